Source: an optimization exercise on an open RTL-to-GDS flow (aim: small area). Production flows keep margins and buffers that such runs may drop. RTL that was checked went through simulation tests only; none was proved equivalent to the original. Runs are listed by start time; runs that overlapped did not see each other's results, and the first one shown may already differ from the original design. The series may have gaps, and a smaller design here may also do less where the tests do not look. No functional check of the RTL was part of run 12. Power is estimated from default activity; no workload was simulated.

**config.mk**
```make
export PLATFORM = sky130hd
export DESIGN_NAME = GameOfLife_20
export DESIGN_NICKNAME = GameOfLife_20
export VERILOG_FILES = /design/flow/design.v
export SDC_FILE = /design/flow/constraint.sdc
export NUM_CORES = 4
export LEC_CHECK = 0
export CAP_MARGIN = 20
export CORE_MARGIN = 2
export CORE_UTILIZATION = 40
export SLEW_MARGIN = 20
```
**constraint.sdc**
```tcl
create_clock -name core_clock -period 10.0 [get_ports {clk}]
set_input_delay 2.0000 -clock core_clock [delete_from_list [all_inputs] [get_ports {clk}]]
set_output_delay 2.0000 -clock core_clock [all_outputs]
set_load 0.01 [all_outputs]
```
**design.v**
```verilog
module edge_detector(
  input  logic clk,
  input  logic rst,
  input  logic in,
  output logic out
);
  logic [1:0] s_reg;
  always_ff @(posedge clk,posedge rst) begin
    if (rst)
      s_reg <= 2'b0;
    else begin
      s_reg[1] <= s_reg[0];
      s_reg[0] <= in;
    end
  end
  assign out = ~s_reg[1] & s_reg[0];
endmodule
module cellCA_sv(
	input logic clk,
	input logic rst,
	input logic load,
	input logic userIn,
	input logic l,
	input logic r,
	input logic u,
	input logic d,
	input logic ul,
	input logic ur,
	input logic dl,
	input logic dr,
	output logic sigOut,
	input logic [8:0] vsync_edge,
	input logic edgeDet,
	input logic [1:0] speedCounter);
logic cellState;
logic [3:0] neighboursSum;
always_comb
begin
	neighboursSum=l+r+u+d+ul+ur+dl+dr;
end
always_ff @ (posedge clk, posedge rst)
	begin
		if(rst)
			cellState<=1'b0;
		else if (load)
		  cellState<=userIn;
		else begin
		if(vsync_edge >= 9'd3 - {7'd0, speedCounter} && edgeDet)
			begin
                if (cellState==1 && (neighboursSum==2 || neighboursSum==3))
					cellState <= 1'b1;
				else if (cellState==0 && neighboursSum==3)
					cellState <= 1'b1;
				else
					cellState <=1'b0;
			end
		end
	end	
	assign sigOut=cellState;
endmodule
module PanelDisplay (
	input logic clk,
	input logic rst,
	input logic [19:0][19:0] deadOrAlive,
	output logic hsync,
	output logic vsync,
	output logic [3:0] red,
	output logic [3:0] green,
	output logic [3:0] blue);
  localparam H_PIXELS = 800; 
  localparam H_FRONT= 56; 
  localparam H_SYNC = 120; 
  localparam H_BACK= 64; 
  localparam H_SUM = H_PIXELS + H_FRONT + H_SYNC + H_BACK;
  localparam V_LINES = 600; 
  localparam V_FRONT= 37; 
  localparam V_SYNC = 6; 
  localparam V_BACK= 23; 
  localparam V_SUM = V_LINES + V_FRONT + V_SYNC + V_BACK;
  logic [10:0] cntRow;
  logic [10:0] cntColumn;
  logic enable;
  always_ff @(posedge clk, posedge rst) begin
    if (rst)
      enable <= 1'b1;
    else
      enable <=  ~enable;
  end
  always_ff @(posedge clk, posedge rst) begin
    if (rst) 
      cntColumn <= 0;
    else begin
      if (enable) begin
        cntColumn <= cntColumn + 1;
        if (cntColumn == H_SUM-1)
          cntColumn <= 0;
      end
	end	
  end
  always_ff @(posedge clk,posedge rst) begin
    if (rst) 
      cntRow <= 0;
    else begin
      if (enable) begin
        if (cntColumn == H_SUM-1) begin
          cntRow <= cntRow + 1;
          if (cntRow == V_SUM-1)
            cntRow <= 0;
        end
      end
    end
  end
  assign hsync = (cntColumn >= H_PIXELS + H_FRONT && cntColumn <H_PIXELS+H_FRONT+H_SYNC) ? 1'b0 : 1'b1;
  assign vsync = (cntRow >= V_LINES + V_FRONT && cntRow <V_LINES+V_FRONT+V_SYNC) ? 1'b0 : 1'b1;
  logic [5:0] cx, cy, x,y;
  always_ff @(posedge clk, posedge rst) begin
  if (rst) begin
   x<=0;
   y<=0;
   cx<=1;
   cy<=1;
  end else begin
    if (enable) begin
    if(cntColumn>=100 && cntColumn<H_PIXELS-100 && cntRow>=0 && cntRow<V_LINES) begin
      x <= (x==29 || cntColumn==H_PIXELS-100) ? 0 : x+1;
      if (x == 29) begin
        cx <= (cx==20 || cntColumn==H_PIXELS-100)? 1 : cx+1;
      end else cx <= cx;
      if (cx==20 && x==29 && cntColumn==H_PIXELS -101) begin
         y <= (y==29 || cntRow==V_LINES)? 0 : y+1;
      end else y <= y;
       if (y ==29 && cntColumn==H_PIXELS-101 ) begin
            cy <= (cy == 20 || cntRow==V_LINES) ? 1 : cy + 1;
      end else cy <= cy;
   end   
  end
  end
  end
logic temp;  
assign temp=deadOrAlive[cy-1][cx-1];  
  always_comb begin
	red = 4'b0000;
    green = 4'b0000;
	blue = 4'b0000;
			if(cntColumn<H_PIXELS && cntRow<V_LINES) begin
            if (cntColumn<100 || cntColumn>=H_PIXELS-100) begin
				red = 4'b1111;
				green = 4'b1001;
				blue = 4'b1111;	
			end else if (x==29 || x==30 || y==29 || y==30) begin
					red = 4'b1111;
					green = 4'b0000;
					blue = 4'b0000;						
			end else if(  temp==1'b1)begin			        
					red = 4'b1111;
					green = 4'b1111;
					blue = 4'b1111;
				end else begin
	               red = 4'b0000;
	               green = 4'b0000;
	               blue = 4'b0000;								
				end		
  end
  end
endmodule
module GameOfLife_20(
	input logic clk,
	input logic rst,
	input logic load,
	input logic [4:0] load_row,  
	input logic [19:0] load_data,  
	input logic speedButton,  
	output logic vsync_out,
	output logic hsync_out,
	output logic [3:0] red,
	output logic [3:0] green,
	output logic [3:0] blue);
localparam GRID_SIZE_H=20;  
localparam GRID_SIZE_V=20;  
logic [19:0][19:0] userIn;
logic [19:0] rowLoad;
logic [8:0] vsync_edge;
logic vsync, hsync;
logic [19:0][19:0] arrayOut;
logic edgeDet;
logic [1:0] speedCounter;  
genvar i;
genvar j;
edge_detector hsync_edge_det(.clk(clk),
                            .rst(rst),
                            .in(vsync),
                            .out(edgeDet));
assign vsync_out = vsync;
assign hsync_out=hsync;
generate
for (i=0;i<=GRID_SIZE_V-1;i++) begin
	assign rowLoad[i] = load && (load_row == i);
	for (j=0;j<=GRID_SIZE_H-1;j++) begin
	   assign userIn[i][j]=load_data[j];
		if(i==0 && j==0)  
			cellCA_sv caCell00 (clk,rst,rowLoad[i],userIn[i][j],1'b0,arrayOut[i][j+1],1'b0,arrayOut[i+1][j],1'b0,1'b0,1'b0,arrayOut[i+1][j+1],arrayOut[i][j],vsync_edge,edgeDet,speedCounter);
		else if(i==0 && j==GRID_SIZE_H-1)
			cellCA_sv caCell1919 (clk,rst,rowLoad[i],userIn[i][j],arrayOut[i][j-1],1'b0,1'b0,arrayOut[i+1][j],1'b0,1'b0,arrayOut[i+1][j-1],1'b0,arrayOut[i][j],vsync_edge,edgeDet,speedCounter);
		else if (i==GRID_SIZE_V-1 && j==0)
			cellCA_sv caCell018 (clk,rst,rowLoad[i],userIn[i][j],1'b0,arrayOut[i][j+1],arrayOut[i-1][j],1'b0,1'b0,arrayOut[i-1][j+1],1'b0,1'b0,arrayOut[i][j],vsync_edge,edgeDet,speedCounter);	
		else if (i==GRID_SIZE_V-1 && j==GRID_SIZE_H-1)
			cellCA_sv caCell018 (clk,rst,rowLoad[i],userIn[i][j],arrayOut[i][j-1],1'b0,arrayOut[i-1][j],1'b0,arrayOut[i-1][j-1],1'b0,1'b0,1'b0,arrayOut[i][j],vsync_edge,edgeDet,speedCounter);
		else if(i==0 && j <GRID_SIZE_H-1)
			cellCA_sv caCell018 (clk,rst,rowLoad[i],userIn[i][j],arrayOut[i][j-1],arrayOut[i][j+1],1'b0,arrayOut[i+1][j],1'b0,1'b0,arrayOut[i+1][j-1],arrayOut[i+1][j+1],arrayOut[i][j],vsync_edge,edgeDet,speedCounter);
		else if(i<GRID_SIZE_V-1 && j==0)
			cellCA_sv caCell018 (clk,rst,rowLoad[i],userIn[i][j],1'b0,arrayOut[i][j+1],arrayOut[i-1][j],arrayOut[i+1][j],1'b0,arrayOut[i-1][j+1],1'b0,arrayOut[i+1][j+1],arrayOut[i][j],vsync_edge,edgeDet,speedCounter);
		else if(i==GRID_SIZE_V-1 && j <GRID_SIZE_H-1)
			cellCA_sv caCell018 (clk,rst,rowLoad[i],userIn[i][j],arrayOut[i][j-1],arrayOut[i][j+1],arrayOut[i-1][j],1'b0,arrayOut[i-1][j-1],arrayOut[i-1][j+1],1'b0,1'b0,arrayOut[i][j],vsync_edge,edgeDet,speedCounter);		
		else if(i<GRID_SIZE_V-1 && j==GRID_SIZE_H-1)
			cellCA_sv caCell018 (clk,rst,rowLoad[i],userIn[i][j],arrayOut[i][j-1],1'b0,arrayOut[i-1][j],arrayOut[i+1][j],arrayOut[i-1][j-1],1'b0,arrayOut[i+1][j-1],1'b0,arrayOut[i][j],vsync_edge,edgeDet,speedCounter);		
		else
			cellCA_sv caCell018 (clk,rst,rowLoad[i],userIn[i][j],arrayOut[i][j-1],arrayOut[i][j+1],arrayOut[i-1][j],arrayOut[i+1][j],arrayOut[i-1][j-1],arrayOut[i-1][j+1],arrayOut[i+1][j-1],arrayOut[i+1][j+1],arrayOut[i][j],vsync_edge,edgeDet,speedCounter);		
	end
end
endgenerate
PanelDisplay panel(.clk(clk),
                    .rst(rst),
                    .deadOrAlive(arrayOut),
                    .hsync(hsync),
                    .vsync(vsync),
                    .red(red),
                    .green(green),
                    .blue(blue));
  logic speedButtonEdge;  
  always_ff @ (posedge clk, posedge rst) begin  
  if(rst) begin
    speedCounter<=0;
  end else begin
    if(speedButtonEdge)
     speedCounter <= speedCounter +1;
    end   
  end
edge_detector speedButton_edge (.rst(rst),
                                .clk(clk),
                                .in(speedButton),
                                .out(speedButtonEdge));
always_ff @(posedge clk, posedge rst) begin
    if (rst)
        vsync_edge<=0;
    else begin
        if(edgeDet) begin
            if (vsync_edge >= 9'd3 - {7'd0, speedCounter})
                vsync_edge<=0;
            else
                vsync_edge<=vsync_edge+1;
            end
        end
    end
endmodule
```
**run.sh**
```bash
#!/bin/bash
# synth_recipe.tcl (not shown) runs the flow's synth.tcl, then flattens the netlist and writes it again
# the make line also repeats each setting of config.mk as NAME=value (left out here)
make -C /OpenROAD-flow-scripts/flow DESIGN_CONFIG=/design/flow/config.mk WORK_HOME=/design/flow/orfs CLKGATE_MAP_FILE= SYNTH_SCRIPT=/design/flow/synth_recipe.tcl finish
```
==> results.yml, run 1 <==
run:
  max-cap-violations: 0
floorplanning:
  die_w_um: 469
  core_mm2: 0.215
  fp.dieH_um: 469
  rows: 170
  die_area_mm2: 0.220
  ioPinCount: 43
  start_util_pct: 40.3
final_layout:
  stdcell_count: 12409
  multi_input_area_mm2: 0.0631
  area_delta_synth_final_pct: 6.77
  layout.nets: 12151
  seq_area_mm2: 0.0116
  final.fill_count: 20639
  layout-drive-gt1-share_pct: 3.04
synthesis:
  synthTopCellsByArea: "fa_1 (34%), ha_1 (17%), dfrtp_1 (13%), inv_1 (12%), a21oi_1 (4.8%)"
  ys.flop_type: "dfrtp_1"
  synth_top_family_by_area: "adder cells"
  ys_seq_area_share_pct: 13.4
  netlist-cell-type-count: 72
  synthXorXnorAreaFrac_pct: 0.375
  synth_top_area_share_pct: 33.5
  synth-seq-cells: 462
  synth.yosys.warnings: 4
  synth.largest_area_cell: "fa_1"
  synth_edf_count: 0
  syn_nets: 12237
  yosys.area_share.adder_pct: 50.3
  avgSynthCellArea_um2: 9.00
  async_flop_share_pct: 100
  synth_compound_area_share_pct: 12.3
  synthesis.area_mm2: 0.0864
  syn_inst: 9599
  yosys-mux-area-fraction_pct: 2.58
  synthSimpleGateAreaFrac_pct: 7.37
placement:
  dp_cells: 12274
  io_buffers: 42
  hpwl_um: 194000
  pre_cts_slack_ps: 1390
  place.gp.congestion: 0.961
critical_path:
  worstPathMaxFanout: 23
  r2r_cells: 9
  worst_ep_arrival_time_ps: 7660
  cp_cell_sequence: "clkinv_1 -> ha_4 -> xor2_1 -> ha_4 -> fa_2 -> clkinv_1 -> mux4_2 -> o211a_1 -> a2111oi_0 -> o41a_1 -> o311ai_1 -> a211oi_1 -> buf_4 -> nor3b_1 -> clkdlybuf4s50_1"
  end_kind: "primary output"
  cp_data_required_time_ps: 8000
  reg2reg_slack_ps: 6120
  critPathLaunchType: "flip-flop"
  regToRegStartpoint: "vsync_edge[0]"
  worstSetupPathType: "reg -> out"
  crit_slowest_cell: "clkinv_1"
  max_stage_delay_ps: 870
  cp-startpoint: "panel.cx[0]"
detailed_routing:
  first_pass_iters: 7
  drtAntennaViolNets: 0
  drt-initial-drc-count: 4001
  vias: 65430
  routedWlPerCell_um: 20.0
  drc: 0
  routed_wl_um: 249000
  viasPerCell: 5.27
min_path:
  holdPathStages: 0
  hp-class: "reg -> reg"
  hp-start: "speedButton_edge.s_reg[0]"
  min_to: "speedButton_edge.s_reg[1]"
timing:
  fin_skew_ps: 38.4
  clock.fmax_mhz: 103
  rsz0062_at_grt: "no"
  tightest_slew_ps: 1060
  period_minus_slack_ps: 9660
  final.setup.tns_ps: 0
  setup_viol: 0
  setup_slack_ps: 337
  slew_headroom_pct: 29.0
  period_share_pct: 96.6
  slew_violations: 0
  hold_viol_final: 0
clock_network:
  numCtsBuffers: 72
  cts_root_buf: "clkbuf_16"
  htreeDepth: 3
  cts_setup_buffers: 0
  clock-sinks: 462
  post_cts_resized: 0
  cts_tree: "built"
  cts_hold_buf: 0
  clkTransAtPathRegs_ps: 60
  insertion_delay_ps: 730
  clockBufferDepth: 3
power_and_ir_drop:
  power_density_mw_per_mm2: 254
  power_w: 0.0235
  leakage_nw: 46.7
  vdd_ir_drop_max_mv: 0.135
global_route:
  grt_pass1_wl_um: 396000
  grt_max_degree: 121
  antenna_found_initial: 10
  grt_use_total_pct: 23.3
  grt_pass1_vias: 69335
  grt_overflow: 0
run_status:
  outcome: "no timing/DRC/antenna violations"
[worst max-delay path by stage]
stage	endpoint	slack, ps	cells past startpoint
3_3_place_gp	green[1]	1410	14
4_1_cts	green[2]	570	14
2_1_floorplan	genblk1[0].genblk1[0].genblk1.caCell00.cellState	1750	1
3_5_place_dp	green[2]	1390	14
6_report	green[2]	340	15
5_1_grt	green[1]	160	14
[final cells by class]
type / instances / share of cell area [%]
inverters: 2856 / 11.6
well taps: 2838 / 3.85
diodes: 4 / 0.0109
flip-flops and latches: 462 / 12.5
clock inverters: 16 / 0.221
repair buffers: 99 / 1.00
multi-input cells: 6022 / 68.4
clock buffers: 112 / 2.32
[metal layers]
metal	routed length (µm)	global-route usage [%]	up-vias
met5	30	0	-
met4	11100	9.48	6
met3	12200	3.09	395
met2	121000	40.0	1460
met1	105000	29.6	33451
li1	-	-	30118
[Yosys cell counts, types with 9 or more instances]
library cell	n
mux2i_1	21
a221oi_1	9
mux4_2	84
o31ai_1	59
buf_4	15
nor3b_1	9
buf_2	25
ha_1	1163
xor2_1	14
mux2_2	11
nand3_1	154
o21ai_0	409
nand2_1	553
a211oi_1	10
o22ai_1	245
a2111oi_0	134
nor3_1	29
a31oi_1	88
a21oi_1	825
nor2b_1	121
clkinv_1	20
fa_1	1446
or3_1	10
inv_1	2836
nand2b_1	127
xnor2_1	23
and3_1	12
clkbuf_1	209
nor4_1	10
dfrtp_1	459
nor2_1	355
[where the power goes]
part	total [W]	switching [W]	leakage [nW]	internal (W)
Clock	0.00270	0.00115	1.15	0.00155
Sequential	0.00337	0.00117	5.82	0.00219
Combinational	0.0174	0.00985	39.7	0.00756
[layout by cell type (no fill, tap or decap), drive strengths merged, types with 154 or more instances in the layout]
cell type	n
a21oi	826
dfrtp	459
fa	1446
ha	1163
inv	2839
nand2	553
nand3	154
nor2	355
o21ai	417
o22ai	245
[through the flow]
step	instance area, µm²	hold WS, ps	util (%)
6_report	92300	374	43.0
3_3_place_gp	89800	366	41.9
2_1_floorplan	86400	347	-
4_1_cts	92200	384	43.0
3_5_place_dp	89800	370	41.9
5_1_grt	92200	389	43.0
[logic make-up (layout without fill, tap and decap cells)]
| group | count (synthesis) | after routing |
|---|---|---|
| xor+xnor | 37 | 37 |
| buf+inv | 3115 | 3083 |
| flops | 462 | 462 |
| mux | 116 | 116 |
| other cells | 0 | 4 |
| fa+ha+maj | 2609 | 2609 |
| compound gates | 1849 | 1849 |
| simple gates | 1411 | 1411 |
[worst max-delay path: cells and delay by family, from the launching register on]
kind | cells | cell delay, ps
buf+inv | 4 | 2160
compound gates | 5 | 1760
fa+ha+maj | 3 | 1420
flops | 1 | 610
mux | 1 | 530
simple gates | 1 | 250
xor+xnor | 1 | 160
==> run 2, diff against run 1 <==
==> design.v (replaced) <==
module edge_detector(
  input  logic clk,
  input  logic rst,
  input  logic in,
  output logic out
);
  logic [1:0] s_reg;
  always_ff @(posedge clk,posedge rst) begin
    if (rst)
      s_reg <= 2'b0;
    else begin
      s_reg[1] <= s_reg[0];
      s_reg[0] <= in;
    end
  end
  assign out = ~s_reg[1] & s_reg[0];
endmodule
module cellCA_sv(
	input logic self,
	input logic [1:0] vl,  
	input logic [1:0] vc,  
	input logic [1:0] vr,  
	output logic next);
logic [3:0] s9;
always_comb begin
	s9 = vl + vc + vr;  
	next = (s9 == 4'd3) | (self & (s9 == 4'd4));
end
endmodule
module PanelDisplay (
	input logic clk,
	input logic rst,
	input logic cellOn,
	output logic [4:0] cellRow,
	output logic [4:0] cellCol,
	output logic hsync,
	output logic vsync,
	output logic [3:0] red,
	output logic [3:0] green,
	output logic [3:0] blue);
  localparam H_PIXELS = 800;
  localparam H_FRONT= 56;
  localparam H_SYNC = 120;
  localparam H_BACK= 64;
  localparam H_SUM = H_PIXELS + H_FRONT + H_SYNC + H_BACK;
  localparam V_LINES = 600;
  localparam V_FRONT= 37;
  localparam V_SYNC = 6;
  localparam V_BACK= 23;
  localparam V_SUM = V_LINES + V_FRONT + V_SYNC + V_BACK;
  logic [10:0] cntRow;
  logic [10:0] cntColumn;
  logic enable;
  always_ff @(posedge clk, posedge rst) begin
    if (rst)
      enable <= 1'b1;
    else
      enable <= ~enable;
  end
  always_ff @(posedge clk, posedge rst) begin
    if (rst)
      cntColumn <= 0;
    else if (enable) begin
      if (cntColumn == H_SUM-1)
        cntColumn <= 0;
      else
        cntColumn <= cntColumn + 1;
    end
  end
  always_ff @(posedge clk, posedge rst) begin
    if (rst)
      cntRow <= 0;
    else if (enable && cntColumn == H_SUM-1) begin
      if (cntRow == V_SUM-1)
        cntRow <= 0;
      else
        cntRow <= cntRow + 1;
    end
  end
  assign hsync = (cntColumn >= H_PIXELS + H_FRONT && cntColumn < H_PIXELS+H_FRONT+H_SYNC) ? 1'b0 : 1'b1;
  assign vsync = (cntRow >= V_LINES + V_FRONT && cntRow < V_LINES+V_FRONT+V_SYNC) ? 1'b0 : 1'b1;
  logic [4:0] x, y;
  always_ff @(posedge clk, posedge rst) begin
    if (rst) begin
      x <= 0;
      y <= 0;
      cellCol <= 0;
      cellRow <= 0;
    end else if (enable && cntColumn >= 100 && cntColumn < H_PIXELS-100 && cntRow < V_LINES) begin
      x <= (x == 29) ? 5'd0 : x + 5'd1;
      if (x == 29)
        cellCol <= (cellCol == 19) ? 5'd0 : cellCol + 5'd1;
      if (cellCol == 19 && x == 29 && cntColumn == H_PIXELS-101)
        y <= (y == 29) ? 5'd0 : y + 5'd1;
      if (y == 29 && cntColumn == H_PIXELS-101)
        cellRow <= (cellRow == 19) ? 5'd0 : cellRow + 5'd1;
    end
  end
  always_comb begin
    red = 4'b0000;
    green = 4'b0000;
    blue = 4'b0000;
    if (cntColumn < H_PIXELS && cntRow < V_LINES) begin
      if (cntColumn < 100 || cntColumn >= H_PIXELS-100) begin
        red = 4'b1111;
        green = 4'b1001;
        blue = 4'b1111;
      end else if (x == 29 || y == 29) begin
        red = 4'b1111;
      end else if (cellOn) begin
        red = 4'b1111;
        green = 4'b1111;
        blue = 4'b1111;
      end
    end
  end
endmodule
module GameOfLife_20(
	input logic clk,
	input logic rst,
	input logic load,
	input logic [4:0] load_row,  
	input logic [19:0] load_data,  
	input logic speedButton,  
	output logic vsync_out,
	output logic hsync_out,
	output logic [3:0] red,
	output logic [3:0] green,
	output logic [3:0] blue);
localparam logic [4:0] R0_RESET = 5'd0;
localparam int QN = 10;  
logic vsync, hsync;
logic edgeDet, speedButtonEdge, step;
logic [1:0] vsync_edge;
logic [1:0] speedCounter;
logic [19:0][19:0] ring;   
logic [19:0] vld;          
logic [4:0] r0;            
logic [19:0] prev;         
logic sweep;               
logic sweepReg;
always_ff @(posedge clk, posedge rst) begin
	if (rst)
		r0 <= R0_RESET;
	else
		r0 <= (r0 == 5'd19) ? 5'd0 : r0 + 5'd1;
end
assign sweep = step | sweepReg;
always_ff @(posedge clk, posedge rst) begin
	if (rst)
		sweepReg <= 1'b0;
	else
		sweepReg <= sweep & (r0 != 5'd19);
end
logic rowOk, pending, enq;
logic [5:0] dsum;
logic [4:0] dslot;
logic [19:0] ldSlot;
assign rowOk = load && (load_row < 5'd20);
assign pending = sweep && (load_row > r0);    
assign enq = rowOk && pending;
assign dsum = {1'b0, load_row} + 6'd19 - {1'b0, r0};
assign dslot = (dsum >= 6'd20) ? 5'(dsum - 6'd20) : dsum[4:0];
always_comb
	for (int s = 0; s < 20; s++)
		ldSlot[s] = rowOk && !pending && (dslot == 5'(s));
logic [QN-1:0] qv;
logic [QN-1:0][4:0] qtag;
logic [QN-1:0][19:0] qdata;
logic [QN-1:0] qhit, qfree, qalloc, qwr, qcm;
logic qanyhit, qcommit;
logic [19:0] qout;
always_comb begin
	qanyhit = 1'b0;
	qcommit = 1'b0;
	qout = 20'd0;
	for (int i = 0; i < QN; i++) begin
		qhit[i] = qv[i] && (qtag[i] == load_row);
		qfree[i] = !qv[i];
		qcm[i] = qv[i] && (qtag[i] == r0);
		qanyhit |= qhit[i];
		qcommit |= qcm[i];
		qout |= qcm[i] ? qdata[i] : 20'd0;
	end
	for (int i = 0; i < QN; i++) begin
		qalloc[i] = qfree[i];
		for (int k = 0; k < i; k++)
			if (qfree[k]) qalloc[i] = 1'b0;
		qwr[i] = enq && (qanyhit ? qhit[i] : qalloc[i]);
	end
end
always_ff @(posedge clk, posedge rst) begin
	if (rst)
		qv <= '0;
	else
		for (int i = 0; i < QN; i++)
			if (qwr[i])
				qv[i] <= 1'b1;
			else if (sweep && qcm[i])
				qv[i] <= 1'b0;
end
always_ff @(posedge clk)
	for (int i = 0; i < QN; i++)
		if (qwr[i]) begin
			qtag[i] <= load_row;
			qdata[i] <= load_data;
		end
logic [19:0] above, below, self, newRow;
logic [21:0][1:0] vsum;
assign self = ring[0];
assign above = (r0 == 5'd0) ? 20'd0 : prev;
assign below = (r0 == 5'd19) ? 20'd0 : ring[1];
assign vsum[0] = 2'd0;
assign vsum[21] = 2'd0;
genvar j;
generate
for (j = 0; j < 20; j++) begin : g_col
	assign vsum[j+1] = above[j] + self[j] + below[j];
	cellCA_sv u_cell (.self(self[j]), .vl(vsum[j]), .vc(vsum[j+1]), .vr(vsum[j+2]),
	                .next(newRow[j]));
end
endgenerate
logic [19:0] wpoint;
always_comb begin
	if (!vld[0])
		wpoint = 20'd0;
	else if (sweep)
		wpoint = qcommit ? qout : newRow;
	else
		wpoint = ring[0];
end
always_ff @(posedge clk) begin
	prev <= ring[0];
	for (int s = 0; s < 19; s++)
		ring[s] <= ldSlot[s] ? load_data : ring[s+1];
	ring[19] <= ldSlot[19] ? load_data : wpoint;
end
always_ff @(posedge clk, posedge rst) begin
	if (rst)
		vld <= '0;
	else begin
		for (int s = 0; s < 19; s++)
			vld[s] <= ldSlot[s] | vld[s+1];
		vld[19] <= 1'b1;
	end
end
logic [4:0] cellRow, cellCol;
logic [19:0] lineBuf;   
always_ff @(posedge clk) begin
	if (rowOk && load_row == cellRow)
		lineBuf <= load_data;
	else if (r0 == cellRow)
		lineBuf <= ring[0];
end
PanelDisplay panel(.clk(clk), .rst(rst), .cellOn(lineBuf[cellCol]),
                   .cellRow(cellRow), .cellCol(cellCol), .hsync(hsync),
                   .vsync(vsync), .red(red), .green(green), .blue(blue));
assign vsync_out = vsync;
assign hsync_out = hsync;
edge_detector vsync_edge_det(.clk(clk), .rst(rst), .in(vsync), .out(edgeDet));
edge_detector speedButton_edge(.clk(clk), .rst(rst), .in(speedButton), .out(speedButtonEdge));
always_ff @(posedge clk, posedge rst) begin
	if (rst)
		speedCounter <= 2'd0;
	else if (speedButtonEdge)
		speedCounter <= speedCounter + 2'd1;
end
assign step = edgeDet && ({1'b0, vsync_edge} >= 3'd3 - {1'b0, speedCounter});
always_ff @(posedge clk, posedge rst) begin
	if (rst)
		vsync_edge <= 2'd0;
	else if (edgeDet) begin
		if (step)
			vsync_edge <= 2'd0;
		else
			vsync_edge <= vsync_edge + 2'd1;
	end
end
endmodule
==> results.yml, run 2 <==
final_layout:
  mostFrequentLayoutCells: "dfxtp_1 (420), mux2_2 (382), edfxtp_1 (270)"
  stdcell_count: 3668
  regMostFlops: "ring"
  layout-drive-gt1-share_pct: 24.5
  largest_registers: "ring: 400 flops, qdata: 200 flops, qtag: 50 flops"
  final_common_cell: "dfxtp_1"
  layout.nets: 2711
  fin_util_pct: 45.9
  area_delta_synth_final_pct: 13.4
  largest_reg_flops: 400
critical_path:
  cp_cell_sequence: "clkdlybuf4s50_1 -> buf_4 -> inv_1 -> ha_1 -> fa_1 -> xor2_1 -> ha_1 -> a21bo_1 -> o211a_2 -> or4_1 -> and2_1 -> or4_4 -> mux2_1"
  cp_data_required_time_ps: 10520
  end_kind: "flip-flop"
  crit_top_cell: "ha_1"
  critPathTopFamily: "simple AND/OR/NAND/NOR gates"
  worstSetupPathType: "in -> reg"
  worst_ep_arrival_time_ps: 6850
  max_stage_delay_ps: 710
  crit_slowest_cell: "or4_4"
  regToRegStartpoint: "r0[1]"
  worstPathMaxFanout: 24
  cp-startpoint: "load_row[2]"
  crit_buf_inv: 3
  critPathLaunchType: "primary input"
clock_network:
  cts_hold_buf: 0
  post_cts_resized: 0
  cts_tree: "built"
  cts_setup_buffers: 0
  htreeDepth: 3
  cts_root_buf: "clkbuf_16"
  clock-sinks: 777
  insertion_delay_ps: 650
  clockBufferDepth: 3
  numCtsBuffers: 80
  clkTransAtPathRegs_ps: 60
synthesis:
  syn_inst: 2505
  synthesis.area_mm2: 0.0327
  synthXorXnorAreaFrac_pct: 3.48
  netlist-cell-type-count: 74
  synth_compound_area_share_pct: 5.97
  syn_nets: 2675
  synth_top_family_by_area: "multiplexers"
  avgSynthCellArea_um2: 13.0
  synthSimpleGateAreaFrac_pct: 8.00
  yosys.area_share.adder_pct: 6.78
  synth.largest_area_cell: "dfxtp_1"
  async_flop_share_pct: 11.2
  ys_seq_area_share_pct: 57.2
  synth-seq-cells: 777
  yosys-mux-area-fraction_pct: 15.4
  synth_edf_count: 270
  ys.flop_type: "dfxtp_1"
  synth.yosys.warnings: 4
  synth_top_area_share_pct: 25.7
  synthTopCellsByArea: "dfxtp_1 (26%), edfxtp_1 (25%), mux2_2 (13%), dfrtp_1 (6.6%), fa_1 (3.7%)"
  synth_most_common_cell: "dfxtp_1"
  synth_common_cells: "dfxtp_1 (420), mux2_2 (382), edfxtp_1 (270)"
floorplanning:
  rows: 104
  start_util_pct: 40.5
  die_w_um: 290
  core_mm2: 0.0807
  fp.dieH_um: 290
  ioPinCount: 43
  die_area_mm2: 0.0840
placement:
  dp_cells: 3516
  hpwl_um: 50100
  io_buffers: 42
  place.gp.congestion: 0.870
detailed_routing:
  routed_wl_um: 81000
  first_pass_iters: 6
  drc: 0
  vias: 19796
  drtAntennaViolNets: 0
  viasPerCell: 5.40
  routedWlPerCell_um: 22.1
  drt-initial-drc-count: 1498
run_status:
  outcome: "no timing/DRC/antenna violations"
global_route:
  grt_pass1_vias: 20601
  top_usage_layer: "met2"
  grt_pass1_wl_um: 124000
  grt_use_total_pct: 19.1
  grt_max_degree: 53
  grt_util_met1_pct: 25.1
  grt_use_met3_pct: 3.16
  gr-usage-met2_pct: 32.0
  antenna_found_initial: 1
  grt_overflow: 0
min_path:
  hp-class: "reg -> reg"
  hp-start: "speedButton_edge.s_reg[0]"
power_and_ir_drop:
  vdd_ir_drop_max_mv: 0.128
  power_w: 0.00888
  power_density_mw_per_mm2: 240
  leakage_nw: 14.5
timing:
  slew_violations: 0
  fin_skew_ps: 22.5
  slew_headroom_pct: 27.0
  clock.fmax_mhz: 158
  setup_viol: 0
  hold_viol_final: 0
  rsz0062_at_grt: "no"
  period_minus_slack_ps: 6330
  period_share_pct: 63.3
  tightest_slew_ps: 1090
  hold_slack_ps: 380
  final.setup.tns_ps: 0
run:
  max-cap-violations: 0
run 2: cells by family after synthesis:
kind of cell    after synthesis
compound gates              279
xor+xnor                    130
fa+ha+maj                   141
buf+inv                     255
flops                       777
mux                         444
other cells                   1
simple gates                478
run 2: per-layer routing:
metal | wire [µm] | up-vias | share of wire [%]
li1 | - | 9094 | -
met1 | 35300 | 10004 | 44
met2 | 38700 | 560 | 48
met3 | 4060 | 138 | 5.0
met4 | 2840 | 0 | 3.5
met5 | 0 | - | 0
run 2: worst reg2reg max path, cell delays in order (launching register included):
cell      delay (ps)
dfrtp_1          940
ha_1             390
nand3_1          740
and2_1           510
fa_1             470
ha_1             240
fa_1             590
inv_1             90
fa_1             480
nor2b_1          140
mux2i_1           70
o21ai_0          370
a211oi_1         180
o31ai_1          650
run 2: where the power goes:
| group | switching, W | leakage [nW] | internal (W) |
|---|---|---|---|
| Combinational | 0.00108 | 6.30 | 0.000999 |
| Clock | 0.00125 | 1.25 | 0.00163 |
| Sequential | 0.000193 | 6.98 | 0.00372 |
| Total | 0.00253 | 14.5 | 0.00635 |
run 2: stage by stage:
step | area (µm²) | setup WS, ps
after global routing | 37100 | 3480
after floorplan | 32700 | 2880
after detailed placement | 34500 | 2840
final | 37100 | 3670
after global placement | 34500 | 2980
after CTS | 37000 | 3490
run 2: area by class of cell:
cell class                 count  area, µm²
clock inverter                37        360
inverter                      94        355
timing repair buffer         115        980
tap                         1060       1330
antenna                        2       5.00
fill                        7169      43600
sequential                   777      18700
multi-input combinational   1473      13200
clock buffer                 110       2180
run 2: path summary, 6_finish.rpt:
path	endpoint	slack [ps]	cells after the start
setup / recovery	ring[4]	3670	13
hold / removal	speedButton_edge.s_reg[1]	380	0
setup reg to reg	ring[381]	3970	13
hold reg to reg	speedButton_edge.s_reg[1]	380	0
max in group asynchronous	panel.cntColumn[4]	7100	3
min in group asynchronous	r0[3]	1800	2
==> run 3, diff against run 2 <==
==> design.v (replaced) <==
module edge_detector(
  input  logic clk,
  input  logic rst,
  input  logic in,
  output logic out
);
  logic [1:0] s_reg;
  always_ff @(posedge clk,posedge rst) begin
    if (rst)
      s_reg <= 2'b0;
    else begin
      s_reg[1] <= s_reg[0];
      s_reg[0] <= in;
    end
  end
  assign out = ~s_reg[1] & s_reg[0];
endmodule
module cellCA_sv(
	input logic self,
	input logic [2:0] vs,
	input logic [2:0] vc,
	output logic next);
logic p0, p1, q0, q1;
assign {p1, p0} = vs[0] + vs[1] + vs[2];
assign {q1, q0} = vc[0] + vc[1] + vc[2];
assign next = (p0 & ~q1 & (q0 ^ p1)) |
              (self & ~p0 & (q1 ? (~q0 & ~p1) : (q0 & p1)));
endmodule
module PanelDisplay (
	input logic clk,
	input logic rst,
	input logic cellOn,
	output logic [4:0] cellRow,
	output logic [5:0] cellCol,
	output logic [4:0] cycle20,
	output logic hsync,
	output logic vsync,
	output logic [3:0] red,
	output logic [3:0] green,
	output logic [3:0] blue);
  logic half;            
  logic [3:0] hOne;      
  logic [1:0] hTen;      
  logic [5:0] hCell;     
  logic [4:0] vLine;     
  logic [4:0] vCell;     
  logic hOneEnd, hTenEnd, lineEnd;
  assign hOneEnd = !half && hOne == 4'd9;
  assign hTenEnd = hOneEnd && (hTen == 2'd2 || (hCell == 6'd34 && hTen == 2'd1));
  assign lineEnd = hOneEnd && hCell == 6'd31 && hTen == 2'd0;
  always_ff @(posedge clk, posedge rst) begin
    if (rst) begin
      half <= 1'b0;
      hOne <= 4'd0;
      hTen <= 2'd1;      
      hCell <= 6'd31;
      vLine <= 5'd0;
      vCell <= 5'd0;
    end else begin
      half <= !half;
      if (!half)
        hOne <= (hOne == 4'd9) ? 4'd0 : hOne + 4'd1;
      if (hOneEnd)
        hTen <= hTenEnd ? 2'd0 : hTen + 2'd1;
      if (hTenEnd)
        hCell <= (hCell == 6'd34) ? 6'd0 : hCell + 6'd1;
      if (lineEnd) begin
        if (vLine == 5'd29 || (vCell == 5'd22 && vLine == 5'd5)) begin
          vLine <= 5'd0;
          vCell <= (vCell == 5'd22) ? 5'd0 : vCell + 5'd1;
        end else
          vLine <= vLine + 5'd1;
      end
    end
  end
  assign cellRow = vCell;
  assign cellCol = hCell;
  logic [3:0] hOneLag;
  assign hOneLag = !half ? hOne : (hOne == 4'd0) ? 4'd9 : hOne - 4'd1;
  assign cycle20 = {hOneLag, half};
  logic hsLow;
  always_comb begin
    if (hCell > 6'd25 && hCell < 6'd29)
      hsLow = 1'b1;
    else if (hCell == 6'd25)
      hsLow = hTen != 2'd0 || hOne >= 4'd6;
    else if (hCell == 6'd29)
      hsLow = hTen == 2'd0 && hOne <= 4'd5;
    else
      hsLow = 1'b0;
  end
  assign hsync = !hsLow;
  assign vsync = !(vCell == 5'd21 && vLine >= 5'd7 && vLine <= 5'd12);
  logic leftBar, rightBar, board, grid;
  assign leftBar = hCell > 6'd31 || (hCell == 6'd31 && hTen != 2'd0);   
  assign rightBar = (hCell >= 6'd20 && hCell <= 6'd22) || (hCell == 6'd23 && hTen == 2'd0);  
  assign board = hCell < 6'd20;                                           
  assign grid = (hTen == 2'd2 && hOne == 4'd9) || vLine == 5'd29;
  always_comb begin
    red = 4'b0000;
    green = 4'b0000;
    blue = 4'b0000;
    if (vCell < 5'd20) begin
      if (leftBar || rightBar) begin
        red = 4'b1111;
        green = 4'b1001;
        blue = 4'b1111;
      end else if (board) begin
        if (grid)
          red = 4'b1111;
        else if (cellOn) begin
          red = 4'b1111;
          green = 4'b1111;
          blue = 4'b1111;
        end
      end
    end
  end
endmodule
module GameOfLife_20(
	input logic clk,
	input logic rst,
	input logic load,
	input logic [4:0] load_row,  
	input logic [19:0] load_data,  
	input logic speedButton,  
	output logic vsync_out,
	output logic hsync_out,
	output logic [3:0] red,
	output logic [3:0] green,
	output logic [3:0] blue);
localparam int QN = 10;  
logic vsync, hsync;
logic edgeDet, speedButtonEdge, step;
logic [1:0] vsync_edge;
logic [1:0] speedCounter;
logic [19:0][19:0] ring;   
logic [19:0] vld;          
logic [4:0] r0;            
logic [19:0] prev;         
logic sweep;               
logic sweepReg;
assign sweep = step | sweepReg;
always_ff @(posedge clk, posedge rst) begin
	if (rst)
		sweepReg <= 1'b0;
	else
		sweepReg <= sweep & (r0 != 5'd19);
end
logic rowOk, pending, enq;
logic [5:0] dsum;
logic [4:0] dslot;
logic [19:0] ldSlot;
assign rowOk = load && (load_row < 5'd20);
assign pending = sweep && (load_row > r0);    
assign enq = rowOk && pending;
assign dsum = {1'b0, load_row} + 6'd19 - {1'b0, r0};
assign dslot = (dsum >= 6'd20) ? 5'(dsum - 6'd20) : dsum[4:0];
always_comb
	for (int s = 0; s < 20; s++)
		ldSlot[s] = rowOk && !pending && (dslot == 5'(s));
logic [QN-1:0] qv;
logic [QN-1:0][4:0] qtag;
logic [QN-1:0][19:0] qdata;
logic [QN-1:0] qhit, qfree, qalloc, qwr, qcm;
logic qanyhit, qcommit;
logic [19:0] qout;
always_comb begin
	qanyhit = 1'b0;
	qcommit = 1'b0;
	qout = 20'd0;
	for (int i = 0; i < QN; i++) begin
		qhit[i] = qv[i] && (qtag[i] == load_row);
		qfree[i] = !qv[i];
		qcm[i] = qv[i] && (qtag[i] == r0);
		qanyhit |= qhit[i];
		qcommit |= qcm[i];
		qout |= qcm[i] ? qdata[i] : 20'd0;
	end
	for (int i = 0; i < QN; i++) begin
		qalloc[i] = qfree[i];
		for (int k = 0; k < i; k++)
			if (qfree[k]) qalloc[i] = 1'b0;
		qwr[i] = enq && (qanyhit ? qhit[i] : qalloc[i]);
	end
end
always_ff @(posedge clk, posedge rst) begin
	if (rst)
		qv <= '0;
	else
		for (int i = 0; i < QN; i++)
			if (qwr[i])
				qv[i] <= 1'b1;
			else if (sweep && qcm[i])
				qv[i] <= 1'b0;
end
always_ff @(posedge clk)
	for (int i = 0; i < QN; i++)
		if (qwr[i]) begin
			qtag[i] <= load_row;
			qdata[i] <= load_data;
		end
logic [19:0] above, below, self, newRow;
logic [21:0] vs, vc;   
assign self = ring[0];
assign above = (r0 == 5'd0) ? 20'd0 : prev;
assign below = (r0 == 5'd19) ? 20'd0 : ~ring[1];
assign vs[0] = 1'b0;
assign vc[0] = 1'b0;
assign vs[21] = 1'b0;
assign vc[21] = 1'b0;
genvar j;
generate
for (j = 0; j < 20; j++) begin : g_col
	assign {vc[j+1], vs[j+1]} = above[j] + self[j] + below[j];
	cellCA_sv u_cell (.self(self[j]), .vs(vs[j+2:j]), .vc(vc[j+2:j]), .next(newRow[j]));
end
endgenerate
logic [19:0] wpoint;
always_comb begin
	if (!vld[0])
		wpoint = 20'd0;
	else if (sweep)
		wpoint = qcommit ? qout : newRow;
	else
		wpoint = ring[0];
end
always_ff @(posedge clk) begin
	prev <= ring[0];
	for (int s = 0; s < 19; s++)
		ring[s] <= ldSlot[s] ? ((s % 2 == 1) ? ~load_data : load_data) : ~ring[s+1];
	ring[19] <= ldSlot[19] ? ~load_data : ~wpoint;
end
always_ff @(posedge clk, posedge rst) begin
	if (rst)
		vld <= '0;
	else begin
		for (int s = 0; s < 19; s++)
			vld[s] <= ldSlot[s] | vld[s+1];
		vld[19] <= 1'b1;
	end
end
logic [4:0] cellRow;
logic [5:0] cellCol;
logic [19:0] lineBuf;   
always_ff @(posedge clk) begin
	if (rowOk && load_row == cellRow)
		lineBuf <= load_data;
	else if (r0 == cellRow)
		lineBuf <= ring[0];
end
PanelDisplay panel(.clk(clk), .rst(rst), .cellOn(lineBuf[cellCol[4:0]]),
                   .cellRow(cellRow), .cellCol(cellCol), .cycle20(r0), .hsync(hsync),
                   .vsync(vsync), .red(red), .green(green), .blue(blue));
assign vsync_out = vsync;
assign hsync_out = hsync;
edge_detector vsync_edge_det(.clk(clk), .rst(rst), .in(vsync), .out(edgeDet));
edge_detector speedButton_edge(.clk(clk), .rst(rst), .in(speedButton), .out(speedButtonEdge));
always_ff @(posedge clk, posedge rst) begin
	if (rst)
		speedCounter <= 2'd0;
	else if (speedButtonEdge)
		speedCounter <= speedCounter + 2'd1;
end
assign step = edgeDet && ({1'b0, vsync_edge} >= 3'd3 - {1'b0, speedCounter});
always_ff @(posedge clk, posedge rst) begin
	if (rst)
		vsync_edge <= 2'd0;
	else if (edgeDet) begin
		if (step)
			vsync_edge <= 2'd0;
		else
			vsync_edge <= vsync_edge + 2'd1;
	end
end
endmodule
--- a/config.mk
+++ b/config.mk
@@ -8,4 +8,5 @@
 export CAP_MARGIN = 20
 export CORE_MARGIN = 2
 export CORE_UTILIZATION = 40
+export CTS_BUF_LIST = sky130_fd_sc_hd__clkbuf_4
 export SLEW_MARGIN = 20
==> results.yml, run 3 <==
run_status:
  outcome: "no timing/DRC/antenna violations"
detailed_routing:
  first_pass_iters: 5
  drtAntennaViolNets: 0
  routedWlPerCell_um: 20.3
  drt-initial-drc-count: 1171
  drc: 0
  routed_wl_um: 77800
  viasPerCell: 5.14
  vias: 19710
clock_network:
  clkTransAtPathRegs_ps: 70
  htreeDepth: 4
  cts_setup_buffers: 0
  clock-sinks: 752
  clockBufferDepth: 3
  cts_root_buf: "clkbuf_4"
  cts_tree: "built"
  numCtsBuffers: 191
  cts_hold_buf: 0
  post_cts_resized: 0
  insertion_delay_ps: 1050
final_layout:
  mostFrequentLayoutCells: "dfxtp_1 (420), mux2i_1 (291), clkbuf_4 (277)"
  largest_reg_flops: 400
  regMostFlops: "ring"
  layout-drive-gt1-share_pct: 16.8
  final_common_cell: "dfxtp_1"
  design_area_mm2: 0.0350
  layout.nets: 2828
  final.fill_count: 6907
  area_delta_synth_final_pct: 13.7
  largest_registers: "ring: 400 flops, qdata: 200 flops, qtag: 50 flops"
critical_path:
  critPathTopFamily: "adder cells"
  worstSetupPathType: "reg -> reg"
  cp_cell_sequence: "inv_1 -> ha_1 -> inv_1 -> ha_1 -> ha_1 -> inv_1 -> fa_1 -> xnor2_1 -> inv_1 -> ha_1 -> nand2_1 -> nand2_1 -> a21oi_1 -> nand2_1 -> mux2_2 -> nor2_4 -> mux2i_1"
  worstPathMaxFanout: 21
  crit_buf_inv: 4
  critPathLaunchType: "flip-flop"
  crit_slowest_cell: "dfrtp_1"
  cp-startpoint: "panel.half"
  regToRegStartpoint: "panel.half"
  cp_data_required_time_ps: 10920
  worst_ep_arrival_time_ps: 7170
  end_kind: "flip-flop"
  max_stage_delay_ps: 1020
global_route:
  grt_overflow: 0
  grt_max_degree: 63
  grt_pass1_vias: 20443
  antenna_found_initial: 3
  grt_pass1_wl_um: 120000
  grt_use_total_pct: 20.0
timing:
  setup_viol: 0
  final.setup.tns_ps: 0
  clock.fmax_mhz: 160
  hold_viol_final: 0
  period_minus_slack_ps: 6250
  slew_headroom_pct: 23.3
  rsz0062_at_grt: "no"
  period_share_pct: 62.5
  fin_skew_ps: 77.7
  slew_violations: 0
  tightest_slew_ps: 1150
floorplanning:
  ioPinCount: 43
  die_area_mm2: 0.0792
  core_mm2: 0.0761
  rows: 101
  start_util_pct: 40.5
  fp.dieH_um: 281
  die_w_um: 281
synthesis:
  avgSynthCellArea_um2: 12.3
  synth_top_family_by_area: "multiplexers"
  netlist-cell-type-count: 68
  synth-seq-cells: 752
  synthSimpleGateAreaFrac_pct: 8.05
  synthXorXnorAreaFrac_pct: 3.27
  synth_most_common_cell: "dfxtp_1"
  yosys.area_share.adder_pct: 6.80
  syn_nets: 2674
  async_flop_share_pct: 8.24
  syn_inst: 2513
  synth.yosys.warnings: 3
  synth_top_area_share_pct: 27.3
  synthTopCellsByArea: "dfxtp_1 (27%), edfxtp_1 (26%), mux2i_1 (9.5%), dfrtp_1 (4.6%), fa_1 (3.8%)"
  synth.largest_area_cell: "dfxtp_1"
  synth_edf_count: 270
  synth_compound_area_share_pct: 8.54
  ys_seq_area_share_pct: 58.7
  synth_common_cells: "dfxtp_1 (420), mux2i_1 (291), edfxtp_1 (270)"
  yosys-mux-area-fraction_pct: 10.8
  ys.flop_type: "dfxtp_1"
  synthesis.area_mm2: 0.0308
power_and_ir_drop:
  power_density_mw_per_mm2: 254
  leakage_nw: 12.9
  power_w: 0.00887
  vdd_ir_drop_max_mv: 0.145
placement:
  hpwl_um: 47400
  place.gp.congestion: 0.865
  io_buffers: 42
  dpl_cell_area_mm2: 0.0326
min_path:
  hp-class: "reg -> reg"
  hp-start: "ring[78]"
run:
  max-cap-violations: 0
## run 3: changes by cell type after synthesis, moves of 44 or more
cell,before,now
mux2_2,382,24
inv_1,94,145
a22oi_1,65,21
a21oi_1,37,117
mux2i_1,37,291
nor2_1,39,165
## run 3: worst register-to-register path: cells and delay by family (launching register included)
| kind | cells | cell delay, ps |
|---|---|---|
| flops | 1 | 1020 |
| xor+xnor | 1 | 350 |
| compound gates | 1 | 310 |
| simple gates | 4 | 1150 |
| fa+ha+maj | 5 | 2070 |
| buf+inv | 4 | 550 |
| mux | 2 | 700 |
## run 3: logic make-up after synthesis
| logic type | Yosys count |
|---|---|
| xor+xnor | 113 |
| mux | 322 |
| flops | 752 |
| buf+inv | 292 |
| compound gates | 386 |
| fa+ha+maj | 132 |
| other cells | 1 |
| simple gates | 515 |
## run 3: routing by layer
| layer | wire length [µm] | vias to the layer above | global-route usage (%) |
|---|---|---|---|
| met5 | 0 | - | 0 |
| met4 | 2500 | 0 | 8.40 |
| met3 | 3680 | 132 | 4.03 |
| met2 | 37100 | 529 | 32.7 |
| met1 | 34500 | 9768 | 25.8 |
| li1 | - | 9281 | - |
## run 3: power breakdown
part           internal (W)  switching (W)
combinational       0.00101        0.00132
clock               0.00129        0.00126
sequential          0.00377       0.000215
total               0.00608        0.00280
## run 3: cell type report
class	count	area (µm²)	area share [%]
repair buffers	108	916	2.62
diodes	2	5.00	0.0143
multi-input cells	1469	11800	33.6
clock inverters	53	327	0.933
clock buffers	277	2080	5.94
well taps	1030	1290	3.68
inverters	145	544	1.56
flip-flops and latches	752	18100	51.6
## run 3: worst paths after layout
check,endpoint,slack [ps],cells after the start
worst max-delay path,ring[297],3750,17
worst min-delay path,ring[58],350,1
worst max register to register,ring[297],3750,17
worst min register to register,ring[58],350,1
max in group asynchronous,vld[0],7810,3
min in group asynchronous,speedCounter[0],1520,3
## run 3: per-stage QoR
| step | std cells | utilization [%] | setup slack, ps | hold WS [ps] |
|---|---|---|---|---|
| after global routing | 3836 | 46.0 | 3390 | 348 |
| after detailed placement | 3504 | 42.8 | 3460 | 362 |
| after CTS | 3834 | 46.0 | 3810 | 332 |
| final | 3836 | 46.0 | 3750 | 353 |
| after floorplan | 2513 | - | 3370 | 346 |
| after global placement | 3504 | 42.8 | 3570 | 359 |
==> run 4, diff against run 3 <==
--- a/config.mk
+++ b/config.mk
@@ -7,6 +7,7 @@
 export LEC_CHECK = 0
 export CAP_MARGIN = 20
 export CORE_MARGIN = 2
-export CORE_UTILIZATION = 40
-export CTS_BUF_LIST = sky130_fd_sc_hd__clkbuf_4
+export CORE_UTILIZATION = 60
+export CTS_BUF_LIST = sky130_fd_sc_hd__clkbuf_8
+export CTS_CLUSTER_SIZE = 30
 export SLEW_MARGIN = 20
==> results.yml, run 4 <==
run_status:
  outcome: "no timing/DRC/antenna violations"
timing:
  slew_violations: 0
  clock.fmax_mhz: 167
  slew_headroom_pct: 24.0
  hold_viol_final: 0
  period_share_pct: 60.0
  fin_skew_ps: 22.4
  tightest_slew_ps: 1140
  rsz0062_at_grt: "no"
  setup_viol: 0
  final.setup.tns_ps: 0
  period_minus_slack_ps: 6000
floorplanning:
  rows: 83
  core_mm2: 0.0510
  start_util_pct: 60.4
  ioPinCount: 43
  die_area_mm2: 0.0532
  die_w_um: 231
  fp.dieH_um: 231
detailed_routing:
  drc: 0
  drtAntennaViolNets: 0
  routedWlPerCell_um: 23.8
  first_pass_iters: 7
  viasPerCell: 5.86
  routed_wl_um: 80300
  vias: 19763
  drt-initial-drc-count: 1479
clock_network:
  cts_setup_buffers: 0
  cts_tree: "built"
  clockBufferDepth: 3
  insertion_delay_ps: 750
  post_cts_resized: 0
  clkTransAtPathRegs_ps: 60
  cts_root_buf: "clkbuf_8"
  htreeDepth: 3
  clock-sinks: 752
  numCtsBuffers: 116
  cts_hold_buf: 0
final_layout:
  final.fill_count: 3842
  largest_registers: "ring: 400 flops, qdata: 200 flops, qtag: 50 flops"
  area_delta_synth_final_pct: 12.5
  final_common_cell: "dfxtp_1"
  stdcell_count: 3374
  layout-drive-gt1-share_pct: 12.8
  mostFrequentLayoutCells: "dfxtp_1 (420), mux2i_1 (291), edfxtp_1 (270)"
  largest_reg_flops: 400
  layout.nets: 2753
  design_area_mm2: 0.0346
  regMostFlops: "ring"
placement:
  dpl_cell_area_mm2: 0.0322
  dp_cells: 3153
  hpwl_um: 50600
  place.gp.congestion: 0.862
  io_buffers: 42
critical_path:
  regToRegStartpoint: "panel.half"
  reg2reg_slack_ps: 4340
  rr_endpoint: "ring[300]"
  worst_ep_arrival_time_ps: 6660
  r2r_cells: 17
  worstSetupPathType: "in -> reg"
  end_kind: "flip-flop"
  worstPathMaxFanout: 24
  critPathLaunchType: "primary input"
  cp_data_required_time_ps: 10660
synthesis:
  ys.flop_type: "dfxtp_1"
  synthTopCellsByArea: "dfxtp_1 (27%), edfxtp_1 (26%), mux2i_1 (9.5%), dfrtp_1 (4.6%), fa_1 (3.8%)"
  synth_common_cells: "dfxtp_1 (420), mux2i_1 (291), edfxtp_1 (270)"
  synth_edf_count: 270
  syn_nets: 2674
  synth.largest_area_cell: "dfxtp_1"
  avgSynthCellArea_um2: 12.3
  synth_top_area_share_pct: 27.3
  synth.yosys.warnings: 3
  synth_most_common_cell: "dfxtp_1"
  syn_inst: 2513
  netlist-cell-type-count: 68
  synthesis.area_mm2: 0.0308
  synth-seq-cells: 752
  ys_seq_area_share_pct: 58.7
  async_flop_share_pct: 8.24
power_and_ir_drop:
  power_density_mw_per_mm2: 261
  leakage_nw: 12.9
  vdd_ir_drop_max_mv: 0.155
  internal-power_w: 0.00619
  power.switching_w: 0.00285
  comb_power_share_pct: 26.4
  seqPwrFrac_pct: 44.5
  p_clk_share_pct: 29.1
  swShare_pct: 31.5
global_route:
  grt_use_total_pct: 30.7
  antenna_found_initial: 1
  grt_pass1_wl_um: 123000
  grt_pass1_vias: 20231
  grt_max_degree: 63
  grt_overflow: 0
min_path:
  hp-start: "ring[15]"
  min_to: "prev[15]"
  hp-class: "reg -> reg"
  holdPathStages: 0
run:
  max-cap-violations: 0
run 4: cell counts after synthesis:
Identical to the previous run, type by type.
run 4: worst max-delay path, stage by stage:
cell             delay [ps]
clkdlybuf4s50_1         460
buf_4                   350
inv_1                    90
ha_1                    370
fa_1                    450
xnor2_1                 310
inv_1                   140
ha_1                    200
nand2_1                  50
nand2_1                  50
a21oi_1                 300
nand2_1                 130
mux2_2                  390
nor2_2                  680
buf_4                   420
mux2i_1                 240
run 4: worst max-delay path by stage:
| stage | start | end | cells past startpoint |
|---|---|---|---|
| 3_5_place_dp | load_row[2] | ring[390] | 15 |
| 6_report | load_row[2] | ring[300] | 16 |
| 2_1_floorplan | load_row[1] | qdata[120] | 9 |
| 5_1_grt | load_row[2] | ring[315] | 16 |
| 3_3_place_gp | load_row[2] | ring[386] | 15 |
| 4_1_cts | load_row[2] | ring[389] | 15 |
run 4: through the flow:
stage / setup WS (ps) / utilization (%) / hold WS [ps] / total power (W)
after detailed placement: 3220 / 63.1 / 365 / 0.00643
after floorplan: 3370 / - / 346 / 0.00566
after global routing: 3800 / 67.9 / 390 / 0.00959
after CTS: 3980 / 67.9 / 376 / 0.00907
after global placement: 3310 / 63.0 / 362 / 0.00624
final: 4000 / 67.9 / 371 / 0.00904
run 4: layer usage:
| metal | vias up | track usage [%] | part of all wire [%] |
|---|---|---|---|
| met5 | - | 0 | 0 |
| met1 | 9910 | 41.1 | 43 |
| met4 | 0 | 10.5 | 3.3 |
| li1 | 9035 | - | - |
| met2 | 656 | 51.4 | 48 |
| met3 | 162 | 4.62 | 5.7 |
run 4: power by group through the flow:
| stage | combinational (W) | clock, W | sequential [W] |
|---|---|---|---|
| after floorplan | 0.00171 | 0 | 0.00396 |
| final | 0.00239 | 0.00263 | 0.00402 |
| after global routing | 0.00272 | 0.00280 | 0.00407 |
| after CTS | 0.00238 | 0.00267 | 0.00402 |
| after global placement | 0.00217 | 0 | 0.00408 |
| after detailed placement | 0.00236 | 0 | 0.00408 |
run 4: layout make-up:
class	instances	area, µm²	share of cell area (%)
Timing Repair Buffer	108	922	2.66
Antenna cell	1	2.50	0.00722
Clock buffer	146	2010	5.80
Sequential cell	752	18100	52.2
Multi-Input combinational cell	1469	11800	34.0
Clock inverter	73	445	1.29
Tap cell	680	851	2.46
Inverter	145	544	1.57
run 4: cell families after synthesis:
group	count (synthesis)	share of synthesized area, %
other	1	0.0122
AOI/OAI and AO/OA	386	8.54
and+or+nand+nor	515	8.05
buffers and inverters	292	3.81
DFF	752	58.7
xor gates and xnor gates	113	3.27
adders and majority gates	132	6.80
muxes	322	10.8
==> run 5, diff against run 4 <==
--- a/config.mk
+++ b/config.mk
@@ -8,6 +8,5 @@
 export CAP_MARGIN = 20
 export CORE_MARGIN = 2
 export CORE_UTILIZATION = 60
-export CTS_BUF_LIST = sky130_fd_sc_hd__clkbuf_8
-export CTS_CLUSTER_SIZE = 30
+export CTS_BUF_LIST = sky130_fd_sc_hd__clkbuf_1 sky130_fd_sc_hd__clkbuf_2 sky130_fd_sc_hd__clkbuf_4 sky130_fd_sc_hd__clkbuf_8
 export SLEW_MARGIN = 20
==> results.yml, run 5 <==
run_status:
  outcome: "no timing/DRC/antenna violations"
synthesis:
  yosys-mux-area-fraction_pct: 10.8
  synth.yosys.warnings: 3
  synth_most_common_cell: "dfxtp_1"
  ys_seq_area_share_pct: 58.7
  synthesis.area_mm2: 0.0308
  ys.flop_type: "dfxtp_1"
  synth_common_cells: "dfxtp_1 (420), mux2i_1 (291), edfxtp_1 (270)"
  syn_nets: 2674
  synthTopCellsByArea: "dfxtp_1 (27%), edfxtp_1 (26%), mux2i_1 (9.5%), dfrtp_1 (4.6%), fa_1 (3.8%)"
  synth.largest_area_cell: "dfxtp_1"
  async_flop_share_pct: 8.24
  avgSynthCellArea_um2: 12.3
  synth-seq-cells: 752
  yosys.area_share.adder_pct: 6.80
  synth_compound_area_share_pct: 8.54
  synth_top_area_share_pct: 27.3
  synth_edf_count: 270
  synth_top_family_by_area: "multiplexers"
  synthSimpleGateAreaFrac_pct: 8.05
  syn_inst: 2513
  synthXorXnorAreaFrac_pct: 3.27
  netlist-cell-type-count: 68
timing:
  period_share_pct: 59.9
  fin_skew_ps: 25.1
  slew_headroom_pct: 24.7
  clock.fmax_mhz: 167
  period_minus_slack_ps: 5990
  tightest_slew_ps: 1130
  slew_violations: 0
  hold_slack_ps: 372
  hold_viol_final: 0
  setup_viol: 0
  rsz0062_at_grt: "no"
  final.setup.tns_ps: 0
final_layout:
  largest_registers: "ring: 400 flops, qdata: 200 flops, qtag: 50 flops"
  largest_reg_flops: 400
  mostFrequentLayoutCells: "dfxtp_1 (420), mux2i_1 (291), edfxtp_1 (270)"
  layout-drive-gt1-share_pct: 12.8
  seq_area_mm2: 0.0181
  final_common_cell: "dfxtp_1"
  regMostFlops: "ring"
  layout.nets: 2753
  multi_input_area_mm2: 0.0118
  area_delta_synth_final_pct: 12.5
  final.fill_count: 3842
placement:
  hpwl_um: 50600
  io_buffers: 42
  place.gp.congestion: 0.862
clock_network:
  cts_root_buf: "clkbuf_8"
  insertion_delay_ps: 750
  cts_tree: "built"
  clockBufferDepth: 3
  cts_setup_buffers: 0
  htreeDepth: 3
  clkTransAtPathRegs_ps: 60
  clock-sinks: 752
  post_cts_resized: 0
  cts_hold_buf: 0
  numCtsBuffers: 116
critical_path:
  end_kind: "flip-flop"
  worstSetupPathType: "in -> reg"
  cp_data_required_time_ps: 10660
  worstPathMaxFanout: 24
  critPathLaunchType: "primary input"
  worst_ep_arrival_time_ps: 6650
global_route:
  grt_pass1_vias: 20230
  grt_max_degree: 63
  antenna_found_initial: 1
  grt_use_total_pct: 30.7
  grt_overflow: 0
  grt_pass1_wl_um: 123000
detailed_routing:
  routedWlPerCell_um: 23.8
  routed_wl_um: 80300
  drtAntennaViolNets: 0
  drc: 0
  first_pass_iters: 8
  vias: 19736
  drt-initial-drc-count: 1451
  viasPerCell: 5.85
floorplanning:
  start_util_pct: 60.4
  die_area_mm2: 0.0532
  die_w_um: 231
  fp.dieH_um: 231
  rows: 83
  core_mm2: 0.0510
  ioPinCount: 43
power_and_ir_drop:
  vdd_ir_drop_max_mv: 0.155
  power_density_mw_per_mm2: 262
  leakage_nw: 12.7
min_path:
  hp-class: "reg -> reg"
run:
  max-cap-violations: 0
==> run 5: changes by cell type in the layout (fill, tap and decap cells not counted) <==
cell | previous run | this run
clkbuf_1 | 0 | 42
inv_1 | 186 | 144
==> run 5: cell families after synthesis <==
group,Yosys count
flip-flops,752
XOR/XNOR,113
other,1
multiplexers,322
adder cells (fa/ha/maj),132
AO/OA/AOI/OAI,386
buffers and inverters,292
AND/OR/NAND/NOR,515
==> run 5: through the flow <==
| step | worst slack, ps | util, % | total power (W) | instances | cell area (µm²) |
|---|---|---|---|---|---|
| final | 4010 | 67.9 | 0.00908 | 3374 | 34600 |
| after global routing | 3800 | 67.9 | 0.00963 | 3374 | 34600 |
| after CTS | 3980 | 67.9 | 0.00911 | 3372 | 34600 |
| after detailed placement | 3220 | 63.1 | 0.00643 | 3153 | 32200 |
| after global placement | 3310 | 63.0 | 0.00624 | 3151 | 32100 |
| after floorplan | 3370 | - | 0.00566 | 2513 | 30800 |
==> run 5: metal layers <==
layer / vias up / global-route usage [%] / share of wire, %
met5: - / 0 / 0
met4: 0 / 10.5 / 3.2
met3: 161 / 4.62 / 5.5
met2: 634 / 51.4 / 48
met1: 9902 / 41.1 / 43
li1: 9039 / - / -
==> run 5: worst paths after layout <==
kind                        startpoint            end  slack, ps  cells past startpoint
max reg2reg                 panel.half      ring[300]       4330                     17
min reg2reg                   ring[15]       prev[15]        370                      0
min in group asynchronous          rst  vsync_edge[1]       1880                      3
max in group asynchronous          rst         vld[5]       7470                      3
max                        load_row[2]      ring[300]       4010                     16
min                           ring[15]       prev[15]        370                      0
==> run 5: final cells by class <==
class                           instances  share of cell area (%)
Antenna cell                            1                 0.00722
Multi-Input combinational cell       1469                    34.0
Timing Repair Buffer                  108                    2.66
Tap cell                              680                    2.46
Clock inverter                         31                   0.831
Clock buffer                          188                    6.26
Inverter                              145                    1.57
Sequential cell                       752                    52.2
==> run 5: worst max-delay path, stage by stage <==
cell and delay [ps]:
clkdlybuf4s50_1 460, buf_4 350, inv_1 80, ha_1 370
fa_1 450, xnor2_1 310, inv_1 140, ha_1 200
nand2_1 50, nand2_1 50, a21oi_1 300, nand2_1 130
mux2_2 390, nor2_2 680, buf_4 410, mux2i_1 240
==> run 5: power by group <==
part / internal [W] / switching (W)
logic: 0.00101 / 0.00137
clock network: 0.00145 / 0.00123
registers: 0.00378 / 0.000249
total: 0.00624 / 0.00285
==> run 6, diff against run 5 <==
--- a/config.mk
+++ b/config.mk
@@ -8,5 +8,6 @@
 export CAP_MARGIN = 20
 export CORE_MARGIN = 2
 export CORE_UTILIZATION = 60
-export CTS_BUF_LIST = sky130_fd_sc_hd__clkbuf_1 sky130_fd_sc_hd__clkbuf_2 sky130_fd_sc_hd__clkbuf_4 sky130_fd_sc_hd__clkbuf_8
+export CTS_BUF_LIST = sky130_fd_sc_hd__clkbuf_2
+export CTS_CLUSTER_SIZE = 10
 export SLEW_MARGIN = 20
==> results.yml, run 6 <==
detailed_routing:
  first_pass_iters: 5
  drc: 0
  viasPerCell: 5.76
  routedWlPerCell_um: 23.1
  routed_wl_um: 80700
  drt-initial-drc-count: 1416
  vias: 20100
  drtAntennaViolNets: 0
critical_path:
  max_stage_delay_ps: 720
  cp_data_required_time_ps: 8000
  worstSetupPathType: "reg -> out"
  worstPathMaxFanout: 10
  crit_slowest_cell: "dfstp_2"
  end_kind: "primary output"
  worst_ep_arrival_time_ps: 4250
  cp_cell_sequence: "mux4_2 -> mux4_2 -> mux2_2 -> nor4bb_1 -> o21bai_1 -> clkdlybuf4s50_1"
  crit_top_cell: "mux4_2"
  critPathLaunchType: "flip-flop"
run:
  max-cap-violations: 0
timing:
  fin_skew_ps: 71.2
  setup_viol: 0
  tightest_slew_ps: 1160
  clock.fmax_mhz: 160
  setup_slack_ps: 3750
  hold_viol_final: 0
  period_minus_slack_ps: 6250
  period_share_pct: 62.5
  final.setup.tns_ps: 0
  slew_headroom_pct: 22.8
  rsz0062_at_grt: "no"
  slew_violations: 0
floorplanning:
  fp.dieH_um: 231
  core_mm2: 0.0510
  die_w_um: 231
  rows: 83
  start_util_pct: 60.4
  ioPinCount: 43
  die_area_mm2: 0.0532
clock_network:
  numCtsBuffers: 184
  cts_setup_buffers: 0
  cts_root_buf: "clkbuf_2"
  clockBufferDepth: 3
  insertion_delay_ps: 1350
  post_cts_resized: 0
  htreeDepth: 4
  cts_hold_buf: 0
  clkTransAtPathRegs_ps: 100
  clock-sinks: 752
  cts_tree: "built"
synthesis:
  synth_top_family_by_area: "multiplexers"
  synthXorXnorAreaFrac_pct: 3.27
  synth_common_cells: "dfxtp_1 (420), mux2i_1 (291), edfxtp_1 (270)"
  syn_inst: 2513
  yosys-mux-area-fraction_pct: 10.8
  async_flop_share_pct: 8.24
  netlist-cell-type-count: 68
  synthesis.area_mm2: 0.0308
  synth.largest_area_cell: "dfxtp_1"
  ys_seq_area_share_pct: 58.7
  synthSimpleGateAreaFrac_pct: 8.05
  synth-seq-cells: 752
  avgSynthCellArea_um2: 12.3
  synth_most_common_cell: "dfxtp_1"
  syn_nets: 2674
  synth.yosys.warnings: 3
  synth_top_area_share_pct: 27.3
  yosys.area_share.adder_pct: 6.80
  ys.flop_type: "dfxtp_1"
  synth_compound_area_share_pct: 8.54
  synth_edf_count: 270
  synthTopCellsByArea: "dfxtp_1 (27%), edfxtp_1 (26%), mux2i_1 (9.5%), dfrtp_1 (4.6%), fa_1 (3.8%)"
power_and_ir_drop:
  vdd_ir_drop_max_mv: 0.131
  leakage_nw: 12.8
  power_density_mw_per_mm2: 250
placement:
  io_buffers: 42
  place.gp.congestion: 0.862
  pre_cts_slack_ps: 3220
  hpwl_um: 50600
final_layout:
  multi_input_area_mm2: 0.0118
  largest_registers: "ring: 400 flops, qdata: 200 flops, qtag: 50 flops"
  mostFrequentLayoutCells: "dfxtp_1 (420), mux2i_1 (291), clkbuf_2 (282)"
  largest_reg_flops: 400
  final.fill_count: 3994
  regMostFlops: "ring"
  layout-drive-gt1-share_pct: 16.9
  seq_area_mm2: 0.0181
  final_common_cell: "dfxtp_1"
  layout.nets: 2821
  area_delta_synth_final_pct: 10.1
min_path:
  hp-class: "reg -> reg"
global_route:
  grt_pass1_vias: 20809
  grt_overflow: 0
  antenna_found_initial: 1
  grt_max_degree: 63
  grt_pass1_wl_um: 123000
  grt_use_total_pct: 31.2
run_status:
  outcome: "no timing/DRC/antenna violations"
run 6: cell types whose count changed in the layout (fill, tap and decap cells not counted), sizes merged:
cell / previous run / this run
diode: 1 / 2
clkinv: 23 / 40
clkbuf: 188 / 282
bufinv: 3 / 4
run 6: cell families after synthesis:
kind of cell | Yosys count
adders and majority gates | 132
and+or+nand+nor | 515
DFF | 752
muxes | 322
xor gates and xnor gates | 113
buffers and inverters | 292
AOI/OAI and AO/OA | 386
other | 1
run 6: final cells by class:
cell class                      count  share of cell area (%)
Sequential cell                   752                    53.3
Multi-Input combinational cell   1469                    34.8
Clock buffer                      282                    4.16
Timing Repair Buffer              108                    2.72
Tap cell                          680                    2.51
Inverter                          145                    1.60
Clock inverter                     49                   0.930
Antenna cell                        2                  0.0148
run 6: report_power, final:
group          internal (W)  total (W)  switching (W)
sequential          0.00377    0.00402       0.000250
clock              0.000853    0.00207        0.00121
combinational       0.00101    0.00239        0.00138
total               0.00563    0.00847        0.00284
run 6: worst paths after layout:
check | startpoint | endpoint | slack, ps | depth (start not counted)
max in group asynchronous | rst | vld[14] | 8060 | 3
setup reg to reg | panel.half | ring[311] | 4390 | 17
setup / recovery | panel.hCell[0] | blue[0] | 3750 | 6
min in group asynchronous | rst | vsync_edge[0] | 1270 | 3
hold / removal | ring[17] | prev[17] | 380 | 0
hold reg to reg | ring[17] | prev[17] | 380 | 0
run 6: metrics by stage:
stage	area (µm²)	hold WS [ps]	util, %	std cells	power (W)
CTS	33900	384	66.5	3484	0.00851
global placement	32100	362	63.0	3151	0.00624
floorplan	30800	346	-	2513	0.00566
detailed placement	32200	365	63.1	3153	0.00643
global route	33900	388	66.5	3487	0.00905
finish	33900	381	66.5	3487	0.00847
run 6: routing by layer:
layer / vias up / routed length, µm / part of all wire (%) / track usage, %
li1: 9252 / - / - / -
met1: 10096 / 35100 / 44 / 40.9
met2: 623 / 39000 / 48 / 51.7
met3: 129 / 4250 / 5.3 / 5.30
met4: 0 / 2250 / 2.8 / 12.7
met5: - / 0 / 0 / 0
run 6: worst max-delay path, delay by kind of cell (launching register included):
| kind | cells | cell delay (ps) |
|---|---|---|
| AOI/OAI and AO/OA | 1 | 240 |
| buffers and inverters | 1 | 500 |
| DFF | 1 | 720 |
| muxes | 3 | 1300 |
| and+or+nand+nor | 1 | 160 |
==> run 7, diff against run 6 <==
--- a/design.v
+++ b/design.v
@@ -135,17 +135,19 @@
 logic [1:0] vsync_edge;
 logic [1:0] speedCounter;
 logic [19:0][19:0] ring;   
-logic [19:0] vld;          
 logic [4:0] r0;            
-logic [19:0] prev;         
 logic sweep;               
 logic sweepReg;
+logic clearing;            
 assign sweep = step | sweepReg;
 always_ff @(posedge clk, posedge rst) begin
-	if (rst)
-		sweepReg <= 1'b0;
-	else
+	if (rst) begin
+		sweepReg <= 1'b1;
+		clearing <= 1'b1;
+	end else begin
 		sweepReg <= sweep & (r0 != 5'd19);
+		clearing <= clearing & (r0 != 5'd19);
+	end
 end
 logic rowOk, pending, enq;
 logic [5:0] dsum;
@@ -201,9 +203,10 @@
 			qdata[i] <= load_data;
 		end
 logic [19:0] above, below, self, newRow;
+logic [19:0] lineBuf;
 logic [21:0] vs, vc;   
 assign self = ring[0];
-assign above = (r0 == 5'd0) ? 20'd0 : prev;
+assign above = (r0 == 5'd0) ? 20'd0 : lineBuf;   
 assign below = (r0 == 5'd19) ? 20'd0 : ~ring[1];
 assign vs[0] = 1'b0;
 assign vc[0] = 1'b0;
@@ -218,35 +221,22 @@
 endgenerate
 logic [19:0] wpoint;
 always_comb begin
-	if (!vld[0])
-		wpoint = 20'd0;
-	else if (sweep)
-		wpoint = qcommit ? qout : newRow;
+	if (sweep)
+		wpoint = qcommit ? qout : clearing ? 20'd0 : newRow;
 	else
 		wpoint = ring[0];
 end
 always_ff @(posedge clk) begin
-	prev <= ring[0];
 	for (int s = 0; s < 19; s++)
 		ring[s] <= ldSlot[s] ? ((s % 2 == 1) ? ~load_data : load_data) : ~ring[s+1];
 	ring[19] <= ldSlot[19] ? ~load_data : ~wpoint;
 end
-always_ff @(posedge clk, posedge rst) begin
-	if (rst)
-		vld <= '0;
-	else begin
-		for (int s = 0; s < 19; s++)
-			vld[s] <= ldSlot[s] | vld[s+1];
-		vld[19] <= 1'b1;
-	end
-end
 logic [4:0] cellRow;
 logic [5:0] cellCol;
-logic [19:0] lineBuf;   
 always_ff @(posedge clk) begin
 	if (rowOk && load_row == cellRow)
 		lineBuf <= load_data;
-	else if (r0 == cellRow)
+	else if (sweep || r0 == cellRow)
 		lineBuf <= ring[0];
 end
 PanelDisplay panel(.clk(clk), .rst(rst), .cellOn(lineBuf[cellCol[4:0]]),
==> flow/run.sh (new file) <==
#!/bin/bash
set -e
cp standard.sh standard_sh_copy.log
export CTS_ARGS="-sink_clustering_enable -repair_clock_nets -buf_list sky130_fd_sc_hd__clkbuf_2 -sink_clustering_size 10 -dont_use_dummy_load"
bash standard.sh > standard_run.log 2>&1
==> standard.sh (new file) <==
#!/bin/bash
# synth_recipe.tcl (not shown) runs the flow's synth.tcl, then flattens the netlist and writes it again
# the make line also repeats each setting of config.mk as NAME=value (left out here)
make -C /OpenROAD-flow-scripts/flow DESIGN_CONFIG=/design/flow/config.mk WORK_HOME=/design/flow/orfs CLKGATE_MAP_FILE= SYNTH_SCRIPT=/design/flow/synth_recipe.tcl "${@:-finish}"
removed: run.sh
==> results.yml, run 7 <==
run_status:
  outcome: "no timing/DRC/antenna violations"
detailed_routing:
  drtAntennaViolNets: 0
  drc: 0
  routed_wl_um: 78000
  vias: 19826
  viasPerCell: 5.94
  first_pass_iters: 5
  routedWlPerCell_um: 23.4
  drt-initial-drc-count: 1597
final_layout:
  area_delta_synth_final_pct: 6.52
  fin_util_pct: 64.4
  mostFrequentLayoutCells: "dfxtp_1 (400), mux2i_1 (332), edfxtp_1 (270)"
  largest_registers: "ring: 400 flops, qdata: 200 flops, qtag: 50 flops"
  layout.nets: 2786
  regMostFlops: "ring"
  layout-drive-gt1-share_pct: 11.7
  final.fill_count: 3979
  stdcell_count: 3335
  largest_reg_flops: 400
  design_area_mm2: 0.0322
  final_common_cell: "dfxtp_1"
synthesis:
  synth.yosys.warnings: 3
  synthesis.area_mm2: 0.0302
  synth.largest_area_cell: "edfxtp_1"
  async_flop_share_pct: 6.03
  synth_common_cells: "dfxtp_1 (400), mux2i_1 (332), edfxtp_1 (270)"
  synth-seq-cells: 713
  avgSynthCellArea_um2: 11.9
  synth_most_common_cell: "dfxtp_1"
  ys_seq_area_share_pct: 56.9
  syn_nets: 2662
  netlist-cell-type-count: 83
  synthTopCellsByArea: "edfxtp_1 (27%), dfxtp_1 (26%), mux2i_1 (11%), ha_1 (3.0%), dfrtp_1 (2.9%)"
  ys.flop_type: "dfxtp_1"
  synth_edf_count: 270
  synth_top_area_share_pct: 26.8
  syn_inst: 2534
critical_path:
  worstPathMaxFanout: 10
  crit_slowest_cell: "dfstp_2"
  critPathTopFamily: "multiplexers"
  crit_cells: 7
  worst_ep_arrival_time_ps: 4090
  end_kind: "primary output"
  cp_cell_sequence: "mux4_2 -> mux4_2 -> nand2b_1 -> a21oi_1 -> nand2_1 -> a21oi_1 -> clkdlybuf4s50_1"
  r2r_cells: 15
  max_stage_delay_ps: 730
  cp_data_required_time_ps: 8000
  crit_buf_inv: 1
  critPathLaunchType: "flip-flop"
  worstSetupPathType: "reg -> out"
placement:
  hpwl_um: 49800
  dpl_cell_area_mm2: 0.0313
  dp_cells: 3155
  io_buffers: 42
  place.gp.congestion: 0.906
timing:
  rsz0062_at_grt: "no"
  clock.fmax_mhz: 164
  setup_viol: 0
  period_share_pct: 60.9
  fin_skew_ps: 180
  slew_violations: 0
  hold_viol_final: 0
  slew_headroom_pct: 30.3
  tightest_slew_ps: 1050
  period_minus_slack_ps: 6090
  final.setup.tns_ps: 0
floorplanning:
  ioPinCount: 43
  die_w_um: 228
  core_mm2: 0.0500
  start_util_pct: 60.5
  rows: 82
  die_area_mm2: 0.0522
  fp.dieH_um: 228
min_path:
  hp-class: "reg -> reg"
  holdPathStages: 1
clock_network:
  post_cts_resized: 0
  numCtsBuffers: 172
  cts_hold_buf: 0
  cts_root_buf: "clkbuf_2"
  clkTransAtPathRegs_ps: 90
  clockBufferDepth: 3
  clock-sinks: 713
  cts_tree: "built"
  insertion_delay_ps: 1360
  cts_setup_buffers: 0
  htreeDepth: 4
power_and_ir_drop:
  leakage_nw: 14.1
  internal-power_w: 0.00520
  comb_power_share_pct: 31.1
  power_w: 0.00789
  seqPwrFrac_pct: 50.6
  power_density_mw_per_mm2: 245
  p_clk_share_pct: 18.3
  power.switching_w: 0.00269
  vdd_ir_drop_max_mv: 0.138
  swShare_pct: 34.1
global_route:
  grt_pass1_vias: 20208
  grt_max_degree: 46
  grt_pass1_wl_um: 119000
  grt_overflow: 0
  antenna_found_initial: 2
  grt_use_total_pct: 30.3
run:
  max-cap-violations: 0
run 7: logic make-up after synthesis:
family	synth area share [%]
AOI/OAI and AO/OA	9.18
and+or+nand+nor	8.53
muxes	11.8
xor gates and xnor gates	4.33
adders and majority gates	5.23
DFF	56.9
buffers and inverters	4.02
run 7: path summary, 6_finish.rpt:
path | startpoint | end | slack [ps]
worst max-delay path | panel.hCell[0] | blue[2] | 3910
worst min-delay path | ring[144] | ring[124] | 320
worst max register to register | panel.half | ring[388] | 4280
worst min register to register | ring[144] | ring[124] | 320
max in group asynchronous | rst | qv[5] | 8120
min in group asynchronous | rst | vsync_edge_det.s_reg[1] | 1180
run 7: power groups by stage:
stage	logic, W	registers, W	clock network [W]
2_1_floorplan	0.00178	0.00390	0
3_3_place_gp	0.00233	0.00406	0
3_5_place_dp	0.00243	0.00405	0
4_1_cts	0.00245	0.00399	0.00149
5_1_grt	0.00272	0.00404	0.00163
6_report	0.00246	0.00400	0.00144
run 7: per-layer routing:
layer,global-route usage [%],routed length (µm),vias up
met5,0,0,-
met4,14.3,2880,0
met3,5.83,4730,148
met2,49.7,37300,683
met1,39.0,33100,9748
li1,-,-,9247
run 7: area by class of cell:
| cell class | instances | area (µm²) | share of cell area (%) |
|---|---|---|---|
| Inverter | 121 | 454 | 1.41 |
| Sequential cell | 713 | 17200 | 53.4 |
| Antenna cell | 7 | 17.5 | 0.0544 |
| Multi-Input combinational cell | 1537 | 11900 | 36.8 |
| Clock buffer | 172 | 861 | 2.67 |
| Tap cell | 672 | 841 | 2.61 |
| Timing Repair Buffer | 113 | 956 | 2.97 |
run 7: per-stage QoR:
step                      hold slack, ps  setup slack (ps)
after floorplan                      355              4490
final                                321              3910
after detailed placement             378              3340
after global placement               361              3520
after global routing                 299              3630
after CTS                            287              3750
==> run 8, diff against run 7 <==
==> flow/run.sh (replaced) <==
#!/bin/bash
set -e
export CTS_ARGS="-sink_clustering_enable -repair_clock_nets -buf_list sky130_fd_sc_hd__clkbuf_4 -dont_use_dummy_load"
bash standard.sh > standard_run.log 2>&1
--- a/config.mk
+++ b/config.mk
@@ -8,6 +8,4 @@
 export CAP_MARGIN = 20
 export CORE_MARGIN = 2
 export CORE_UTILIZATION = 60
-export CTS_BUF_LIST = sky130_fd_sc_hd__clkbuf_2
-export CTS_CLUSTER_SIZE = 10
 export SLEW_MARGIN = 20
==> results.yml, run 8 <==
run_status:
  outcome: "no timing/DRC/antenna violations"
timing:
  hold_slack_ps: 352
  hold_viol_final: 0
  setup_viol: 0
  clock.fmax_mhz: 173
  rsz0062_at_grt: "no"
  slew_violations: 0
  slew_headroom_pct: 28.1
  fin_skew_ps: 102
  setup_slack_ps: 4230
  period_minus_slack_ps: 5770
  final.setup.tns_ps: 0
  period_share_pct: 57.7
  tightest_slew_ps: 1080
synthesis:
  synth.largest_area_cell: "edfxtp_1"
  synthTopCellsByArea: "edfxtp_1 (27%), dfxtp_1 (26%), mux2i_1 (11%), ha_1 (3.0%), dfrtp_1 (2.9%)"
  synth_most_common_cell: "dfxtp_1"
  netlist-cell-type-count: 83
  async_flop_share_pct: 6.03
  synth_edf_count: 270
  synthesis.area_mm2: 0.0302
  ys_seq_area_share_pct: 56.9
  synth_top_area_share_pct: 26.8
  synth-seq-cells: 713
  syn_nets: 2662
  syn_inst: 2534
  synth_common_cells: "dfxtp_1 (400), mux2i_1 (332), edfxtp_1 (270)"
  avgSynthCellArea_um2: 11.9
  synth.yosys.warnings: 3
  ys.flop_type: "dfxtp_1"
critical_path:
  regToRegStartpoint: "panel.half"
  rr_endpoint: "ring[388]"
  reg2reg_slack_ps: 4350
  end_kind: "primary output"
  worstSetupPathType: "reg -> out"
  worstPathMaxFanout: 22
  critPathLaunchType: "flip-flop"
  cp_data_required_time_ps: 8000
  r2r_cells: 15
  worst_ep_arrival_time_ps: 3770
clock_network:
  insertion_delay_ps: 990
  cts_root_buf: "clkbuf_4"
  cts_hold_buf: 0
  clock-sinks: 713
  cts_setup_buffers: 0
  cts_tree: "built"
  clkTransAtPathRegs_ps: 60
  htreeDepth: 4
  post_cts_resized: 0
  clockBufferDepth: 3
  numCtsBuffers: 178
placement:
  hpwl_um: 49800
  place.gp.congestion: 0.906
  io_buffers: 42
  pre_cts_slack_ps: 3340
floorplanning:
  start_util_pct: 60.5
  ioPinCount: 43
  fp.dieH_um: 228
  die_area_mm2: 0.0522
  core_mm2: 0.0500
  rows: 82
  die_w_um: 228
global_route:
  grt_max_degree: 46
  grt_pass1_vias: 20281
  antenna_found_initial: 2
  grt_overflow: 0
  grt_use_total_pct: 30.3
  grt_pass1_wl_um: 119000
power_and_ir_drop:
  leakage_nw: 14.2
  vdd_ir_drop_max_mv: 0.156
  power_density_mw_per_mm2: 253
min_path:
  min_to: "ring[123]"
  holdPathStages: 1
  hp-start: "ring[143]"
  hp-class: "reg -> reg"
detailed_routing:
  viasPerCell: 5.97
  drtAntennaViolNets: 0
  vias: 19903
  routedWlPerCell_um: 23.3
  first_pass_iters: 6
  drt-initial-drc-count: 1563
  routed_wl_um: 77800
  drc: 0
final_layout:
  final.fill_count: 3892
  seq_area_mm2: 0.0172
  layout-drive-gt1-share_pct: 11.9
  largest_registers: "ring: 400 flops, qdata: 200 flops, qtag: 50 flops"
  regMostFlops: "ring"
  largest_reg_flops: 400
  final_common_cell: "dfxtp_1"
  layout.nets: 2791
  area_delta_synth_final_pct: 8.00
  mostFrequentLayoutCells: "dfxtp_1 (400), mux2i_1 (332), edfxtp_1 (270)"
  multi_input_area_mm2: 0.0119
run:
  max-cap-violations: 0
-- run 8: cell count changes in the layout (fill, tap and decap cells not counted), sizes merged --
cell,before,now
buf,72,71
diode,7,2
clkbuf,172,178
-- run 8: cell families after synthesis --
group,count (synthesis),share of synthesized area (%)
AO/OA/AOI/OAI,408,9.18
XOR/XNOR,148,4.33
AND/OR/NAND/NOR,522,8.53
adder cells (fa/ha/maj),113,5.23
buffers and inverters,284,4.02
multiplexers,346,11.8
flip-flops,713,56.9
-- run 8: worst max path at each step --
stage                  start   endpoint  slack, ps
4_1_cts        panel.hOne[1]    blue[2]       4110
2_1_floorplan    load_row[2]  ring[320]       4490
6_report       panel.hOne[1]   green[1]       4230
3_3_place_gp     load_row[2]  ring[382]       3520
5_1_grt        panel.hOne[1]    blue[2]       3960
3_5_place_dp     load_row[2]  ring[332]       3340
-- run 8: worst max-delay path: stages (launching register included) --
cell             delay [ps]
dfrtp_1                 890
inv_1                   530
a41oi_1                 400
nand2_1                 130
nor3b_1                 280
clkdlybuf4s50_1         590
-- run 8: where the power goes --
part | leakage, nW | switching (W) | internal (W)
clock network | 0.819 | 0.000999 | 0.000804
logic | 6.93 | 0.00140 | 0.00105
registers | 6.43 | 0.000292 | 0.00371
-- run 8: through the flow --
step           cell area (µm²)  instances  util (%)  power (W)
6_report                 32600       3335      65.3    0.00826
5_1_grt                  32600       3335      65.3    0.00877
4_1_cts                  32600       3333      65.3    0.00830
3_5_place_dp             31300       3155      62.7    0.00648
3_3_place_gp             31300       3155      62.7    0.00638
2_1_floorplan            30200       2534         -    0.00568
-- run 8: final cells by class --
type / count / area share [%]
timing repair buffer: 112 / 2.88
antenna: 2 / 0.0153
sequential: 713 / 52.7
clock buffer: 178 / 4.09
tap: 672 / 2.58
inverter: 121 / 1.39
multi-input combinational: 1537 / 36.3
-- run 8: routing by layer --
metal / vias up / track usage, % / wire length, µm
met5: - / 0 / 0
met4: 0 / 14.4 / 2950
met3: 151 / 5.60 / 5030
met2: 712 / 49.8 / 37100
met1: 9764 / 38.9 / 32700
li1: 9276 / - / -
==> run 9, diff against run 8 <==
==> flow/run.sh (replaced) <==
#!/bin/bash
set -e
export CTS_ARGS="-sink_clustering_enable -repair_clock_nets -buf_list sky130_fd_sc_hd__clkbuf_2 -sink_clustering_size 8 -dont_use_dummy_load"
bash standard.sh > standard_run.log 2>&1
--- a/config.mk
+++ b/config.mk
@@ -7,5 +7,5 @@
 export LEC_CHECK = 0
 export CAP_MARGIN = 20
 export CORE_MARGIN = 2
-export CORE_UTILIZATION = 60
+export CORE_UTILIZATION = 70
 export SLEW_MARGIN = 20
==> results.yml, run 9 <==
timing:
  period_minus_slack_ps: 6120
  slew_headroom_pct: 28.6
  period_share_pct: 61.2
  setup_viol: 0
  clock.fmax_mhz: 163
  hold_viol_final: 0
  tightest_slew_ps: 1070
  fin_skew_ps: 118
  rsz0062_at_grt: "no"
  slew_violations: 0
  final.setup.tns_ps: 0
clock_network:
  clock-sinks: 713
  cts_hold_buf: 0
  post_cts_resized: 0
  htreeDepth: 4
  clockBufferDepth: 3
  cts_tree: "built"
  numCtsBuffers: 168
  clkTransAtPathRegs_ps: 80
  cts_setup_buffers: 0
  insertion_delay_ps: 1350
  cts_root_buf: "clkbuf_2"
power_and_ir_drop:
  vdd_ir_drop_max_mv: 0.184
  power_density_mw_per_mm2: 246
  power_w: 0.00788
  leakage_nw: 14.1
final_layout:
  final.fill_count: 2955
  largest_reg_flops: 400
  area_delta_synth_final_pct: 6.10
  stdcell_count: 3241
  regMostFlops: "ring"
  multi_input_area_mm2: 0.0119
  fin_util_pct: 74.8
  layout.nets: 2781
  layout-drive-gt1-share_pct: 11.5
  largest_registers: "ring: 400 flops, qdata: 200 flops, qtag: 50 flops"
  final_common_cell: "dfxtp_1"
  mostFrequentLayoutCells: "dfxtp_1 (400), mux2i_1 (332), edfxtp_1 (270)"
  seq_area_mm2: 0.0172
critical_path:
  worstSetupPathType: "reg -> out"
  worstPathMaxFanout: 22
  regToRegStartpoint: "panel.half"
  rr_endpoint: "ring[382]"
  cp_data_required_time_ps: 8000
  worst_ep_arrival_time_ps: 4120
  critPathLaunchType: "flip-flop"
  end_kind: "primary output"
  r2r_cells: 15
  reg2reg_slack_ps: 4320
placement:
  place.gp.congestion: 0.942
  dp_cells: 3067
  hpwl_um: 48700
  io_buffers: 42
global_route:
  grt_overflow: 0
  grt_use_total_pct: 34.7
  grt_max_degree: 46
  grt_pass1_vias: 20148
  antenna_found_initial: 2
  grt_pass1_wl_um: 115000
min_path:
  min_to: "ring[136]"
  hp-start: "ring[156]"
  holdPathStages: 1
  hp-class: "reg -> reg"
detailed_routing:
  drc: 0
  vias: 19972
  viasPerCell: 6.16
  first_pass_iters: 9
  drtAntennaViolNets: 0
  routedWlPerCell_um: 23.3
  drt-initial-drc-count: 2031
  routed_wl_um: 75600
synthesis:
  syn_nets: 2662
  ys.flop_type: "dfxtp_1"
  synth.largest_area_cell: "edfxtp_1"
  synth_edf_count: 270
  ys_seq_area_share_pct: 56.9
  synthTopCellsByArea: "edfxtp_1 (27%), dfxtp_1 (26%), mux2i_1 (11%), ha_1 (3.0%), dfrtp_1 (2.9%)"
  synthesis.area_mm2: 0.0302
  synth.yosys.warnings: 3
  synth_most_common_cell: "dfxtp_1"
  synth_top_area_share_pct: 26.8
  synth_common_cells: "dfxtp_1 (400), mux2i_1 (332), edfxtp_1 (270)"
  netlist-cell-type-count: 83
  syn_inst: 2534
  synth-seq-cells: 713
  async_flop_share_pct: 6.03
  avgSynthCellArea_um2: 11.9
floorplanning:
  core_mm2: 0.0429
  die_w_um: 212
  fp.dieH_um: 212
  die_area_mm2: 0.0449
  start_util_pct: 70.5
  rows: 76
  ioPinCount: 43
run_status:
  outcome: "no timing/DRC/antenna violations"
run:
  max-cap-violations: 0
[run 9: worst max-delay path: stages, from the launching register on]
cell,delay [ps]
dfrtp_1,890
inv_1,510
a41oi_1,390
nand2_1,140
a21oi_1,320
clkdlybuf4s50_1,600
[run 9: routing by layer]
layer | routed length [µm] | up-vias | global-route usage [%]
met2 | 36300 | 792 | 57.0
li1 | - | 9252 | -
met3 | 5330 | 148 | 8.20
met5 | 0 | - | 0
met4 | 2850 | 0 | 15.6
met1 | 31200 | 9780 | 44.0
[run 9: logic make-up after synthesis]
group                      Yosys count  synth area share (%)
DFF                                713                  56.9
and+or+nand+nor                    522                  8.53
AOI/OAI and AO/OA                  408                  9.18
muxes                              346                  11.8
buffers and inverters              284                  4.02
xor gates and xnor gates           148                  4.33
adders and majority gates          113                  5.23
[run 9: worst max-delay path by stage]
stage | start | endpoint | slack (ps)
3_5_place_dp | load_row[2] | ring[382] | 3330
5_1_grt | panel.hOne[1] | blue[3] | 3640
3_3_place_gp | load_row[2] | ring[396] | 3440
4_1_cts | panel.hOne[1] | blue[2] | 3770
6_report | panel.hOne[1] | blue[2] | 3880
2_1_floorplan | load_row[2] | ring[320] | 4490
[run 9: cell type report]
| cell class | instances | share of cell area (%) |
|---|---|---|
| clock buffer | 168 | 2.62 |
| multi-input combinational | 1537 | 37.0 |
| tap | 585 | 2.28 |
| timing repair buffer | 112 | 3.00 |
| sequential | 713 | 53.6 |
| antenna | 5 | 0.0390 |
| inverter | 121 | 1.42 |
[run 9: per-stage QoR]
stage	area, µm²	hold slack [ps]	setup slack, ps
after floorplan	30200	355	4490
after global placement	31200	363	3440
after detailed placement	31200	375	3330
after CTS	32000	320	3770
after global routing	32100	347	3640
final	32100	319	3880
[run 9: power by group]
group	leakage, nW	total [W]	internal (W)	switching [W]
Clock	0.698	0.00141	0.000436	0.000970
Combinational	6.93	0.00248	0.00106	0.00142
Sequential	6.43	0.00400	0.00370	0.000297
==> run 10, diff against run 9 <==
--- a/config.mk
+++ b/config.mk
@@ -5,7 +5,7 @@
 export SDC_FILE = /design/flow/constraint.sdc
 export NUM_CORES = 4
 export LEC_CHECK = 0
-export CAP_MARGIN = 20
+export CAP_MARGIN = 0
 export CORE_MARGIN = 2
 export CORE_UTILIZATION = 70
-export SLEW_MARGIN = 20
+export SLEW_MARGIN = 0
==> results.yml, run 10 <==
global_route:
  grt_pass1_vias: 20200
  grt_use_total_pct: 34.7
  antenna_found_initial: 1
  grt_overflow: 0
  grt_pass1_wl_um: 116000
  grt_max_degree: 46
final_layout:
  mostFrequentLayoutCells: "dfxtp_1 (400), mux2i_1 (332), edfxtp_1 (270)"
  regMostFlops: "ring"
  layout.nets: 2778
  final_common_cell: "dfxtp_1"
  final.fill_count: 2990
  largest_registers: "ring: 400 flops, qdata: 200 flops, qtag: 50 flops"
  layout-drive-gt1-share_pct: 11.4
  area_delta_synth_final_pct: 5.97
  design_area_mm2: 0.0320
  stdcell_count: 3237
  largest_reg_flops: 400
floorplanning:
  core_mm2: 0.0429
  fp.dieH_um: 212
  die_w_um: 212
  die_area_mm2: 0.0449
  rows: 76
  ioPinCount: 43
  start_util_pct: 70.5
synthesis:
  synth_edf_count: 270
  avgSynthCellArea_um2: 11.9
  async_flop_share_pct: 6.03
  synth-seq-cells: 713
  synth_top_area_share_pct: 26.8
  netlist-cell-type-count: 83
  synth_common_cells: "dfxtp_1 (400), mux2i_1 (332), edfxtp_1 (270)"
  syn_inst: 2534
  synth.largest_area_cell: "edfxtp_1"
  synthesis.area_mm2: 0.0302
  syn_nets: 2662
  synthTopCellsByArea: "edfxtp_1 (27%), dfxtp_1 (26%), mux2i_1 (11%), ha_1 (3.0%), dfrtp_1 (2.9%)"
  ys.flop_type: "dfxtp_1"
  ys_seq_area_share_pct: 56.9
  synth_most_common_cell: "dfxtp_1"
  synth.yosys.warnings: 3
detailed_routing:
  routedWlPerCell_um: 23.4
  first_pass_iters: 6
  vias: 19960
  drt-initial-drc-count: 1736
  drc: 0
  drtAntennaViolNets: 0
  viasPerCell: 6.17
  routed_wl_um: 75700
clock_network:
  cts_tree: "built"
  numCtsBuffers: 167
  cts_root_buf: "clkbuf_2"
  clkTransAtPathRegs_ps: 90
  cts_setup_buffers: 0
  clock-sinks: 713
  htreeDepth: 4
  post_cts_resized: 0
  insertion_delay_ps: 1350
  cts_hold_buf: 0
  clockBufferDepth: 3
placement:
  io_buffers: 42
  hpwl_um: 48600
  dp_cells: 3066
  place.gp.congestion: 0.942
  dpl_cell_area_mm2: 0.0312
  pre_cts_slack_ps: 3280
timing:
  setup_slack_ps: 3900
  hold_slack_ps: 341
  slew_headroom_pct: 17.6
  setup_viol: 0
  fin_skew_ps: 135
  period_minus_slack_ps: 6100
  rsz0062_at_grt: "no"
  clock.fmax_mhz: 164
  tightest_slew_ps: 1230
  slew_violations: 0
  hold_viol_final: 0
  final.setup.tns_ps: 0
  period_share_pct: 61.0
critical_path:
  critPathLaunchType: "flip-flop"
  worst_ep_arrival_time_ps: 4100
  worstSetupPathType: "reg -> out"
  end_kind: "primary output"
  cp_data_required_time_ps: 8000
  worstPathMaxFanout: 22
power_and_ir_drop:
  vdd_ir_drop_max_mv: 0.173
  power_density_mw_per_mm2: 246
  leakage_nw: 14.0
run_status:
  outcome: "no timing/DRC/antenna violations"
min_path:
  hp-class: "reg -> reg"
run:
  max-cap-violations: 0
## run 10: kinds of logic (layout without fill, tap and decap cells)
logic type / after synthesis / in the layout / share of synthesized area (%)
DFF: 713 / 713 / 56.9
muxes: 346 / 346 / 11.8
adders and majority gates: 113 / 113 / 5.23
xor gates and xnor gates: 148 / 148 / 4.33
buffers and inverters: 284 / 398 / 4.02
and+or+nand+nor: 522 / 522 / 8.53
other: 0 / 4 / 0
AOI/OAI and AO/OA: 408 / 408 / 9.18
## run 10: cell type report
| type | count | area, µm² | share of cell area, % |
|---|---|---|---|
| timing repair buffer | 110 | 931 | 2.91 |
| tap | 585 | 732 | 2.29 |
| clock buffer | 167 | 836 | 2.61 |
| antenna | 4 | 10.0 | 0.0313 |
| multi-input combinational | 1537 | 11900 | 37.0 |
| sequential | 713 | 17200 | 53.7 |
| inverter | 121 | 454 | 1.42 |
## run 10: through the flow
step,power (W),util [%]
after detailed placement,0.00648,72.7
after floorplan,0.00568,-
after global placement,0.00635,72.7
final,0.00788,74.7
after CTS,0.00789,74.7
after global routing,0.00834,74.7
## run 10: final timing paths
kind                               startpoint  slack (ps)              to  cells after the start
worst max-delay path            panel.hOne[1]        3900         blue[3]                      5
worst min-delay path                ring[213]         340       ring[193]                      1
worst max register to register     panel.half        4430       ring[382]                     15
worst min register to register      ring[213]         340       ring[193]                      1
max in group asynchronous                 rst        8090      panel.half                      2
min in group asynchronous                 rst        1240  panel.hCell[5]                      2
## run 10: layer usage
| metal | routed length, µm | global-route usage (%) | up-vias |
|---|---|---|---|
| li1 | - | - | 9241 |
| met1 | 31200 | 44.5 | 9809 |
| met2 | 36400 | 56.6 | 775 |
| met3 | 5460 | 7.74 | 135 |
| met4 | 2660 | 15.8 | 0 |
| met5 | 0 | 0 | - |
## run 10: critical path: stages, from the launching register on
cell and delay (ps):
dfrtp_1 890, inv_1 500, a41oi_1 390, nand2_1 130, a21oi_1 300, clkdlybuf4s50_1 600
## run 10: power breakdown
group	internal, W	leakage [nW]	switching (W)
clock network	0.000434	0.694	0.000972
logic	0.00106	6.92	0.00142
registers	0.00370	6.43	0.000296
total	0.00519	14.0	0.00269
==> run 11, diff against run 10 <==
==> flow/run.sh (replaced) <==
#!/bin/bash
set -e
export CTS_ARGS="-sink_clustering_enable -repair_clock_nets -buf_list sky130_fd_sc_hd__clkbuf_2 -sink_clustering_size 8 -dont_use_dummy_load"
export BUFFER_PORTS_ARGS="-buffer_cell sky130_fd_sc_hd__buf_1"
bash standard.sh > standard_run.log 2>&1
==> results.yml, run 11 <==
synthesis:
  syn_inst: 2534
  synth_top_area_share_pct: 26.8
  synth-seq-cells: 713
  ys.flop_type: "dfxtp_1"
  avgSynthCellArea_um2: 11.9
  async_flop_share_pct: 6.03
  synth_most_common_cell: "dfxtp_1"
  synthesis.area_mm2: 0.0302
  ys_seq_area_share_pct: 56.9
  synth.yosys.warnings: 3
  synth.largest_area_cell: "edfxtp_1"
  netlist-cell-type-count: 83
  syn_nets: 2662
  synth_common_cells: "dfxtp_1 (400), mux2i_1 (332), edfxtp_1 (270)"
  synthTopCellsByArea: "edfxtp_1 (27%), dfxtp_1 (26%), mux2i_1 (11%), ha_1 (3.0%), dfrtp_1 (2.9%)"
  synth_edf_count: 270
power_and_ir_drop:
  vdd_ir_drop_max_mv: 0.173
  internal-power_w: 0.00519
  seqPwrFrac_pct: 50.7
  p_clk_share_pct: 17.9
  power.switching_w: 0.00270
  power_w: 0.00789
  swShare_pct: 34.2
  power_density_mw_per_mm2: 248
  comb_power_share_pct: 31.3
  leakage_nw: 13.9
global_route:
  grt_pass1_wl_um: 115000
  grt_pass1_vias: 20182
  grt_use_total_pct: 34.8
  grt_max_degree: 46
  grt_overflow: 0
  antenna_found_initial: 2
detailed_routing:
  drtAntennaViolNets: 0
  drc: 0
  drt-initial-drc-count: 1871
  first_pass_iters: 8
  vias: 20088
  routed_wl_um: 76000
  viasPerCell: 6.20
  routedWlPerCell_um: 23.5
final_layout:
  layout-drive-gt1-share_pct: 11.5
  area_delta_synth_final_pct: 5.15
  regMostFlops: "ring"
  largest_registers: "ring: 400 flops, qdata: 200 flops, qtag: 50 flops"
  final.fill_count: 2993
  mostFrequentLayoutCells: "dfxtp_1 (400), mux2i_1 (332), edfxtp_1 (270)"
  largest_reg_flops: 400
  layout.nets: 2780
  fin_util_pct: 74.1
  final_common_cell: "dfxtp_1"
critical_path:
  end_kind: "flip-flop"
  crit_slowest_cell: "nor2_4"
  critPathLaunchType: "flip-flop"
  worst_ep_arrival_time_ps: 6750
  cp_cell_sequence: "buf_4 -> nand2b_1 -> nand2_1 -> and2_1 -> inv_1 -> ha_1 -> fa_1 -> xor2_1 -> ha_1 -> nand2_1 -> a21oi_1 -> mux2_2 -> nor2_4 -> nor2_2 -> a221o_1"
  worstSetupPathType: "reg -> reg"
  max_stage_delay_ps: 640
  cp-startpoint: "panel.half"
  worstPathMaxFanout: 40
  reg2reg_slack_ps: 4350
  regToRegStartpoint: "panel.half"
  cp_data_required_time_ps: 11100
min_path:
  hp-class: "reg -> reg"
  hp-start: "ring[333]"
timing:
  rsz0062_at_grt: "no"
  hold_viol_final: 0
  clock.fmax_mhz: 177
  hold_slack_ps: 361
  final.setup.tns_ps: 0
  period_share_pct: 56.5
  slew_violations: 0
  period_minus_slack_ps: 5650
  tightest_slew_ps: 1120
  slew_headroom_pct: 25.5
  fin_skew_ps: 166
  setup_viol: 0
clock_network:
  cts_hold_buf: 0
  clkTransAtPathRegs_ps: 110
  clockBufferDepth: 3
  insertion_delay_ps: 1320
  cts_root_buf: "clkbuf_2"
  htreeDepth: 4
  numCtsBuffers: 168
  post_cts_resized: 0
  clock-sinks: 713
  cts_setup_buffers: 0
  cts_tree: "built"
floorplanning:
  rows: 76
  ioPinCount: 43
  core_mm2: 0.0429
  fp.dieH_um: 212
  die_w_um: 212
  die_area_mm2: 0.0449
  start_util_pct: 70.5
run_status:
  outcome: "no timing/DRC/antenna violations"
run:
  max-cap-violations: 0
placement:
  place.gp.congestion: 0.985
  io_buffers: 42
  hpwl_um: 49100
==> run 11: cell type report <==
class / instances / area, µm² / area share (%)
inverters: 121 / 454 / 1.43
clock buffers: 168 / 841 / 2.65
flip-flops and latches: 713 / 17200 / 54.1
multi-input cells: 1537 / 11900 / 37.3
repair buffers: 111 / 677 / 2.13
diodes: 4 / 10.0 / 0.0315
well taps: 585 / 732 / 2.30
==> run 11: metal layers <==
layer,wire length (µm),track usage (%),vias to the layer above
li1,-,-,9244
met1,31000,44.6,9818
met2,35300,55.0,838
met3,5710,7.70,188
met4,3940,19.8,0
met5,0,0,-
==> run 11: metrics by stage <==
stage | setup slack [ps] | instances | cell area [µm²]
detailed placement | 3680 | 3067 | 30900
global placement | 3830 | 3067 | 30900
finish | 4350 | 3239 | 31800
CTS | 4230 | 3235 | 31800
global route | 4050 | 3239 | 31800
floorplan | 4490 | 2534 | 30200
==> run 11: path summary, 6_finish.rpt <==
check                            endpoint  depth (start not counted)
setup reg to reg                ring[395]                         15
hold reg to reg                 ring[313]                          1
hold / removal                  ring[313]                          1
max in group asynchronous  panel.vLine[3]                          2
min in group asynchronous           qv[5]                          2
setup / recovery                ring[395]                         15
==> run 11: kinds of logic (layout without fill, tap and decap cells) <==
family	after synthesis	in the layout	synth area share (%)
compound gates	408	408	9.18
xor+xnor	148	148	4.33
fa+ha+maj	113	113	5.23
buf+inv	284	400	4.02
flops	713	713	56.9
mux	346	346	11.8
other cells	0	4	0
simple gates	522	522	8.53
==> run 11: power groups by stage <==
| stage | sequential [W] | combinational [W] | clock (W) |
|---|---|---|---|
| floorplan | 0.00390 | 0.00178 | 0 |
| global placement | 0.00405 | 0.00228 | 0 |
| detailed placement | 0.00405 | 0.00242 | 0 |
| CTS | 0.00399 | 0.00245 | 0.00145 |
| global route | 0.00404 | 0.00274 | 0.00158 |
| finish | 0.00400 | 0.00247 | 0.00141 |
==> run 11: critical path, delay by kind of cell, from the launching register on <==
family	cells	cell delay, ps
AO/OA/AOI/OAI	2	790
AND/OR/NAND/NOR	6	1930
buffers and inverters	2	440
adder cells (fa/ha/maj)	3	1050
XOR/XNOR	1	460
multiplexers	1	460
flip-flops	1	340
==> run 12, diff against run 11 <==
--- a/design.v
+++ b/design.v
@@ -129,55 +129,69 @@
 	output logic [3:0] red,
 	output logic [3:0] green,
 	output logic [3:0] blue);
-localparam int QN = 10;  
+localparam int QN = 6;
 logic vsync, hsync;
 logic edgeDet, speedButtonEdge, step;
 logic [1:0] vsync_edge;
 logic [1:0] speedCounter;
-logic [19:0][19:0] ring;   
-logic [4:0] r0;            
-logic sweep;               
+logic [9:0][19:0] ringE, ringO;
+logic [4:0] cycle20;      
+logic [3:0] pair;         
+logic sweep;              
 logic sweepReg;
-logic clearing;            
+logic clearing;           
+assign pair = (cycle20 >= 5'd10) ? 4'(cycle20 - 5'd10) : cycle20[3:0];
 assign sweep = step | sweepReg;
 always_ff @(posedge clk, posedge rst) begin
 	if (rst) begin
 		sweepReg <= 1'b1;
 		clearing <= 1'b1;
 	end else begin
-		sweepReg <= sweep & (r0 != 5'd19);
-		clearing <= clearing & (r0 != 5'd19);
+		sweepReg <= sweep & (pair != 4'd9);
+		clearing <= clearing & (pair != 4'd9);
 	end
 end
 logic rowOk, pending, enq;
-logic [5:0] dsum;
-logic [4:0] dslot;
-logic [19:0] ldSlot;
+logic [3:0] lpair;
+logic [4:0] dsum;
+logic [3:0] dslot;
+logic [9:0] ldE, ldO;
 assign rowOk = load && (load_row < 5'd20);
-assign pending = sweep && (load_row > r0);    
+assign lpair = load_row[4:1];
+assign pending = sweep && (lpair > pair);    
 assign enq = rowOk && pending;
-assign dsum = {1'b0, load_row} + 6'd19 - {1'b0, r0};
-assign dslot = (dsum >= 6'd20) ? 5'(dsum - 6'd20) : dsum[4:0];
+assign dsum = {1'b0, lpair} + 5'd9 - {1'b0, pair};
+assign dslot = (dsum >= 5'd10) ? 4'(dsum - 5'd10) : dsum[3:0];
 always_comb
-	for (int s = 0; s < 20; s++)
-		ldSlot[s] = rowOk && !pending && (dslot == 5'(s));
+	for (int s = 0; s < 10; s++) begin
+		ldE[s] = rowOk && !pending && !load_row[0] && (dslot == 4'(s));
+		ldO[s] = rowOk && !pending && load_row[0] && (dslot == 4'(s));
+	end
 logic [QN-1:0] qv;
 logic [QN-1:0][4:0] qtag;
 logic [QN-1:0][19:0] qdata;
 logic [QN-1:0] qhit, qfree, qalloc, qwr, qcm;
-logic qanyhit, qcommit;
-logic [19:0] qout;
+logic qanyhit, qcommitE, qcommitO;
+logic [19:0] qoutE, qoutO;
 always_comb begin
 	qanyhit = 1'b0;
-	qcommit = 1'b0;
-	qout = 20'd0;
+	qcommitE = 1'b0;
+	qcommitO = 1'b0;
+	qoutE = 20'd0;
+	qoutO = 20'd0;
 	for (int i = 0; i < QN; i++) begin
 		qhit[i] = qv[i] && (qtag[i] == load_row);
-		qfree[i] = !qv[i];
-		qcm[i] = qv[i] && (qtag[i] == r0);
+		qcm[i] = sweep && qv[i] && (qtag[i][4:1] == pair);
+		qfree[i] = !qv[i] || qcm[i];    
 		qanyhit |= qhit[i];
-		qcommit |= qcm[i];
-		qout |= qcm[i] ? qdata[i] : 20'd0;
+		if (qcm[i] && !qtag[i][0]) begin
+			qcommitE = 1'b1;
+			qoutE |= qdata[i];
+		end
+		if (qcm[i] && qtag[i][0]) begin
+			qcommitO = 1'b1;
+			qoutO |= qdata[i];
+		end
 	end
 	for (int i = 0; i < QN; i++) begin
 		qalloc[i] = qfree[i];
@@ -193,7 +207,7 @@
 		for (int i = 0; i < QN; i++)
 			if (qwr[i])
 				qv[i] <= 1'b1;
-			else if (sweep && qcm[i])
+			else if (qcm[i])
 				qv[i] <= 1'b0;
 end
 always_ff @(posedge clk)
@@ -202,45 +216,58 @@
 			qtag[i] <= load_row;
 			qdata[i] <= load_data;
 		end
-logic [19:0] above, below, self, newRow;
 logic [19:0] lineBuf;
-logic [21:0] vs, vc;   
-assign self = ring[0];
-assign above = (r0 == 5'd0) ? 20'd0 : lineBuf;   
-assign below = (r0 == 5'd19) ? 20'd0 : ~ring[1];
-assign vs[0] = 1'b0;
-assign vc[0] = 1'b0;
-assign vs[21] = 1'b0;
-assign vc[21] = 1'b0;
+logic [19:0] rowA, rowE, rowO, rowB, newE, newO;
+assign rowA = (pair == 4'd0) ? 20'd0 : lineBuf;
+assign rowE = ringE[0];
+assign rowO = ringO[0];
+assign rowB = (pair == 4'd9) ? 20'd0 : ~ringE[1];
+logic [21:0] vsE, vcE, vsO, vcO;   
+assign vsE[0] = 1'b0;
+assign vcE[0] = 1'b0;
+assign vsE[21] = 1'b0;
+assign vcE[21] = 1'b0;
+assign vsO[0] = 1'b0;
+assign vcO[0] = 1'b0;
+assign vsO[21] = 1'b0;
+assign vcO[21] = 1'b0;
 genvar j;
 generate
 for (j = 0; j < 20; j++) begin : g_col
-	assign {vc[j+1], vs[j+1]} = above[j] + self[j] + below[j];
-	cellCA_sv u_cell (.self(self[j]), .vs(vs[j+2:j]), .vc(vc[j+2:j]), .next(newRow[j]));
+	assign {vcE[j+1], vsE[j+1]} = rowA[j] + rowE[j] + rowO[j];
+	assign {vcO[j+1], vsO[j+1]} = rowE[j] + rowO[j] + rowB[j];
+	cellCA_sv u_cellE (.self(rowE[j]), .vs(vsE[j+2:j]), .vc(vcE[j+2:j]), .next(newE[j]));
+	cellCA_sv u_cellO (.self(rowO[j]), .vs(vsO[j+2:j]), .vc(vcO[j+2:j]), .next(newO[j]));
 end
 endgenerate
-logic [19:0] wpoint;
+logic [19:0] wpE, wpO;
 always_comb begin
-	if (sweep)
-		wpoint = qcommit ? qout : clearing ? 20'd0 : newRow;
-	else
-		wpoint = ring[0];
+	if (sweep) begin
+		wpE = qcommitE ? qoutE : clearing ? 20'd0 : newE;
+		wpO = qcommitO ? qoutO : clearing ? 20'd0 : newO;
+	end else begin
+		wpE = ringE[0];
+		wpO = ringO[0];
+	end
 end
 always_ff @(posedge clk) begin
-	for (int s = 0; s < 19; s++)
-		ring[s] <= ldSlot[s] ? ((s % 2 == 1) ? ~load_data : load_data) : ~ring[s+1];
-	ring[19] <= ldSlot[19] ? ~load_data : ~wpoint;
+	for (int s = 0; s < 9; s++) begin
+		ringE[s] <= ldE[s] ? ((s % 2 == 1) ? ~load_data : load_data) : ~ringE[s+1];
+		ringO[s] <= ldO[s] ? ((s % 2 == 1) ? ~load_data : load_data) : ~ringO[s+1];
+	end
+	ringE[9] <= ldE[9] ? ~load_data : ~wpE;
+	ringO[9] <= ldO[9] ? ~load_data : ~wpO;
 end
 logic [4:0] cellRow;
 logic [5:0] cellCol;
 always_ff @(posedge clk) begin
 	if (rowOk && load_row == cellRow)
 		lineBuf <= load_data;
-	else if (sweep || r0 == cellRow)
-		lineBuf <= ring[0];
+	else if (sweep || cellRow[4:1] == pair)
+		lineBuf <= (sweep || cellRow[0]) ? ringO[0] : ringE[0];
 end
 PanelDisplay panel(.clk(clk), .rst(rst), .cellOn(lineBuf[cellCol[4:0]]),
-                   .cellRow(cellRow), .cellCol(cellCol), .cycle20(r0), .hsync(hsync),
+                   .cellRow(cellRow), .cellCol(cellCol), .cycle20(cycle20), .hsync(hsync),
                    .vsync(vsync), .red(red), .green(green), .blue(blue));
 assign vsync_out = vsync;
 assign hsync_out = hsync;
==> flow/run.sh (replaced) <==
#!/bin/bash
set -e
export CTS_ARGS="-sink_clustering_enable -repair_clock_nets -buf_list sky130_fd_sc_hd__clkbuf_2 -sink_clustering_size 6 -dont_use_dummy_load"
export BUFFER_PORTS_ARGS="-buffer_cell sky130_fd_sc_hd__buf_1"
bash standard.sh > standard_run.log 2>&1
==> results.yml, run 12 <==
timing:
  slew_headroom_pct: 15.8
  period_share_pct: 72.6
  hold_slack_ps: 377
  rsz0062_at_grt: "no"
  slew_violations: 0
  fin_skew_ps: 111
  final.setup.tns_ps: 0
  tightest_slew_ps: 1260
  clock.fmax_mhz: 138
  period_minus_slack_ps: 7260
  setup_viol: 0
  hold_viol_final: 0
detailed_routing:
  routed_wl_um: 82100
  routedWlPerCell_um: 22.9
  vias: 22599
  drt-initial-drc-count: 2841
  viasPerCell: 6.29
  drc: 0
  drtAntennaViolNets: 0
  first_pass_iters: 6
synthesis:
  ys.flop_type: "dfxtp_1"
  synth.yosys.warnings: 3
  syn_inst: 2957
  synth_edf_count: 170
  synth_common_cells: "dfxtp_1 (400), nor2_1 (255), a21oi_1 (244)"
  syn_nets: 3214
  synth-seq-cells: 609
  synth_top_area_share_pct: 26.5
  synthesis.area_mm2: 0.0303
  ys_seq_area_share_pct: 46.6
  async_flop_share_pct: 6.40
  synth_most_common_cell: "dfxtp_1"
  synthTopCellsByArea: "dfxtp_1 (26%), edfxtp_1 (17%), fa_1 (7.5%), mux2i_1 (6.4%), ha_1 (4.7%)"
  avgSynthCellArea_um2: 10.2
  netlist-cell-type-count: 76
  synth.largest_area_cell: "dfxtp_1"
final_layout:
  mostFrequentLayoutCells: "dfxtp_1 (400), nor2_1 (251), a21oi_1 (244)"
  final.fill_count: 3125
  layout.nets: 3260
  layout-drive-gt1-share_pct: 13.5
  design_area_mm2: 0.0316
  area_delta_synth_final_pct: 4.24
  final_common_cell: "dfxtp_1"
  largest_registers: "ringE: 200 flops, ringO: 200 flops, qdata: 120 flops"
placement:
  place.gp.congestion: 0.986
  hpwl_um: 55500
  dpl_cell_area_mm2: 0.0308
  io_buffers: 42
critical_path:
  end_kind: "flip-flop"
  critPathTopFamily: "simple AND/OR/NAND/NOR gates"
  max_stage_delay_ps: 970
  crit_buf_inv: 3
  worst_ep_arrival_time_ps: 8200
  cp_data_required_time_ps: 10940
  critPathLaunchType: "flip-flop"
  cp_cell_sequence: "inv_1 -> nand2_1 -> and2_1 -> ha_1 -> nor2b_4 -> o21ai_1 -> and4b_1 -> a31o_2 -> inv_1 -> ha_1 -> inv_1 -> ha_1 -> fa_1 -> or3b_2 -> a21boi_1 -> a21oi_4 -> xnor2_2 -> or2_1 -> or3_2 -> nor2_1 -> a21oi_2"
  crit_slowest_cell: "or3_2"
  worstSetupPathType: "reg -> reg"
  worstPathMaxFanout: 40
floorplanning:
  fp.dieH_um: 212
  die_area_mm2: 0.0449
  ioPinCount: 43
  die_w_um: 212
  start_util_pct: 70.6
  rows: 76
  core_mm2: 0.0429
global_route:
  grt_pass1_wl_um: 126000
  grt_use_total_pct: 37.2
  grt_overflow: 0
  antenna_found_initial: 5
  grt_max_degree: 50
  grt_pass1_vias: 22309
power_and_ir_drop:
  internal-power_w: 0.00544
  p_clk_share_pct: 13.7
  swShare_pct: 40.1
  power_density_mw_per_mm2: 288
  vdd_ir_drop_max_mv: 0.173
  power.switching_w: 0.00364
  comb_power_share_pct: 45.4
  leakage_nw: 14.0
  seqPwrFrac_pct: 40.9
clock_network:
  insertion_delay_ps: 1130
  clockBufferDepth: 3
  cts_tree: "built"
  clkTransAtPathRegs_ps: 100
  numCtsBuffers: 147
  clock-sinks: 609
  post_cts_resized: 0
  cts_root_buf: "clkbuf_2"
  cts_hold_buf: 0
  cts_setup_buffers: 0
  htreeDepth: 4
min_path:
  hp-class: "reg -> reg"
run:
  max-cap-violations: 0
run_status:
  outcome: "no timing/DRC/antenna violations"
==> run 12: cell type report <==
cell class	count	area (µm²)	area share [%]
Antenna cell	4	10.0	0.0317
Clock buffer	147	736	2.33
Inverter	237	890	2.82
Multi-Input combinational cell	1900	14400	45.7
Sequential cell	609	14100	44.7
Tap cell	585	732	2.32
Timing Repair Buffer	108	653	2.07
==> run 12: logic make-up (layout without fill, tap and decap cells) <==
family	Yosys count	count (layout)	synth area share, %
other	0	4	0
DFF	609	609	46.6
buffers and inverters	448	492	6.19
AOI/OAI and AO/OA	628	628	13.3
adders and majority gates	228	228	12.3
muxes	201	201	6.89
xor gates and xnor gates	54	54	1.59
and+or+nand+nor	789	789	13.2
==> run 12: power by group through the flow <==
stage          clock network, W  logic [W]  registers, W
5_1_grt                 0.00136    0.00466       0.00375
4_1_cts                 0.00126    0.00408       0.00368
3_3_place_gp                  0    0.00364       0.00372
6_report                0.00124    0.00413       0.00372
2_1_floorplan                 0    0.00299       0.00350
3_5_place_dp                  0    0.00404       0.00373
==> run 12: path summary, 6_finish.rpt <==
kind,from,slack [ps],endpoint,cells past startpoint
setup / recovery,panel.half,2740,ringE[87],21
hold / removal,ringO[97],380,ringO[77],1
setup reg to reg,panel.half,2740,ringE[87],21
hold reg to reg,ringO[97],380,ringO[77],1
max in group asynchronous,rst,8540,panel.vCell[3],3
min in group asynchronous,rst,1000,vsync_edge_det.s_reg[0],3
==> run 12: layer usage <==
| layer | up-vias | global-route usage (%) | wire [µm] |
|---|---|---|---|
| li1 | 10273 | - | - |
| met1 | 10762 | 52.8 | 33700 |
| met2 | 1367 | 52.5 | 34200 |
| met3 | 195 | 12.6 | 11600 |
| met4 | 2 | 14.3 | 2450 |
| met5 | - | 0 | 13 |
==> run 12: stage by stage <==
step / worst slack (ps) / cells / power (W) / util, %
6_report: 2740 / 3590 / 0.00909 / 73.6
5_1_grt: 2340 / 3587 / 0.00977 / 73.6
4_1_cts: 2860 / 3586 / 0.00901 / 73.6
3_5_place_dp: 2850 / 3439 / 0.00777 / 71.8
3_3_place_gp: 3170 / 3439 / 0.00736 / 71.8
2_1_floorplan: 4430 / 2957 / 0.00650 / -
==> run 12: worst register-to-register path, delay by kind of cell (launching register included) <==
family,cells,cell delay (ps)
AO/OA/AOI/OAI,5,1090
XOR/XNOR,1,260
adder cells (fa/ha/maj),4,1390
buffers and inverters,3,510
flip-flops,1,930
AND/OR/NAND/NOR,8,3000
==> run 13, diff against run 12 <==
--- a/design.v
+++ b/design.v
@@ -20,11 +20,12 @@
 	input logic [2:0] vs,
 	input logic [2:0] vc,
 	output logic next);
-logic p0, p1, q0, q1;
-assign {p1, p0} = vs[0] + vs[1] + vs[2];
-assign {q1, q0} = vc[0] + vc[1] + vc[2];
-assign next = (p0 & ~q1 & (q0 ^ p1)) |
-              (self & ~p0 & (q1 ? (~q0 & ~p1) : (q0 & p1)));
+logic p0, p1, q0, q1, h, c;
+assign {p1, p0} = {1'b0, vs[0]} + {1'b0, vs[1]} + {1'b0, vs[2]};
+assign {q1, q0} = {1'b0, vc[0]} + {1'b0, vc[1]} + {1'b0, vc[2]};
+assign h = p1 ^ q0;
+assign c = p1 & q0;
+assign next = (p0 & h & ~(c | q1)) | (self & ~p0 & ~h & (c ^ q1));
 endmodule
 module PanelDisplay (
 	input logic clk,
@@ -234,8 +235,8 @@
 genvar j;
 generate
 for (j = 0; j < 20; j++) begin : g_col
-	assign {vcE[j+1], vsE[j+1]} = rowA[j] + rowE[j] + rowO[j];
-	assign {vcO[j+1], vsO[j+1]} = rowE[j] + rowO[j] + rowB[j];
+	assign {vcE[j+1], vsE[j+1]} = {1'b0, rowA[j]} + {1'b0, rowE[j]} + {1'b0, rowO[j]};
+	assign {vcO[j+1], vsO[j+1]} = {1'b0, rowE[j]} + {1'b0, rowO[j]} + {1'b0, rowB[j]};
 	cellCA_sv u_cellE (.self(rowE[j]), .vs(vsE[j+2:j]), .vc(vcE[j+2:j]), .next(newE[j]));
 	cellCA_sv u_cellO (.self(rowO[j]), .vs(vsO[j+2:j]), .vc(vcO[j+2:j]), .next(newO[j]));
 end
==> results.yml, run 13 <==
run_status:
  outcome: "no timing/DRC/antenna violations"
detailed_routing:
  vias: 23144
  first_pass_iters: 8
  drtAntennaViolNets: 0
  routedWlPerCell_um: 25.0
  routed_wl_um: 87900
  drc: 0
  drt-initial-drc-count: 2580
  viasPerCell: 6.58
clock_network:
  cts_root_buf: "clkbuf_2"
  clockBufferDepth: 3
  numCtsBuffers: 151
  cts_setup_buffers: 0
  clkTransAtPathRegs_ps: 80
  post_cts_resized: 0
  cts_tree: "built"
  insertion_delay_ps: 1390
  htreeDepth: 4
  clock-sinks: 609
  cts_hold_buf: 0
floorplanning:
  die_area_mm2: 0.0440
  start_util_pct: 70.7
  ioPinCount: 43
  core_mm2: 0.0419
  fp.dieH_um: 210
  die_w_um: 210
  rows: 75
synthesis:
  async_flop_share_pct: 6.40
  netlist-cell-type-count: 79
  synthTopCellsByArea: "dfxtp_1 (27%), edfxtp_1 (17%), fa_1 (8.0%), mux2i_1 (5.4%), a21oi_1 (4.7%)"
  synth_top_area_share_pct: 27.0
  synthesis.area_mm2: 0.0296
  synth.largest_area_cell: "dfxtp_1"
  syn_nets: 3171
  syn_inst: 2922
  synth_edf_count: 170
  avgSynthCellArea_um2: 10.1
  synth_most_common_cell: "dfxtp_1"
  ys.flop_type: "dfxtp_1"
  synth_common_cells: "dfxtp_1 (400), nor2_1 (307), a21oi_1 (280)"
  synth-seq-cells: 609
  ys_seq_area_share_pct: 47.6
  synth.yosys.warnings: 3
power_and_ir_drop:
  leakage_nw: 12.7
  power_density_mw_per_mm2: 275
  vdd_ir_drop_max_mv: 0.183
timing:
  hold_viol_final: 0
  slew_headroom_pct: 7.14
  period_minus_slack_ps: 7540
  fin_skew_ps: 204
  period_share_pct: 75.4
  rsz0062_at_grt: "no"
  final.setup.tns_ps: 0
  tightest_slew_ps: 1370
  slew_violations: 0
  setup_viol: 0
  clock.fmax_mhz: 133
placement:
  io_buffers: 42
  dpl_cell_area_mm2: 0.0302
  hpwl_um: 59900
  place.gp.congestion: 1.05
global_route:
  grt_pass1_vias: 23211
  grt_use_total_pct: 40.9
  grt_max_degree: 63
  grt_pass1_wl_um: 134000
  grt_overflow: 0
  antenna_found_initial: 6
critical_path:
  worst_ep_arrival_time_ps: 8680
  worstPathMaxFanout: 20
  r2r_cells: 23
  worstSetupPathType: "reg -> reg"
  cp_data_required_time_ps: 11150
  cp-startpoint: "panel.half"
  critPathLaunchType: "flip-flop"
  end_kind: "flip-flop"
  regToRegStartpoint: "panel.half"
min_path:
  holdPathStages: 1
  hp-start: "ringO[67]"
  hp-class: "reg -> reg"
final_layout:
  area_delta_synth_final_pct: 4.65
  layout-drive-gt1-share_pct: 10.5
  largest_registers: "ringE: 200 flops, ringO: 200 flops, qdata: 120 flops"
  mostFrequentLayoutCells: "dfxtp_1 (400), nor2_1 (293), a21oi_1 (280)"
  design_area_mm2: 0.0310
  final_common_cell: "dfxtp_1"
  layout.nets: 3226
run:
  max-cap-violations: 0
## run 13: changes by cell type after synthesis, moves of 32 or more
cell	previous run	this run
nor2_1	255	307
nand2_1	213	164
a22oi_1	89	47
a21oi_2	40	0
nand3_1	51	89
nor2_2	38	0
a21oi_1	244	280
buf_2	46	12
mux2i_1	195	161
nand4b_1	0	33
clkbuf_1	117	149
## run 13: per-layer routing
metal,track usage [%],part of all wire [%],vias to the layer above
met4,26.5,6.7,4
met5,0,0.025,-
li1,-,-,10287
met1,51.0,37,11091
met2,62.5,45,1417
met3,12.2,12,345
## run 13: path summary, 6_finish.rpt
kind / endpoint / slack (ps)
min in group asynchronous: speedCounter[1] / 800
worst min register to register: ringO[47] / 280
worst min-delay path: ringO[47] / 280
worst max register to register: ringO[188] / 2460
max in group asynchronous: qv[5] / 8690
worst max-delay path: ringO[188] / 2460
## run 13: cells by family after synthesis
family / count (synthesis) / synth area share, %
AO/OA/AOI/OAI: 562 / 12.0
XOR/XNOR: 55 / 1.63
adder cells (fa/ha/maj): 220 / 12.3
buffers and inverters: 446 / 5.89
flip-flops: 609 / 47.6
multiplexers: 169 / 5.98
AND/OR/NAND/NOR: 861 / 14.7
## run 13: report_power, final
| group | internal [W] | switching, W |
|---|---|---|
| clock | 0.000393 | 0.000881 |
| sequential | 0.00322 | 0.000349 |
| combinational | 0.00162 | 0.00205 |
## run 13: through the flow
step | hold slack, ps | total power, W | utilization, % | setup slack, ps | instances
global placement | 370 | 0.00689 | 72.2 | 3010 | 3363
CTS | 290 | 0.00845 | 74.0 | 2650 | 3514
detailed placement | 373 | 0.00719 | 72.2 | 2690 | 3363
global route | 245 | 0.00912 | 74.0 | 2020 | 3517
floorplan | 355 | 0.00605 | - | 4170 | 2922
finish | 283 | 0.00852 | 74.0 | 2460 | 3519
## run 13: critical path: stages (launching register included)
cell and delay, ps:
dfrtp_1 840, nor2b_2 430, o21ai_0 170, mux2_2 300
ha_1 300, and3b_1 240, or4_1 230, and4b_1 490
a31o_2 260, inv_1 70, ha_1 300, inv_1 50
ha_1 220, fa_1 550, inv_1 90, ha_1 220
inv_1 90, a221o_1 360, nor3_1 210, o21ai_1 300
a211oi_4 1010, a2111oi_0 140, nand3_1 390, o221ai_1 190
## run 13: final cells by class
class	count	area, µm²
fill	3006	10900
timing repair buffer	112	686
inverter	236	886
clock buffer	151	756
sequential	609	14100
antenna	5	12.5
multi-input combinational	1867	13900
tap	539	674
==> run 14, diff against run 13 <==
==> flow/run.sh (replaced) <==
#!/bin/bash
set -e
export CTS_ARGS="-sink_clustering_enable -repair_clock_nets -buf_list sky130_fd_sc_hd__clkbuf_2 -sink_clustering_size 6 -sink_buffer_max_cap_derate 0.7 -dont_use_dummy_load"
export BUFFER_PORTS_ARGS="-buffer_cell sky130_fd_sc_hd__buf_1"
bash standard.sh > standard_run.log 2>&1
==> results.yml, run 14 <==
run_status:
  outcome: "no timing/DRC/antenna violations"
floorplanning:
  fp.dieH_um: 210
  ioPinCount: 43
  start_util_pct: 70.7
  die_area_mm2: 0.0440
  rows: 75
  core_mm2: 0.0419
  die_w_um: 210
timing:
  hold_slack_ps: 283
  slew_violations: 0
  period_share_pct: 75.4
  final.setup.tns_ps: 0
  rsz0062_at_grt: "no"
  hold_viol_final: 0
  fin_skew_ps: 204
  period_minus_slack_ps: 7540
  setup_viol: 0
  tightest_slew_ps: 1370
  clock.fmax_mhz: 133
  slew_headroom_pct: 7.14
synthesis:
  ys_seq_area_share_pct: 47.6
  synthTopCellsByArea: "dfxtp_1 (27%), edfxtp_1 (17%), fa_1 (8.0%), mux2i_1 (5.4%), a21oi_1 (4.7%)"
  netlist-cell-type-count: 79
  syn_nets: 3171
  synth_most_common_cell: "dfxtp_1"
  synthesis.area_mm2: 0.0296
  synth_top_area_share_pct: 27.0
  ys.flop_type: "dfxtp_1"
  async_flop_share_pct: 6.40
  syn_inst: 2922
  avgSynthCellArea_um2: 10.1
  synth_edf_count: 170
  synth-seq-cells: 609
  synth_common_cells: "dfxtp_1 (400), nor2_1 (307), a21oi_1 (280)"
  synth.largest_area_cell: "dfxtp_1"
  synth.yosys.warnings: 3
power_and_ir_drop:
  power.switching_w: 0.00328
  seqPwrFrac_pct: 42.0
  comb_power_share_pct: 43.1
  internal-power_w: 0.00524
  swShare_pct: 38.5
  p_clk_share_pct: 15.0
  leakage_nw: 12.7
  vdd_ir_drop_max_mv: 0.183
  power_density_mw_per_mm2: 275
global_route:
  grt_pass1_wl_um: 134000
  grt_use_total_pct: 40.9
  grt_pass1_vias: 23211
  antenna_found_initial: 6
  grt_max_degree: 63
  grt_overflow: 0
final_layout:
  stdcell_count: 3519
  layout.nets: 3226
  fin_util_pct: 74.0
  design_area_mm2: 0.0310
  area_delta_synth_final_pct: 4.65
  final_common_cell: "dfxtp_1"
  layout-drive-gt1-share_pct: 10.5
  mostFrequentLayoutCells: "dfxtp_1 (400), nor2_1 (293), a21oi_1 (280)"
  largest_registers: "ringE: 200 flops, ringO: 200 flops, qdata: 120 flops"
clock_network:
  cts_tree: "built"
  cts_setup_buffers: 0
  cts_root_buf: "clkbuf_2"
  clock-sinks: 609
  cts_hold_buf: 0
  post_cts_resized: 0
  numCtsBuffers: 151
  htreeDepth: 4
  clockBufferDepth: 3
  insertion_delay_ps: 1390
  clkTransAtPathRegs_ps: 80
detailed_routing:
  first_pass_iters: 8
  drc: 0
  drtAntennaViolNets: 0
  vias: 23144
  viasPerCell: 6.58
  routed_wl_um: 87900
  drt-initial-drc-count: 2580
  routedWlPerCell_um: 25.0
placement:
  dp_cells: 3363
  dpl_cell_area_mm2: 0.0302
  hpwl_um: 59900
  io_buffers: 42
  place.gp.congestion: 1.05
critical_path:
  end_kind: "flip-flop"
  critPathLaunchType: "flip-flop"
  cp_data_required_time_ps: 11150
  worstPathMaxFanout: 20
  worstSetupPathType: "reg -> reg"
  worst_ep_arrival_time_ps: 8680
run:
  max-cap-violations: 0
min_path:
  hp-class: "reg -> reg"
## run 14: cell counts after synthesis
Identical to the previous run, type by type.
## run 14: path summary, 6_finish.rpt
path / from / cells after the start / end / slack (ps)
max: panel.half / 23 / ringO[188] / 2460
min: ringO[67] / 1 / ringO[47] / 280
max reg2reg: panel.half / 23 / ringO[188] / 2460
min reg2reg: ringO[67] / 1 / ringO[47] / 280
max in group asynchronous: rst / 3 / qv[5] / 8690
min in group asynchronous: rst / 3 / speedCounter[1] / 800
## run 14: cell type report
class	count	area, µm²
antenna	5	12.5
sequential	609	14100
fill	3006	10900
timing repair buffer	112	686
tap	539	674
inverter	236	886
clock buffer	151	756
multi-input combinational	1867	13900
## run 14: per-layer routing
layer  global-route usage, %  share of wire, %  up-vias
li1                        -                 -    10287
met1                    51.0                37    11091
met2                    62.5                45     1417
met4                    26.5               6.7        4
met5                       0             0.025        -
met3                    12.2                12      345
## run 14: critical path, stage by stage (launching register included)
cell       delay, ps
dfrtp_1          840
nor2b_2          430
o21ai_0          170
mux2_2           300
ha_1             300
and3b_1          240
or4_1            230
and4b_1          490
a31o_2           260
inv_1             70
ha_1             300
inv_1             50
ha_1             220
fa_1             550
inv_1             90
ha_1             220
inv_1             90
a221o_1          360
nor3_1           210
o21ai_1          300
a211oi_4        1010
a2111oi_0        140
nand3_1          390
o221ai_1         190
## run 14: metrics by stage
stage | setup WS, ps | power [W]
final | 2460 | 0.00852
after global routing | 2020 | 0.00912
after CTS | 2650 | 0.00845
after detailed placement | 2690 | 0.00719
after global placement | 3010 | 0.00689
after floorplan | 4170 | 0.00605
## run 14: cells by family after synthesis
logic type                 share of synthesized area (%)
and+or+nand+nor                                     14.7
DFF                                                 47.6
AOI/OAI and AO/OA                                   12.0
buffers and inverters                               5.89
adders and majority gates                           12.3
muxes                                               5.98
xor gates and xnor gates                            1.63
## run 14: power groups by stage
stage	clock, W	combinational (W)	sequential (W)
2_1_floorplan	0	0.00263	0.00342
3_3_place_gp	0	0.00330	0.00359
3_5_place_dp	0	0.00359	0.00360
4_1_cts	0.00129	0.00362	0.00354
5_1_grt	0.00140	0.00412	0.00361
6_report	0.00127	0.00367	0.00357
==> run 15, diff against run 14 <==
==> flow/run.sh (replaced) <==
#!/bin/bash
set -e
export CTS_ARGS="-sink_clustering_enable -repair_clock_nets -buf_list sky130_fd_sc_hd__clkbuf_4 -dont_use_dummy_load"
export BUFFER_PORTS_ARGS="-buffer_cell sky130_fd_sc_hd__buf_1"
bash standard.sh > standard_run.log 2>&1
--- a/config.mk
+++ b/config.mk
@@ -5,7 +5,7 @@
 export SDC_FILE = /design/flow/constraint.sdc
 export NUM_CORES = 4
 export LEC_CHECK = 0
-export CAP_MARGIN = 0
+export CAP_MARGIN = 10
 export CORE_MARGIN = 2
 export CORE_UTILIZATION = 70
 export SLEW_MARGIN = 0
==> results.yml, run 15 <==
run_status:
  outcome: "failed layout checks"
  so_faults: "max-capacitance violations, max-slew violations"
power_and_ir_drop:
  internal-power_w: 0.00555
  power_density_mw_per_mm2: 281
  power.switching_w: 0.00327
  p_clk_share_pct: 17.8
  power_w: 0.00882
  seqPwrFrac_pct: 40.6
  comb_power_share_pct: 41.6
  vdd_ir_drop_max_mv: 0.191
  leakage_nw: 12.8
  swShare_pct: 37.1
clock_network:
  cts_setup_buffers: 0
  numCtsBuffers: 155
  insertion_delay_ps: 1020
  post_cts_resized: 0
  htreeDepth: 4
  cts_hold_buf: 0
  clock-sinks: 609
  cts_tree: "built"
  cts_root_buf: "clkbuf_4"
  clkTransAtPathRegs_ps: 60
  clockBufferDepth: 3
final_layout:
  layout.nets: 3230
  final_common_cell: "dfxtp_1"
  mostFrequentLayoutCells: "dfxtp_1 (400), nor2_1 (293), a21oi_1 (280)"
  layout-drive-gt1-share_pct: 10.6
  largest_registers: "ringE: 200 flops, ringO: 200 flops, qdata: 120 flops"
  area_delta_synth_final_pct: 6.04
  seq_area_mm2: 0.0141
  multi_input_area_mm2: 0.0139
  final.fill_count: 2947
floorplanning:
  fp.dieH_um: 210
  start_util_pct: 70.7
  ioPinCount: 43
  die_w_um: 210
  rows: 75
  core_mm2: 0.0419
  die_area_mm2: 0.0440
placement:
  place.gp.congestion: 1.05
  io_buffers: 42
  hpwl_um: 59900
timing:
  slew_violations: 1
  hold_viol_final: 0
  rsz0062_at_grt: "no"
  setup_viol: 0
  clock.fmax_mhz: 134
  period_share_pct: 74.7
  period_minus_slack_ps: 7470
  slew_headroom_pct: -1.36
  tightest_slew_ps: 1500
  final.setup.tns_ps: 0
  fin_skew_ps: 124
detailed_routing:
  vias: 23099
  drtAntennaViolNets: 0
  viasPerCell: 6.55
  drt-initial-drc-count: 2560
  routedWlPerCell_um: 24.9
  routed_wl_um: 87700
  first_pass_iters: 9
  drc: 0
synthesis:
  ys.flop_type: "dfxtp_1"
  synth_edf_count: 170
  synth.yosys.warnings: 3
  ys_seq_area_share_pct: 47.6
  syn_inst: 2922
  synth.largest_area_cell: "dfxtp_1"
  synth_top_area_share_pct: 27.0
  avgSynthCellArea_um2: 10.1
  synth-seq-cells: 609
  netlist-cell-type-count: 79
  synth_most_common_cell: "dfxtp_1"
  syn_nets: 3171
  async_flop_share_pct: 6.40
  synth_common_cells: "dfxtp_1 (400), nor2_1 (307), a21oi_1 (280)"
  synthTopCellsByArea: "dfxtp_1 (27%), edfxtp_1 (17%), fa_1 (8.0%), mux2i_1 (5.4%), a21oi_1 (4.7%)"
  synthesis.area_mm2: 0.0296
global_route:
  antenna_found_initial: 6
  grt_overflow: 0
  grt_max_degree: 63
  grt_pass1_wl_um: 134000
  grt_pass1_vias: 23318
  grt_use_total_pct: 41.0
critical_path:
  worstSetupPathType: "reg -> reg"
  worstPathMaxFanout: 20
  cp_data_required_time_ps: 10830
  end_kind: "flip-flop"
  worst_ep_arrival_time_ps: 8310
  critPathLaunchType: "flip-flop"
min_path:
  hp-class: "reg -> reg"
run:
  max-cap-violations: 1
==> run 15: cell counts after synthesis <==
Identical to the previous run, type by type.
==> run 15: power groups by stage <==
stage                     Combinational, W  Sequential, W  Clock (W)
after floorplan                    0.00263        0.00342          0
after global placement             0.00330        0.00359          0
after detailed placement           0.00359        0.00360          0
after CTS                          0.00362        0.00355    0.00160
after global routing               0.00412        0.00361    0.00172
final                              0.00367        0.00358    0.00157
==> run 15: layer usage <==
layer	vias up	wire, µm	GRT usage (%)
li1	10291	-	-
met4	8	5900	27.4
met2	1412	39300	62.5
met3	332	9980	12.7
met5	-	46	0
met1	11056	32500	50.4
==> run 15: layout make-up <==
cell class / instances / share of cell area [%]
flip-flops and latches: 609 / 44.9
well taps: 539 / 2.15
multi-input cells: 1867 / 44.2
repair buffers: 112 / 2.18
clock buffers: 155 / 3.71
inverters: 236 / 2.82
diodes: 7 / 0.0558
==> run 15: critical path, cell delays in order, from the launching register on <==
cell	delay [ps]
dfrtp_1	840
nor2b_2	430
o21ai_0	180
mux2_2	300
ha_1	300
and3b_1	240
or4_1	230
and4b_1	500
a31o_2	260
inv_1	70
ha_1	300
inv_1	50
ha_1	220
fa_1	550
inv_1	90
ha_1	220
inv_1	90
a221o_1	360
o21a_1	190
o21ai_1	620
a211o_1	210
and2_1	680
nand3_1	170
o31ai_1	300
==> run 15: cell families (layout without fill, tap and decap cells) <==
kind of cell | Yosys count | after routing | synth area share [%]
and+or+nand+nor | 861 | 861 | 14.7
xor gates and xnor gates | 55 | 55 | 1.63
AOI/OAI and AO/OA | 562 | 562 | 12.0
muxes | 169 | 169 | 5.98
other | 0 | 7 | 0
DFF | 609 | 609 | 47.6
adders and majority gates | 220 | 220 | 12.3
buffers and inverters | 446 | 503 | 5.89
==> run 15: path summary, 6_finish.rpt <==
check,slack [ps],startpoint,depth (start not counted),to
worst max-delay path,2530,panel.half,23,ringE[183]
worst min-delay path,300,ringE[108],1,ringE[88]
worst max register to register,2530,panel.half,23,ringE[183]
worst min register to register,300,ringE[108],1,ringE[88]
max in group asynchronous,8420,rst,3,panel.hOne[0]
min in group asynchronous,1170,rst,3,speedCounter[1]
==> run 15: metrics by stage <==
stage	std cells	hold WS (ps)	setup WS (ps)	utilization, %	cell area [µm²]
detailed placement	3363	373	2690	72.2	30200
CTS	3518	296	2630	75.0	31400
finish	3525	302	2530	75.0	31400
floorplan	2922	355	4170	-	29600
global placement	3363	370	3010	72.2	30200
global route	3524	309	2050	75.0	31400
==> run 16, diff against run 15 <==
--- a/design.v
+++ b/design.v
@@ -21,8 +21,13 @@
 	input logic [2:0] vc,
 	output logic next);
 logic p0, p1, q0, q1, h, c;
-assign {p1, p0} = {1'b0, vs[0]} + {1'b0, vs[1]} + {1'b0, vs[2]};
-assign {q1, q0} = {1'b0, vc[0]} + {1'b0, vc[1]} + {1'b0, vc[2]};
+logic p0n, p1n, q0n, q1n;
+assign {p1n, p0n} = {1'b0, ~vs[0]} + {1'b0, ~vs[1]} + {1'b0, ~vs[2]};
+assign {q1n, q0n} = {1'b0, ~vc[0]} + {1'b0, ~vc[1]} + {1'b0, ~vc[2]};
+assign p0 = ~p0n;
+assign p1 = ~p1n;
+assign q0 = ~q0n;
+assign q1 = ~q1n;
 assign h = p1 ^ q0;
 assign c = p1 & q0;
 assign next = (p0 & h & ~(c | q1)) | (self & ~p0 & ~h & (c ^ q1));
==> flow/run.sh (replaced) <==
#!/bin/bash
set -e
export CTS_ARGS="-sink_clustering_enable -repair_clock_nets -buf_list sky130_fd_sc_hd__clkbuf_2 -sink_clustering_size 6 -dont_use_dummy_load"
export BUFFER_PORTS_ARGS="-buffer_cell sky130_fd_sc_hd__buf_1"
bash standard.sh > standard_run.log 2>&1
--- a/config.mk
+++ b/config.mk
@@ -5,7 +5,7 @@
 export SDC_FILE = /design/flow/constraint.sdc
 export NUM_CORES = 4
 export LEC_CHECK = 0
-export CAP_MARGIN = 10
+export CAP_MARGIN = 0
 export CORE_MARGIN = 2
 export CORE_UTILIZATION = 70
 export SLEW_MARGIN = 0
==> results.yml, run 16 <==
synthesis:
  synthTopCellsByArea: "dfxtp_1 (28%), edfxtp_1 (18%), fa_1 (8.2%), mux2i_1 (6.3%), a21oi_1 (4.6%)"
  synth_top_area_share_pct: 27.7
  syn_inst: 2764
  synth-seq-cells: 609
  netlist-cell-type-count: 77
  ys.flop_type: "dfxtp_1"
  synth.largest_area_cell: "dfxtp_1"
  synthesis.area_mm2: 0.0289
  async_flop_share_pct: 6.40
  avgSynthCellArea_um2: 10.5
  synth_common_cells: "dfxtp_1 (400), a21oi_1 (267), inv_1 (257)"
  ys_seq_area_share_pct: 48.8
  synth_most_common_cell: "dfxtp_1"
  synth_edf_count: 170
  syn_nets: 3014
  synth.yosys.warnings: 3
clock_network:
  cts_tree: "built"
  cts_hold_buf: 0
  htreeDepth: 4
  numCtsBuffers: 147
  post_cts_resized: 0
  cts_setup_buffers: 0
  clockBufferDepth: 3
  insertion_delay_ps: 1380
  cts_root_buf: "clkbuf_2"
  clock-sinks: 609
  clkTransAtPathRegs_ps: 120
placement:
  io_buffers: 42
  hpwl_um: 52500
  place.gp.congestion: 0.937
critical_path:
  r2r_cells: 19
  worstPathMaxFanout: 36
  cp_data_required_time_ps: 11160
  rr_endpoint: "ringO[180]"
  cp-startpoint: "panel.half"
  reg2reg_slack_ps: 2550
  worstSetupPathType: "reg -> reg"
  critPathCapture: "ringO[180]"
  regToRegStartpoint: "panel.half"
  critPathLaunchType: "flip-flop"
  end_kind: "flip-flop"
  worst_ep_arrival_time_ps: 8610
detailed_routing:
  drt-initial-drc-count: 2294
  first_pass_iters: 6
  viasPerCell: 6.39
  routedWlPerCell_um: 23.5
  drc: 0
  drtAntennaViolNets: 0
  vias: 21594
  routed_wl_um: 79400
final_layout:
  final_common_cell: "dfxtp_1"
  mostFrequentLayoutCells: "dfxtp_1 (400), a21oi_1 (267), inv_1 (257)"
  final.fill_count: 2902
  layout.nets: 3093
  multi_input_area_mm2: 0.0132
  layout-drive-gt1-share_pct: 10.2
  area_delta_synth_final_pct: 4.97
  seq_area_mm2: 0.0141
  largest_registers: "ringE: 200 flops, ringO: 200 flops, qdata: 120 flops"
global_route:
  grt_use_total_pct: 37.6
  grt_pass1_vias: 21767
  grt_pass1_wl_um: 123000
  antenna_found_initial: 7
  grt_max_degree: 47
  grt_overflow: 0
timing:
  setup_viol: 0
  hold_slack_ps: 268
  tightest_slew_ps: 1260
  final.setup.tns_ps: 0
  period_share_pct: 74.5
  clock.fmax_mhz: 134
  rsz0062_at_grt: "no"
  fin_skew_ps: 181
  hold_viol_final: 0
  period_minus_slack_ps: 7450
  slew_headroom_pct: 16.1
  slew_violations: 0
power_and_ir_drop:
  swShare_pct: 38.8
  p_clk_share_pct: 14.6
  power_density_mw_per_mm2: 283
  internal-power_w: 0.00525
  power.switching_w: 0.00333
  comb_power_share_pct: 43.6
  vdd_ir_drop_max_mv: 0.162
  leakage_nw: 13.2
  seqPwrFrac_pct: 41.8
floorplanning:
  start_util_pct: 70.8
  ioPinCount: 43
  rows: 74
  core_mm2: 0.0408
  die_w_um: 207
  fp.dieH_um: 207
  die_area_mm2: 0.0429
min_path:
  holdPathStages: 1
  hp-class: "reg -> reg"
run:
  max-cap-violations: 0
run_status:
  outcome: "no timing/DRC/antenna violations"
[run 16: changes by cell type after synthesis, sizes merged, moves of 16 or more]
cell	delta
nand3	-56
o221ai	-24
nor3	-24
nor4	-37
a2bb2oi	+21
clkbuf	-16
and4b	-20
nor2	-67
inv	+21
mux2i	+20
o21ai	+54
o2111ai	+23
[run 16: worst min-delay path by stage]
| stage | from | end | slack (ps) |
|---|---|---|---|
| 2_1_floorplan | speedButton_edge.s_reg[0] | speedButton_edge.s_reg[1] | 350 |
| 3_3_place_gp | speedButton_edge.s_reg[0] | speedButton_edge.s_reg[1] | 360 |
| 3_5_place_dp | speedButton_edge.s_reg[0] | speedButton_edge.s_reg[1] | 380 |
| 4_1_cts | ringO[94] | ringO[74] | 290 |
| 5_1_grt | ringO[94] | ringO[74] | 270 |
| 6_report | ringO[94] | ringO[74] | 270 |
[run 16: power groups by stage]
stage / logic [W] / clock network [W] / registers (W)
finish: 0.00374 / 0.00126 / 0.00358
global route: 0.00430 / 0.00138 / 0.00362
CTS: 0.00368 / 0.00128 / 0.00356
detailed placement: 0.00365 / 0 / 0.00361
global placement: 0.00335 / 0 / 0.00360
floorplan: 0.00275 / 0 / 0.00342
[run 16: worst max-delay path: stages, from the launching register on]
cell and delay (ps):
dfrtp_1 720, inv_1 280, ha_1 610, ha_1 340, nand3b_1 120, a21oi_2 230, a2bb2oi_1 770, or2_2 280
inv_1 70, ha_1 330, fa_1 630, inv_1 80, ha_1 320, inv_1 80, o311ai_1 860, nand4_1 610
buf_4 480, nand2_1 170, a211oi_1 70, a31o_2 260
[run 16: per-stage QoR]
step	total power [W]	utilization, %	std cells	setup WS, ps	cell area, µm²
2_1_floorplan	0.00617	-	2764	3860	28900
4_1_cts	0.00852	74.3	3373	2770	30300
5_1_grt	0.00931	74.3	3377	2180	30300
6_report	0.00858	74.3	3378	2550	30300
3_3_place_gp	0.00694	72.5	3226	3080	29600
3_5_place_dp	0.00726	72.5	3226	2830	29600
[run 16: routing by layer]
| metal | wire length, µm | up-vias | GRT usage, % |
|---|---|---|---|
| met5 | 106 | - | 1.00 |
| met4 | 3480 | 10 | 18.5 |
| met3 | 9990 | 270 | 14.7 |
| met2 | 34500 | 1235 | 55.5 |
| met1 | 31300 | 10383 | 48.5 |
| li1 | - | 9696 | - |
[run 16: cell families (layout without fill, tap and decap cells)]
kind of cell,count (synthesis),count (layout),share of synthesized area (%)
other,0,5,0
xor gates and xnor gates,66,66,2.19
and+or+nand+nor,621,621,10.2
buffers and inverters,437,514,5.91
adders and majority gates,221,221,12.6
DFF,609,609,48.8
AOI/OAI and AO/OA,623,623,13.5
muxes,187,187,6.74
[run 16: cell type report]
type | count | area share (%)
Multi-Input combinational cell | 1718 | 43.5
Antenna cell | 5 | 0.0412
Timing Repair Buffer | 110 | 2.20
Tap cell | 532 | 2.19
Sequential cell | 609 | 46.5
Inverter | 257 | 3.18
Clock buffer | 147 | 2.43
==> run 17, diff against run 16 <==
--- a/config.mk
+++ b/config.mk
@@ -5,7 +5,7 @@
 export SDC_FILE = /design/flow/constraint.sdc
 export NUM_CORES = 4
 export LEC_CHECK = 0
-export CAP_MARGIN = 0
+export CAP_MARGIN = 20
 export CORE_MARGIN = 2
 export CORE_UTILIZATION = 70
-export SLEW_MARGIN = 0
+export SLEW_MARGIN = 20
==> results.yml, run 17 <==
clock_network:
  clockBufferDepth: 3
  cts_hold_buf: 0
  cts_setup_buffers: 0
  htreeDepth: 4
  post_cts_resized: 0
  numCtsBuffers: 148
  insertion_delay_ps: 1390
  cts_tree: "built"
  clkTransAtPathRegs_ps: 100
  clock-sinks: 609
  cts_root_buf: "clkbuf_2"
detailed_routing:
  viasPerCell: 6.33
  routedWlPerCell_um: 23.3
  drtAntennaViolNets: 0
  vias: 21430
  drc: 0
  first_pass_iters: 6
  routed_wl_um: 79000
  drt-initial-drc-count: 2334
critical_path:
  worstSetupPathType: "reg -> reg"
  worst_ep_arrival_time_ps: 8690
  reg2reg_slack_ps: 2500
  critPathLaunchType: "flip-flop"
  worstPathMaxFanout: 36
  regToRegStartpoint: "panel.half"
  end_kind: "flip-flop"
  r2r_cells: 19
  cp_data_required_time_ps: 11190
  rr_endpoint: "ringO[180]"
floorplanning:
  start_util_pct: 70.8
  rows: 74
  die_area_mm2: 0.0429
  fp.dieH_um: 207
  core_mm2: 0.0408
  die_w_um: 207
  ioPinCount: 43
min_path:
  holdPathStages: 1
  hp-start: "ringE[63]"
  min_to: "ringE[43]"
  hp-class: "reg -> reg"
power_and_ir_drop:
  power.switching_w: 0.00332
  comb_power_share_pct: 43.6
  vdd_ir_drop_max_mv: 0.170
  leakage_nw: 13.2
  seqPwrFrac_pct: 41.8
  swShare_pct: 38.7
  power_w: 0.00857
  p_clk_share_pct: 14.6
  power_density_mw_per_mm2: 282
  internal-power_w: 0.00525
final_layout:
  design_area_mm2: 0.0304
  layout-drive-gt1-share_pct: 10.3
  mostFrequentLayoutCells: "dfxtp_1 (400), a21oi_1 (267), inv_1 (257)"
  largest_registers: "ringE: 200 flops, ringO: 200 flops, qdata: 120 flops"
  layout.nets: 3095
  stdcell_count: 3383
  final.fill_count: 2908
  final_common_cell: "dfxtp_1"
  area_delta_synth_final_pct: 5.07
timing:
  period_minus_slack_ps: 7500
  tightest_slew_ps: 1160
  clock.fmax_mhz: 133
  fin_skew_ps: 156
  rsz0062_at_grt: "no"
  slew_headroom_pct: 22.5
  hold_slack_ps: 314
  hold_viol_final: 0
  slew_violations: 0
  setup_viol: 0
  final.setup.tns_ps: 0
  period_share_pct: 75.0
synthesis:
  synthesis.area_mm2: 0.0289
  synth.yosys.warnings: 3
  ys.flop_type: "dfxtp_1"
  synth_common_cells: "dfxtp_1 (400), a21oi_1 (267), inv_1 (257)"
  netlist-cell-type-count: 77
  synth_top_family_by_area: "compound AO/OA/AOI/OAI gates"
  synth_most_common_cell: "dfxtp_1"
  synth-seq-cells: 609
  synth_top_area_share_pct: 27.7
  async_flop_share_pct: 6.40
  synth.largest_area_cell: "dfxtp_1"
  yosys-mux-area-fraction_pct: 6.74
  syn_nets: 3014
  synthXorXnorAreaFrac_pct: 2.19
  syn_inst: 2764
  synthSimpleGateAreaFrac_pct: 10.2
  ys_seq_area_share_pct: 48.8
  synth_compound_area_share_pct: 13.5
  yosys.area_share.adder_pct: 12.6
  synthTopCellsByArea: "dfxtp_1 (28%), edfxtp_1 (18%), fa_1 (8.2%), mux2i_1 (6.3%), a21oi_1 (4.6%)"
  synth_edf_count: 170
  avgSynthCellArea_um2: 10.5
global_route:
  grt_max_degree: 47
  antenna_found_initial: 2
  grt_pass1_vias: 21623
  grt_overflow: 0
  grt_pass1_wl_um: 122000
  grt_use_total_pct: 37.3
placement:
  hpwl_um: 52500
  io_buffers: 42
  dpl_cell_area_mm2: 0.0296
  dp_cells: 3226
  place.gp.congestion: 0.937
run_status:
  outcome: "no timing/DRC/antenna violations"
run:
  max-cap-violations: 0
## run 17: changes by cell type in the layout (fill, tap and decap cells not counted)
| cell | delta |
|---|---|
| diode_2 | +3 |
| clkbuf_2 | +2 |
| nand2_1 | -2 |
| nand2_2 | +2 |
| buf_1 | -1 |
| buf_6 | +1 |
## run 17: power by group through the flow
| stage | Clock (W) | Combinational (W) | Sequential (W) |
|---|---|---|---|
| after floorplan | 0 | 0.00275 | 0.00342 |
| after global placement | 0 | 0.00335 | 0.00360 |
| after detailed placement | 0 | 0.00366 | 0.00361 |
| after CTS | 0.00127 | 0.00369 | 0.00356 |
| after global routing | 0.00139 | 0.00431 | 0.00362 |
| final | 0.00125 | 0.00374 | 0.00359 |
## run 17: worst max-delay path, cell delays in order (launching register included)
cell and delay (ps):
dfrtp_1 720, inv_1 290, ha_1 620, ha_1 330, nand3b_1 120, a21oi_2 220, a2bb2oi_1 750, or2_2 280
inv_1 70, ha_1 230, fa_1 530, o21bai_1 210, xor2_1 420, nand2_1 130, o311ai_1 850, nand4_1 620
buf_4 480, nand2_1 170, a211oi_1 70, a31o_2 260
## run 17: cell type report
type	count	area (µm²)	area share [%]
Inverter	257	965	3.18
Antenna cell	8	20.0	0.0659
Timing Repair Buffer	111	681	2.24
Multi-Input combinational cell	1718	13200	43.5
Tap cell	532	666	2.19
Sequential cell	609	14100	46.4
Clock buffer	148	741	2.44
## run 17: layer usage
metal,up-vias,GRT usage (%),routed length [µm]
met2,1201,56.2,34700
met5,-,1.89,110
met4,2,17.5,3190
li1,9700,-,-
met1,10287,49.0,30900
met3,240,12.0,10100
## run 17: kinds of logic (layout without fill, tap and decap cells)
group | after synthesis | count (layout)
other | 0 | 8
AOI/OAI and AO/OA | 623 | 623
xor gates and xnor gates | 66 | 66
adders and majority gates | 221 | 221
muxes | 187 | 187
DFF | 609 | 609
buffers and inverters | 437 | 516
and+or+nand+nor | 621 | 621
## run 17: through the flow
stage	utilization, %	setup slack [ps]
finish	74.4	2500
global route	74.3	2040
CTS	74.3	2730
detailed placement	72.5	2780
global placement	72.5	3080
floorplan	-	3860
## run 17: worst max-delay path by stage
stage,start,end,slack [ps],depth (start not counted)
after floorplan,load_row[0],qdata[100],3860,10
after global placement,panel.half,ringO[7],3080,21
after detailed placement,panel.half,ringO[180],2780,19
after CTS,panel.half,ringO[180],2730,19
after global routing,panel.half,ringO[185],2040,19
final,panel.half,ringO[180],2500,19
==> run 18, diff against run 17 <==
--- a/config.mk
+++ b/config.mk
@@ -7,5 +7,5 @@
 export LEC_CHECK = 0
 export CAP_MARGIN = 20
 export CORE_MARGIN = 2
-export CORE_UTILIZATION = 70
+export CORE_UTILIZATION = 80
 export SLEW_MARGIN = 20
==> results.yml, run 18 <==
run_status:
  outcome: "no timing/DRC/antenna violations"
timing:
  rsz0062_at_grt: "no"
  tightest_slew_ps: 1240
  period_minus_slack_ps: 7740
  final.setup.tns_ps: 0
  clock.fmax_mhz: 129
  period_share_pct: 77.4
  slew_violations: 0
  slew_headroom_pct: 17.1
  hold_viol_final: 0
  fin_skew_ps: 151
  setup_viol: 0
clock_network:
  clkTransAtPathRegs_ps: 100
  clock-sinks: 609
  post_cts_resized: 0
  clockBufferDepth: 3
  cts_tree: "built"
  numCtsBuffers: 148
  htreeDepth: 4
  insertion_delay_ps: 1140
  cts_root_buf: "clkbuf_2"
  cts_hold_buf: 0
  cts_setup_buffers: 0
power_and_ir_drop:
  leakage_nw: 13.2
  power_density_mw_per_mm2: 288
  vdd_ir_drop_max_mv: 0.331
detailed_routing:
  viasPerCell: 6.74
  wl_met1_um: 28800
  first_pass_iters: 10
  highest_layer: "met5"
  drc: 0
  wl_met3_um: 11700
  vias: 22247
  routedWlPerCell_um: 24.5
  wl_met2_um: 36000
  routed_wl_um: 80800
  drtAntennaViolNets: 0
  drt-initial-drc-count: 2646
floorplanning:
  fp.dieH_um: 194
  ioPinCount: 43
  die_w_um: 194
  start_util_pct: 81.2
  core_mm2: 0.0356
  rows: 69
  die_area_mm2: 0.0377
run:
  max-cap-violations: 0
synthesis:
  ys.flop_type: "dfxtp_1"
  ys_seq_area_share_pct: 48.8
  syn_nets: 3014
  async_flop_share_pct: 6.40
  avgSynthCellArea_um2: 10.5
  synth_top_area_share_pct: 27.7
  synth.largest_area_cell: "dfxtp_1"
  synthTopCellsByArea: "dfxtp_1 (28%), edfxtp_1 (18%), fa_1 (8.2%), mux2i_1 (6.3%), a21oi_1 (4.6%)"
  synth.yosys.warnings: 3
  synth_common_cells: "dfxtp_1 (400), a21oi_1 (267), inv_1 (257)"
  syn_inst: 2764
  synth_most_common_cell: "dfxtp_1"
  netlist-cell-type-count: 77
  synthesis.area_mm2: 0.0289
  synth-seq-cells: 609
  synth_edf_count: 170
placement:
  dpl_cell_area_mm2: 0.0295
  io_buffers: 42
  hpwl_um: 53400
  place.gp.congestion: 0.956
final_layout:
  layout-drive-gt1-share_pct: 10.2
  largest_registers: "ringE: 200 flops, ringO: 200 flops, qdata: 120 flops"
  design_area_mm2: 0.0303
  layout.nets: 3092
  final_common_cell: "dfxtp_1"
  area_delta_synth_final_pct: 4.72
  final.fill_count: 1958
  mostFrequentLayoutCells: "dfxtp_1 (400), a21oi_1 (267), inv_1 (257)"
critical_path:
  worstPathMaxFanout: 22
  rr_endpoint: "ringE[177]"
  r2r_cells: 21
  worst_ep_arrival_time_ps: 8630
  worstSetupPathType: "reg -> reg"
  reg2reg_slack_ps: 2260
  end_kind: "flip-flop"
  critPathLaunchType: "flip-flop"
  cp_data_required_time_ps: 10890
  regToRegStartpoint: "panel.half"
global_route:
  grt_pass1_vias: 22260
  antenna_found_initial: 5
  grt_overflow: 0
  grt_use_total_pct: 42.8
  grt_max_degree: 51
  grt_pass1_wl_um: 123000
min_path:
  hp-class: "reg -> reg"
  hp-start: "ringE[77]"
  min_to: "ringE[57]"
  holdPathStages: 1
-- run 18: cell counts after synthesis --
Identical to the previous run, type by type.
-- run 18: through the flow --
step	utilization, %	hold slack [ps]	instances	setup slack (ps)	power [W]
6_report	85.1	310	3302	2260	0.00872
2_1_floorplan	-	355	2764	3860	0.00617
4_1_cts	85.0	313	3299	2480	0.00861
3_3_place_gp	82.8	362	3150	2950	0.00689
5_1_grt	85.1	309	3302	1850	0.00933
3_5_place_dp	82.9	372	3151	2520	0.00737
-- run 18: worst max-delay path by stage --
stage / from / to / depth (start not counted)
finish: panel.half / ringE[177] / 21
global route: panel.half / ringE[177] / 21
CTS: panel.half / ringE[177] / 21
detailed placement: panel.half / ringE[175] / 21
global placement: panel.half / ringE[177] / 21
floorplan: load_row[0] / qdata[100] / 10
-- run 18: final cells by class --
type	count	area (µm²)	area share [%]
Multi-Input combinational cell	1718	13200	43.6
Timing Repair Buffer	108	684	2.26
Clock buffer	148	741	2.45
Antenna cell	1	2.50	0.00827
Sequential cell	609	14100	46.6
Inverter	257	965	3.19
Tap cell	461	577	1.91
-- run 18: layer usage --
layer  up-vias  track usage (%)
li1       9686                -
met1     10550             55.0
met2      1628             65.4
met3       377             14.6
met4         6             20.9
met5         -                0
-- run 18: kinds of logic after synthesis --
kind of cell | after synthesis | synth area share, %
AO/OA/AOI/OAI | 623 | 13.5
XOR/XNOR | 66 | 2.19
adder cells (fa/ha/maj) | 221 | 12.6
buffers and inverters | 437 | 5.91
flip-flops | 609 | 48.8
multiplexers | 187 | 6.74
AND/OR/NAND/NOR | 621 | 10.2
-- run 18: report_power, final --
part / leakage [nW] / switching (W) / internal, W
Clock: 0.615 / 0.000871 / 0.000384
Sequential: 5.42 / 0.000375 / 0.00322
Combinational: 7.20 / 0.00219 / 0.00168
-- run 18: worst max-delay path, stage by stage (launching register included) --
cell and delay (ps):
dfrtp_1 770, inv_1 300, ha_1 620, ha_1 340, nor2b_1 100, nor3_1 250
a2bb2oi_1 850, or2_2 300, inv_1 90, ha_1 340, fa_1 560, inv_1 110
ha_1 230, nand2b_1 100, and2_1 180, or3_1 330, a21oi_1 440, nor2b_1 440
nand3b_1 620, buf_4 460, nor2_1 120, a21oi_1 60

==> port drivers added, routing unchanged <==
No port has a modelled driver above. Below, the same layouts with a new extraction and two added sets of constraints. Step 1 sets driving cells, clkbuf_16 on the clock port and buf_2 on the other inputs (assumed; they add their load-dependent delay and slew). Step 2 moves the port delays by t, midway between the first and last clock arrival at a register: inputs arrive t later, outputs are due t later. That takes back most of the time a late clock gives input paths. a / b / c = ideal / step 1 / step 2; a / b = the first two.
run	t (ns)	slack for setup (ns)	hold WS [ns]
run 1	0.811	0.337 / 0.238 / 1.049	0.374 / 0.374 / 0.374
run 2	0.701	3.665 / 3.706 / 3.005	0.380 / 0.380 / 0.380
run 3	1.076	3.749 / 3.749 / 3.352	0.353 / 0.353 / 0.353
run 4	0.796	4.000 / 4.034 / 3.238	0.371 / 0.371 / 0.371
run 5	0.792	4.009 / 4.042 / 3.250	0.372 / 0.372 / 0.372
run 6	1.363	3.752 / 3.700 / 3.280	0.381 / 0.381 / 0.381
run 7	1.337	3.914 / 3.862 / 3.212	0.321 / 0.321 / 0.321
run 8	1.011	4.228 / 4.168 / 3.256	0.352 / 0.352 / 0.352
run 9	1.353	3.881 / 3.825 / 3.189	0.319 / 0.319 / 0.319
run 10	1.328	3.901 / 3.846 / 3.240	0.341 / 0.341 / 0.341
run 11	1.301	4.349 / 4.332 / 3.555	0.361 / 0.361 / 0.361
run 12	1.130	2.736 / 2.736 / 2.736	0.377 / 0.377 / 0.377
run 13	1.335	2.463 / 2.463 / 2.463	0.283 / 0.283 / 0.283
run 14	1.335	2.463 / 2.463 / 2.463	0.283 / 0.283 / 0.283
run 15	1.017	2.525 / 2.525 / 2.525	0.302 / 0.302 / 0.302
run 16	1.352	2.551 / 2.551 / 2.551	0.268 / 0.268 / 0.268
run 17	1.362	2.502 / 2.502 / 2.502	0.314 / 0.314 / 0.314
run 18	1.119	2.261 / 2.261 / 2.261	0.310 / 0.310 / 0.310
The setup slack of run 8, which loses most, moves by -0.060 ns with the drivers and by -0.972 ns with both steps.
